This is an optimization exercise on Yosys and OpenROAD, whose aim is small area and a short achievable clock period, not a production implementation.
RTL that was checked went through simulation tests only; none was proved equivalent to the original.
Order is by start time. A run may have started before the one above it ended, and the first run may already hold edits.
The series may have gaps, and a smaller design here may also do less where the tests do not look.
Only the layout flow was run in runs 1, 3 to 9 and 11; the RTL was not checked for function there.

`flow/constraint.sdc`:
```
create_clock -name core_clock -period 28.0 [get_ports {clk}]
set_input_delay 5.6000 -clock core_clock [delete_from_list [all_inputs] [get_ports {clk}]]
set_output_delay 5.6000 -clock core_clock [all_outputs]
set_load 0.01 [all_outputs]
```
`flow/run.sh`:
```
#!/bin/bash
# synth_recipe.tcl (not shown) runs the flow's synth.tcl, then flattens the netlist and writes it again
# the make line also repeats each setting of config.mk as NAME=value (left out here)
make -C /OpenROAD-flow-scripts/flow DESIGN_CONFIG=/design/flow/config.mk WORK_HOME=/design/flow/orfs CLKGATE_MAP_FILE= SYNTH_SCRIPT=/design/flow/synth_recipe.tcl finish
```
`flow/config.mk`:
```
export PLATFORM = sky130hd
export DESIGN_NAME = color_match
export DESIGN_NICKNAME = color_match
export VERILOG_FILES = /design/flow/design.v
export SDC_FILE = /design/flow/constraint.sdc
export NUM_CORES = 4
export LEC_CHECK = 0
export CAP_MARGIN = 20
export CORE_MARGIN = 2
export CORE_UTILIZATION = 40
export PLACE_DENSITY = 0.6
export SLEW_MARGIN = 20
```
`flow/design.v`:
```
module  rgb_hsv(
	input                         clk,
	input                         rst,	
	input	     [7:0]            rgb_r,
	input	     [7:0]            rgb_g,
	input	     [7:0]            rgb_b,	
	output reg [8:0] 			  hsv_h, 
	output reg [7:0] 			  hsv_s, 
	output reg [7:0] 			  hsv_v  
);
reg [7:0] top; 
reg [13:0] top_60; 
reg [2:0] rgb_se;
reg [2:0] rgb_se_n; 
reg [7:0] max; 
reg [7:0] min; 
reg [7:0] max_min; 
reg [7:0] hsv_s_m;
reg [7:0] max_n;
reg [7:0] division; 
wire r_g, r_b, g_b;
assign r_g = (rgb_r > rgb_g)? 1'b1:1'b0; 
assign r_b = (rgb_r > rgb_b)? 1'b1:1'b0; 
assign g_b = (rgb_g > rgb_b)? 1'b1:1'b0; 
always @ (posedge clk or negedge rst)
begin
	if (!rst)
	begin
		max <= 8'd0;
		min <= 8'd0;
		top <= 8'd0;
		rgb_se <= 3'b010;
	end
	else 
	begin
	case ({r_g,r_b,g_b})
	3'b000:
			begin 
			max <= rgb_b;
			min <= rgb_r;
			top <= rgb_g - rgb_r; 
			rgb_se <= 3'b000;
			end
	3'b001:
			begin 
			max <= rgb_g;
			min <= rgb_r;
			top <= rgb_b - rgb_r; 
			rgb_se <= 3'b001;
			end
	3'b011:
			begin 
			max <= rgb_g;
			min <= rgb_b;
			top <= rgb_r - rgb_b; 
			rgb_se <= 3'b011;
			end
	3'b100:
			begin 
			max <= rgb_b;
			min <= rgb_g;
			top <= rgb_r - rgb_g; 
			rgb_se <= 3'b100;
			end
	3'b110:
			begin 
			max <= rgb_r;
			min <= rgb_g;
			top <= rgb_b - rgb_g; 
			rgb_se <= 3'b110;
			end
	3'b111:
			begin 
			max <= rgb_r;
			min <= rgb_b;
			top <= rgb_g - rgb_b; 
			rgb_se <= 3'b111;
			end
	default
			begin
			max <= 8'd0;
			min <= 8'd0;
			top <= 8'd0;
			rgb_se <= 3'b010;
			end
	endcase
end
end
always @ (posedge clk or negedge rst)
begin
	if (!rst)
		begin
		top_60 <= 14'd0;
		rgb_se_n <= 3'b010;
		max_min <= 8'd0;
		max_n <= 8'd0;
		end
	else
		begin
		top_60 <= {top,6'b000000} - {top,2'b00}; 
		rgb_se_n <= rgb_se;
		max_min <= max - min;
		max_n <= max;
		end
end
always @ (*)
begin
	division = (max_min > 8'd0) ? top_60 / max_min : 8'd240; 
end
always @ (posedge clk or negedge rst)
begin
	if (!rst)
		hsv_h <= 9'd0;
	else 
	begin
	case (rgb_se_n)
	3'b000:
			hsv_h <= 9'd240 - division; 
	3'b001:
			hsv_h <= 9'd120 + division; 
	3'b011:
			hsv_h <= 9'd120 - division; 
	3'b100:
			hsv_h <= 9'd240 + division; 
	3'b110:
			hsv_h <= 9'd360 - division; 
	3'b111:
			hsv_h <= division; 
	default
			hsv_h <= 9'd0;
	endcase
end
end
always @ (*)
begin
	hsv_s_m = (max_n > 8'd0)? ((max_min == max_n) ? 8'd255 : {max_min[7:0],8'b00000000} / max_n) : 8'd0;
end
always@(posedge clk or negedge rst)
begin
	if (!rst)
      hsv_s <= 8'd0;
	else
	hsv_s <= hsv_s_m;
end
always@(posedge clk or negedge rst)
begin
  if (!rst)
  hsv_v <= 8'd0;
  else
  hsv_v <= max_n;
 end
endmodule
module HSVComparator (
    input   clk,
    input wire [8:0] hsv_get_h, hsv_get_s, hsv_get_v,
    input wire [8:0] hsv_set_h, hsv_set_s, hsv_set_v,
    input wire [2:0] threshold_level,
    output reg [1:0] similar_flag  
);
parameter THRESHOLD1_H = 60, THRESHOLD1_S = 32, THRESHOLD1_V = 32;   
parameter THRESHOLD2_H = 15, THRESHOLD2_S = 8,  THRESHOLD2_V = 8;  
parameter THRESHOLD3_H = 10, THRESHOLD3_S = 5,  THRESHOLD3_V = 5;  
parameter THRESHOLD4_H = 5,  THRESHOLD4_S = 3,  THRESHOLD4_V = 3;   
reg [8:0] h_diff, s_diff, v_diff;
function [8:0] abs_diff;
    input [8:0] a, b;
    if (a > b) begin
        abs_diff = a - b;
    end else begin
        abs_diff = b - a;
    end
endfunction
always @(posedge clk) begin
    similar_flag <= 2'b0;  
    h_diff = abs_diff(hsv_get_h, hsv_set_h);
    s_diff = abs_diff(hsv_get_s, hsv_set_s);
    v_diff = abs_diff(hsv_get_v, hsv_set_v);
    if (h_diff > 180) begin
        h_diff = 360 - h_diff;
    end
    if ({hsv_set_h,hsv_set_s,hsv_set_v} == 24'b0)begin
        similar_flag <= 2'b10;
    end
    else begin
    case(threshold_level)
        3'b000: begin  
            if (h_diff <= THRESHOLD1_H && s_diff <= THRESHOLD1_S && v_diff <= THRESHOLD1_V) begin
                similar_flag <= 2'b01;  
            end
        end
        3'b001: begin  
            if (h_diff <= THRESHOLD2_H && s_diff <= THRESHOLD2_S && v_diff <= THRESHOLD2_V) begin
                similar_flag <= 2'b01;  
            end
        end
        3'b010: begin  
            if (h_diff <= THRESHOLD3_H && s_diff <= THRESHOLD3_S && v_diff <= THRESHOLD3_V) begin
                similar_flag <= 2'b01;  
            end
        end
        3'b111: begin  
            if (h_diff <= THRESHOLD4_H && s_diff <= THRESHOLD4_S && v_diff <= THRESHOLD4_V) begin
                similar_flag <= 2'b01;  
            end
        end
        default: ;  
    endcase 
    end
end
endmodule
module color_match (
    input  wire       clk,
    input  wire       rst_n,
    input  wire [7:0] get_r,
    input  wire [7:0] get_g,
    input  wire [7:0] get_b,
    input  wire [7:0] set_r,
    input  wire [7:0] set_g,
    input  wire [7:0] set_b,
    input  wire [2:0] threshold_level,
    output wire [8:0] get_h,
    output wire [7:0] get_s,
    output wire [7:0] get_v,
    output wire [8:0] set_h,
    output wire [7:0] set_s,
    output wire [7:0] set_v,
    output wire [1:0] similar_flag
);
    rgb_hsv rgb_hsv_get_inst (
        .clk   (clk),
        .rst   (rst_n),
        .rgb_r (get_r),
        .rgb_g (get_g),
        .rgb_b (get_b),
        .hsv_h (get_h),
        .hsv_s (get_s),
        .hsv_v (get_v)
    );
    rgb_hsv rgb_hsv_set_inst (
        .clk   (clk),
        .rst   (rst_n),
        .rgb_r (set_r),
        .rgb_g (set_g),
        .rgb_b (set_b),
        .hsv_h (set_h),
        .hsv_s (set_s),
        .hsv_v (set_v)
    );
    HSVComparator HSVComparator_inst (
        .clk             (clk),
        .hsv_get_h       (get_h),
        .hsv_get_s       ({1'b0, get_s}),
        .hsv_get_v       ({1'b0, get_v}),
        .hsv_set_h       (set_h),
        .hsv_set_s       ({1'b0, set_s}),
        .hsv_set_v       ({1'b0, set_v}),
        .threshold_level (threshold_level),
        .similar_flag    (similar_flag)
    );
endmodule
```
==> PnR_summary.wiki, run 1 <==
{| class="wikitable"
! Metric !! Value
|-
| Type of the worst setup path || flop to flop
|-
| Wire length of the first global-routing pass || 159,400 µm
|-
| Area overhead of the layout relative to synthesis || 18.66%
|-
| Fraction of layout instances using a drive strength above 1 || 0.1619
|-
| Flip-flop and latch count after synthesis || 168
|-
| Count of final setup violators || 0
|-
| Count of flip-flops with a built-in enable after synthesis || 0
|-
| Total vias in the final route || 33.12k
|-
| Outcome || no timing/DRC/antenna violations
|-
| Sink Count || 168
|-
| Total Routed Length || 102,000 µm
|-
| Startpoint of the most critical register-to-register path || rgb_hsv_get_inst.max_n[6]
|-
| Transition time at the pin with the least slew margin || 1.010 ns
|-
| DIE AREA || 85,440 µm²
|-
| Setup repair after global routing missed its margin || true
|-
| CTS tree || yes
|-
| Crit-path slowest cell || sky130_fd_sc_hd__or4b_2
|-
| Total CTS buffers || 17
|-
| Clk Latency, worst-skew pair || 0.48 ns
|-
| Worst Min Path Start || rgb_hsv_get_inst.rgb_se[0]
|-
| Vias in the first global route || 30.45k
|-
| Post-Synthesis Mean Instance Area || 7.696 µm²
|-
| Worst rel slew slack || 0.3217
|-
| Number of nets still failing antenna checks after routing || 0
|-
| Type of origin of the critical path || flop
|-
| Depth of the CTS H-tree || 4
|-
| Final #Nets || 5,213
|-
| CTS hold repair buffers || 0
|-
| Starting Density || 0.4043
|-
| Initial antenna violation count || 0
|-
| Placed wire-length estimate after detailed placement || 80,060 µm
|-
| Type of the tightest min-delay check || flop to flop
|-
| Input/output buffers || 104
|-
| WL/cell || 17.88 µm
|-
| CP Capture Type || flop
|-
| All-layer global routing usage || 0.2264
|-
| Share of the yosys chip area belonging to registers || 0.1263
|-
| Minimum clock period after layout || 26.71 ns
|-
| Number of buffers between clock root and the deepest sink || 2
|-
| Smallest setup slack after layout || 1.289 ns
|-
| DRT iter0 DRCs || 2,488
|-
| Initial DRT Pass Iterations || 6
|-
| Global route total overflow || 0
|-
| Maximum fanout along the worst path || 16
|-
| Worst slack after detailed placement || -0.8561 ns
|-
| Critical path launch point || rgb_hsv_get_inst.max_n[6]
|-
| Final period util || 0.9540
|-
| Crit path required time || 28.36 ns
|-
| Proportion of synthesized flip-flops having asynchronous set or reset || 0.9881
|-
| Post-synthesis cell count || 4,320
|-
| Pin count of the biggest net entering global routing || 67
|-
| Area of the mapped netlist || 33,250 µm²
|-
| Num ports || 105
|-
| Core region area || 82,240 µm²
|-
| Number of endpoints with negative hold slack in the final report || 0
|-
| Clock Skew || 0.01842 ns
|-
| Clock slew seen by the registers of the worst setup and hold paths || 0.08 ns
|-
| CP max stage delay || 0.61 ns
|-
| Post-synth net total || 4,913
|-
| Max-cap violations || 0
|-
| Horizontal die dimension || 292.3 µm
|-
| Primary flip-flop cell chosen by synthesis mapping || sky130_fd_sc_hd__dfrtp_1
|-
| Root cell of the clock tree || sky130_fd_sc_hd__clkbuf_16
|-
| DR DRC count || 0
|-
| CP most frequent cell || sky130_fd_sc_hd__o21a_1
|-
| Number of unique standard cell types used by synthesis || 120
|-
| Yosys warning count || 2
|-
| Gp weighted congestion || 0.9092
|-
| Upper clock frequency limit || 0.03744 GHz
|-
| Number of placement rows || 105
|-
| Vertical die dimension || 292.3 µm
|-
| Final slew viol count || 0
|-
| Arr. time, crit path || 27.07 ns
|-
| Drt via density || 5.806
|}
==> cells by family (layout without fill, tap and decap cells) <==
group / Yosys count / count (layout) / share of synthesized area
AO/OA/AOI/OAI: 1394 / 1394 / 0.2874
XOR/XNOR: 245 / 245 / 0.06454
adder cells (fa/ha/maj): 545 / 545 / 0.2097
buffers and inverters: 444 / 756 / 0.05084
flip-flops: 168 / 168 / 0.1263
multiplexers: 175 / 175 / 0.05762
other: 0 / 1 / 0
AND/OR/NAND/NOR: 1349 / 1350 / 0.2036
==> final timing paths <==
check	end	slack, ns	depth (start not counted)
worst max register to register	rgb_hsv_get_inst.hsv_s[0]	1.29	136
worst max-delay path	rgb_hsv_get_inst.hsv_s[0]	1.29	136
worst min register to register	rgb_hsv_get_inst.rgb_se_n[0]	0.34	0
min in group asynchronous	rgb_hsv_set_inst.hsv_s[4]	5.08	1
max in group asynchronous	rgb_hsv_set_inst.top_60[6]	21.09	3
worst min-delay path	rgb_hsv_get_inst.rgb_se_n[0]	0.34	0
==> layer usage <==
layer  up-vias  part of all wire  routed length (µm)  GRT usage
met2       849              0.45               45600     0.3696
li1      16610                 -                   -          -
met1     15530              0.48               49020     0.3176
met5         -                 0                   0          0
met3       124             0.050                5105    0.02276
met4         0             0.022                2280    0.06016
==> repair_timing <==
item                                    4_1_cts  5_1_grt
buffers inserted                              6      113
resized for setup                            17      264
pin swaps                                     7      152
endpoints found under the setup margin       12       22
gates cloned                                  0        2
==> area by class of cell <==
type | count | area [µm²]
inverters | 316 | 1191
clock buffers | 17 | 425.4
clock inverters | 15 | 173.9
diodes | 1 | 2.502
multi-input cells | 3709 | 28720
repair buffers | 408 | 3402
flip-flops and latches | 168 | 4199
well taps | 1070 | 1339
fillers | 8072 | 42790
==> worst max-delay path, delay by kind of cell (launching register included) <==
kind	cells	cell delay, ns
AO/OA/AOI/OAI	68	12.58
adder cells (fa/ha/maj)	16	4.23
buffers and inverters	8	0.99
flip-flops	1	0.41
multiplexers	6	1.68
AND/OR/NAND/NOR	38	6.71
==> layout by cell type (no fill, tap or decap), types with 40 or more instances in the layout <==
| cell | instances |
|---|---|
| sky130_fd_sc_hd__ha_1 | 494 |
| sky130_fd_sc_hd__nor2_1 | 343 |
| sky130_fd_sc_hd__inv_1 | 314 |
| sky130_fd_sc_hd__buf_4 | 292 |
| sky130_fd_sc_hd__nand2_1 | 272 |
| sky130_fd_sc_hd__a21oi_1 | 248 |
| sky130_fd_sc_hd__o21ai_0 | 209 |
| sky130_fd_sc_hd__a21o_1 | 185 |
| sky130_fd_sc_hd__o21a_1 | 181 |
| sky130_fd_sc_hd__nor3_1 | 177 |
| sky130_fd_sc_hd__dfrtp_1 | 162 |
| sky130_fd_sc_hd__xnor2_1 | 155 |
| sky130_fd_sc_hd__clkdlybuf4s50_1 | 103 |
| sky130_fd_sc_hd__mux2_2 | 96 |
| sky130_fd_sc_hd__xor2_1 | 89 |
| sky130_fd_sc_hd__nand2b_1 | 73 |
| sky130_fd_sc_hd__nand3_1 | 65 |
| sky130_fd_sc_hd__nor2b_1 | 64 |
| sky130_fd_sc_hd__mux2i_1 | 62 |
| sky130_fd_sc_hd__nand4_1 | 54 |
| sky130_fd_sc_hd__or3_1 | 40 |
| sky130_fd_sc_hd__o211ai_1 | 40 |
==> cell usage after synthesis, drive strengths merged, types with 46 or more instances <==
master  number  share of area
o21ai      267          0.041
o31ai       47          0.011
clkbuf     107          0.012
nand4       54          0.010
nand2      288          0.033
o21a       183          0.041
xnor2      156          0.041
nand3       68          0.010
nand2b      75          0.014
nor3       188          0.029
or3         46         0.0090
mux2i       69          0.021
dfrtp      162           0.12
mux2       106          0.036
inv        315          0.036
nor2b       66          0.012
nor2       358          0.040
xor2        89          0.023
a21oi      290          0.044
ha         518           0.19
a21o       185          0.042
==> flip-flops by register name (all words and copies together) (netlist names), 9 cells and up <==
| name | count |
|---|---|
| rgb_hsv_get_inst.top_60 | 12 |
| rgb_hsv_set_inst.top_60 | 12 |
| rgb_hsv_get_inst.hsv_h | 9 |
| rgb_hsv_set_inst.hsv_h | 9 |
==> through the flow <==
step                        util  hold slack, ns  setup TNS, ns  instances  cell area (µm²)
after floorplan                -          0.3312       -0.04297       4320            33460
after global placement    0.4462          0.3347         -2.269       5548            36690
after detailed placement  0.4464          0.3355         -4.094       5550            36720
after CTS                 0.4548          0.3462              0       5588            37410
after global routing      0.4797          0.3513        -0.9826       5703            39450
final                     0.4797          0.3415              0       5704            39450
Power of run 1 is not shown: default switching activity piles up to over one toggle a cycle in this logic, so the estimate is an artifact.
==> run 2: changes to the inputs <==
==> flow/design.v (replaced) <==
module rgb_hsv (
    input            clk,
    input            rst,
    input      [7:0] rgb_r,
    input      [7:0] rgb_g,
    input      [7:0] rgb_b,
    output reg [8:0] hsv_h,
    output reg [7:0] hsv_s,
    output reg [7:0] hsv_v
);
parameter KH = 3;    
parameter KS = 4;    
reg [7:0] r1, g1, b1;
always @(posedge clk or negedge rst)
    if (!rst) begin
        r1 <= 8'd0; g1 <= 8'd0; b1 <= 8'd0;
    end else begin
        r1 <= rgb_r; g1 <= rgb_g; b1 <= rgb_b;
    end
wire c_rg = r1 > g1;
wire c_rb = r1 > b1;
wire c_gb = g1 > b1;
reg [7:0] mx, mn, md;
always @(*) begin
    if (c_rg & c_rb)       mx = r1;
    else if (!c_rg & c_gb) mx = g1;
    else                   mx = b1;
    if (!c_rg & !c_rb)     mn = r1;
    else if (c_rb & c_gb)  mn = b1;
    else                   mn = g1;
    if (c_rg ^ c_rb)       md = r1;    
    else if (c_rg ^ c_gb)  md = b1;    
    else                   md = g1;    
end
wire [7:0]  mm  = mx - mn;
wire [7:0]  x   = md - mn;
wire [13:0] n60 = {x, 6'd0} - {x, 2'd0};
reg [8:0] ph;
reg [7:0] ph2;
reg [KH-1:0] qh2;
integer i;
always @(*) begin
    ph = {1'b0, n60[13:6]};
    for (i = 5; i >= 6 - KH; i = i - 1) begin
        ph = {ph[7:0], n60[i]};
        if (ph >= {1'b0, mm}) begin
            ph = ph - {1'b0, mm};
            qh2[i - 6 + KH] = 1'b1;
        end else
            qh2[i - 6 + KH] = 1'b0;
    end
    ph2 = ph[7:0];
end
reg [8:0] ps;
reg [7:0] ps2;
reg [KS-1:0] qs2;
integer j;
always @(*) begin
    ps = {1'b0, mm};
    for (j = 7; j >= 8 - KS; j = j - 1) begin
        ps = {ps[7:0], 1'b0};
        if (ps >= {1'b0, mx}) begin
            ps = ps - {1'b0, mx};
            qs2[j - 8 + KS] = 1'b1;
        end else
            qs2[j - 8 + KS] = 1'b0;
    end
    ps2 = ps[7:0];
end
reg [7:0]    mm_2, mx_2, ph_2, ps_2;
reg [KH-1:0] qh_2;
reg [KS-1:0] qs_2;
reg [5-KH:2] nl_2;
reg [2:0]    sec_2;
reg          mz_2;
always @(posedge clk or negedge rst)
    if (!rst) begin
        mm_2 <= 8'd0; mx_2 <= 8'd0; ph_2 <= 8'd0; ps_2 <= 8'd0;
        qh_2 <= {KH{1'b0}}; qs_2 <= {KS{1'b0}}; nl_2 <= 0;
        sec_2 <= 3'd0; mz_2 <= 1'b1;
    end else begin
        mm_2 <= mm; mx_2 <= mx; ph_2 <= ph2; ps_2 <= ps2;
        qh_2 <= qh2; qs_2 <= qs2; nl_2 <= n60[5-KH:2];
        sec_2 <= {c_rg, c_rb, c_gb}; mz_2 <= (mn == 8'd0);
    end
reg [8:0] th;
reg [5:0] qh;
integer k;
always @(*) begin
    th = {1'b0, ph_2};
    qh = {qh_2, {(6-KH){1'b0}}};
    for (k = 5 - KH; k >= 0; k = k - 1) begin
        th = {th[7:0], (k >= 2) ? nl_2[k] : 1'b0};
        if (th >= {1'b0, mm_2}) begin
            th = th - {1'b0, mm_2};
            qh[k] = 1'b1;
        end
    end
end
reg [8:0] ts;
reg [7:0] qs;
integer l;
always @(*) begin
    ts = {1'b0, ps_2};
    qs = {qs_2, {(8-KS){1'b0}}};
    for (l = 7 - KS; l >= 0; l = l - 1) begin
        ts = {ts[7:0], 1'b0};
        if (ts >= {1'b0, mx_2}) begin
            ts = ts - {1'b0, mx_2};
            qs[l] = 1'b1;
        end
    end
end
wire       neg = ~(^sec_2);
reg  [8:0] base;
always @(*)
    case (sec_2)
        3'b000, 3'b100: base = 9'd240;
        3'b001, 3'b011: base = 9'd120;
        3'b110:         base = 9'd360;
        default:        base = 9'd0;
    endcase
wire [8:0] h3 = (mm_2 == 8'd0) ? 9'd0 : neg ? base - {3'd0, qh} : base + {3'd0, qh};
wire [7:0] s3 = mz_2 ? ((mx_2 == 8'd0) ? 8'd0 : 8'd255) : qs;
always @(posedge clk or negedge rst)
    if (!rst) begin
        hsv_h <= 9'd0; hsv_s <= 8'd0; hsv_v <= 8'd0;
    end else begin
        hsv_h <= h3; hsv_s <= s3; hsv_v <= mx_2;
    end
endmodule
module HSVComparator (
    input            clk,
    input      [8:0] hsv_get_h,
    input      [7:0] hsv_get_s,
    input      [7:0] hsv_get_v,
    input      [8:0] hsv_set_h,
    input      [7:0] hsv_set_s,
    input      [7:0] hsv_set_v,
    input      [2:0] threshold_level,
    output reg [1:0] similar_flag    
);
wire [9:0] dh  = {1'b0, hsv_get_h} - {1'b0, hsv_set_h};
wire [8:0] adh = dh[9] ? -dh[8:0] : dh[8:0];
wire [8:0] ds  = {1'b0, hsv_get_s} - {1'b0, hsv_set_s};
wire [7:0] ads = ds[8] ? -ds[7:0] : ds[7:0];
wire [8:0] dv  = {1'b0, hsv_get_v} - {1'b0, hsv_set_v};
wire [7:0] adv = dv[8] ? -dv[7:0] : dv[7:0];
reg [8:0] th;
reg [7:0] ts;
reg       ok;
always @(*) begin
    ok = 1'b1;
    th = 9'd0; ts = 8'd0;
    case (threshold_level)
        3'b000: begin th = 9'd60; ts = 8'd32; end
        3'b001: begin th = 9'd15; ts = 8'd8;  end
        3'b010: begin th = 9'd10; ts = 8'd5;  end
        3'b111: begin th = 9'd5;  ts = 8'd3;  end
        default: ok = 1'b0;
    endcase
end
wire hit_h = (adh <= th) | (adh >= 9'd360 - th);
wire hit   = ok & hit_h & (ads <= ts) & (adv <= ts);
wire unset = ~|{hsv_set_h, hsv_set_s, hsv_set_v};
always @(posedge clk)
    similar_flag <= unset ? 2'b10 : {1'b0, hit};
endmodule
module color_match (
    input  wire       clk,
    input  wire       rst_n,
    input  wire [7:0] get_r,
    input  wire [7:0] get_g,
    input  wire [7:0] get_b,
    input  wire [7:0] set_r,
    input  wire [7:0] set_g,
    input  wire [7:0] set_b,
    input  wire [2:0] threshold_level,
    output wire [8:0] get_h,
    output wire [7:0] get_s,
    output wire [7:0] get_v,
    output wire [8:0] set_h,
    output wire [7:0] set_s,
    output wire [7:0] set_v,
    output wire [1:0] similar_flag
);
    rgb_hsv rgb_hsv_get_inst (
        .clk   (clk),
        .rst   (rst_n),
        .rgb_r (get_r),
        .rgb_g (get_g),
        .rgb_b (get_b),
        .hsv_h (get_h),
        .hsv_s (get_s),
        .hsv_v (get_v)
    );
    rgb_hsv rgb_hsv_set_inst (
        .clk   (clk),
        .rst   (rst_n),
        .rgb_r (set_r),
        .rgb_g (set_g),
        .rgb_b (set_b),
        .hsv_h (set_h),
        .hsv_s (set_s),
        .hsv_v (set_v)
    );
    HSVComparator HSVComparator_inst (
        .clk             (clk),
        .hsv_get_h       (get_h),
        .hsv_get_s       (get_s),
        .hsv_get_v       (get_v),
        .hsv_set_h       (set_h),
        .hsv_set_s       (set_s),
        .hsv_set_v       (set_v),
        .threshold_level (threshold_level),
        .similar_flag    (similar_flag)
    );
endmodule
==> PnR_summary.wiki, run 2 <==
{| class="wikitable"
! Metric !! Value
|-
| Outcome || no timing/DRC/antenna violations
|-
| Cell types occupying the most area after synthesis || sky130_fd_sc_hd__dfrtp_1 20%, sky130_fd_sc_hd__ha_1 19%, sky130_fd_sc_hd__xnor2_1 6.3%
|-
| WL/cell || 18.19 µm
|-
| Count of flip-flops with a built-in enable after synthesis || 0
|-
| Pin count of the biggest net entering global routing || 73
|-
| Type of the tightest min-delay check || flop to flop
|-
| Maximum fanout along the worst path || 14
|-
| Clock Skew || 0.01443 ns
|-
| Share of the yosys chip area belonging to registers || 0.2064
|-
| Core region area || 56,280 µm²
|-
| Number of buffers inserted by post-CTS setup repair || 0
|-
| Starting Density || 0.4044
|-
| Crit-path slowest cell || sky130_fd_sc_hd__fa_1
|-
| Max-cap violations || 0
|-
| CTS hold repair buffers || 0
|-
| Count of final setup violators || 0
|-
| Worst flop-to-flop path endpoint || rgb_hsv_get_inst.ps_2[2]
|-
| Initial antenna violation count || 0
|-
| CP max stage delay || 0.79 ns
|-
| Upper clock frequency limit || 0.06949 GHz
|-
| Drt via density || 5.628
|-
| Post-synthesis cell count || 2,698
|-
| Number of filler cells placed in the layout || 5,447
|-
| Final core utilization || 0.4491
|-
| Count of buffering cells on the critical path with inverters included || 7
|-
| Area overhead of the layout relative to synthesis || 11.04%
|-
| Number of cells traversed by the worst register-to-register path || 53
|-
| Final period util || 0.5139
|-
| Global route total overflow || 0
|-
| Num ports || 105
|-
| Worst Min Path Start || rgb_hsv_set_inst.mx_2[3]
|-
| Number of endpoints with negative hold slack in the final report || 0
|-
| Post-Synthesis Mean Instance Area || 8.435 µm²
|-
| Horizontal die dimension || 242.5 µm
|-
| Most repeated cell in the gate-level netlist after synthesis || sky130_fd_sc_hd__ha_1
|-
| Number of unique standard cell types used by synthesis || 110
|-
| Flop2flop setup slack || 13.61 ns
|-
| End of the worst hold path || rgb_hsv_set_inst.hsv_v[3]
|-
| Proportion of synthesized flip-flops having asynchronous set or reset || 0.9894
|-
| Most common cell after layout, fill and taps aside || sky130_fd_sc_hd__ha_1
|-
| Most numerous cell types in the synthesized netlist || 354 x sky130_fd_sc_hd__ha_1, 258 x sky130_fd_sc_hd__inv_1, 205 x sky130_fd_sc_hd__nor2_1
|-
| Vertical die dimension || 242.5 µm
|-
| Number of placement rows || 87
|-
| Sink Count || 188
|-
| Yosys warning count || 2
|-
| Depth of the CTS H-tree || 4
|-
| Number of nets still failing antenna checks after routing || 0
|-
| Flip-flop and latch count after synthesis || 188
|-
| Hold depth || 0
|-
| Final #Nets || 3,221
|-
| Worst rel slew slack || 0.2651
|-
| Most frequent cells in the layout || 354 x sky130_fd_sc_hd__ha_1, 258 x sky130_fd_sc_hd__inv_1, 205 x sky130_fd_sc_hd__nor2_1, 186 x sky130_fd_sc_hd__a21oi_1, 184 x sky130_fd_sc_hd__dfrtp_1
|-
| Wire length of the first global-routing pass || 104,700 µm
|-
| DR DRC count || 0
|-
| Gp weighted congestion || 0.9201
|-
| Minimum clock period after layout || 14.39 ns
|-
| Setup TNS Final || 0 ns
|-
| Diode count || 0
|-
| Placed wire-length estimate after detailed placement || 52,820 µm
|-
| Clock slew seen by the registers of the worst setup and hold paths || 0.08 ns
|-
| Cell type with the largest total area after synthesis || sky130_fd_sc_hd__dfrtp_1
|-
| Type of origin of the critical path || flop
|-
| CTS tree || yes
|-
| Arr. time, crit path || 14.76 ns
|-
| Resized cells post-CTS || 0
|-
| Biggest registers after layout || rgb_hsv_get_inst.hsv_h (9), rgb_hsv_set_inst.hsv_h (9)
|-
| Total Routed Length || 64,780 µm
|-
| Critical path launch point || rgb_hsv_get_inst.g1[3]
|-
| DIE AREA || 58,820 µm²
|-
| Input/output buffers || 104
|-
| Root cell of the clock tree || sky130_fd_sc_hd__clkbuf_16
|-
| CP top delay family || compound AO/OA/AOI/OAI gates
|-
| DRT iter0 DRCs || 1,504
|-
| Type of the worst setup path || flop to flop
|-
| Total CTS buffers || 17
|-
| Clk Latency, worst-skew pair || 0.48 ns
|-
| Vias in the first global route || 19.73k
|-
| Initial DRT Pass Iterations || 6
|-
| Transition time at the pin with the least slew margin || 1.100 ns
|-
| Setup repair after global routing missed its margin || false
|-
| Final slew viol count || 0
|-
| Area of the mapped netlist || 22,760 µm²
|-
| Top-area cell type share of the netlist area || 0.2023
|-
| Number of buffers between clock root and the deepest sink || 2
|-
| All-layer global routing usage || 0.2200
|-
| Primary flip-flop cell chosen by synthesis mapping || sky130_fd_sc_hd__dfrtp_1
|-
| Fraction of layout instances using a drive strength above 1 || 0.07270
|-
| Startpoint of the most critical register-to-register path || rgb_hsv_get_inst.g1[3]
|-
| CP Capture Type || flop
|-
| Worst slack after detailed placement || 13.81 ns
|-
| Post-synth net total || 3,126
|-
| Crit path required time || 28.37 ns
|-
| Smallest setup slack after layout || 13.61 ns
|-
| Total vias in the final route || 20.05k
|}
[run 2: changes by cell type after synthesis, moves of 45 or more]
cell	previous run	this run
sky130_fd_sc_hd__o21a_1	183	26
sky130_fd_sc_hd__nor3_1	184	48
sky130_fd_sc_hd__ha_1	518	354
sky130_fd_sc_hd__nor2_1	357	205
sky130_fd_sc_hd__clkbuf_1	107	28
sky130_fd_sc_hd__nand2_1	285	172
sky130_fd_sc_hd__o21ai_0	256	180
sky130_fd_sc_hd__a21o_1	185	102
sky130_fd_sc_hd__inv_1	315	258
sky130_fd_sc_hd__a21oi_1	288	186
sky130_fd_sc_hd__mux2_2	100	55
[run 2: cells by family (layout without fill, tap and decap cells)]
logic type / Yosys count / after routing / synth area share
buffers and inverters: 323 / 431 / 0.05553
xor gates and xnor gates: 245 / 245 / 0.09616
adders and majority gates: 386 / 386 / 0.2181
and+or+nand+nor: 721 / 721 / 0.1560
muxes: 95 / 95 / 0.04887
DFF: 188 / 188 / 0.2064
AOI/OAI and AO/OA: 740 / 740 / 0.2189
[run 2: per-layer routing]
metal / track usage / vias up / routed length, µm
li1: - / 9860 / -
met1: 0.3029 / 9509 / 30710
met2: 0.3602 / 602 / 29400
met3: 0.02858 / 75 / 3375
met4: 0.06191 / 0 / 1295
met5: 0 / - / 0
[run 2: cell type report]
class / count / area [µm²] / area share
Sequential cell: 188 / 4697 / 0.1859
Clock buffer: 20 / 456.7 / 0.01807
Inverter: 277 / 1046 / 0.04139
Tap cell: 756 / 945.9 / 0.03743
Multi-Input combinational cell: 2187 / 16800 / 0.6647
Timing Repair Buffer: 122 / 1180 / 0.04669
Clock inverter: 12 / 148.9 / 0.005892
[run 2: how the worst max path moves through the flow]
stage / slack (ns) / cells after the start / endpoint
after floorplan: 15.84 / 59 / rgb_hsv_get_inst.ps_2[2]
after global placement: 13.91 / 53 / rgb_hsv_get_inst.ps_2[2]
after detailed placement: 13.81 / 53 / rgb_hsv_get_inst.ps_2[2]
after CTS: 13.76 / 54 / rgb_hsv_get_inst.ps_2[4]
after global routing: 12.76 / 53 / rgb_hsv_get_inst.ps_2[4]
final: 13.61 / 53 / rgb_hsv_get_inst.ps_2[2]
[run 2: stage by stage]
step	hold slack, ns	area, µm²	std cells
floorplan	0.3537	22760	2698
global placement	0.3689	24670	3530
detailed placement	0.3698	24670	3530
CTS	0.3872	25270	3562
global route	0.4204	25270	3562
finish	0.3870	25270	3562
Power of run 2 is left out for the same reason.
==> run 3: changes to the inputs <==
--- a/flow/design.v
+++ b/flow/design.v
@@ -9,16 +9,59 @@
     output reg [7:0] hsv_v
 );
-parameter KH = 3;    
+parameter KH = 2;    
 parameter KS = 4;    
+function gt8;
+    input [7:0] a, b;
+    reg         c;
+    integer     i;
+    begin
+        c = 1'b0;
+        for (i = 0; i < 8; i = i + 1)
+            c = (a[i] & ~b[i]) | ((a[i] | ~b[i]) & c);
+        gt8 = c;
+    end
+endfunction
+function [11:0] add12;
+    input [11:0] a, b;
+    input        ci;
+    reg   [12:0] c;
+    reg   [11:0] g, t;
+    integer      k;
+    begin
+        g = a & b;
+        t = a | b;
+        c[0] = ci;
+        for (k = 0; k < 12; k = k + 2) begin
+            c[k+1] = g[k] | (t[k] & c[k]);
+            c[k+2] = g[k+1] | (t[k+1] & g[k]) | (t[k+1] & t[k] & c[k]);
+        end
+        add12 = a ^ b ^ c[11:0];
+    end
+endfunction
+function [8:0] dstep;
+    input [8:0] p;
+    input [7:0] d;
+    reg   [8:0] b;
+    integer     i;
+    begin
+        b[0] = 1'b0;
+        for (i = 0; i < 8; i = i + 1)
+            b[i+1] = (~p[i] & d[i]) | ((~p[i] | d[i]) & b[i]);
+        dstep[8]   = p[8] | ~b[8];
+        dstep[7:0] = p[7:0] ^ ({8{dstep[8]}} & (d ^ b[7:0]));
+    end
+endfunction
 reg [7:0] r1, g1, b1;
+reg       c_rg, c_rb, c_gb;
 always @(posedge clk or negedge rst)
     if (!rst) begin
         r1 <= 8'd0; g1 <= 8'd0; b1 <= 8'd0;
+        c_rg <= 1'b0; c_rb <= 1'b0; c_gb <= 1'b0;
     end else begin
         r1 <= rgb_r; g1 <= rgb_g; b1 <= rgb_b;
-    end
-wire c_rg = r1 > g1;
-wire c_rb = r1 > b1;
-wire c_gb = g1 > b1;
+        c_rg <= gt8(rgb_r, rgb_g);
+        c_rb <= gt8(rgb_r, rgb_b);
+        c_gb <= gt8(rgb_g, rgb_b);
+    end
 reg [7:0] mx, mn, md;
 always @(*) begin
@@ -33,9 +76,11 @@
     else                   md = g1;    
 end
-wire [7:0]  mm  = mx - mn;
-wire [7:0]  x   = md - mn;
-wire [13:0] n60 = {x, 6'd0} - {x, 2'd0};
-reg [8:0] ph;
-reg [7:0] ph2;
+wire [11:0] mm12 = add12({4'd0, mx}, ~{4'd0, mn}, 1'b1);
+wire [11:0] x12  = add12({4'd0, md}, ~{4'd0, mn}, 1'b1);
+wire [7:0]  mm   = mm12[7:0];
+wire [7:0]  x    = x12[7:0];
+wire [11:0] x15  = add12({x, 4'd0}, ~{4'd0, x}, 1'b1);    
+wire [13:0] n60  = {x15, 2'd0};
+reg [8:0]    ph;
 reg [KH-1:0] qh2;
 integer i;
@@ -43,15 +88,9 @@
     ph = {1'b0, n60[13:6]};
     for (i = 5; i >= 6 - KH; i = i - 1) begin
-        ph = {ph[7:0], n60[i]};
-        if (ph >= {1'b0, mm}) begin
-            ph = ph - {1'b0, mm};
-            qh2[i - 6 + KH] = 1'b1;
-        end else
-            qh2[i - 6 + KH] = 1'b0;
-    end
-    ph2 = ph[7:0];
-end
-reg [8:0] ps;
-reg [7:0] ps2;
+        ph = dstep({ph[7:0], n60[i]}, mm);
+        qh2[i - 6 + KH] = ph[8];
+    end
+end
+reg [8:0]    ps;
 reg [KS-1:0] qs2;
 integer j;
@@ -59,12 +98,7 @@
     ps = {1'b0, mm};
     for (j = 7; j >= 8 - KS; j = j - 1) begin
-        ps = {ps[7:0], 1'b0};
-        if (ps >= {1'b0, mx}) begin
-            ps = ps - {1'b0, mx};
-            qs2[j - 8 + KS] = 1'b1;
-        end else
-            qs2[j - 8 + KS] = 1'b0;
-    end
-    ps2 = ps[7:0];
+        ps = dstep({ps[7:0], 1'b0}, mx);
+        qs2[j - 8 + KS] = ps[8];
+    end
 end
 reg [7:0]    mm_2, mx_2, ph_2, ps_2;
@@ -73,14 +107,13 @@
 reg [5-KH:2] nl_2;
 reg [2:0]    sec_2;
-reg          mz_2;
 always @(posedge clk or negedge rst)
     if (!rst) begin
         mm_2 <= 8'd0; mx_2 <= 8'd0; ph_2 <= 8'd0; ps_2 <= 8'd0;
         qh_2 <= {KH{1'b0}}; qs_2 <= {KS{1'b0}}; nl_2 <= 0;
-        sec_2 <= 3'd0; mz_2 <= 1'b1;
+        sec_2 <= 3'd0;
     end else begin
-        mm_2 <= mm; mx_2 <= mx; ph_2 <= ph2; ps_2 <= ps2;
+        mm_2 <= mm; mx_2 <= mx; ph_2 <= ph[7:0]; ps_2 <= ps[7:0];
         qh_2 <= qh2; qs_2 <= qs2; nl_2 <= n60[5-KH:2];
-        sec_2 <= {c_rg, c_rb, c_gb}; mz_2 <= (mn == 8'd0);
+        sec_2 <= {c_rg, c_rb, c_gb};
     end
 reg [8:0] th;
@@ -91,9 +124,6 @@
     qh = {qh_2, {(6-KH){1'b0}}};
     for (k = 5 - KH; k >= 0; k = k - 1) begin
-        th = {th[7:0], (k >= 2) ? nl_2[k] : 1'b0};
-        if (th >= {1'b0, mm_2}) begin
-            th = th - {1'b0, mm_2};
-            qh[k] = 1'b1;
-        end
+        th = dstep({th[7:0], (k >= 2) ? nl_2[k] : 1'b0}, mm_2);
+        qh[k] = th[8];
     end
 end
@@ -105,9 +135,6 @@
     qs = {qs_2, {(8-KS){1'b0}}};
     for (l = 7 - KS; l >= 0; l = l - 1) begin
-        ts = {ts[7:0], 1'b0};
-        if (ts >= {1'b0, mx_2}) begin
-            ts = ts - {1'b0, mx_2};
-            qs[l] = 1'b1;
-        end
+        ts = dstep({ts[7:0], 1'b0}, mx_2);
+        qs[l] = ts[8];
     end
 end
@@ -121,6 +148,9 @@
         default:        base = 9'd0;
     endcase
-wire [8:0] h3 = (mm_2 == 8'd0) ? 9'd0 : neg ? base - {3'd0, qh} : base + {3'd0, qh};
-wire [7:0] s3 = mz_2 ? ((mx_2 == 8'd0) ? 8'd0 : 8'd255) : qs;
+wire       grey = ~|mm_2;
+wire [11:0] hq12 = add12({3'd0, base}, {6'd0, qh} ^ {12{neg}}, neg);
+wire [8:0] hq   = hq12[8:0];
+wire [8:0] h3   = hq & {9{~grey}};
+wire [7:0] s3   = qs & {8{|mx_2}};
 always @(posedge clk or negedge rst)
     if (!rst) begin
@@ -141,27 +171,57 @@
     output reg [1:0] similar_flag    
 );
-wire [9:0] dh  = {1'b0, hsv_get_h} - {1'b0, hsv_set_h};
-wire [8:0] adh = dh[9] ? -dh[8:0] : dh[8:0];
-wire [8:0] ds  = {1'b0, hsv_get_s} - {1'b0, hsv_set_s};
-wire [7:0] ads = ds[8] ? -ds[7:0] : ds[7:0];
-wire [8:0] dv  = {1'b0, hsv_get_v} - {1'b0, hsv_set_v};
-wire [7:0] adv = dv[8] ? -dv[7:0] : dv[7:0];
-reg [8:0] th;
-reg [7:0] ts;
-reg       ok;
-always @(*) begin
-    ok = 1'b1;
-    th = 9'd0; ts = 8'd0;
+function [9:0] sub9;
+    input [8:0] a, b;
+    reg         c;
+    integer     i;
+    begin
+        c = 1'b0;
+        for (i = 0; i < 9; i = i + 1) begin
+            sub9[i] = a[i] ^ b[i] ^ c;
+            c = (~a[i] & b[i]) | ((~a[i] | b[i]) & c);
+        end
+        sub9[9] = c;
+    end
+endfunction
+wire [9:0] dh = sub9(hsv_get_h, hsv_set_h);
+wire [9:0] ds = sub9({1'b0, hsv_get_s}, {1'b0, hsv_set_s});
+wire [9:0] dv = sub9({1'b0, hsv_get_v}, {1'b0, hsv_set_v});
+wire [8:0] ah = dh[8:0] ^ {9{dh[9]}};
+wire [7:0] as = ds[7:0] ^ {8{ds[9]}};
+wire [7:0] av = dv[7:0] ^ {8{dv[9]}};
+wire       nh = dh[9], ns = ds[9], nv = dv[9];
+function gt9;
+    input [8:0] a, b;
+    reg         c;
+    integer     i;
+    begin
+        c = 1'b0;
+        for (i = 0; i < 9; i = i + 1)
+            c = (a[i] & ~b[i]) | ((a[i] | ~b[i]) & c);
+        gt9 = c;
+    end
+endfunction
+wire h0 = nh ? (~gt9(ah, 9'd59) | ~gt9(9'd299, ah)) : (~gt9(ah, 9'd60) | ~gt9(9'd300, ah));
+wire h1 = nh ? (~gt9(ah, 9'd14) | ~gt9(9'd344, ah)) : (~gt9(ah, 9'd15) | ~gt9(9'd345, ah));
+wire h2 = nh ? (~gt9(ah, 9'd9)  | ~gt9(9'd349, ah)) : (~gt9(ah, 9'd10) | ~gt9(9'd350, ah));
+wire h3 = nh ? (~gt9(ah, 9'd4)  | ~gt9(9'd354, ah)) : (~gt9(ah, 9'd5)  | ~gt9(9'd355, ah));
+wire s0 = ~gt9({1'b0, as}, ns ? 9'd31 : 9'd32);
+wire s1 = ~gt9({1'b0, as}, ns ? 9'd7  : 9'd8);
+wire s2 = ~gt9({1'b0, as}, ns ? 9'd4  : 9'd5);
+wire s3 = ~gt9({1'b0, as}, ns ? 9'd2  : 9'd3);
+wire v0 = ~gt9({1'b0, av}, nv ? 9'd31 : 9'd32);
+wire v1 = ~gt9({1'b0, av}, nv ? 9'd7  : 9'd8);
+wire v2 = ~gt9({1'b0, av}, nv ? 9'd4  : 9'd5);
+wire v3 = ~gt9({1'b0, av}, nv ? 9'd2  : 9'd3);
+reg hit;
+always @(*)
     case (threshold_level)
-        3'b000: begin th = 9'd60; ts = 8'd32; end
-        3'b001: begin th = 9'd15; ts = 8'd8;  end
-        3'b010: begin th = 9'd10; ts = 8'd5;  end
-        3'b111: begin th = 9'd5;  ts = 8'd3;  end
-        default: ok = 1'b0;
+        3'b000:  hit = h0 & s0 & v0;
+        3'b001:  hit = h1 & s1 & v1;
+        3'b010:  hit = h2 & s2 & v2;
+        3'b111:  hit = h3 & s3 & v3;
+        default: hit = 1'b0;
     endcase
-end
-wire hit_h = (adh <= th) | (adh >= 9'd360 - th);
-wire hit   = ok & hit_h & (ads <= ts) & (adv <= ts);
-wire unset = ~|{hsv_set_h, hsv_set_s, hsv_set_v};
+wire unset = ~|hsv_set_v;
 always @(posedge clk)
     similar_flag <= unset ? 2'b10 : {1'b0, hit};
--- a/flow/config.mk
+++ b/flow/config.mk
@@ -6,4 +6,5 @@
 export NUM_CORES = 4
 export LEC_CHECK = 0
+export ABC_AREA = 1
 export CAP_MARGIN = 20
 export CORE_MARGIN = 2
==> PnR_summary.wiki, run 3 <==
{| class="wikitable"
! Metric !! Value
|-
| Pin count of the biggest net entering global routing || 80
|-
| Number of nets still failing antenna checks after routing || 0
|-
| Final slew viol count || 0
|-
| Share of the yosys chip area belonging to registers || 0.2452
|-
| Most common cell after layout, fill and taps aside || sky130_fd_sc_hd__nand2_1
|-
| Global route total overflow || 0
|-
| Transition time at the pin with the least slew margin || 0.9428 ns
|-
| Initial DRT Pass Iterations || 6
|-
| Placed wire-length estimate after detailed placement || 40,390 µm
|-
| Worst flop-to-flop path endpoint || rgb_hsv_set_inst.ph_2[7]
|-
| Resized cells post-CTS || 0
|-
| Number of unique standard cell types used by synthesis || 55
|-
| Most numerous cell types in the synthesized netlist || 778 x sky130_fd_sc_hd__nand2_1, 449 x sky130_fd_sc_hd__inv_1, 323 x sky130_fd_sc_hd__nand3_1
|-
| DRT iter0 DRCs || 936
|-
| Number of placement rows || 81
|-
| All-layer global routing usage || 0.1967
|-
| Crit path capture || rgb_hsv_set_inst.ph_2[7]
|-
| Cell types occupying the most area after synthesis || sky130_fd_sc_hd__dfrtp_1 24%, sky130_fd_sc_hd__nand2_1 15%, sky130_fd_sc_hd__inv_1 8.6%
|-
| Setup TNS Final || 0 ns
|-
| Crit path required time || 28.37 ns
|-
| Clock Skew || 0.007994 ns
|-
| Type of the tightest min-delay check || flop to flop
|-
| Top-area cell type share of the netlist area || 0.2432
|-
| Core region area || 48,550 µm²
|-
| Num ports || 105
|-
| Area of the mapped netlist || 19,550 µm²
|-
| Number of cells traversed by the worst register-to-register path || 50
|-
| Post-DP Area || 21,110 µm²
|-
| Starting Density || 0.4027
|-
| Primary flip-flop cell chosen by synthesis mapping || sky130_fd_sc_hd__dfrtp_1
|-
| Yosys warning count || 2
|-
| CTS tree || yes
|-
| Smallest setup slack after layout || 20.36 ns
|-
| Crit-path slowest cell || sky130_fd_sc_hd__fa_1
|-
| Flip-flop and latch count after synthesis || 192
|-
| Startpoint of the most critical register-to-register path || rgb_hsv_set_inst.c_gb
|-
| Total Routed Length || 48,250 µm
|-
| Type of the worst setup path || flop to flop
|-
| Number of endpoints with negative hold slack in the final report || 0
|-
| Fraction of layout instances using a drive strength above 1 || 0.07270
|-
| Input/output buffers || 104
|-
| Final period util || 0.2728
|-
| Setup repair after global routing missed its margin || false
|-
| Total vias in the final route || 17.59k
|-
| Vias in the first global route || 16.73k
|-
| Cell type with the largest total area after synthesis || sky130_fd_sc_hd__dfrtp_1
|-
| Final instance area || 21,690 µm²
|-
| Biggest registers after layout || rgb_hsv_get_inst.hsv_h (9), rgb_hsv_set_inst.hsv_h (9)
|-
| WL/cell || 13.58 µm
|-
| Outcome || no timing/DRC/antenna violations
|-
| Maximum fanout along the worst path || 14
|-
| Gp weighted congestion || 0.9011
|-
| Upper clock frequency limit || 0.1309 GHz
|-
| Post-synthesis cell count || 2,833
|-
| Total CTS buffers || 17
|-
| CTS hold repair buffers || 0
|-
| Minimum clock period after layout || 7.638 ns
|-
| Count of flip-flops with a built-in enable after synthesis || 0
|-
| Worst rel slew slack || 0.3715
|-
| Arr. time, crit path || 8.01 ns
|-
| Fin Hold WS || 0.4015 ns
|-
| Proportion of synthesized flip-flops having asynchronous set or reset || 0.9896
|-
| CP Capture Type || flop
|-
| Area overhead of the layout relative to synthesis || 10.94%
|-
| Final #Nets || 3,129
|-
| Horizontal die dimension || 225.1 µm
|-
| Critical path launch point || rgb_hsv_set_inst.c_gb
|-
| Root cell of the clock tree || sky130_fd_sc_hd__clkbuf_16
|-
| Flop2flop setup slack || 20.36 ns
|-
| Post-synth net total || 3,045
|-
| Post-Synthesis Mean Instance Area || 6.901 µm²
|-
| Diode count || 0
|-
| CP max stage delay || 0.52 ns
|-
| DR DRC count || 0
|-
| DIE AREA || 50,660 µm²
|-
| Number of buffers between clock root and the deepest sink || 2
|-
| Initial antenna violation count || 0
|-
| Type of origin of the critical path || flop
|-
| Depth of the CTS H-tree || 4
|-
| Number of buffers inserted by post-CTS setup repair || 0
|-
| Wire length of the first global-routing pass || 80,560 µm
|-
| CP most frequent cell || sky130_fd_sc_hd__nand2_1
|-
| Sink Count || 192
|-
| Max-cap violations || 0
|-
| Most repeated cell in the gate-level netlist after synthesis || sky130_fd_sc_hd__nand2_1
|-
| Most frequent cells in the layout || 778 x sky130_fd_sc_hd__nand2_1, 449 x sky130_fd_sc_hd__inv_1, 323 x sky130_fd_sc_hd__nand3_1, 190 x sky130_fd_sc_hd__dfrtp_1, 172 x sky130_fd_sc_hd__xor2_1
|-
| Clock slew seen by the registers of the worst setup and hold paths || 0.07 ns
|-
| Clk Latency, worst-skew pair || 0.48 ns
|-
| Vertical die dimension || 225.1 µm
|-
| Count of final setup violators || 0
|-
| Worst slack after detailed placement || 20.35 ns
|-
| Drt via density || 4.952
|}
## run 3: cell count changes after synthesis, moves of 49 or more
| cell | before | now |
|---|---|---|
| sky130_fd_sc_hd__o21ai_0 | 180 | 102 |
| sky130_fd_sc_hd__nor2_1 | 205 | 141 |
| sky130_fd_sc_hd__xnor2_1 | 163 | 35 |
| sky130_fd_sc_hd__xor2_1 | 78 | 172 |
| sky130_fd_sc_hd__nand2_1 | 172 | 778 |
| sky130_fd_sc_hd__inv_1 | 258 | 449 |
| sky130_fd_sc_hd__a21oi_1 | 186 | 64 |
| sky130_fd_sc_hd__nand3_2 | 0 | 51 |
| sky130_fd_sc_hd__mux2_2 | 55 | 0 |
| sky130_fd_sc_hd__a21o_1 | 102 | 4 |
| sky130_fd_sc_hd__ha_1 | 354 | 117 |
| sky130_fd_sc_hd__nand3_1 | 50 | 323 |
| sky130_fd_sc_hd__nand2b_1 | 49 | 0 |
## run 3: area by class of cell
type                            count  area [µm²]
Multi-Input combinational cell   2123       12670
Timing Repair Buffer              113        1121
Inverter                          470        1764
Fill cell                        4873       26860
Sequential cell                   192        4795
Clock buffer                       20       446.7
Tap cell                          622       778.2
Clock inverter                     12       117.6
## run 3: worst min path at each step
stage	depth (start not counted)	slack (ns)	startpoint	to
floorplan	0	0.35	rgb_hsv_get_inst.mx_2[3]	rgb_hsv_get_inst.hsv_v[3]
global placement	0	0.39	rgb_hsv_set_inst.c_rg	rgb_hsv_set_inst.sec_2[2]
detailed placement	0	0.40	rgb_hsv_set_inst.c_rg	rgb_hsv_set_inst.sec_2[2]
CTS	0	0.41	rgb_hsv_set_inst.c_rg	rgb_hsv_set_inst.sec_2[2]
global route	0	0.43	rgb_hsv_set_inst.c_rg	rgb_hsv_set_inst.sec_2[2]
finish	0	0.40	rgb_hsv_set_inst.c_rg	rgb_hsv_set_inst.sec_2[2]
## run 3: through the flow
step	std cells	utilization
CTS	3551	0.4464
detailed placement	3519	0.4348
floorplan	2833	-
global route	3552	0.4468
finish	3552	0.4468
global placement	3518	0.4347
## run 3: kinds of logic after synthesis
family	after synthesis	share of synthesized area
adder cells (fa/ha/maj)	161	0.1189
flip-flops	192	0.2452
AO/OA/AOI/OAI	288	0.08857
buffers and inverters	518	0.1072
AND/OR/NAND/NOR	1461	0.3424
XOR/XNOR	213	0.09772
## run 3: per-layer routing
metal | GRT usage | up-vias | routed length [µm]
met5 | 0 | - | 0
met4 | 0.06751 | 0 | 1116
met3 | 0.02999 | 64 | 1911
met2 | 0.3394 | 292 | 23270
met1 | 0.2502 | 8141 | 21950
li1 | - | 9091 | -
## run 3: worst max-delay path: cells and delay by family (launching register included)
| family | cells | cell delay, ns |
|---|---|---|
| flops | 1 | 0.42 |
| simple gates | 20 | 2.35 |
| fa+ha+maj | 5 | 1.46 |
| buf+inv | 5 | 0.51 |
| compound gates | 18 | 2.41 |
| xor+xnor | 2 | 0.37 |
Power of run 3 is left out for the same reason.
==> run 4: changes to the inputs <==
--- a/flow/design.v
+++ b/flow/design.v
@@ -2,4 +2,5 @@
     input            clk,
     input            rst,
+    input            vld,    
     input      [7:0] rgb_r,
     input      [7:0] rgb_g,
@@ -54,14 +55,10 @@
 reg [7:0] r1, g1, b1;
 reg       c_rg, c_rb, c_gb;
-always @(posedge clk or negedge rst)
-    if (!rst) begin
-        r1 <= 8'd0; g1 <= 8'd0; b1 <= 8'd0;
-        c_rg <= 1'b0; c_rb <= 1'b0; c_gb <= 1'b0;
-    end else begin
-        r1 <= rgb_r; g1 <= rgb_g; b1 <= rgb_b;
-        c_rg <= gt8(rgb_r, rgb_g);
-        c_rb <= gt8(rgb_r, rgb_b);
-        c_gb <= gt8(rgb_g, rgb_b);
-    end
+always @(posedge clk) begin
+    r1 <= rgb_r; g1 <= rgb_g; b1 <= rgb_b;
+    c_rg <= gt8(rgb_r, rgb_g);
+    c_rb <= gt8(rgb_r, rgb_b);
+    c_gb <= gt8(rgb_g, rgb_b);
+end
 reg [7:0] mx, mn, md;
 always @(*) begin
@@ -107,14 +104,9 @@
 reg [5-KH:2] nl_2;
 reg [2:0]    sec_2;
-always @(posedge clk or negedge rst)
-    if (!rst) begin
-        mm_2 <= 8'd0; mx_2 <= 8'd0; ph_2 <= 8'd0; ps_2 <= 8'd0;
-        qh_2 <= {KH{1'b0}}; qs_2 <= {KS{1'b0}}; nl_2 <= 0;
-        sec_2 <= 3'd0;
-    end else begin
-        mm_2 <= mm; mx_2 <= mx; ph_2 <= ph[7:0]; ps_2 <= ps[7:0];
-        qh_2 <= qh2; qs_2 <= qs2; nl_2 <= n60[5-KH:2];
-        sec_2 <= {c_rg, c_rb, c_gb};
-    end
+always @(posedge clk) begin
+    mm_2 <= mm; mx_2 <= mx & {8{vld}}; ph_2 <= ph[7:0]; ps_2 <= ps[7:0];
+    qh_2 <= qh2; qs_2 <= qs2; nl_2 <= n60[5-KH:2];
+    sec_2 <= {c_rg, c_rb, c_gb};
+end
 reg [8:0] th;
 reg [5:0] qh;
@@ -151,6 +143,7 @@
 wire [11:0] hq12 = add12({3'd0, base}, {6'd0, qh} ^ {12{neg}}, neg);
 wire [8:0] hq   = hq12[8:0];
-wire [8:0] h3   = hq & {9{~grey}};
-wire [7:0] s3   = qs & {8{|mx_2}};
+wire       nz   = |mx_2;
+wire [8:0] h3   = hq & {9{~grey & nz}};
+wire [7:0] s3   = qs & {8{nz}};
 always @(posedge clk or negedge rst)
     if (!rst) begin
@@ -245,7 +238,12 @@
     output wire [1:0] similar_flag
 );
+    reg vld;
+    always @(posedge clk or negedge rst_n)
+        if (!rst_n) vld <= 1'b0;
+        else        vld <= 1'b1;
     rgb_hsv rgb_hsv_get_inst (
         .clk   (clk),
         .rst   (rst_n),
+        .vld   (vld),
         .rgb_r (get_r),
         .rgb_g (get_g),
@@ -258,4 +256,5 @@
         .clk   (clk),
         .rst   (rst_n),
+        .vld   (vld),
         .rgb_r (set_r),
         .rgb_g (set_g),
==> flow/flow/run.sh (new file) <==
#!/bin/bash
# The standard layout, with plain buffers (not delay cells) on the ports
set -euo pipefail
export BUFFER_PORTS_ARGS="-buffer_cell sky130_fd_sc_hd__buf_2"
bash standard.sh > standard.log 2>&1
==> flow/standard.sh (new file) <==
#!/bin/bash
# synth_recipe.tcl (not shown) runs the flow's synth.tcl, then flattens the netlist and writes it again
# the make line also repeats each setting of config.mk as NAME=value (left out here)
make -C /OpenROAD-flow-scripts/flow DESIGN_CONFIG=/design/flow/config.mk WORK_HOME=/design/flow/orfs CLKGATE_MAP_FILE= SYNTH_SCRIPT=/design/flow/synth_recipe.tcl "${@:-finish}"
removed: flow/run.sh
==> PnR_summary.wiki, run 4 <==
{| class="wikitable"
! Metric !! Value
|-
| Outcome || no timing/DRC/antenna violations
|-
| Root cell of the clock tree || sky130_fd_sc_hd__clkbuf_16
|-
| Count of flip-flops with a built-in enable after synthesis || 0
|-
| Vias in the first global route || 16.31k
|-
| Worst rel slew slack || 0.4355
|-
| CP Capture Type || flop
|-
| Type of the tightest min-delay check || flop to flop
|-
| Horizontal die dimension || 223.0 µm
|-
| Crit path required time || 28.38 ns
|-
| Cell types occupying the most area after synthesis || sky130_fd_sc_hd__dfxtp_1 15%, sky130_fd_sc_hd__nand2_1 15%, sky130_fd_sc_hd__inv_1 9.0%
|-
| Post-Synth Simple-Gate Area || 0.3578
|-
| Proportion of synthesized flip-flops having asynchronous set or reset || 0.2642
|-
| Setup TNS Final || 0 ns
|-
| Placed wire-length estimate after detailed placement || 40,220 µm
|-
| Main combinational cell family by area after synthesis || simple AND/OR/NAND/NOR gates
|-
| Biggest registers after layout || rgb_hsv_get_inst.hsv_h (9), rgb_hsv_set_inst.hsv_h (9)
|-
| Clock slew seen by the registers of the worst setup and hold paths || 0.07 ns
|-
| Share of the yosys chip area belonging to registers || 0.2148
|-
| Initial DRT Pass Iterations || 8
|-
| Number of endpoints with negative hold slack in the final report || 0
|-
| Number of nets still failing antenna checks after routing || 0
|-
| Sequential Area || 4119 µm²
|-
| Final period util || 0.2712
|-
| Count of final setup violators || 0
|-
| Arr. time, crit path || 7.97 ns
|-
| Total Routed Length || 47,740 µm
|-
| CP top delay family || simple AND/OR/NAND/NOR gates
|-
| Clk Latency, worst-skew pair || 0.49 ns
|-
| Post-Synthesis Mean Instance Area || 6.699 µm²
|-
| Most frequent cells in the layout || 755 x sky130_fd_sc_hd__nand2_1, 459 x sky130_fd_sc_hd__inv_1, 310 x sky130_fd_sc_hd__nand3_1, 176 x sky130_fd_sc_hd__xor2_1, 169 x sky130_fd_sc_hd__nor2_1
|-
| DIE AREA || 49,710 µm²
|-
| Top-area cell type share of the netlist area || 0.1482
|-
| Flop2flop setup slack || 20.41 ns
|-
| Maximum fanout along the worst path || 14
|-
| Max-cap violations || 0
|-
| Total CTS buffers || 17
|-
| Crit-path slowest cell || sky130_fd_sc_hd__ha_1
|-
| Depth of the CTS H-tree || 4
|-
| Area overhead of the layout relative to synthesis || 7.731%
|-
| CP max stage delay || 0.54 ns
|-
| Minimum clock period after layout || 7.595 ns
|-
| Starting Density || 0.4034
|-
| Most repeated cell in the gate-level netlist after synthesis || sky130_fd_sc_hd__nand2_1
|-
| Fraction of synthesized cell area in xor and xnor cells || 0.1011
|-
| Pin count of the biggest net entering global routing || 52
|-
| All-layer global routing usage || 0.1944
|-
| Initial antenna violation count || 1
|-
| Most numerous cell types in the synthesized netlist || 755 x sky130_fd_sc_hd__nand2_1, 459 x sky130_fd_sc_hd__inv_1, 310 x sky130_fd_sc_hd__nand3_1
|-
| Gp weighted congestion || 0.9093
|-
| Setup repair after global routing missed its margin || false
|-
| Input/output buffers || 104
|-
| Number of unique standard cell types used by synthesis || 63
|-
| Primary flip-flop cell chosen by synthesis mapping || sky130_fd_sc_hd__dfxtp_1
|-
| Yosys warning count || 3
|-
| Most common cell after layout, fill and taps aside || sky130_fd_sc_hd__nand2_1
|-
| Vertical die dimension || 223.0 µm
|-
| Fin Hold WS || 0.3752 ns
|-
| Clock Skew || 0.01336 ns
|-
| Type of origin of the critical path || flop
|-
| Type of the worst setup path || flop to flop
|-
| Drt via density || 4.910
|-
| Core region area || 47,550 µm²
|-
| Fraction of layout instances using a drive strength above 1 || 0.1158
|-
| DRT iter0 DRCs || 929
|-
| Number of placement rows || 80
|-
| Post-synthesis cell count || 2,863
|-
| Compound-Gate Fraction of Synth Area || 0.08788
|-
| CTS hold repair buffers || 0
|-
| Global route total overflow || 0
|-
| Upper clock frequency limit || 0.1317 GHz
|-
| Resized cells post-CTS || 0
|-
| Adder-cell share of the synthesized area || 0.1207
|-
| Count of buffering cells on the critical path with inverters included || 5
|-
| DR DRC count || 0
|-
| Num ports || 105
|-
| Area of the mapped netlist || 19,180 µm²
|-
| CTS tree || yes
|-
| Diode count || 0
|-
| Final slew viol count || 0
|-
| Final instance area || 20,660 µm²
|-
| Number of filler cells placed in the layout || 4,836
|-
| Total vias in the final route || 17.52k
|-
| WL/cell || 13.38 µm
|-
| Final #Nets || 3,153
|-
| CP most frequent cell || sky130_fd_sc_hd__nand2_1
|-
| Post-synth net total || 3,075
|-
| Sink Count || 193
|-
| Area of the multi-input gates || 12,810 µm²
|-
| Flip-flop and latch count after synthesis || 193
|-
| Wire length of the first global-routing pass || 79,140 µm
|-
| Number of buffers inserted by post-CTS setup repair || 0
|-
| Number of buffers between clock root and the deepest sink || 2
|-
| Transition time at the pin with the least slew margin || 0.8389 ns
|-
| Cell type with the largest total area after synthesis || sky130_fd_sc_hd__dfxtp_1
|-
| Share of cell area taken by muxes after synthesis || 0
|-
| Post-DP Area || 20,090 µm²
|}
-- run 4: cell count changes after synthesis, moves of 10 or more --
cell	previous run	this run
sky130_fd_sc_hd__dfxtp_1	2	142
sky130_fd_sc_hd__dfrtp_1	190	51
sky130_fd_sc_hd__nor2_1	141	169
sky130_fd_sc_hd__nand2_1	778	755
sky130_fd_sc_hd__nand2_2	42	65
sky130_fd_sc_hd__nand3_1	323	310
sky130_fd_sc_hd__inv_1	449	459
-- run 4: kinds of logic (layout without fill, tap and decap cells) --
kind of cell / after synthesis / in the layout
xor+xnor: 217 / 217
simple gates: 1482 / 1482
other cells: 1 / 1
buf+inv: 529 / 620
flops: 193 / 193
fa+ha+maj: 160 / 160
compound gates: 281 / 281
-- run 4: metrics by stage --
stage,instances,setup slack [ns],util
6_report,3569,20.41,0.4346
5_1_grt,3569,19.43,0.4346
4_1_cts,3569,20.43,0.4346
3_5_place_dp,3537,20.45,0.4226
3_3_place_gp,3537,20.82,0.4226
2_1_floorplan,2863,21.16,-
-- run 4: path summary, 6_finish.rpt --
check,startpoint,endpoint,cells after the start
min in group asynchronous,rst_n,rgb_hsv_get_inst.hsv_h[0],2
max reg2reg,rgb_hsv_get_inst.c_rb,rgb_hsv_get_inst.ph_2[7],50
max in group asynchronous,rst_n,rgb_hsv_set_inst.hsv_s[5],2
min reg2reg,rgb_hsv_set_inst.c_rg,rgb_hsv_set_inst.sec_2[2],0
min,rgb_hsv_set_inst.c_rg,rgb_hsv_set_inst.sec_2[2],0
max,rgb_hsv_get_inst.c_rb,rgb_hsv_get_inst.ph_2[7],50
-- run 4: layer usage --
| layer | global-route usage | wire length [µm] | vias up |
|---|---|---|---|
| met5 | 0 | 0 | - |
| met4 | 0.06105 | 884 | 0 |
| met3 | 0.03029 | 1686 | 48 |
| met2 | 0.3392 | 22950 | 291 |
| met1 | 0.2455 | 22220 | 8048 |
| li1 | - | - | 9137 |
-- run 4: area by class of cell --
cell class                 count  area share
multi-input combinational   2141      0.6200
sequential                   193      0.1994
inverter                     476     0.08781
tap                          615     0.03724
timing repair buffer         112     0.02810
clock buffer                  21     0.02132
clock inverter                11    0.006177
Power of run 4 is left out for the same reason.
==> run 5: changes to the inputs <==
==> flow/run.sh (new file) <==
#!/bin/bash
# synth_recipe.tcl (not shown) runs the flow's synth.tcl, then flattens the netlist and writes it again
# the make line also repeats each setting of config.mk as NAME=value (left out here)
make -C /OpenROAD-flow-scripts/flow DESIGN_CONFIG=/design/flow/config.mk WORK_HOME=/design/flow/orfs CLKGATE_MAP_FILE= SYNTH_SCRIPT=/design/flow/synth_recipe.tcl finish
removed: flow/flow/run.sh
removed: flow/standard.sh
==> PnR_summary.wiki, run 5 <==
{| class="wikitable"
! Metric !! Value
|-
| Outcome || no timing/DRC/antenna violations
|-
| Fraction of layout instances using a drive strength above 1 || 0.08192
|-
| Flip-flop and latch count after synthesis || 193
|-
| DR DRC count || 0
|-
| DRT iter0 DRCs || 906
|-
| Vertical die dimension || 223.0 µm
|-
| Biggest registers after layout || rgb_hsv_get_inst.hsv_h (9), rgb_hsv_set_inst.hsv_h (9)
|-
| Crit-path slowest cell || sky130_fd_sc_hd__ha_1
|-
| Number of endpoints with negative hold slack in the final report || 0
|-
| Final #Nets || 3,153
|-
| Number of nets still failing antenna checks after routing || 0
|-
| Final core utilization || 0.4454
|-
| Number of buffers inserted by post-CTS setup repair || 0
|-
| Post-Synthesis Mean Instance Area || 6.699 µm²
|-
| Number of buffers between clock root and the deepest sink || 2
|-
| Clock Skew || 0.01041 ns
|-
| Depth of the CTS H-tree || 4
|-
| Top-area cell type share of the netlist area || 0.1482
|-
| Max-cap violations || 0
|-
| Total vias in the final route || 17.49k
|-
| Met3 wirelength from detailed routing || 1517 µm
|-
| Upper clock frequency limit || 0.1328 GHz
|-
| WL/cell || 13.16 µm
|-
| Num ports || 105
|-
| Cell type with the largest total area after synthesis || sky130_fd_sc_hd__dfxtp_1
|-
| CTS tree || yes
|-
| DIE AREA || 49,710 µm²
|-
| Gp weighted congestion || 0.8871
|-
| Count of flip-flops with a built-in enable after synthesis || 0
|-
| Primary flip-flop cell chosen by synthesis mapping || sky130_fd_sc_hd__dfxtp_1
|-
| Total Routed Length || 46,960 µm
|-
| Share of the yosys chip area belonging to registers || 0.2148
|-
| Setup repair after global routing missed its margin || false
|-
| CTS hold repair buffers || 0
|-
| Most frequent cells in the layout || 755 x sky130_fd_sc_hd__nand2_1, 459 x sky130_fd_sc_hd__inv_1, 310 x sky130_fd_sc_hd__nand3_1, 176 x sky130_fd_sc_hd__xor2_1, 169 x sky130_fd_sc_hd__nor2_1
|-
| Final slew viol count || 0
|-
| Diode count || 0
|-
| Resized cells post-CTS || 0
|-
| DR top layer || met4
|-
| Proportion of synthesized flip-flops having asynchronous set or reset || 0.2642
|-
| Worst rel slew slack || 0.4059
|-
| Wire length of the first global-routing pass || 78,230 µm
|-
| Area of the mapped netlist || 19,180 µm²
|-
| All-layer global routing usage || 0.1902
|-
| CP top delay family || simple AND/OR/NAND/NOR gates
|-
| Yosys warning count || 3
|-
| Initial antenna violation count || 0
|-
| Count of buffering cells on the critical path with inverters included || 6
|-
| Clock slew seen by the registers of the worst setup and hold paths || 0.07 ns
|-
| Fin Hold WS || 0.3678 ns
|-
| Input/output buffers || 104
|-
| Post-synth net total || 3,075
|-
| Global route total overflow || 0
|-
| Clk Latency, worst-skew pair || 0.47 ns
|-
| Vias in the first global route || 16.25k
|-
| Arr. time, crit path || 7.89 ns
|-
| Starting Density || 0.4034
|-
| Crit path required time || 28.36 ns
|-
| CP max stage delay || 0.52 ns
|-
| Transition time at the pin with the least slew margin || 0.8837 ns
|-
| Number of unique standard cell types used by synthesis || 63
|-
| Post-synthesis cell count || 2,863
|-
| Most common cell after layout, fill and taps aside || sky130_fd_sc_hd__nand2_1
|-
| Total CTS buffers || 17
|-
| Met1 Wirelength || 22,030 µm
|-
| Type of the worst setup path || flop to flop
|-
| Most numerous cell types in the synthesized netlist || 755 x sky130_fd_sc_hd__nand2_1, 459 x sky130_fd_sc_hd__inv_1, 310 x sky130_fd_sc_hd__nand3_1
|-
| Root cell of the clock tree || sky130_fd_sc_hd__clkbuf_16
|-
| Pin count of the biggest net entering global routing || 52
|-
| Most repeated cell in the gate-level netlist after synthesis || sky130_fd_sc_hd__nand2_1
|-
| Placed wire-length estimate after detailed placement || 39,580 µm
|-
| Type of the tightest min-delay check || flop to flop
|-
| Initial DRT Pass Iterations || 5
|-
| CP most frequent cell || sky130_fd_sc_hd__nand2_1
|-
| Final period util || 0.2689
|-
| Sink Count || 193
|-
| Minimum clock period after layout || 7.528 ns
|-
| Cell types occupying the most area after synthesis || sky130_fd_sc_hd__dfxtp_1 15%, sky130_fd_sc_hd__nand2_1 15%, sky130_fd_sc_hd__inv_1 9.0%
|-
| Routed length on met2 || 22,530 µm
|-
| Drt via density || 4.899
|-
| Core region area || 47,550 µm²
|-
| Setup TNS Final || 0 ns
|-
| Type of origin of the critical path || flop
|-
| Number of placement rows || 80
|-
| Number of filler cells placed in the layout || 4,814
|-
| Horizontal die dimension || 223.0 µm
|-
| Area overhead of the layout relative to synthesis || 10.42%
|-
| Maximum fanout along the worst path || 13
|-
| Count of final setup violators || 0
|-
| CP Capture Type || flop
|}
run 5: cell types whose count changed in the layout (fill, tap and decap cells not counted), sizes merged:
cell / previous run / this run
buf: 112 / 9
clkdlybuf4s50: 0 / 103
clkbuf: 21 / 18
bufinv: 3 / 2
clkinv: 5 / 8
clkinvlp: 4 / 1
inv: 475 / 479
run 5: worst paths after layout:
kind | from | end | cells past startpoint | slack [ns]
max in group asynchronous | rst_n | rgb_hsv_set_inst.hsv_s[4] | 2 | 22.33
min in group asynchronous | rst_n | rgb_hsv_get_inst.hsv_h[0] | 2 | 5.23
worst max register to register | rgb_hsv_set_inst.c_rb | rgb_hsv_set_inst.ph_2[7] | 51 | 20.47
worst max-delay path | rgb_hsv_set_inst.c_rb | rgb_hsv_set_inst.ph_2[7] | 51 | 20.47
worst min-delay path | rgb_hsv_get_inst.c_rg | rgb_hsv_get_inst.sec_2[2] | 0 | 0.37
worst min register to register | rgb_hsv_get_inst.c_rg | rgb_hsv_get_inst.sec_2[2] | 0 | 0.37
run 5: layer usage:
| layer | global-route usage | vias to the layer above |
|---|---|---|
| li1 | - | 9142 |
| met1 | 0.2435 | 8005 |
| met2 | 0.3347 | 285 |
| met3 | 0.02147 | 53 |
| met4 | 0.05910 | 0 |
| met5 | 0 | - |
run 5: metrics by stage:
step           area [µm²]  worst slack [ns]  cells
4_1_cts             21180             20.52   3569
6_report            21180             20.47   3569
2_1_floorplan       19180             21.16   2863
3_5_place_dp        20610             20.55   3537
3_3_place_gp        20610             20.61   3537
5_1_grt             21180             19.54   3569
run 5: final cells by class:
cell class | instances | area (µm²) | share of cell area
Clock buffer | 18 | 429.2 | 0.02027
Clock inverter | 14 | 138.9 | 0.006558
Inverter | 476 | 1814 | 0.08567
Multi-Input combinational cell | 2141 | 12810 | 0.6049
Sequential cell | 193 | 4119 | 0.1945
Tap cell | 615 | 769.5 | 0.03634
Timing Repair Buffer | 112 | 1096 | 0.05176
run 5: cell families after synthesis:
| logic type | after synthesis | synth area share |
|---|---|---|
| buffers and inverters | 529 | 0.1176 |
| and+or+nand+nor | 1482 | 0.3578 |
| xor gates and xnor gates | 217 | 0.1011 |
| DFF | 193 | 0.2148 |
| other | 1 | 0.0001955 |
| AOI/OAI and AO/OA | 281 | 0.08788 |
| adders and majority gates | 160 | 0.1207 |
run 5: worst register-to-register path: cells and delay by family (launching register included):
family / cells / cell delay, ns
AOI/OAI and AO/OA: 14 / 1.89
adders and majority gates: 5 / 1.63
DFF: 1 / 0.43
xor gates and xnor gates: 2 / 0.38
and+or+nand+nor: 24 / 2.72
buffers and inverters: 6 / 0.37
Power of run 5 is left out for the same reason.
==> run 6: changes to the inputs <==
--- a/flow/design.v
+++ b/flow/design.v
@@ -11,5 +11,5 @@
 );
 parameter KH = 2;    
-parameter KS = 4;    
+parameter KS = 3;    
 function gt8;
     input [7:0] a, b;
@@ -26,16 +26,17 @@
     input [11:0] a, b;
     input        ci;
-    reg   [12:0] c;
     reg   [11:0] g, t;
-    integer      k;
+    integer      m, n;
     begin
         g = a & b;
         t = a | b;
-        c[0] = ci;
-        for (k = 0; k < 12; k = k + 2) begin
-            c[k+1] = g[k] | (t[k] & c[k]);
-            c[k+2] = g[k+1] | (t[k+1] & g[k]) | (t[k+1] & t[k] & c[k]);
-        end
-        add12 = a ^ b ^ c[11:0];
+        g[0] = g[0] | (t[0] & ci);
+        for (m = 1; m < 12; m = m * 2)
+            for (n = 11; n >= 0; n = n - 1)
+                if ((n / m) % 2 == 1) begin
+                    g[n] = g[n] | (t[n] & g[(n / m) * m - 1]);
+                    t[n] = t[n] & t[(n / m) * m - 1];
+                end
+        add12 = a ^ b ^ {g[10:0], ci};
     end
 endfunction
@@ -53,24 +54,25 @@
     end
 endfunction
+wire c_rg = gt8(rgb_r, rgb_g);
+wire c_rb = gt8(rgb_r, rgb_b);
+wire c_gb = gt8(rgb_g, rgb_b);
 reg [7:0] r1, g1, b1;
-reg       c_rg, c_rb, c_gb;
+reg       xr1, xg1, nr1, nb1;
 always @(posedge clk) begin
-    r1 <= rgb_r; g1 <= rgb_g; b1 <= rgb_b;
-    c_rg <= gt8(rgb_r, rgb_g);
-    c_rb <= gt8(rgb_r, rgb_b);
-    c_gb <= gt8(rgb_g, rgb_b);
-end
-reg [7:0] mx, mn, md;
-always @(*) begin
-    if (c_rg & c_rb)       mx = r1;
-    else if (!c_rg & c_gb) mx = g1;
-    else                   mx = b1;
-    if (!c_rg & !c_rb)     mn = r1;
-    else if (c_rb & c_gb)  mn = b1;
-    else                   mn = g1;
-    if (c_rg ^ c_rb)       md = r1;    
-    else if (c_rg ^ c_gb)  md = b1;    
-    else                   md = g1;    
-end
+    r1  <= rgb_r; g1 <= rgb_g; b1 <= rgb_b;
+    xr1 <= c_rg & c_rb;
+    xg1 <= ~c_rg & c_gb;
+    nr1 <= ~c_rg & ~c_rb;
+    nb1 <= c_rb & c_gb;
+end
+wire xb1 = ~xr1 & ~xg1;
+wire ng1 = ~nr1 & ~nb1;
+wire dr1 = ~xr1 & ~nr1;           
+wire db1 = ~xb1 & ~nb1;           
+wire dg1 = ~dr1 & ~db1;
+wire [7:0] mx = ({8{xr1}} & r1) | ({8{xg1}} & g1) | ({8{xb1}} & b1);
+wire [7:0] mn = ({8{nr1}} & r1) | ({8{ng1}} & g1) | ({8{nb1}} & b1);
+wire [7:0] md = ({8{dr1}} & r1) | ({8{dg1}} & g1) | ({8{db1}} & b1);
+wire neg = (xb1 & nr1) | (xg1 & nb1) | (xr1 & ng1);
 wire [11:0] mm12 = add12({4'd0, mx}, ~{4'd0, mn}, 1'b1);
 wire [11:0] x12  = add12({4'd0, md}, ~{4'd0, mn}, 1'b1);
@@ -103,9 +105,9 @@
 reg [KS-1:0] qs_2;
 reg [5-KH:2] nl_2;
-reg [2:0]    sec_2;
+reg          xr_2, xg_2, neg_2;
 always @(posedge clk) begin
     mm_2 <= mm; mx_2 <= mx & {8{vld}}; ph_2 <= ph[7:0]; ps_2 <= ps[7:0];
     qh_2 <= qh2; qs_2 <= qs2; nl_2 <= n60[5-KH:2];
-    sec_2 <= {c_rg, c_rb, c_gb};
+    xr_2 <= xr1; xg_2 <= xg1; neg_2 <= neg;
 end
 reg [8:0] th;
@@ -131,16 +133,11 @@
     end
 end
-wire       neg = ~(^sec_2);
-reg  [8:0] base;
-always @(*)
-    case (sec_2)
-        3'b000, 3'b100: base = 9'd240;
-        3'b001, 3'b011: base = 9'd120;
-        3'b110:         base = 9'd360;
-        default:        base = 9'd0;
-    endcase
+wire [5:0] bhi = xr_2 ? (neg_2 ? 6'd45 : 6'd0) : xg_2 ? 6'd15 : 6'd30;
+wire [5:0] up  = bhi + {3'd0, qh[5:3]};
+wire [5:0] dn0 = bhi - {3'd0, qh[5:3]};
+wire [5:0] dn1 = bhi + ~{3'd0, qh[5:3]};               
+wire       bw  = |qh[2:0];
+wire [8:0] hq  = neg_2 ? {bw ? dn1 : dn0, 3'd0 - qh[2:0]} : {up, qh[2:0]};
 wire       grey = ~|mm_2;
-wire [11:0] hq12 = add12({3'd0, base}, {6'd0, qh} ^ {12{neg}}, neg);
-wire [8:0] hq   = hq12[8:0];
 wire       nz   = |mx_2;
 wire [8:0] h3   = hq & {9{~grey & nz}};
==> flow/flow/run.sh (new file) <==
#!/bin/bash
# The standard layout, with plain buffers (not delay cells) on the ports
set -euo pipefail
export BUFFER_PORTS_ARGS="-buffer_cell sky130_fd_sc_hd__buf_2"
bash standard.sh > standard.log 2>&1
==> flow/standard.sh (new file) <==
#!/bin/bash
# synth_recipe.tcl (not shown) runs the flow's synth.tcl, then flattens the netlist and writes it again
# the make line also repeats each setting of config.mk as NAME=value (left out here)
make -C /OpenROAD-flow-scripts/flow DESIGN_CONFIG=/design/flow/config.mk WORK_HOME=/design/flow/orfs CLKGATE_MAP_FILE= SYNTH_SCRIPT=/design/flow/synth_recipe.tcl "${@:-finish}"
removed: flow/run.sh
==> PnR_summary.wiki, run 6 <==
{| class="wikitable"
! Metric !! Value
|-
| Maximum fanout along the worst path || 10
|-
| Number of endpoints with negative hold slack in the final report || 0
|-
| Final period util || 0.2863
|-
| Number of unique standard cell types used by synthesis || 62
|-
| Number of cells traversed by the worst register-to-register path || 45
|-
| Global route total overflow || 0
|-
| Area of the mapped netlist || 17,950 µm²
|-
| Type of the tightest min-delay check || flop to flop
|-
| Resized cells post-CTS || 0
|-
| Setup TNS Final || 0 ns
|-
| Most numerous cell types in the synthesized netlist || 699 x sky130_fd_sc_hd__nand2_1, 455 x sky130_fd_sc_hd__inv_1, 289 x sky130_fd_sc_hd__nand3_1
|-
| Initial DRT Pass Iterations || 7
|-
| Number of buffers between clock root and the deepest sink || 2
|-
| Startpoint of the most critical register-to-register path || rgb_hsv_get_inst.xg1
|-
| Root cell of the clock tree || sky130_fd_sc_hd__clkbuf_16
|-
| Vertical die dimension || 215.9 µm
|-
| Number of buffers inserted by post-CTS setup repair || 0
|-
| Type of origin of the critical path || flop
|-
| Worst flop-to-flop path endpoint || rgb_hsv_get_inst.ph_2[6]
|-
| Post-synth net total || 2,910
|-
| Minimum clock period after layout || 8.017 ns
|-
| Diode count || 0
|-
| Setup repair after global routing missed its margin || false
|-
| Clk Latency, worst-skew pair || 0.47 ns
|-
| Core region area || 44,220 µm²
|-
| Clock slew seen by the registers of the worst setup and hold paths || 0.07 ns
|-
| Starting Density || 0.4060
|-
| Flop2flop setup slack || 19.98 ns
|-
| Final slew viol count || 0
|-
| Yosys warning count || 3
|-
| Top-area cell type share of the netlist area || 0.1583
|-
| Max-cap violations || 0
|-
| Gp weighted congestion || 0.9065
|-
| Drt via density || 4.932
|-
| Number of placement rows || 77
|-
| Count of flip-flops with a built-in enable after synthesis || 0
|-
| Crit-path slowest cell || sky130_fd_sc_hd__fa_1
|-
| Most frequent cells in the layout || 699 x sky130_fd_sc_hd__nand2_1, 455 x sky130_fd_sc_hd__inv_1, 289 x sky130_fd_sc_hd__nand3_1, 187 x sky130_fd_sc_hd__nor2_1, 164 x sky130_fd_sc_hd__xor2_1
|-
| CP max stage delay || 0.54 ns
|-
| Initial antenna violation count || 0
|-
| Cell type with the largest total area after synthesis || sky130_fd_sc_hd__dfxtp_1
|-
| Vias in the first global route || 15.77k
|-
| End of the worst hold path || rgb_hsv_set_inst.hsv_s[7]
|-
| CTS hold repair buffers || 0
|-
| Fraction of layout instances using a drive strength above 1 || 0.1051
|-
| Flip-flop and latch count after synthesis || 193
|-
| CP Capture Type || flop
|-
| Biggest registers after layout || rgb_hsv_get_inst.hsv_h (9), rgb_hsv_set_inst.hsv_h (9)
|-
| Transition time at the pin with the least slew margin || 0.9144 ns
|-
| Total vias in the final route || 16.86k
|-
| Input/output buffers || 104
|-
| CTS tree || yes
|-
| Total CTS buffers || 17
|-
| Proportion of synthesized flip-flops having asynchronous set or reset || 0.2642
|-
| Placed wire-length estimate after detailed placement || 38,410 µm
|-
| WL/cell || 13.43 µm
|-
| Outcome || no timing/DRC/antenna violations
|-
| DIE AREA || 46,590 µm²
|-
| Final #Nets || 2,994
|-
| Count of final setup violators || 0
|-
| Most repeated cell in the gate-level netlist after synthesis || sky130_fd_sc_hd__nand2_1
|-
| Horizontal die dimension || 215.9 µm
|-
| Most common cell after layout, fill and taps aside || sky130_fd_sc_hd__nand2_1
|-
| Num ports || 105
|-
| Area overhead of the layout relative to synthesis || 9.339%
|-
| Arr. time, crit path || 8.41 ns
|-
| Post-synthesis cell count || 2,730
|-
| Sink Count || 193
|-
| Hold depth || 2
|-
| Cell types occupying the most area after synthesis || sky130_fd_sc_hd__dfxtp_1 16%, sky130_fd_sc_hd__nand2_1 15%, sky130_fd_sc_hd__inv_1 9.5%
|-
| Upper clock frequency limit || 0.1247 GHz
|-
| Wire length of the first global-routing pass || 77,060 µm
|-
| Share of the yosys chip area belonging to registers || 0.2294
|-
| All-layer global routing usage || 0.2017
|-
| Worst Min Path Start || rgb_hsv_set_inst.qs_2[2]
|-
| Number of nets still failing antenna checks after routing || 0
|-
| Type of the worst setup path || flop to flop
|-
| Clock Skew || 0.01374 ns
|-
| Primary flip-flop cell chosen by synthesis mapping || sky130_fd_sc_hd__dfxtp_1
|-
| Worst rel slew slack || 0.3883
|-
| Number of filler cells placed in the layout || 4,562
|-
| Post-Synthesis Mean Instance Area || 6.576 µm²
|-
| Total Routed Length || 45,930 µm
|-
| DR DRC count || 0
|-
| Crit path required time || 28.40 ns
|-
| DRT iter0 DRCs || 965
|-
| Depth of the CTS H-tree || 4
|-
| Pin count of the biggest net entering global routing || 52
|}
==> run 6: cell count changes after synthesis, moves of 17 or more <==
cell | before | now
sky130_fd_sc_hd__nand2_1 | 755 | 699
sky130_fd_sc_hd__nand3_2 | 50 | 16
sky130_fd_sc_hd__ha_1 | 117 | 89
sky130_fd_sc_hd__o22ai_1 | 15 | 43
sky130_fd_sc_hd__and2_1 | 24 | 0
sky130_fd_sc_hd__nand3_1 | 310 | 289
sky130_fd_sc_hd__o21ai_0 | 97 | 77
sky130_fd_sc_hd__nor2_1 | 169 | 187
sky130_fd_sc_hd__a21oi_1 | 60 | 77
==> run 6: worst max path at each step <==
stage,from,to,cells past startpoint
6_report,rgb_hsv_get_inst.xg1,rgb_hsv_get_inst.ph_2[6],45
4_1_cts,rgb_hsv_get_inst.xg1,rgb_hsv_get_inst.ph_2[6],43
5_1_grt,rgb_hsv_get_inst.xg1,rgb_hsv_get_inst.ph_2[6],43
2_1_floorplan,rgb_hsv_get_inst.xg1,rgb_hsv_get_inst.ph_2[2],44
3_5_place_dp,rgb_hsv_get_inst.xg1,rgb_hsv_get_inst.ph_2[6],43
3_3_place_gp,rgb_hsv_get_inst.xg1,rgb_hsv_get_inst.ph_2[6],43
==> run 6: critical path, delay by kind of cell, from the launching register on <==
kind	cells	cell delay [ns]
AO/OA/AOI/OAI	17	2.27
XOR/XNOR	2	0.32
adder cells (fa/ha/maj)	5	1.85
buffers and inverters	2	0.20
flip-flops	1	0.53
AND/OR/NAND/NOR	19	2.75
==> run 6: through the flow <==
stage / instances / setup slack (ns) / instance area [µm²] / util / hold slack, ns
after global routing: 3419 / 19.26 / 19630 / 0.4439 / 0.4255
after detailed placement: 3387 / 20.05 / 18980 / 0.4292 / 0.3936
final: 3419 / 19.98 / 19630 / 0.4439 / 0.4055
after floorplan: 2730 / 21.22 / 17950 / - / 0.3289
after global placement: 3387 / 20.10 / 18980 / 0.4292 / 0.3962
after CTS: 3419 / 19.99 / 19630 / 0.4439 / 0.4053
==> run 6: layout make-up <==
| class | instances | area (µm²) | area share |
|---|---|---|---|
| clock buffer | 23 | 509.2 | 0.02594 |
| clock inverter | 9 | 141.4 | 0.007203 |
| inverter | 475 | 1783 | 0.09083 |
| multi-input combinational | 2020 | 11790 | 0.6008 |
| sequential | 193 | 4119 | 0.2098 |
| tap | 592 | 740.7 | 0.03773 |
| timing repair buffer | 107 | 543.0 | 0.02766 |
==> run 6: per-layer routing <==
layer,vias up,part of all wire,global-route usage
met3,46,0.040,0.03679
li1,8809,-,-
met4,0,0.016,0.05034
met2,319,0.46,0.3372
met5,-,0,0
met1,7687,0.49,0.2681
==> run 6: cell families after synthesis <==
kind of cell,count (synthesis),synth area share
xor gates and xnor gates,206,0.1013
AOI/OAI and AO/OA,320,0.1104
other,1,0.0002089
DFF,193,0.2294
and+or+nand+nor,1365,0.3393
buffers and inverters,517,0.1144
adders and majority gates,128,0.1050
Power of run 6 is left out for the same reason.
==> run 7: changes to the inputs <==
==> flow/flow/run.sh (replaced) <==
#!/bin/bash
# The standard layout, with plain buffers (not delay cells) on the ports,
# and timing repair asked to leave 21 ns of setup slack at the 28 ns clock
set -euo pipefail
export BUFFER_PORTS_ARGS="-buffer_cell sky130_fd_sc_hd__buf_2"
export SETUP_SLACK_MARGIN=21
bash standard.sh > standard.log 2>&1
==> PnR_summary.wiki, run 7 <==
{| class="wikitable"
! Metric !! Value
|-
| Cell types occupying the most area after synthesis || sky130_fd_sc_hd__dfxtp_1 16%, sky130_fd_sc_hd__nand2_1 15%, sky130_fd_sc_hd__inv_1 9.5%
|-
| Count of final setup violators || 0
|-
| Input/output buffers || 104
|-
| Fraction of synthesized cell area in xor and xnor cells || 0.1013
|-
| Fin Hold WS || 0.4048 ns
|-
| Total vias in the final route || 17.75k
|-
| Upper clock frequency limit || 0.1426 GHz
|-
| Crit path required time || 28.40 ns
|-
| Cell type with the largest total area after synthesis || sky130_fd_sc_hd__dfxtp_1
|-
| Vertical die dimension || 215.9 µm
|-
| CTS tree || yes
|-
| Final slew viol count || 0
|-
| Worst rel slew slack || 0.2339
|-
| Total Routed Length || 50,740 µm
|-
| Setup TNS Final || 0 ns
|-
| CP most frequent cell || sky130_fd_sc_hd__nand2_2
|-
| Total CTS buffers || 17
|-
| Initial DRT Pass Iterations || 6
|-
| Non-Filler Instances || 3,555
|-
| Area of the mapped netlist || 17,950 µm²
|-
| Biggest registers after layout || rgb_hsv_get_inst.hsv_h (9), rgb_hsv_set_inst.hsv_h (9)
|-
| Most repeated cell in the gate-level netlist after synthesis || sky130_fd_sc_hd__nand2_1
|-
| Type of origin of the critical path || flop
|-
| Adder-cell share of the synthesized area || 0.1050
|-
| DRT iter0 DRCs || 991
|-
| Initial antenna violation count || 0
|-
| Final #Nets || 3,130
|-
| Number of unique standard cell types used by synthesis || 62
|-
| CP max stage delay || 0.39 ns
|-
| Type of the worst setup path || flop to flop
|-
| Outcome || no timing/DRC/antenna violations
|-
| Proportion of synthesized flip-flops having asynchronous set or reset || 0.2642
|-
| Compound-Gate Fraction of Synth Area || 0.1104
|-
| Depth of the CTS H-tree || 4
|-
| Number of nets still failing antenna checks after routing || 0
|-
| Most frequent cells in the layout || 606 x sky130_fd_sc_hd__nand2_1, 439 x sky130_fd_sc_hd__inv_1, 248 x sky130_fd_sc_hd__nand3_1, 167 x sky130_fd_sc_hd__nor2_1, 150 x sky130_fd_sc_hd__xor2_1
|-
| All-layer global routing usage || 0.2042
|-
| Minimum clock period after layout || 7.011 ns
|-
| Number of buffers between clock root and the deepest sink || 2
|-
| Post-synth net total || 2,910
|-
| Setup repair after global routing missed its margin || true
|-
| WL/cell || 14.27 µm
|-
| Type of the tightest min-delay check || flop to flop
|-
| Main combinational cell family by area after synthesis || simple AND/OR/NAND/NOR gates
|-
| Primary flip-flop cell chosen by synthesis mapping || sky130_fd_sc_hd__dfxtp_1
|-
| Clock Skew || 0.01114 ns
|-
| Drt via density || 4.994
|-
| Flip-flop and latch count after synthesis || 193
|-
| Placed wire-length estimate after detailed placement || 38,410 µm
|-
| Fraction of layout instances using a drive strength above 1 || 0.2416
|-
| Post-synthesis cell count || 2,730
|-
| Maximum fanout along the worst path || 7
|-
| DIE AREA || 46,590 µm²
|-
| Count of flip-flops with a built-in enable after synthesis || 0
|-
| Top-area cell type share of the netlist area || 0.1583
|-
| DR DRC count || 0
|-
| Most common cell after layout, fill and taps aside || sky130_fd_sc_hd__nand2_1
|-
| Number of endpoints with negative hold slack in the final report || 0
|-
| Num ports || 105
|-
| Total placed cells including tap cells || 3,387
|-
| Share of the yosys chip area belonging to registers || 0.2294
|-
| Arr. time, crit path || 7.41 ns
|-
| Max-cap violations || 0
|-
| Post-Synth Simple-Gate Area || 0.3393
|-
| Clk Latency, worst-skew pair || 0.48 ns
|-
| Diode count || 0
|-
| Vias in the first global route || 16.07k
|-
| Yosys warning count || 3
|-
| Area overhead of the layout relative to synthesis || 22.85%
|-
| Share of cell area taken by muxes after synthesis || 0
|-
| Post-DP Area || 18,980 µm²
|-
| Final instance area || 22,060 µm²
|-
| Horizontal die dimension || 215.9 µm
|-
| Starting Density || 0.4060
|-
| Pin count of the biggest net entering global routing || 52
|-
| Final period util || 0.2504
|-
| Wire length of the first global-routing pass || 78,030 µm
|-
| CP Capture Type || flop
|-
| Most numerous cell types in the synthesized netlist || 699 x sky130_fd_sc_hd__nand2_1, 455 x sky130_fd_sc_hd__inv_1, 289 x sky130_fd_sc_hd__nand3_1
|-
| Global route total overflow || 0
|-
| Sink Count || 193
|-
| Root cell of the clock tree || sky130_fd_sc_hd__clkbuf_16
|-
| Core region area || 44,220 µm²
|-
| CTS hold repair buffers || 0
|-
| Number of filler cells placed in the layout || 4,348
|-
| Number of placement rows || 77
|-
| Post-Synthesis Mean Instance Area || 6.576 µm²
|-
| Transition time at the pin with the least slew margin || 1.145 ns
|-
| Gp weighted congestion || 0.9065
|-
| Clock slew seen by the registers of the worst setup and hold paths || 0.07 ns
|-
| Crit-path slowest cell || sky130_fd_sc_hd__dfxtp_4
|}
[run 7: cells by family after synthesis]
group                    count (synthesis)
XOR/XNOR                               206
AO/OA/AOI/OAI                          320
other                                    1
flip-flops                             193
adder cells (fa/ha/maj)                128
AND/OR/NAND/NOR                       1365
buffers and inverters                  517
[run 7: critical path: cells and delay by family, from the launching register on]
family          cells  cell delay [ns]
compound gates     10             1.30
xor+xnor            3             0.53
fa+ha+maj           3             0.69
buf+inv             2             0.12
flops               1             0.39
simple gates       45             3.89
[run 7: metrics by stage]
stage                     utilization  setup slack [ns]
after floorplan                     -             21.22
after global placement         0.4292             20.10
after detailed placement       0.4292             20.05
after CTS                      0.4525             21.00
after global routing           0.4988             20.52
final                          0.4988             20.99
[run 7: path summary, 6_finish.rpt]
kind / from / to / slack, ns / cells past startpoint
setup / recovery: rgb_hsv_get_inst.mm_2[0] / rgb_hsv_get_inst.hsv_h[8] / 20.99 / 63
hold / removal: rgb_hsv_set_inst.qs_2[2] / rgb_hsv_set_inst.hsv_s[7] / 0.40 / 2
setup reg to reg: rgb_hsv_get_inst.mm_2[0] / rgb_hsv_get_inst.hsv_h[8] / 20.99 / 63
hold reg to reg: rgb_hsv_set_inst.qs_2[2] / rgb_hsv_set_inst.hsv_s[7] / 0.40 / 2
max in group asynchronous: rst_n / rgb_hsv_get_inst.hsv_s[6] / 22.33 / 2
min in group asynchronous: rst_n / rgb_hsv_get_inst.hsv_v[2] / 5.23 / 2
[run 7: layout make-up]
| class | instances | area [µm²] | area share |
|---|---|---|---|
| multi-input cells | 2027 | 13140 | 0.5958 |
| flip-flops and latches | 193 | 4159 | 0.1886 |
| inverters | 475 | 1818 | 0.08243 |
| repair buffers | 236 | 1546 | 0.07012 |
| well taps | 592 | 740.7 | 0.03358 |
| clock buffers | 23 | 509.2 | 0.02309 |
| clock inverters | 9 | 141.4 | 0.006410 |
[run 7: timing repair]
| action | 4_1_cts | 5_1_grt |
|---|---|---|
| resized for setup | 63 | 321 |
| buffers inserted | 23 | 106 |
| pin swaps | 15 | 139 |
| endpoints found under the setup margin | 28 | 46 |
| gates cloned | 1 | 6 |
[run 7: layer usage]
layer  up-vias  part of all wire  wire length, µm  GRT usage
met1      8246              0.46            23470     0.2703
met3        60             0.039             2004    0.03326
li1       9082                 -                -          -
met2       364              0.48            24310     0.3419
met4         0             0.019              962    0.05908
met5         -                 0                0          0
Power of run 7 is left out for the same reason.
==> run 8: changes to the inputs <==
--- a/flow/design.v
+++ b/flow/design.v
@@ -14,11 +14,15 @@
 function gt8;
     input [7:0] a, b;
-    reg         c;
-    integer     i;
-    begin
-        c = 1'b0;
-        for (i = 0; i < 8; i = i + 1)
-            c = (a[i] & ~b[i]) | ((a[i] | ~b[i]) & c);
-        gt8 = c;
+    reg   [7:0] g, t;
+    integer     m, n;
+    begin
+        g = a & ~b;
+        t = a | ~b;
+        for (m = 1; m < 8; m = m * 2)
+            for (n = 0; n < 8; n = n + 2 * m) begin
+                g[n + 2 * m - 1] = g[n + 2 * m - 1] | (t[n + 2 * m - 1] & g[n + m - 1]);
+                t[n + 2 * m - 1] = t[n + 2 * m - 1] & t[n + m - 1];
+            end
+        gt8 = g[7];
     end
 endfunction
@@ -58,17 +62,19 @@
 wire c_gb = gt8(rgb_g, rgb_b);
 reg [7:0] r1, g1, b1;
-reg       xr1, xg1, nr1, nb1;
+reg       xr1, xg1, xb1;    
+reg       nr1, ng1, nb1;    
+reg       dr1, dg1, db1;    
 always @(posedge clk) begin
     r1  <= rgb_r; g1 <= rgb_g; b1 <= rgb_b;
     xr1 <= c_rg & c_rb;
     xg1 <= ~c_rg & c_gb;
+    xb1 <= ~(c_rg & c_rb) & ~(~c_rg & c_gb);
     nr1 <= ~c_rg & ~c_rb;
     nb1 <= c_rb & c_gb;
-end
-wire xb1 = ~xr1 & ~xg1;
-wire ng1 = ~nr1 & ~nb1;
-wire dr1 = ~xr1 & ~nr1;           
-wire db1 = ~xb1 & ~nb1;           
-wire dg1 = ~dr1 & ~db1;
+    ng1 <= ~(~c_rg & ~c_rb) & ~(c_rb & c_gb);
+    dr1 <= c_rg ^ c_rb;
+    db1 <= ~(c_rg ^ c_rb) & (c_rg ^ c_gb);
+    dg1 <= ~(c_rg ^ c_rb) & ~(c_rg ^ c_gb);
+end
 wire [7:0] mx = ({8{xr1}} & r1) | ({8{xg1}} & g1) | ({8{xb1}} & b1);
 wire [7:0] mn = ({8{nr1}} & r1) | ({8{ng1}} & g1) | ({8{nb1}} & b1);
@@ -76,8 +82,14 @@
 wire neg = (xb1 & nr1) | (xg1 & nb1) | (xr1 & ng1);
 wire [11:0] mm12 = add12({4'd0, mx}, ~{4'd0, mn}, 1'b1);
-wire [11:0] x12  = add12({4'd0, md}, ~{4'd0, mn}, 1'b1);
 wire [7:0]  mm   = mm12[7:0];
-wire [7:0]  x    = x12[7:0];
-wire [11:0] x15  = add12({x, 4'd0}, ~{4'd0, x}, 1'b1);    
+wire [11:0] ca = {md, 4'd0};
+wire [11:0] cb = ~{4'd0, md};
+wire [11:0] cc = ~{mn, 4'd0};
+wire [11:0] cd = {4'd0, mn};
+wire [11:0] s1 = ca ^ cb ^ cc;
+wire [11:0] k1 = {(ca[10:0] & cb[10:0]) | (ca[10:0] & cc[10:0]) | (cb[10:0] & cc[10:0]), 1'b1};
+wire [11:0] s2 = s1 ^ k1 ^ cd;
+wire [11:0] k2 = {(s1[10:0] & k1[10:0]) | (s1[10:0] & cd[10:0]) | (k1[10:0] & cd[10:0]), 1'b1};
+wire [11:0] x15  = add12(s2, k2, 1'b0);
 wire [13:0] n60  = {x15, 2'd0};
 reg [8:0]    ph;
@@ -133,10 +145,18 @@
     end
 end
-wire [5:0] bhi = xr_2 ? (neg_2 ? 6'd45 : 6'd0) : xg_2 ? 6'd15 : 6'd30;
-wire [5:0] up  = bhi + {3'd0, qh[5:3]};
-wire [5:0] dn0 = bhi - {3'd0, qh[5:3]};
-wire [5:0] dn1 = bhi + ~{3'd0, qh[5:3]};               
-wire       bw  = |qh[2:0];
-wire [8:0] hq  = neg_2 ? {bw ? dn1 : dn0, 3'd0 - qh[2:0]} : {up, qh[2:0]};
+wire [5:0] q53 = {3'd0, qh[5:3]};
+reg  [5:0] up, dn0, dn1;
+always @(*)
+    case ({xr_2, xg_2, neg_2})
+        3'b100:  begin up = q53;          dn0 = 6'd0;        dn1 = 6'd0;            end
+        3'b101:  begin up = 6'd0;         dn0 = 6'd45 - q53; dn1 = 6'd44 - q53;     end
+        3'b010:  begin up = 6'd15 + q53;  dn0 = 6'd0;        dn1 = 6'd0;            end
+        3'b011:  begin up = 6'd0;         dn0 = 6'd15 - q53; dn1 = 6'd14 - q53;     end
+        3'b000:  begin up = 6'd30 + q53;  dn0 = 6'd0;        dn1 = 6'd0;            end
+        default: begin up = 6'd0;         dn0 = 6'd30 - q53; dn1 = 6'd29 - q53;     end
+    endcase
+wire [2:0] nlo = {qh[2] ^ (qh[1] | qh[0]), qh[1] ^ qh[0], qh[0]};
+wire       bw  = qh[2] | qh[1] | qh[0];
+wire [8:0] hq  = neg_2 ? {bw ? dn1 : dn0, nlo} : {up, qh[2:0]};
 wire       grey = ~|mm_2;
 wire       nz   = |mx_2;
==> flow/flow/run.sh (replaced) <==
#!/bin/bash
# The standard layout, with plain buffers (not delay cells) on the ports.
# Placement runs as standard; from clock tree synthesis on, timing repair is
# asked to leave 21 ns of setup slack at the 28 ns clock.
set -euo pipefail
export BUFFER_PORTS_ARGS="-buffer_cell sky130_fd_sc_hd__buf_2"
bash standard.sh place > standard_place.log 2>&1
export SETUP_SLACK_MARGIN=21
bash standard.sh > standard_finish.log 2>&1
==> PnR_summary.wiki, run 8 <==
{| class="wikitable"
! Metric !! Value
|-
| Area of the mapped netlist || 19,850 µm²
|-
| Max-cap violations || 0
|-
| Total CTS buffers || 25
|-
| Gp weighted congestion || 0.8894
|-
| Vias in the first global route || 16.67k
|-
| Number of endpoints with negative hold slack in the final report || 0
|-
| Worst flop-to-flop path endpoint || rgb_hsv_set_inst.ph_2[7]
|-
| Initial antenna violation count || 0
|-
| Starting Density || 0.4055
|-
| Post-synth net total || 3,144
|-
| DRT iter0 DRCs || 998
|-
| Count of final setup violators || 0
|-
| Flip-flop and latch count after synthesis || 203
|-
| Worst Min Path Start || rgb_hsv_set_inst.mx_2[1]
|-
| Fraction of layout instances using a drive strength above 1 || 0.1739
|-
| Clk Latency, worst-skew pair || 0.56 ns
|-
| Setup repair after global routing missed its margin || true
|-
| Number of cells traversed by the worst register-to-register path || 43
|-
| Number of nets still failing antenna checks after routing || 0
|-
| Proportion of synthesized flip-flops having asynchronous set or reset || 0.2512
|-
| Placed wire-length estimate after detailed placement || 40,650 µm
|-
| Drt via density || 4.917
|-
| Number of filler cells placed in the layout || 4,965
|-
| Most numerous cell types in the synthesized netlist || 823 x sky130_fd_sc_hd__nand2_1, 483 x sky130_fd_sc_hd__inv_1, 266 x sky130_fd_sc_hd__nand3_1
|-
| Total vias in the final route || 18.36k
|-
| Primary flip-flop cell chosen by synthesis mapping || sky130_fd_sc_hd__dfxtp_1
|-
| Num ports || 105
|-
| Most frequent cells in the layout || 801 x sky130_fd_sc_hd__nand2_1, 472 x sky130_fd_sc_hd__inv_1, 239 x sky130_fd_sc_hd__nand3_1, 184 x sky130_fd_sc_hd__xor2_1, 146 x sky130_fd_sc_hd__nor2_1
|-
| Clock slew seen by the registers of the worst setup and hold paths || 0.06 ns
|-
| Setup TNS Final || 0 ns
|-
| Horizontal die dimension || 226.8 µm
|-
| Post-Synthesis Mean Instance Area || 6.780 µm²
|-
| End of the worst hold path || rgb_hsv_set_inst.hsv_v[1]
|-
| Number of buffers between clock root and the deepest sink || 3
|-
| Flop2flop setup slack || 21.24 ns
|-
| Post-synthesis cell count || 2,928
|-
| Input/output buffers || 104
|-
| Area overhead of the layout relative to synthesis || 13.12%
|-
| Final #Nets || 3,267
|-
| DIE AREA || 51,430 µm²
|-
| Total Routed Length || 49,990 µm
|-
| Sink Count || 203
|-
| Type of the tightest min-delay check || flop to flop
|-
| Share of the yosys chip area belonging to registers || 0.2176
|-
| Final slew viol count || 0
|-
| Final period util || 0.2450
|-
| Biggest registers after layout || rgb_hsv_get_inst.hsv_h (9), rgb_hsv_set_inst.hsv_h (9)
|-
| Minimum clock period after layout || 6.859 ns
|-
| DR top layer || met4
|-
| Core region area || 48,950 µm²
|-
| Most repeated cell in the gate-level netlist after synthesis || sky130_fd_sc_hd__nand2_1
|-
| Startpoint of the most critical register-to-register path || rgb_hsv_set_inst.dr1
|-
| Arr. time, crit path || 7.31 ns
|-
| Diode count || 0
|-
| Vertical die dimension || 226.8 µm
|-
| Type of the worst setup path || input pin to flop
|-
| Met3 wirelength from detailed routing || 2270 µm
|-
| Worst rel slew slack || 0.3884
|-
| Upper clock frequency limit || 0.1458 GHz
|-
| Crit path required time || 28.45 ns
|-
| CP Capture Type || flop
|-
| Pin count of the biggest net entering global routing || 52
|-
| Root cell of the clock tree || sky130_fd_sc_hd__clkbuf_16
|-
| DR DRC count || 0
|-
| Type of origin of the critical path || input pin
|-
| Cell type with the largest total area after synthesis || sky130_fd_sc_hd__nand2_1
|-
| Number of placement rows || 81
|-
| Outcome || no timing/DRC/antenna violations
|-
| CTS tree || yes
|-
| Wire length of the first global-routing pass || 81,050 µm
|-
| Global route total overflow || 0
|-
| Met1 Wirelength || 24,850 µm
|-
| Initial DRT Pass Iterations || 6
|-
| Most common cell after layout, fill and taps aside || sky130_fd_sc_hd__nand2_1
|-
| Count of flip-flops with a built-in enable after synthesis || 0
|-
| Routed length on met2 || 21,960 µm
|-
| Number of unique standard cell types used by synthesis || 68
|-
| Yosys warning count || 3
|-
| Depth of the CTS H-tree || 1
|-
| WL/cell || 13.39 µm
|-
| Transition time at the pin with the least slew margin || 0.9109 ns
|-
| Cell types occupying the most area after synthesis || sky130_fd_sc_hd__nand2_1 16%, sky130_fd_sc_hd__dfxtp_1 15%, sky130_fd_sc_hd__inv_1 9.1%
|-
| Hold depth || 0
|-
| Top-area cell type share of the netlist area || 0.1556
|-
| Maximum fanout along the worst path || 3
|-
| Clock Skew || 0.02442 ns
|-
| All-layer global routing usage || 0.1911
|}
-- run 8: cell count changes after synthesis, moves of 20 or more --
cell	before	now
sky130_fd_sc_hd__nand2_1	699	823
sky130_fd_sc_hd__nand3_1	289	266
sky130_fd_sc_hd__fa_1	38	58
sky130_fd_sc_hd__nor2_1	187	146
sky130_fd_sc_hd__nand3_2	16	53
sky130_fd_sc_hd__inv_1	455	483
sky130_fd_sc_hd__xor2_1	164	186
-- run 8: cell type report --
| class | count | area (µm²) | area share |
|---|---|---|---|
| clock buffers | 37 | 730.7 | 0.03254 |
| clock inverters | 9 | 96.34 | 0.004290 |
| inverters | 499 | 1878 | 0.08364 |
| multi-input cells | 2167 | 13630 | 0.6071 |
| flip-flops and latches | 203 | 4372 | 0.1947 |
| well taps | 664 | 830.8 | 0.03700 |
| repair buffers | 155 | 914.6 | 0.04073 |
-- run 8: critical path: stages --
cell and delay, ns:
sky130_fd_sc_hd__buf_2 0.12, sky130_fd_sc_hd__inv_1 0.09, sky130_fd_sc_hd__o22ai_1 0.08, sky130_fd_sc_hd__a31oi_1 0.17
sky130_fd_sc_hd__o22ai_1 0.12, sky130_fd_sc_hd__a21oi_1 0.16, sky130_fd_sc_hd__a21oi_1 0.06, sky130_fd_sc_hd__nor2_1 0.09
sky130_fd_sc_hd__a21oi_1 0.05, sky130_fd_sc_hd__maj3_1 0.38, sky130_fd_sc_hd__ha_1 0.31, sky130_fd_sc_hd__inv_1 0.06
sky130_fd_sc_hd__nor2_1 0.03
-- run 8: how the worst max path moves through the flow --
stage                                     from                        to  slack (ns)  cells past startpoint
after global routing      rgb_hsv_set_inst.dr1  rgb_hsv_set_inst.ph_2[7]       20.88                     43
after global placement                set_g[2]      rgb_hsv_set_inst.dg1       20.59                     13
after detailed placement              set_g[2]      rgb_hsv_set_inst.dg1       20.60                     13
after CTS                 rgb_hsv_get_inst.db1  rgb_hsv_get_inst.ph_2[7]       21.00                     41
final                                 set_g[2]      rgb_hsv_set_inst.dg1       21.14                     13
after floorplan                       set_g[1]      rgb_hsv_set_inst.dg1       20.95                     12
-- run 8: metrics by stage --
stage | hold WS (ns) | cell area [µm²] | util | std cells | setup slack (ns)
final | 0.3722 | 22460 | 0.4587 | 3734 | 21.14
after floorplan | 0.3258 | 19850 | - | 2928 | 20.95
after global routing | 0.3918 | 22460 | 0.4587 | 3734 | 20.88
after detailed placement | 0.3606 | 20790 | 0.4247 | 3640 | 20.60
after CTS | 0.3692 | 21650 | 0.4422 | 3686 | 21.00
after global placement | 0.3587 | 20790 | 0.4247 | 3640 | 20.59
-- run 8: cell families (layout without fill, tap and decap cells) --
group,Yosys count,count (layout),synth area share
adder cells (fa/ha/maj),169,169,0.1280
AND/OR/NAND/NOR,1482,1482,0.3460
XOR/XNOR,233,233,0.1036
other,1,1,0.0001889
AO/OA/AOI/OAI,282,282,0.08805
flip-flops,203,203,0.2176
buffers and inverters,558,700,0.1167
-- run 8: timing repair --
action,in CTS,in global routing
setup buffers,0,48
hold buffers,0,0
gates resized for setup,15,126
setup endpoints to repair,14,34
pin swaps,0,48
-- run 8: layer usage --
metal  up-vias  track usage
met4         0      0.03756
li1       9402            -
met1      8529       0.2761
met2       371       0.3056
met3        57      0.02281
met5         -            0
Power of run 8 is left out for the same reason.
==> run 9: changes to the inputs <==
==> flow/flow/run.sh (replaced) <==
#!/bin/bash
# The standard layout, with plain buffers (not delay cells) on the ports
set -euo pipefail
export BUFFER_PORTS_ARGS="-buffer_cell sky130_fd_sc_hd__buf_2"
bash standard.sh > standard.log 2>&1
==> PnR_summary.wiki, run 9 <==
{| class="wikitable"
! Metric !! Value
|-
| Outcome || no timing/DRC/antenna violations
|-
| CP Capture Type || flop
|-
| Area of the mapped netlist || 19,850 µm²
|-
| Number of endpoints with negative hold slack in the final report || 0
|-
| Core region area || 48,950 µm²
|-
| Setup repair after global routing missed its margin || false
|-
| CP max stage delay || 0.55 ns
|-
| Met1 Wirelength || 24,680 µm
|-
| Global route total overflow || 0
|-
| Most frequent cells in the layout || 823 x sky130_fd_sc_hd__nand2_1, 483 x sky130_fd_sc_hd__inv_1, 266 x sky130_fd_sc_hd__nand3_1, 186 x sky130_fd_sc_hd__xor2_1, 152 x sky130_fd_sc_hd__dfxtp_1
|-
| Type of the worst setup path || flop to flop
|-
| Number of placement rows || 81
|-
| Pin count of the biggest net entering global routing || 52
|-
| Top-area cell type share of the netlist area || 0.1556
|-
| Yosys warning count || 3
|-
| Clock Skew || 0.02059 ns
|-
| Horizontal die dimension || 226.8 µm
|-
| Drt via density || 4.901
|-
| Cell types occupying the most area after synthesis || sky130_fd_sc_hd__nand2_1 16%, sky130_fd_sc_hd__dfxtp_1 15%, sky130_fd_sc_hd__inv_1 9.1%
|-
| Worst rel slew slack || 0.4547
|-
| Area overhead of the layout relative to synthesis || 8.899%
|-
| Depth of the CTS H-tree || 1
|-
| Count of flip-flops with a built-in enable after synthesis || 0
|-
| Most common cell after layout, fill and taps aside || sky130_fd_sc_hd__nand2_1
|-
| Share of the yosys chip area belonging to registers || 0.2176
|-
| Max-cap violations || 0
|-
| Fraction of layout instances using a drive strength above 1 || 0.1244
|-
| Post-synthesis cell count || 2,928
|-
| Non-Filler Instances || 3,686
|-
| DRT iter0 DRCs || 1,087
|-
| Final period util || 0.2545
|-
| Initial DRT Pass Iterations || 6
|-
| Input/output buffers || 104
|-
| Maximum fanout along the worst path || 9
|-
| Starting Density || 0.4055
|-
| Count of buffering cells on the critical path with inverters included || 3
|-
| Type of the tightest min-delay check || flop to flop
|-
| Total Routed Length || 49,110 µm
|-
| Arr. time, crit path || 7.58 ns
|-
| CTS tree || yes
|-
| CP top delay family || simple AND/OR/NAND/NOR gates
|-
| Flip-flop and latch count after synthesis || 203
|-
| DIE AREA || 51,430 µm²
|-
| Transition time at the pin with the least slew margin || 0.8122 ns
|-
| WL/cell || 13.32 µm
|-
| Clk Latency, worst-skew pair || 0.56 ns
|-
| Count of final setup violators || 0
|-
| Root cell of the clock tree || sky130_fd_sc_hd__clkbuf_16
|-
| Sink Count || 203
|-
| Number of unique standard cell types used by synthesis || 68
|-
| Gp weighted congestion || 0.8894
|-
| CTS hold repair buffers || 0
|-
| Number of buffers inserted by post-CTS setup repair || 0
|-
| Fin Hold WS || 0.3725 ns
|-
| Post-Synthesis Mean Instance Area || 6.780 µm²
|-
| Routed length on met2 || 21,270 µm
|-
| Resized cells post-CTS || 0
|-
| Met3 wirelength from detailed routing || 2313 µm
|-
| Smallest setup slack after layout || 20.87 ns
|-
| Total vias in the final route || 18.06k
|-
| Total placed cells including tap cells || 3,640
|-
| Num ports || 105
|-
| Worst slack after detailed placement || 20.60 ns
|-
| Upper clock frequency limit || 0.1403 GHz
|-
| All-layer global routing usage || 0.1909
|-
| Crit-path slowest cell || sky130_fd_sc_hd__dfxtp_1
|-
| Post-synth net total || 3,144
|-
| Wire length of the first global-routing pass || 80,960 µm
|-
| Vertical die dimension || 226.8 µm
|-
| Biggest registers after layout || rgb_hsv_get_inst.hsv_h (9), rgb_hsv_set_inst.hsv_h (9)
|-
| Total CTS buffers || 25
|-
| Number of buffers between clock root and the deepest sink || 3
|-
| Most numerous cell types in the synthesized netlist || 823 x sky130_fd_sc_hd__nand2_1, 483 x sky130_fd_sc_hd__inv_1, 266 x sky130_fd_sc_hd__nand3_1
|-
| Final #Nets || 3,219
|-
| Final slew viol count || 0
|-
| Number of nets still failing antenna checks after routing || 0
|-
| Diode count || 0
|-
| Minimum clock period after layout || 7.125 ns
|-
| Clock slew seen by the registers of the worst setup and hold paths || 0.06 ns
|-
| DR top layer || met4
|-
| Proportion of synthesized flip-flops having asynchronous set or reset || 0.2512
|-
| Most repeated cell in the gate-level netlist after synthesis || sky130_fd_sc_hd__nand2_1
|-
| Vias in the first global route || 16.64k
|-
| DR DRC count || 0
|-
| Placed wire-length estimate after detailed placement || 40,650 µm
|-
| Initial antenna violation count || 0
|-
| Type of origin of the critical path || flop
|-
| Cell type with the largest total area after synthesis || sky130_fd_sc_hd__nand2_1
|-
| Crit path required time || 28.46 ns
|-
| Primary flip-flop cell chosen by synthesis mapping || sky130_fd_sc_hd__dfxtp_1
|-
| Setup TNS Final || 0 ns
|}
==> run 9: cell counts after synthesis <==
No cell type changed its count.
==> run 9: metal layers <==
layer  global-route usage  vias up
met5                    0        -
met4              0.03756        0
met3              0.02281       55
met2               0.3049      373
met1               0.2761     8330
li1                     -     9306
==> run 9: final timing paths <==
path | from | end | slack, ns | cells after the start
setup / recovery | rgb_hsv_get_inst.nr1 | rgb_hsv_get_inst.ph_2[7] | 20.87 | 41
hold / removal | rgb_hsv_set_inst.mx_2[1] | rgb_hsv_set_inst.hsv_v[1] | 0.37 | 0
setup reg to reg | rgb_hsv_get_inst.nr1 | rgb_hsv_get_inst.ph_2[7] | 20.87 | 41
hold reg to reg | rgb_hsv_set_inst.mx_2[1] | rgb_hsv_set_inst.hsv_v[1] | 0.37 | 0
max in group asynchronous | rst_n | rgb_hsv_set_inst.hsv_h[5] | 22.40 | 2
min in group asynchronous | rst_n | rgb_hsv_get_inst.hsv_v[4] | 5.17 | 2
==> run 9: layout make-up <==
| type | instances | area [µm²] |
|---|---|---|
| Clock buffer | 37 | 730.7 |
| Clock inverter | 9 | 96.34 |
| Fill cell | 5021 | 27330 |
| Inverter | 499 | 1876 |
| Multi-Input combinational cell | 2167 | 13220 |
| Sequential cell | 203 | 4319 |
| Tap cell | 664 | 830.8 |
| Timing Repair Buffer | 107 | 543.0 |
==> run 9: cells by family after synthesis <==
family	share of synthesized area
DFF	0.2176
buffers and inverters	0.1167
other	0.0001889
and+or+nand+nor	0.3460
AOI/OAI and AO/OA	0.08805
adders and majority gates	0.1280
xor gates and xnor gates	0.1036
==> run 9: metrics by stage <==
stage	util	area [µm²]
after floorplan	-	19850
final	0.4416	21620
after CTS	0.4416	21620
after global placement	0.4247	20790
after detailed placement	0.4247	20790
after global routing	0.4416	21620
==> run 9: worst register-to-register path: cells and delay by family, from the launching register on <==
family	cells	cell delay, ns
AOI/OAI and AO/OA	15	2.04
xor gates and xnor gates	2	0.31
adders and majority gates	4	1.56
buffers and inverters	3	0.27
DFF	1	0.55
and+or+nand+nor	17	2.31
Power of run 9 is left out for the same reason.
==> run 10: changes to the inputs <==
--- a/flow/design.v
+++ b/flow/design.v
@@ -82,14 +82,8 @@
 wire neg = (xb1 & nr1) | (xg1 & nb1) | (xr1 & ng1);
 wire [11:0] mm12 = add12({4'd0, mx}, ~{4'd0, mn}, 1'b1);
+wire [11:0] x12  = add12({4'd0, md}, ~{4'd0, mn}, 1'b1);
 wire [7:0]  mm   = mm12[7:0];
-wire [11:0] ca = {md, 4'd0};
-wire [11:0] cb = ~{4'd0, md};
-wire [11:0] cc = ~{mn, 4'd0};
-wire [11:0] cd = {4'd0, mn};
-wire [11:0] s1 = ca ^ cb ^ cc;
-wire [11:0] k1 = {(ca[10:0] & cb[10:0]) | (ca[10:0] & cc[10:0]) | (cb[10:0] & cc[10:0]), 1'b1};
-wire [11:0] s2 = s1 ^ k1 ^ cd;
-wire [11:0] k2 = {(s1[10:0] & k1[10:0]) | (s1[10:0] & cd[10:0]) | (k1[10:0] & cd[10:0]), 1'b1};
-wire [11:0] x15  = add12(s2, k2, 1'b0);
+wire [7:0]  x    = x12[7:0];
+wire [11:0] x15  = add12({x, 4'd0}, ~{4'd0, x}, 1'b1);    
 wire [13:0] n60  = {x15, 2'd0};
 reg [8:0]    ph;
==> flow/flow/run.sh (replaced) <==
#!/bin/bash
# The standard layout, with plain buffers (not delay cells) on the ports.
# Placement runs as standard; from clock tree synthesis on, timing repair is
# asked to leave 21 ns of setup slack at the 28 ns clock.
set -euo pipefail
export BUFFER_PORTS_ARGS="-buffer_cell sky130_fd_sc_hd__buf_2"
bash standard.sh place > standard_place.log 2>&1
export SETUP_SLACK_MARGIN=21
bash standard.sh > standard_finish.log 2>&1
==> PnR_summary.wiki, run 10 <==
{| class="wikitable"
! Metric !! Value
|-
| Outcome || no timing/DRC/antenna violations
|-
| Yosys warning count || 3
|-
| Most frequent cells in the layout || 833 x sky130_fd_sc_hd__nand2_1, 406 x sky130_fd_sc_hd__inv_1, 255 x sky130_fd_sc_hd__nand3_1, 179 x sky130_fd_sc_hd__xor2_1, 150 x sky130_fd_sc_hd__nor2_1
|-
| Number of placement rows || 79
|-
| Sink Count || 203
|-
| Flop2flop setup slack || 21.07 ns
|-
| All-layer global routing usage || 0.1883
|-
| Post-DP Area || 19,760 µm²
|-
| CP Capture Type || flop
|-
| Transition time at the pin with the least slew margin || 0.9687 ns
|-
| Cell types occupying the most area after synthesis || sky130_fd_sc_hd__nand2_1 17%, sky130_fd_sc_hd__dfxtp_1 16%, sky130_fd_sc_hd__xor2_1 8.6%
|-
| Total CTS buffers || 24
|-
| Cell type with the largest total area after synthesis || sky130_fd_sc_hd__nand2_1
|-
| WL/cell || 13.49 µm
|-
| Placed wire-length estimate after detailed placement || 38,960 µm
|-
| Clock slew seen by the registers of the worst setup and hold paths || 0.06 ns
|-
| Final #Nets || 3,137
|-
| Post-synth net total || 3,047
|-
| Fraction of layout instances using a drive strength above 1 || 0.1546
|-
| Initial antenna violation count || 2
|-
| Input/output buffers || 104
|-
| Setup TNS Final || 0 ns
|-
| Crit-path slowest cell || sky130_fd_sc_hd__fa_2
|-
| Arr. time, crit path || 7.34 ns
|-
| Startpoint of the most critical register-to-register path || rgb_hsv_set_inst.dr1
|-
| Total vias in the final route || 17.67k
|-
| Number of cells traversed by the worst register-to-register path || 45
|-
| Max-cap violations || 0
|-
| Proportion of synthesized flip-flops having asynchronous set or reset || 0.2512
|-
| Number of buffers between clock root and the deepest sink || 3
|-
| Number of endpoints with negative hold slack in the final report || 0
|-
| Drt via density || 4.940
|-
| Flip-flop and latch count after synthesis || 203
|-
| CP max stage delay || 0.49 ns
|-
| Most common cell after layout, fill and taps aside || sky130_fd_sc_hd__nand2_1
|-
| Minimum clock period after layout || 6.929 ns
|-
| Crit path required time || 28.41 ns
|-
| Final slew viol count || 0
|-
| Share of the yosys chip area belonging to registers || 0.2285
|-
| Worst Min Path Start || rgb_hsv_set_inst.qs_2[2]
|-
| Clk Latency, worst-skew pair || 0.53 ns
|-
| Count of final setup violators || 0
|-
| Vias in the first global route || 16.07k
|-
| Vertical die dimension || 221.4 µm
|-
| Post-Synthesis Mean Instance Area || 6.605 µm²
|-
| Gp weighted congestion || 0.9066
|-
| Diode count || 0
|-
| CTS hold repair buffers || 0
|-
| Final core utilization || 0.4559
|-
| Primary flip-flop cell chosen by synthesis mapping || sky130_fd_sc_hd__dfxtp_1
|-
| Most repeated cell in the gate-level netlist after synthesis || sky130_fd_sc_hd__nand2_1
|-
| Final period util || 0.2475
|-
| Type of the tightest min-delay check || flop to flop
|-
| Post-synthesis cell count || 2,861
|-
| Area overhead of the layout relative to synthesis || 12.30%
|-
| Type of the worst setup path || flop to flop
|-
| Initial DRT Pass Iterations || 7
|-
| DR DRC count || 0
|-
| Number of nets still failing antenna checks after routing || 0
|-
| Number of unique standard cell types used by synthesis || 62
|-
| Biggest registers after layout || rgb_hsv_get_inst.hsv_h (9), rgb_hsv_set_inst.hsv_h (9)
|-
| Upper clock frequency limit || 0.1443 GHz
|-
| Type of origin of the critical path || flop
|-
| Pin count of the biggest net entering global routing || 52
|-
| Worst flop-to-flop path endpoint || rgb_hsv_set_inst.ph_2[6]
|-
| Global route total overflow || 0
|-
| Most numerous cell types in the synthesized netlist || 849 x sky130_fd_sc_hd__nand2_1, 410 x sky130_fd_sc_hd__inv_1, 268 x sky130_fd_sc_hd__nand3_1
|-
| End of the worst hold path || rgb_hsv_set_inst.hsv_s[7]
|-
| Final instance area || 21,220 µm²
|-
| Worst rel slew slack || 0.3488
|-
| CTS tree || yes
|-
| Wire length of the first global-routing pass || 78,340 µm
|-
| DIE AREA || 49,000 µm²
|-
| DRT iter0 DRCs || 1,230
|-
| Clock Skew || 0.01561 ns
|-
| Total Routed Length || 48,230 µm
|-
| Starting Density || 0.4059
|-
| Depth of the CTS H-tree || 1
|-
| Hold depth || 2
|-
| Root cell of the clock tree || sky130_fd_sc_hd__clkbuf_16
|-
| Horizontal die dimension || 221.4 µm
|-
| Setup repair after global routing missed its margin || true
|-
| Maximum fanout along the worst path || 7
|-
| Core region area || 46,560 µm²
|-
| Count of flip-flops with a built-in enable after synthesis || 0
|-
| Num ports || 105
|-
| Area of the mapped netlist || 18,900 µm²
|-
| Top-area cell type share of the netlist area || 0.1686
|}
==> run 10: cells by family (layout without fill, tap and decap cells) <==
kind of cell	Yosys count	in the layout	synth area share
other	1	1	0.0001984
xor gates and xnor gates	228	228	0.1061
AOI/OAI and AO/OA	291	291	0.09355
adders and majority gates	134	134	0.1030
DFF	203	203	0.2285
buffers and inverters	499	607	0.1093
and+or+nand+nor	1505	1505	0.3594
==> run 10: worst max-delay path by stage <==
stage | cells after the start | endpoint | from | slack, ns
after floorplan | 13 | rgb_hsv_get_inst.db1 | get_r[1] | 20.99
after global placement | 14 | rgb_hsv_get_inst.dg1 | get_r[1] | 20.62
after detailed placement | 13 | rgb_hsv_get_inst.dg1 | get_r[1] | 20.59
after CTS | 44 | rgb_hsv_get_inst.ph_2[7] | rgb_hsv_get_inst.dr1 | 20.96
after global routing | 45 | rgb_hsv_set_inst.ph_2[6] | rgb_hsv_set_inst.dr1 | 20.63
final | 45 | rgb_hsv_set_inst.ph_2[6] | rgb_hsv_set_inst.dr1 | 21.07
==> run 10: stage by stage <==
step / hold WS, ns / std cells / setup WS [ns]
floorplan: 0.3258 / 2861 / 20.99
global placement: 0.3988 / 3505 / 20.62
detailed placement: 0.3996 / 3505 / 20.59
CTS: 0.4092 / 3549 / 20.96
global route: 0.4217 / 3576 / 20.63
finish: 0.4085 / 3576 / 21.07
==> run 10: what timing repair did <==
item,CTS,global route
resized for setup,11,122
setup endpoints to repair,21,40
pin swaps,1,50
buffers inserted,0,27
==> run 10: area by class of cell <==
class,instances,area [µm²]
sequential,203,4354
inverter,430,1628
clock inverter,8,70.07
fill,4682,25330
timing repair buffer,133,738.2
multi-input combinational,2159,12930
clock buffer,36,739.5
tap,607,759.5
==> run 10: critical path, delay by kind of cell, from the launching register on <==
family                     cells  cell delay [ns]
DFF                            1             0.36
and+or+nand+nor               21             2.69
adders and majority gates      4             1.54
buffers and inverters          2             0.13
AOI/OAI and AO/OA             16             1.77
xor gates and xnor gates       2             0.31
==> run 10: metal layers <==
metal  wire length [µm]  global-route usage
met5                  0                   0
met2              21950              0.3101
met4                847             0.04460
met3               2015             0.02045
met1              23410              0.2636
Power of run 10 is left out for the same reason.
==> run 11: changes to the inputs <==
--- a/flow/design.v
+++ b/flow/design.v
@@ -11,5 +11,5 @@
 );
 parameter KH = 2;    
-parameter KS = 3;    
+parameter KS = 2;    
 function gt8;
     input [7:0] a, b;
==> PnR_summary.wiki, run 11 <==
{| class="wikitable"
! Metric !! Value
|-
| Setup repair after global routing missed its margin || true
|-
| Vias in the first global route || 16.32k
|-
| Cell types occupying the most area after synthesis || sky130_fd_sc_hd__dfxtp_1 16%, sky130_fd_sc_hd__nand2_1 15%, sky130_fd_sc_hd__xor2_1 9.1%
|-
| Number of endpoints with negative hold slack in the final report || 0
|-
| Horizontal die dimension || 218.6 µm
|-
| Most repeated cell in the gate-level netlist after synthesis || sky130_fd_sc_hd__nand2_1
|-
| Critical path launch point || rgb_hsv_get_inst.r1[0]
|-
| Number of filler cells placed in the layout || 4,519
|-
| Final #Nets || 3,035
|-
| WL/cell || 14.38 µm
|-
| Area overhead of the layout relative to synthesis || 16.24%
|-
| Vertical die dimension || 218.6 µm
|-
| Number of nets still failing antenna checks after routing || 0
|-
| Most frequent cells in the layout || 733 x sky130_fd_sc_hd__nand2_1, 362 x sky130_fd_sc_hd__inv_1, 222 x sky130_fd_sc_hd__nand3_1, 187 x sky130_fd_sc_hd__xor2_1, 133 x sky130_fd_sc_hd__nor2_1
|-
| Startpoint of the most critical register-to-register path || rgb_hsv_get_inst.r1[0]
|-
| Final instance area || 21,420 µm²
|-
| Post-synth net total || 2,876
|-
| Total CTS buffers || 24
|-
| Type of origin of the critical path || flop
|-
| Number of placement rows || 78
|-
| Post-synthesis cell count || 2,690
|-
| Arr. time, crit path || 7.76 ns
|-
| Root cell of the clock tree || sky130_fd_sc_hd__clkbuf_16
|-
| Final slew viol count || 0
|-
| Outcome || no timing/DRC/antenna violations
|-
| Pin count of the biggest net entering global routing || 52
|-
| CP Capture Type || flop
|-
| Clock Skew || 0.02091 ns
|-
| Flop2flop setup slack || 20.65 ns
|-
| Crit-path slowest cell || sky130_fd_sc_hd__fa_1
|-
| Total Routed Length || 49,870 µm
|-
| Number of cells traversed by the worst register-to-register path || 42
|-
| Primary flip-flop cell chosen by synthesis mapping || sky130_fd_sc_hd__dfxtp_1
|-
| CTS tree || yes
|-
| DIE AREA || 47,800 µm²
|-
| Crit path required time || 28.42 ns
|-
| Placed wire-length estimate after detailed placement || 38,860 µm
|-
| Minimum clock period after layout || 7.346 ns
|-
| Initial DRT Pass Iterations || 5
|-
| Area of the multi-input gates || 12,870 µm²
|-
| Transition time at the pin with the least slew margin || 1.308 ns
|-
| Num ports || 105
|-
| Sequential Area || 4325 µm²
|-
| Final period util || 0.2624
|-
| Yosys warning count || 3
|-
| Worst flop-to-flop path endpoint || rgb_hsv_get_inst.ph_2[2]
|-
| Top-area cell type share of the netlist area || 0.1630
|-
| Worst rel slew slack || 0.1216
|-
| Depth of the CTS H-tree || 1
|-
| Wire length of the first global-routing pass || 81,110 µm
|-
| Drt via density || 5.004
|-
| DRT iter0 DRCs || 997
|-
| Type of the worst setup path || flop to flop
|-
| All-layer global routing usage || 0.2050
|-
| Hold depth || 2
|-
| Core region area || 45,380 µm²
|-
| Fin Hold WS || 0.4262 ns
|-
| Flip-flop and latch count after synthesis || 201
|-
| Total vias in the final route || 17.35k
|-
| Number of buffers between clock root and the deepest sink || 3
|-
| Starting Density || 0.4060
|-
| Clock slew seen by the registers of the worst setup and hold paths || 0.06 ns
|-
| Input/output buffers || 104
|-
| Most common cell after layout, fill and taps aside || sky130_fd_sc_hd__nand2_1
|-
| Post-DP Area || 19,460 µm²
|-
| Type of the tightest min-delay check || flop to flop
|-
| Max-cap violations || 0
|-
| Global route total overflow || 0
|-
| Maximum fanout along the worst path || 8
|-
| CP max stage delay || 0.54 ns
|-
| Post-Synthesis Mean Instance Area || 6.850 µm²
|-
| Sink Count || 201
|-
| Proportion of synthesized flip-flops having asynchronous set or reset || 0.2537
|-
| Count of flip-flops with a built-in enable after synthesis || 0
|-
| DR DRC count || 0
|-
| Area of the mapped netlist || 18,430 µm²
|-
| Biggest registers after layout || rgb_hsv_get_inst.hsv_h (9), rgb_hsv_set_inst.hsv_h (9)
|-
| Clk Latency, worst-skew pair || 0.55 ns
|-
| Fraction of layout instances using a drive strength above 1 || 0.1967
|-
| Upper clock frequency limit || 0.1361 GHz
|-
| Count of final setup violators || 0
|-
| Cell type with the largest total area after synthesis || sky130_fd_sc_hd__dfxtp_1
|-
| Number of unique standard cell types used by synthesis || 66
|-
| Diode count || 0
|-
| Crit path capture || rgb_hsv_get_inst.ph_2[2]
|-
| Gp weighted congestion || 0.8809
|-
| Initial antenna violation count || 1
|-
| Most numerous cell types in the synthesized netlist || 759 x sky130_fd_sc_hd__nand2_1, 367 x sky130_fd_sc_hd__inv_1, 238 x sky130_fd_sc_hd__nand3_1
|-
| Setup TNS Final || 0 ns
|-
| Share of the yosys chip area belonging to registers || 0.2322
|}
run 11: how the worst min path moves through the flow:
| stage | start | endpoint | slack (ns) |
|---|---|---|---|
| 6_report | rgb_hsv_set_inst.qs_2[0] | rgb_hsv_set_inst.hsv_s[6] | 0.43 |
| 5_1_grt | rgb_hsv_set_inst.mx_2[1] | rgb_hsv_set_inst.hsv_v[1] | 0.43 |
| 4_1_cts | rgb_hsv_set_inst.mx_2[1] | rgb_hsv_set_inst.hsv_v[1] | 0.43 |
| 3_5_place_dp | rgb_hsv_set_inst.qs_2[0] | rgb_hsv_set_inst.hsv_s[6] | 0.43 |
| 3_3_place_gp | rgb_hsv_set_inst.qs_2[0] | rgb_hsv_set_inst.hsv_s[6] | 0.42 |
| 2_1_floorplan | rgb_hsv_set_inst.xg1 | rgb_hsv_set_inst.xg_2 | 0.33 |
run 11: layer usage:
layer  up-vias  track usage  part of all wire
met5         -            0                 0
met4         0      0.05351             0.021
met3        75      0.01893             0.040
met2       351       0.3313              0.45
met1      8082       0.2915              0.49
li1       8842            -                 -
run 11: cell families after synthesis:
kind of cell               Yosys count  synth area share
adders and majority gates          148            0.1135
and+or+nand+nor                   1372            0.3435
AOI/OAI and AO/OA                  273           0.09404
xor gates and xnor gates           245            0.1201
buffers and inverters              450           0.09635
DFF                                201            0.2322
other                                1         0.0002035
run 11: final cells by class:
cell class / instances / share of cell area
clock buffer: 34 / 0.03365
timing repair buffer: 186 / 0.05339
sequential: 201 / 0.2019
clock inverter: 10 / 0.004673
tap: 600 / 0.03505
multi-input combinational: 2040 / 0.6009
inverter: 396 / 0.07039
run 11: timing repair:
item / CTS / global route
setup endpoints to repair: 18 / 35
setup buffers: 62 / 17
cloned: 1 / 0
hold buffers: 0 / 0
resized for setup: 71 / 79
pin swaps: 27 / 38
run 11: worst max-delay path, delay by kind of cell (launching register included):
kind / cells / cell delay [ns]
compound gates: 8 / 1.28
xor+xnor: 2 / 0.24
fa+ha+maj: 9 / 3.06
buf+inv: 3 / 0.14
flops: 1 / 0.33
simple gates: 20 / 2.17
run 11: through the flow:
stage	setup slack, ns	instances	util
after global placement	20.29	3343	0.4288
after global routing	20.35	3467	0.4720
after detailed placement	20.13	3343	0.4288
after floorplan	20.67	2690	-
after CTS	20.73	3450	0.4628
final	20.65	3467	0.4720
Power of run 11 is left out for the same reason.
==> run 12: changes to the inputs <==
--- a/flow/design.v
+++ b/flow/design.v
@@ -11,5 +11,5 @@
 );
 parameter KH = 2;    
-parameter KS = 2;    
+parameter KS = 3;    
 function gt8;
     input [7:0] a, b;
--- a/flow/config.mk
+++ b/flow/config.mk
@@ -10,4 +10,5 @@
 export CORE_MARGIN = 2
 export CORE_UTILIZATION = 40
+export CTS_BUF_LIST = sky130_fd_sc_hd__clkbuf_4
 export PLACE_DENSITY = 0.6
 export SLEW_MARGIN = 20
==> PnR_summary.wiki, run 12 <==
{| class="wikitable"
! Metric !! Value
|-
| Global route total overflow || 0
|-
| Final period util || 0.2483
|-
| Clk Latency, worst-skew pair || 0.76 ns
|-
| Clock Skew || 0.02791 ns
|-
| Core region area || 46,560 µm²
|-
| Starting Density || 0.4059
|-
| Number of unique standard cell types used by synthesis || 62
|-
| All-layer global routing usage || 0.1921
|-
| Hold depth || 2
|-
| Cell type with the largest total area after synthesis || sky130_fd_sc_hd__nand2_1
|-
| Transition time at the pin with the least slew margin || 0.9307 ns
|-
| Initial DRT Pass Iterations || 9
|-
| Count of final setup violators || 0
|-
| CP max stage delay || 0.43 ns
|-
| Count of buffering cells on the critical path with inverters included || 1
|-
| Count of flip-flops with a built-in enable after synthesis || 0
|-
| DR DRC count || 0
|-
| Arr. time, crit path || 1.35 ns
|-
| Upper clock frequency limit || 0.1438 GHz
|-
| Outcome || no timing/DRC/antenna violations
|-
| Flop2flop setup slack || 21.10 ns
|-
| Vertical die dimension || 221.4 µm
|-
| Final slew viol count || 0
|-
| Met3 Track Usage GR || 0.02603
|-
| Depth of the CTS H-tree || 2
|-
| Total vias in the final route || 18.05k
|-
| Most repeated cell in the gate-level netlist after synthesis || sky130_fd_sc_hd__nand2_1
|-
| Area of the mapped netlist || 18,900 µm²
|-
| CTS tree || yes
|-
| Flip-flop and latch count after synthesis || 203
|-
| Final #Nets || 3,191
|-
| WL/cell || 13.28 µm
|-
| Most numerous cell types in the synthesized netlist || 849 x sky130_fd_sc_hd__nand2_1, 410 x sky130_fd_sc_hd__inv_1, 268 x sky130_fd_sc_hd__nand3_1
|-
| Post-Synthesis Mean Instance Area || 6.605 µm²
|-
| Pin count of the biggest net entering global routing || 52
|-
| Max-cap violations || 0
|-
| Maximum fanout along the worst path || 2
|-
| Input/output buffers || 104
|-
| Initial antenna violation count || 2
|-
| Primary flip-flop cell chosen by synthesis mapping || sky130_fd_sc_hd__dfxtp_1
|-
| Setup repair after global routing missed its margin || true
|-
| Biggest registers after layout || rgb_hsv_get_inst.hsv_h (9), rgb_hsv_set_inst.hsv_h (9)
|-
| Drt via density || 4.937
|-
| Global routing met2 resource utilization || 0.3106
|-
| Num ports || 105
|-
| Gp weighted congestion || 0.9066
|-
| Post-synthesis cell count || 2,861
|-
| Sink Count || 203
|-
| Root cell of the clock tree || sky130_fd_sc_hd__clkbuf_4
|-
| Critical path depth in cells || 1
|-
| Wire length of the first global-routing pass || 79,340 µm
|-
| Crit-path slowest cell || sky130_fd_sc_hd__dfrtp_1
|-
| Fraction of layout instances using a drive strength above 1 || 0.1713
|-
| Horizontal die dimension || 221.4 µm
|-
| Share of the yosys chip area belonging to registers || 0.2285
|-
| Type of the worst setup path || flop to primary output
|-
| Vias in the first global route || 16.48k
|-
| Busiest layer in global routing || met2
|-
| Most frequent cells in the layout || 839 x sky130_fd_sc_hd__nand2_1, 407 x sky130_fd_sc_hd__inv_1, 256 x sky130_fd_sc_hd__nand3_1, 180 x sky130_fd_sc_hd__xor2_1, 150 x sky130_fd_sc_hd__nor2_1
|-
| Yosys warning count || 3
|-
| Total Routed Length || 48,540 µm
|-
| DIE AREA || 49,000 µm²
|-
| Minimum clock period after layout || 6.952 ns
|-
| Startpoint of the most critical register-to-register path || rgb_hsv_set_inst.dr1
|-
| GR Util met1 || 0.2627
|-
| Number of buffers between clock root and the deepest sink || 3
|-
| Type of origin of the critical path || flop
|-
| Post-synth net total || 3,047
|-
| DRT iter0 DRCs || 1,207
|-
| Crit path required time || 22.40 ns
|-
| End of the worst hold path || rgb_hsv_set_inst.hsv_s[7]
|-
| Cell types occupying the most area after synthesis || sky130_fd_sc_hd__nand2_1 17%, sky130_fd_sc_hd__dfxtp_1 16%, sky130_fd_sc_hd__xor2_1 8.6%
|-
| CP top delay family || flip-flops
|-
| Sequential Area || 4358 µm²
|-
| Number of cells traversed by the worst register-to-register path || 45
|-
| Number of endpoints with negative hold slack in the final report || 0
|-
| Worst rel slew slack || 0.3744
|-
| Area of the multi-input gates || 12,880 µm²
|-
| Clock slew seen by the registers of the worst setup and hold paths || 0.07 ns
|-
| Setup TNS Final || 0 ns
|-
| Worst Min Path Start || rgb_hsv_set_inst.qs_2[2]
|-
| Proportion of synthesized flip-flops having asynchronous set or reset || 0.2512
|-
| Most common cell after layout, fill and taps aside || sky130_fd_sc_hd__nand2_1
|-
| Number of placement rows || 79
|-
| Area overhead of the layout relative to synthesis || 12.99%
|-
| Top-area cell type share of the netlist area || 0.1686
|-
| Number of filler cells placed in the layout || 4,728
|-
| CP Capture Type || primary output
|-
| Type of the tightest min-delay check || flop to flop
|-
| Cells along the critical path || buf_2
|-
| Number of nets still failing antenna checks after routing || 0
|-
| Worst flop-to-flop path endpoint || rgb_hsv_set_inst.ph_2[5]
|-
| Total CTS buffers || 54
|-
| Placed wire-length estimate after detailed placement || 38,960 µm
|}
==> run 12: final cells by class <==
| type | instances | share of cell area |
|---|---|---|
| Inverter | 430 | 0.07623 |
| Antenna cell | 2 | 0.0002344 |
| Clock buffer | 73 | 0.02567 |
| Timing Repair Buffer | 157 | 0.04506 |
| Sequential cell | 203 | 0.2041 |
| Clock inverter | 25 | 0.009903 |
| Multi-Input combinational cell | 2159 | 0.6032 |
| Tap cell | 607 | 0.03557 |
==> run 12: logic make-up after synthesis <==
logic type | share of synthesized area
compound gates | 0.09355
xor+xnor | 0.1061
fa+ha+maj | 0.1030
buf+inv | 0.1093
flops | 0.2285
other cells | 0.0001984
simple gates | 0.3594
==> run 12: how the worst max path moves through the flow <==
stage | from | to | slack [ns]
2_1_floorplan | get_r[1] | rgb_hsv_get_inst.db1 | 20.99
3_5_place_dp | get_r[1] | rgb_hsv_get_inst.dg1 | 20.59
6_report | rgb_hsv_get_inst.hsv_v[1] | get_v[1] | 21.05
4_1_cts | rgb_hsv_get_inst.db1 | rgb_hsv_get_inst.ph_2[7] | 20.94
5_1_grt | rgb_hsv_set_inst.dr1 | rgb_hsv_set_inst.ph_2[5] | 20.67
3_3_place_gp | get_r[1] | rgb_hsv_get_inst.dg1 | 20.62
==> run 12: metrics by stage <==
| step | instance area, µm² | hold WS, ns | worst slack, ns | utilization | cells |
|---|---|---|---|---|---|
| detailed placement | 19760 | 0.3996 | 20.59 | 0.4245 | 3505 |
| global placement | 19760 | 0.3988 | 20.62 | 0.4245 | 3505 |
| finish | 21350 | 0.4024 | 21.05 | 0.4587 | 3656 |
| CTS | 20780 | 0.4030 | 20.94 | 0.4464 | 3628 |
| global route | 21350 | 0.4241 | 20.67 | 0.4587 | 3656 |
| floorplan | 18900 | 0.3258 | 20.99 | - | 2861 |
==> run 12: timing repair <==
item,4_1_cts,5_1_grt
endpoints found under the hold margin,0,0
setup buffers,25,26
endpoints found under the setup margin,52,42
hold buffers,0,0
pin swaps,1,45
gates resized for setup,25,102
==> run 12: routing by layer <==
metal  vias up  share of wire
met3        77          0.044
met2       393           0.45
met5         -              0
met1      8219           0.48
met4         0          0.023
li1       9361              -
Power of run 12 is left out for the same reason.
==> run 13: changes to the inputs <==
--- a/flow/config.mk
+++ b/flow/config.mk
@@ -10,5 +10,5 @@
 export CORE_MARGIN = 2
 export CORE_UTILIZATION = 40
-export CTS_BUF_LIST = sky130_fd_sc_hd__clkbuf_4
+export CTS_BUF_LIST = sky130_fd_sc_hd__clkbuf_8
 export PLACE_DENSITY = 0.6
 export SLEW_MARGIN = 20
==> PnR_summary.wiki, run 13 <==
{| class="wikitable"
! Metric !! Value
|-
| CTS tree || yes
|-
| Wire length of the first global-routing pass || 78,600 µm
|-
| Initial DRT Pass Iterations || 6
|-
| Type of the worst setup path || flop to flop
|-
| Count of buffering cells on the critical path with inverters included || 2
|-
| Number of placement rows || 79
|-
| Pin count of the biggest net entering global routing || 52
|-
| CP Capture Type || flop
|-
| Clock Skew || 0.03092 ns
|-
| DRT iter0 DRCs || 1,222
|-
| Post-synthesis cell count || 2,861
|-
| Total vias in the final route || 17.81k
|-
| Most numerous cell types in the synthesized netlist || 849 x sky130_fd_sc_hd__nand2_1, 410 x sky130_fd_sc_hd__inv_1, 268 x sky130_fd_sc_hd__nand3_1
|-
| Upper clock frequency limit || 0.1425 GHz
|-
| Crit-path slowest cell || sky130_fd_sc_hd__fa_2
|-
| Post-synth net total || 3,047
|-
| DR DRC count || 0
|-
| Clk Latency, worst-skew pair || 0.59 ns
|-
| Arr. time, crit path || 7.47 ns
|-
| Vias in the first global route || 16.18k
|-
| Flip-flop and latch count after synthesis || 203
|-
| CP top delay family || simple AND/OR/NAND/NOR gates
|-
| Maximum fanout along the worst path || 7
|-
| Clock slew seen by the registers of the worst setup and hold paths || 0.06 ns
|-
| Drt via density || 4.951
|-
| Outcome || no timing/DRC/antenna violations
|-
| Count of flip-flops with a built-in enable after synthesis || 0
|-
| Horizontal die dimension || 221.4 µm
|-
| Input/output buffers || 104
|-
| Share of the yosys chip area belonging to registers || 0.2285
|-
| Total Routed Length || 48,420 µm
|-
| Post-Synthesis Mean Instance Area || 6.605 µm²
|-
| Yosys warning count || 3
|-
| Initial antenna violation count || 3
|-
| Vertical die dimension || 221.4 µm
|-
| Gp weighted congestion || 0.9066
|-
| Hold depth || 2
|-
| Transition time at the pin with the least slew margin || 0.9375 ns
|-
| Crit path required time || 28.45 ns
|-
| Num ports || 105
|-
| Most frequent cells in the layout || 839 x sky130_fd_sc_hd__nand2_1, 412 x sky130_fd_sc_hd__inv_1, 258 x sky130_fd_sc_hd__nand3_1, 180 x sky130_fd_sc_hd__xor2_1, 150 x sky130_fd_sc_hd__nor2_1
|-
| Count of final setup violators || 0
|-
| Number of buffers between clock root and the deepest sink || 3
|-
| Most common cell after layout, fill and taps aside || sky130_fd_sc_hd__nand2_1
|-
| Sink Count || 203
|-
| Critical path depth in cells || 45
|-
| Top-area cell type share of the netlist area || 0.1686
|-
| All-layer global routing usage || 0.1904
|-
| CP max stage delay || 0.49 ns
|-
| Number of endpoints with negative hold slack in the final report || 0
|-
| CTS hold repair buffers || 0
|-
| Area overhead of the layout relative to synthesis || 12.27%
|-
| Fraction of layout instances using a drive strength above 1 || 0.1555
|-
| Most repeated cell in the gate-level netlist after synthesis || sky130_fd_sc_hd__nand2_1
|-
| Type of origin of the critical path || flop
|-
| Primary flip-flop cell chosen by synthesis mapping || sky130_fd_sc_hd__dfxtp_1
|-
| Final period util || 0.2506
|-
| Startpoint of the most critical register-to-register path || rgb_hsv_set_inst.dr1
|-
| Biggest registers after layout || rgb_hsv_get_inst.hsv_h (9), rgb_hsv_set_inst.hsv_h (9)
|-
| Type of the tightest min-delay check || flop to flop
|-
| Area of the mapped netlist || 18,900 µm²
|-
| Max-cap violations || 0
|-
| Cell type with the largest total area after synthesis || sky130_fd_sc_hd__nand2_1
|-
| Global route total overflow || 0
|-
| Root cell of the clock tree || sky130_fd_sc_hd__clkbuf_8
|-
| Number of unique standard cell types used by synthesis || 62
|-
| Diode count || 0
|-
| Total CTS buffers || 37
|-
| Cell types occupying the most area after synthesis || sky130_fd_sc_hd__nand2_1 17%, sky130_fd_sc_hd__dfxtp_1 16%, sky130_fd_sc_hd__xor2_1 8.6%
|-
| DIE AREA || 49,000 µm²
|-
| WL/cell || 13.46 µm
|-
| Starting Density || 0.4059
|-
| Placed wire-length estimate after detailed placement || 38,960 µm
|-
| Number of cells traversed by the worst register-to-register path || 45
|-
| Minimum clock period after layout || 7.017 ns
|-
| Setup repair after global routing missed its margin || true
|-
| Depth of the CTS H-tree || 2
|-
| Proportion of synthesized flip-flops having asynchronous set or reset || 0.2512
|-
| Final #Nets || 3,149
|-
| Critical path launch point || rgb_hsv_set_inst.dr1
|-
| Setup TNS Final || 0 ns
|-
| Final slew viol count || 0
|-
| Core region area || 46,560 µm²
|-
| Worst Min Path Start || rgb_hsv_set_inst.qs_2[2]
|-
| Number of nets still failing antenna checks after routing || 0
|-
| Worst rel slew slack || 0.3698
|}
==> run 13: cell types whose count changed in the layout (fill, tap and decap cells not counted), sizes merged <==
cell,before,now
diode,2,0
clkinv,25,12
buf,157,132
clkinvlp,2,4
inv,424,429
clkbuf,73,48
==> run 13: metal layers <==
layer | global-route usage | share of wire | vias to the layer above
met5 | 0 | 0 | -
met4 | 0.05889 | 0.021 | 0
met3 | 0.02377 | 0.040 | 68
met2 | 0.3095 | 0.45 | 376
met1 | 0.2627 | 0.49 | 8141
li1 | - | - | 9228
==> run 13: what timing repair did <==
action | CTS | global route
gates resized for setup | 12 | 100
setup buffers | 0 | 26
hold endpoints to repair | 0 | 0
endpoints found under the setup margin | 20 | 40
cloned | 0 | 0
pin swaps | 1 | 45
==> run 13: final timing paths <==
check	endpoint	slack (ns)
hold / removal	rgb_hsv_set_inst.hsv_s[7]	0.41
setup reg to reg	rgb_hsv_set_inst.ph_2[6]	20.98
max in group asynchronous	rgb_hsv_set_inst.hsv_s[4]	22.42
setup / recovery	rgb_hsv_set_inst.ph_2[6]	20.98
min in group asynchronous	rgb_hsv_get_inst.hsv_s[7]	5.13
hold reg to reg	rgb_hsv_set_inst.hsv_s[7]	0.41
==> run 13: layout make-up <==
type | count | area (µm²)
fillers | 4697 | 25340
clock buffers | 48 | 660.6
multi-input cells | 2159 | 12890
well taps | 607 | 759.5
clock inverters | 19 | 205.2
inverters | 430 | 1627
flip-flops and latches | 203 | 4347
repair buffers | 132 | 730.7
==> run 13: logic make-up after synthesis <==
family | after synthesis | share of synthesized area
AND/OR/NAND/NOR | 1505 | 0.3594
flip-flops | 203 | 0.2285
XOR/XNOR | 228 | 0.1061
other | 1 | 0.0001984
AO/OA/AOI/OAI | 291 | 0.09355
buffers and inverters | 499 | 0.1093
adder cells (fa/ha/maj) | 134 | 0.1030
==> run 13: worst register-to-register path: cells and delay by family (launching register included) <==
kind | cells | cell delay (ns)
buffers and inverters | 2 | 0.13
flip-flops | 1 | 0.37
AND/OR/NAND/NOR | 21 | 2.73
AO/OA/AOI/OAI | 16 | 1.81
adder cells (fa/ha/maj) | 4 | 1.54
XOR/XNOR | 2 | 0.31
==> run 13: stage by stage <==
stage,hold slack (ns),setup WS (ns),std cells,area (µm²),utilization
final,0.4086,20.98,3598,21220,0.4558
after global routing,0.4288,20.58,3598,21220,0.4558
after CTS,0.4098,20.96,3572,20660,0.4437
after detailed placement,0.3996,20.59,3505,19760,0.4245
after global placement,0.3988,20.62,3505,19760,0.4245
after floorplan,0.3258,20.99,2861,18900,-
Power of run 13 is left out for the same reason.
==> run 14: changes to the inputs <==
==> flow/flow/run.sh (replaced) <==
#!/bin/bash
# The standard layout, with plain buffers (not delay cells) on the ports.
# Placement runs as standard; from clock tree synthesis on, timing repair is
# asked to leave 21.3 ns of setup slack at the 28 ns clock.
set -euo pipefail
export BUFFER_PORTS_ARGS="-buffer_cell sky130_fd_sc_hd__buf_2"
bash standard.sh place > standard_place.log 2>&1
export SETUP_SLACK_MARGIN=21.3
bash standard.sh > standard_finish.log 2>&1
--- a/flow/config.mk
+++ b/flow/config.mk
@@ -10,5 +10,4 @@
 export CORE_MARGIN = 2
 export CORE_UTILIZATION = 40
-export CTS_BUF_LIST = sky130_fd_sc_hd__clkbuf_8
 export PLACE_DENSITY = 0.6
 export SLEW_MARGIN = 20
==> PnR_summary.wiki, run 14 <==
{| class="wikitable"
! Metric !! Value
|-
| Max-cap violations || 0
|-
| Depth of the CTS H-tree || 1
|-
| Root cell of the clock tree || sky130_fd_sc_hd__clkbuf_16
|-
| WL/cell || 13.53 µm
|-
| Maximum fanout along the worst path || 7
|-
| Area overhead of the layout relative to synthesis || 16.70%
|-
| Pin count of the biggest net entering global routing || 52
|-
| Type of the tightest min-delay check || flop to flop
|-
| CP Capture Type || flop
|-
| Vias in the first global route || 16.27k
|-
| Hold depth || 2
|-
| Worst Min Path Start || rgb_hsv_set_inst.qs_2[2]
|-
| Number of unique standard cell types used by synthesis || 62
|-
| Global route total overflow || 0
|-
| Fraction of layout instances using a drive strength above 1 || 0.1866
|-
| Cell types occupying the most area after synthesis || sky130_fd_sc_hd__nand2_1 17%, sky130_fd_sc_hd__dfxtp_1 16%, sky130_fd_sc_hd__xor2_1 8.6%
|-
| End of the worst hold path || rgb_hsv_set_inst.hsv_s[7]
|-
| Flop2flop setup slack || 21.21 ns
|-
| Core region area || 46,560 µm²
|-
| Gp weighted congestion || 0.9066
|-
| Yosys warning count || 3
|-
| Num ports || 105
|-
| Post-synthesis cell count || 2,861
|-
| Area of the mapped netlist || 18,900 µm²
|-
| CTS hold repair buffers || 0
|-
| Top-area cell type share of the netlist area || 0.1686
|-
| Final slew viol count || 0
|-
| Count of final setup violators || 0
|-
| Number of endpoints with negative hold slack in the final report || 0
|-
| Final period util || 0.2426
|-
| Area of the multi-input gates || 13,160 µm²
|-
| Worst flop-to-flop path endpoint || rgb_hsv_set_inst.ph_2[6]
|-
| Cell type with the largest total area after synthesis || sky130_fd_sc_hd__nand2_1
|-
| Number of cells traversed by the worst register-to-register path || 45
|-
| Worst rel slew slack || 0.3638
|-
| Diode count || 0
|-
| Most repeated cell in the gate-level netlist after synthesis || sky130_fd_sc_hd__nand2_1
|-
| Number of placement rows || 79
|-
| Minimum clock period after layout || 6.794 ns
|-
| Total vias in the final route || 17.99k
|-
| Sink Count || 203
|-
| Most common cell after layout, fill and taps aside || sky130_fd_sc_hd__nand2_1
|-
| Total CTS buffers || 24
|-
| Proportion of synthesized flip-flops having asynchronous set or reset || 0.2512
|-
| Primary flip-flop cell chosen by synthesis mapping || sky130_fd_sc_hd__dfxtp_1
|-
| Number of filler cells placed in the layout || 4,598
|-
| Number of nets still failing antenna checks after routing || 0
|-
| Arr. time, crit path || 7.21 ns
|-
| Upper clock frequency limit || 0.1472 GHz
|-
| Clock Skew || 0.01365 ns
|-
| Total Routed Length || 49,260 µm
|-
| Share of the yosys chip area belonging to registers || 0.2285
|-
| Crit path required time || 28.41 ns
|-
| DRT iter0 DRCs || 1,197
|-
| CP max stage delay || 0.46 ns
|-
| Non-Filler Instances || 3,641
|-
| Outcome || no timing/DRC/antenna violations
|-
| Post-Synthesis Mean Instance Area || 6.605 µm²
|-
| Most numerous cell types in the synthesized netlist || 849 x sky130_fd_sc_hd__nand2_1, 410 x sky130_fd_sc_hd__inv_1, 268 x sky130_fd_sc_hd__nand3_1
|-
| Clk Latency, worst-skew pair || 0.53 ns
|-
| Transition time at the pin with the least slew margin || 0.9464 ns
|-
| All-layer global routing usage || 0.1896
|-
| Type of the worst setup path || flop to flop
|-
| Placed wire-length estimate after detailed placement || 38,960 µm
|-
| Final core utilization || 0.4737
|-
| Setup TNS Final || 0 ns
|-
| Total placed cells including tap cells || 3,505
|-
| Count of flip-flops with a built-in enable after synthesis || 0
|-
| DR DRC count || 0
|-
| Biggest registers after layout || rgb_hsv_get_inst.hsv_h (9), rgb_hsv_set_inst.hsv_h (9)
|-
| Initial DRT Pass Iterations || 6
|-
| Most frequent cells in the layout || 827 x sky130_fd_sc_hd__nand2_1, 401 x sky130_fd_sc_hd__inv_1, 251 x sky130_fd_sc_hd__nand3_1, 180 x sky130_fd_sc_hd__xor2_1, 149 x sky130_fd_sc_hd__nor2_1
|-
| CTS tree || yes
|-
| Flip-flop and latch count after synthesis || 203
|-
| Starting Density || 0.4059
|-
| Setup repair after global routing missed its margin || true
|-
| DIE AREA || 49,000 µm²
|-
| Drt via density || 4.942
|-
| Vertical die dimension || 221.4 µm
|-
| Final #Nets || 3,202
|-
| Input/output buffers || 104
|-
| Crit-path slowest cell || sky130_fd_sc_hd__fa_1
|-
| Clock slew seen by the registers of the worst setup and hold paths || 0.06 ns
|-
| Type of origin of the critical path || flop
|-
| Number of buffers between clock root and the deepest sink || 3
|-
| Sequential Area || 4373 µm²
|-
| Wire length of the first global-routing pass || 78,960 µm
|-
| Startpoint of the most critical register-to-register path || rgb_hsv_set_inst.dr1
|-
| Initial antenna violation count || 2
|-
| Post-synth net total || 3,047
|-
| Horizontal die dimension || 221.4 µm
|}
-- run 14: cell counts after synthesis --
No cell type changed its count.
-- run 14: worst max-delay path: cells and delay by family, from the launching register on --
| kind | cells | cell delay [ns] |
|---|---|---|
| xor+xnor | 2 | 0.31 |
| flops | 1 | 0.36 |
| buf+inv | 2 | 0.13 |
| simple gates | 21 | 2.60 |
| compound gates | 16 | 1.75 |
| fa+ha+maj | 4 | 1.51 |
-- run 14: layer usage --
metal | GRT usage | vias to the layer above | share of wire | routed length (µm)
li1 | - | 9345 | - | -
met1 | 0.2644 | 8208 | 0.48 | 23680
met2 | 0.3131 | 377 | 0.46 | 22560
met3 | 0.02071 | 64 | 0.042 | 2050
met4 | 0.04590 | 0 | 0.020 | 963
met5 | 0 | - | 0 | 0
-- run 14: logic make-up (layout without fill, tap and decap cells) --
kind of cell               count (synthesis)  after routing  share of synthesized area
adders and majority gates                134            134                     0.1030
buffers and inverters                    499            671                     0.1093
xor gates and xnor gates                 228            228                     0.1061
DFF                                      203            203                     0.2285
and+or+nand+nor                         1505           1506                     0.3594
AOI/OAI and AO/OA                        291            291                    0.09355
other                                      1              1                  0.0001984
-- run 14: what timing repair did --
item                                    CTS  global route
setup buffers                            39            52
cloned                                    0             1
pin swaps                                 6            79
resized for setup                        60           158
endpoints found under the setup margin   85            88
-- run 14: cell type report --
cell class	instances	share of cell area
inverters	430	0.07426
flip-flops and latches	203	0.1983
clock inverters	8	0.003177
repair buffers	197	0.05968
clock buffers	36	0.03353
well taps	607	0.03444
multi-input cells	2160	0.5966
-- run 14: stage by stage --
stage          cell area [µm²]  hold WS (ns)  setup slack (ns)
2_1_floorplan            18900        0.3258             20.99
3_3_place_gp             19760        0.3988             20.62
3_5_place_dp             19760        0.3996             20.59
6_report                 22050        0.4084             21.21
4_1_cts                  21060        0.4092             21.25
5_1_grt                  22050        0.4217             20.80
-- run 14: worst max path at each step --
| stage | start | to | slack, ns | cells after the start |
|---|---|---|---|---|
| 6_report | rgb_hsv_set_inst.dr1 | rgb_hsv_set_inst.ph_2[6] | 21.21 | 45 |
| 5_1_grt | rgb_hsv_set_inst.dr1 | rgb_hsv_set_inst.ph_2[6] | 20.80 | 45 |
| 4_1_cts | rgb_hsv_get_inst.hsv_s[6] | get_s[6] | 21.25 | 1 |
| 3_5_place_dp | get_r[1] | rgb_hsv_get_inst.dg1 | 20.59 | 13 |
| 3_3_place_gp | get_r[1] | rgb_hsv_get_inst.dg1 | 20.62 | 14 |
| 2_1_floorplan | get_r[1] | rgb_hsv_get_inst.db1 | 20.99 | 13 |
Power of run 14 is left out for the same reason.
==> run 15: changes to the inputs <==
==> flow/flow/run.sh (replaced) <==
#!/bin/bash
# The standard layout, with plain buffers (not delay cells) on the ports.
# Placement runs as standard; from clock tree synthesis on, timing repair is
# asked to leave 21 ns of setup slack at the 28 ns clock.
set -euo pipefail
export BUFFER_PORTS_ARGS="-buffer_cell sky130_fd_sc_hd__buf_2"
bash standard.sh place > standard_place.log 2>&1
export SETUP_SLACK_MARGIN=21
bash standard.sh > standard_finish.log 2>&1
--- a/flow/config.mk
+++ b/flow/config.mk
@@ -9,5 +9,5 @@
 export CAP_MARGIN = 20
 export CORE_MARGIN = 2
-export CORE_UTILIZATION = 40
-export PLACE_DENSITY = 0.6
+export CORE_UTILIZATION = 60
+export PLACE_DENSITY = 0.75
 export SLEW_MARGIN = 20
==> PnR_summary.wiki, run 15 <==
{| class="wikitable"
! Metric !! Value
|-
| Crit path required time || 28.40 ns
|-
| Total placed cells including tap cells || 3,294
|-
| Total CTS buffers || 22
|-
| Count of final setup violators || 0
|-
| Placed wire-length estimate after detailed placement || 36,590 µm
|-
| Cell type with the largest total area after synthesis || sky130_fd_sc_hd__nand2_1
|-
| Flip-flop and latch count after synthesis || 203
|-
| Fraction of layout instances using a drive strength above 1 || 0.1515
|-
| Input/output buffers || 104
|-
| Type of the tightest min-delay check || flop to flop
|-
| Sink Count || 203
|-
| DR DRC count || 0
|-
| Setup repair after global routing missed its margin || true
|-
| Post-Synthesis Mean Instance Area || 6.605 µm²
|-
| Most frequent cells in the layout || 833 x sky130_fd_sc_hd__nand2_1, 407 x sky130_fd_sc_hd__inv_1, 259 x sky130_fd_sc_hd__nand3_1, 179 x sky130_fd_sc_hd__xor2_1, 150 x sky130_fd_sc_hd__nor2_1
|-
| Number of buffers between clock root and the deepest sink || 3
|-
| Maximum fanout along the worst path || 4
|-
| Global routing met2 resource utilization || 0.4566
|-
| Global route total overflow || 0
|-
| Transition time at the pin with the least slew margin || 0.9720 ns
|-
| Cell types occupying the most area after synthesis || sky130_fd_sc_hd__nand2_1 17%, sky130_fd_sc_hd__dfxtp_1 16%, sky130_fd_sc_hd__xor2_1 8.6%
|-
| CTS hold repair buffers || 0
|-
| Root cell of the clock tree || sky130_fd_sc_hd__clkbuf_16
|-
| Met3 Track Usage GR || 0.03169
|-
| Most repeated cell in the gate-level netlist after synthesis || sky130_fd_sc_hd__nand2_1
|-
| Worst rel slew slack || 0.3466
|-
| Number of filler cells placed in the layout || 2,637
|-
| Final core utilization || 0.6778
|-
| Number of unique standard cell types used by synthesis || 62
|-
| Num ports || 105
|-
| Most numerous cell types in the synthesized netlist || 849 x sky130_fd_sc_hd__nand2_1, 410 x sky130_fd_sc_hd__inv_1, 268 x sky130_fd_sc_hd__nand3_1
|-
| Initial DRT Pass Iterations || 6
|-
| Final #Nets || 3,133
|-
| CP max stage delay || 0.27 ns
|-
| Number of endpoints with negative hold slack in the final report || 0
|-
| Proportion of synthesized flip-flops having asynchronous set or reset || 0.2512
|-
| Number of placement rows || 64
|-
| Total vias in the final route || 18.08k
|-
| GR Util met1 || 0.3701
|-
| DRT iter0 DRCs || 1,190
|-
| Depth of the CTS H-tree || 1
|-
| Non-Filler Instances || 3,359
|-
| Post-synth net total || 3,047
|-
| Fin Hold WS || 0.4004 ns
|-
| Initial antenna violation count || 0
|-
| Total Routed Length || 46,160 µm
|-
| Crit-path slowest cell || sky130_fd_sc_hd__ha_4
|-
| Wire length of the first global-routing pass || 75,910 µm
|-
| Yosys warning count || 3
|-
| Max-cap violations || 0
|-
| Vertical die dimension || 181.5 µm
|-
| Horizontal die dimension || 181.5 µm
|-
| Final slew viol count || 0
|-
| Arr. time, crit path || 7.25 ns
|-
| Setup TNS Final || 0 ns
|-
| Biggest registers after layout || rgb_hsv_get_inst.hsv_h (9), rgb_hsv_set_inst.hsv_h (9)
|-
| Type of origin of the critical path || input pin
|-
| Top-area cell type share of the netlist area || 0.1686
|-
| Upper clock frequency limit || 0.1459 GHz
|-
| Gp weighted congestion || 0.9565
|-
| Outcome || no timing/DRC/antenna violations
|-
| Most common cell after layout, fill and taps aside || sky130_fd_sc_hd__nand2_1
|-
| Minimum clock period after layout || 6.852 ns
|-
| Clock slew seen by the registers of the worst setup and hold paths || 0.07 ns
|-
| Primary flip-flop cell chosen by synthesis mapping || sky130_fd_sc_hd__dfxtp_1
|-
| Final period util || 0.2447
|-
| Starting Density || 0.6130
|-
| Post-synthesis cell count || 2,861
|-
| Area of the mapped netlist || 18,900 µm²
|-
| WL/cell || 13.74 µm
|-
| Type of the worst setup path || input pin to flop
|-
| Drt via density || 5.383
|-
| Clock Skew || 0.02378 ns
|-
| Share of the yosys chip area belonging to registers || 0.2285
|-
| Pin count of the biggest net entering global routing || 52
|-
| Clk Latency, worst-skew pair || 0.52 ns
|-
| Vias in the first global route || 16.45k
|-
| CP Capture Type || flop
|-
| Count of flip-flops with a built-in enable after synthesis || 0
|-
| Cells along the critical path || buf_2, inv_2, a211oi_1, a211oi_1, nor2_1, a21oi_1, a21oi_1, o21ai_1, o21ai_1, nand3_1, o21a_1, inv_1, ha_4, nor2_1
|-
| DIE AREA || 32,930 µm²
|-
| Number of nets still failing antenna checks after routing || 0
|-
| Busiest layer in global routing || met2
|-
| CTS tree || yes
|-
| Core region area || 30,830 µm²
|-
| Diode count || 0
|-
| Area overhead of the layout relative to synthesis || 10.58%
|-
| All-layer global routing usage || 0.2719
|}
## run 15: kinds of logic (layout without fill, tap and decap cells)
kind of cell / Yosys count / in the layout / share of synthesized area
AO/OA/AOI/OAI: 291 / 291 / 0.09355
XOR/XNOR: 228 / 228 / 0.1061
adder cells (fa/ha/maj): 134 / 134 / 0.1030
buffers and inverters: 499 / 601 / 0.1093
flip-flops: 203 / 203 / 0.2285
other: 1 / 1 / 0.0001984
AND/OR/NAND/NOR: 1505 / 1505 / 0.3594
## run 15: area by class of cell
class | instances | area, µm² | share of cell area
Clock inverter | 12 | 121.4 | 0.005808
Inverter | 430 | 1622 | 0.07760
Multi-Input combinational cell | 2159 | 12920 | 0.6183
Timing Repair Buffer | 131 | 735.7 | 0.03521
Clock buffer | 28 | 655.6 | 0.03137
Sequential cell | 203 | 4347 | 0.2080
Tap cell | 396 | 495.5 | 0.02371
## run 15: worst max-delay path: cells and delay by family
kind	cells	cell delay (ns)
compound gates	7	0.91
fa+ha+maj	1	0.27
buf+inv	3	0.27
simple gates	3	0.20
## run 15: final timing paths
path                                               start                        end  slack [ns]  cells past startpoint
worst max-delay path                            get_r[1]       rgb_hsv_get_inst.db1       21.15                     14
min in group asynchronous                          rst_n  rgb_hsv_get_inst.hsv_v[5]        5.19                      2
worst max register to register      rgb_hsv_set_inst.dr1   rgb_hsv_set_inst.ph_2[2]       21.18                     43
worst min-delay path            rgb_hsv_set_inst.qs_2[0]  rgb_hsv_set_inst.hsv_s[5]        0.40                      2
max in group asynchronous                          rst_n  rgb_hsv_set_inst.hsv_v[4]       22.36                      2
worst min register to register  rgb_hsv_set_inst.qs_2[0]  rgb_hsv_set_inst.hsv_s[5]        0.40                      2
## run 15: routing by layer
layer,up-vias,share of wire
met1,8253,0.46
met3,78,0.065
met2,558,0.45
met5,-,0
met4,0,0.025
li1,9193,-
## run 15: timing repair
| item | 4_1_cts | 5_1_grt |
|---|---|---|
| resized for setup | 16 | 108 |
| pin swaps | 1 | 35 |
| buffers inserted | 2 | 23 |
| setup endpoints to repair | 17 | 39 |
| endpoints found under the hold margin | 0 | 0 |
## run 15: through the flow
step / setup slack, ns / instance area [µm²]
after floorplan: 20.99 / 18900
after global placement: 20.65 / 19490
after detailed placement: 20.58 / 19490
after CTS: 21.00 / 20330
after global routing: 20.71 / 20900
final: 21.15 / 20900
Power of run 15 is left out for the same reason.
==> run 16: changes to the inputs <==
--- a/flow/config.mk
+++ b/flow/config.mk
@@ -9,5 +9,5 @@
 export CAP_MARGIN = 20
 export CORE_MARGIN = 2
-export CORE_UTILIZATION = 60
-export PLACE_DENSITY = 0.75
+export CORE_UTILIZATION = 70
+export PLACE_DENSITY = 0.85
 export SLEW_MARGIN = 20
==> PnR_summary.wiki, run 16 <==
{| class="wikitable"
! Metric !! Value
|-
| Pin count of the biggest net entering global routing || 52
|-
| CP max stage delay || 0.47 ns
|-
| WL/cell || 15.19 µm
|-
| Worst Min Path Start || rgb_hsv_set_inst.mx_2[1]
|-
| Crit-path slowest cell || sky130_fd_sc_hd__fa_2
|-
| Maximum fanout along the worst path || 8
|-
| Upper clock frequency limit || 0.1349 GHz
|-
| Global route total overflow || 0
|-
| Cell type with the largest total area after synthesis || sky130_fd_sc_hd__nand2_1
|-
| Flip-flop and latch count after synthesis || 203
|-
| Arr. time, crit path || 7.82 ns
|-
| Root cell of the clock tree || sky130_fd_sc_hd__clkbuf_16
|-
| Area overhead of the layout relative to synthesis || 10.77%
|-
| DRT iter0 DRCs || 1,724
|-
| Main combinational cell family by area after synthesis || simple AND/OR/NAND/NOR gates
|-
| Most common cell after layout, fill and taps aside || sky130_fd_sc_hd__nand2_1
|-
| Count of final setup violators || 0
|-
| Most repeated cell in the gate-level netlist after synthesis || sky130_fd_sc_hd__nand2_1
|-
| Setup TNS Final || 0 ns
|-
| Proportion of synthesized flip-flops having asynchronous set or reset || 0.2512
|-
| Diode count || 0
|-
| DR DRC count || 0
|-
| Clock Skew || 0.009558 ns
|-
| Number of unique standard cell types used by synthesis || 62
|-
| Biggest registers after layout || rgb_hsv_get_inst.hsv_h (9), rgb_hsv_set_inst.hsv_h (9)
|-
| Yosys warning count || 3
|-
| Vias in the first global route || 17.07k
|-
| Vertical die dimension || 168.3 µm
|-
| Share of cell area taken by muxes after synthesis || 0
|-
| Placed wire-length estimate after detailed placement || 37,300 µm
|-
| Initial DRT Pass Iterations || 6
|-
| Most numerous cell types in the synthesized netlist || 849 x sky130_fd_sc_hd__nand2_1, 410 x sky130_fd_sc_hd__inv_1, 268 x sky130_fd_sc_hd__nand3_1
|-
| Type of the tightest min-delay check || flop to flop
|-
| Hold depth || 0
|-
| Crit path required time || 28.41 ns
|-
| Depth of the CTS H-tree || 1
|-
| Share of the yosys chip area belonging to registers || 0.2285
|-
| Worst flop-to-flop path endpoint || rgb_hsv_get_inst.ph_2[4]
|-
| Compound-Gate Fraction of Synth Area || 0.09355
|-
| Worst rel slew slack || 0.4651
|-
| Adder-cell share of the synthesized area || 0.1030
|-
| Minimum clock period after layout || 7.412 ns
|-
| Total CTS buffers || 22
|-
| Final slew viol count || 0
|-
| Outcome || no timing/DRC/antenna violations
|-
| Post-Synth Simple-Gate Area || 0.3594
|-
| Top-area cell type share of the netlist area || 0.1686
|-
| Number of placement rows || 60
|-
| Fraction of layout instances using a drive strength above 1 || 0.1572
|-
| Drt via density || 5.752
|-
| Initial antenna violation count || 0
|-
| Type of origin of the critical path || flop
|-
| Sink Count || 203
|-
| Setup repair after global routing missed its margin || true
|-
| Max-cap violations || 0
|-
| Number of endpoints with negative hold slack in the final report || 0
|-
| Most frequent cells in the layout || 832 x sky130_fd_sc_hd__nand2_1, 405 x sky130_fd_sc_hd__inv_1, 253 x sky130_fd_sc_hd__nand3_1, 180 x sky130_fd_sc_hd__xor2_1, 149 x sky130_fd_sc_hd__nor2_1
|-
| Startpoint of the most critical register-to-register path || rgb_hsv_get_inst.dr1
|-
| Number of cells traversed by the worst register-to-register path || 38
|-
| Total vias in the final route || 19.05k
|-
| Area of the mapped netlist || 18,900 µm²
|-
| CTS tree || yes
|-
| Transition time at the pin with the least slew margin || 0.7967 ns
|-
| Flop2flop setup slack || 20.59 ns
|-
| Post-synth net total || 3,047
|-
| Core region area || 26,730 µm²
|-
| Post-synthesis cell count || 2,861
|-
| Input/output buffers || 104
|-
| End of the worst hold path || rgb_hsv_set_inst.hsv_v[1]
|-
| DIE AREA || 28,330 µm²
|-
| Type of the worst setup path || flop to flop
|-
| Final #Nets || 3,142
|-
| Cell types occupying the most area after synthesis || sky130_fd_sc_hd__nand2_1 17%, sky130_fd_sc_hd__dfxtp_1 16%, sky130_fd_sc_hd__xor2_1 8.6%
|-
| All-layer global routing usage || 0.3276
|-
| Post-Synthesis Mean Instance Area || 6.605 µm²
|-
| Starting Density || 0.7071
|-
| Count of flip-flops with a built-in enable after synthesis || 0
|-
| Primary flip-flop cell chosen by synthesis mapping || sky130_fd_sc_hd__dfxtp_1
|-
| Number of buffers between clock root and the deepest sink || 3
|-
| Total Routed Length || 50,300 µm
|-
| Final period util || 0.2647
|-
| Number of nets still failing antenna checks after routing || 0
|-
| Fraction of synthesized cell area in xor and xnor cells || 0.1061
|-
| Gp weighted congestion || 0.9580
|-
| Clk Latency, worst-skew pair || 0.52 ns
|-
| Clock slew seen by the registers of the worst setup and hold paths || 0.06 ns
|-
| Wire length of the first global-routing pass || 78,270 µm
|-
| CP Capture Type || flop
|-
| Horizontal die dimension || 168.3 µm
|-
| Num ports || 105
|}
[run 16: cell counts after synthesis]
No cell type changed its count.
[run 16: area by class of cell]
cell class / count / area (µm²)
fill: 1944 / 5793
tap: 341 / 426.7
inverter: 430 / 1622
timing repair buffer: 140 / 800.8
clock buffer: 31 / 698.2
multi-input combinational: 2159 / 12980
clock inverter: 8 / 62.56
sequential: 203 / 4345
[run 16: critical path, delay by kind of cell, from the launching register on]
kind            cells  cell delay (ns)
compound gates     16             2.57
fa+ha+maj           5             1.63
simple gates       10             1.45
xor+xnor            3             0.74
buf+inv             4             0.56
flops               1             0.38
[run 16: how the worst max path moves through the flow]
stage | start | depth (start not counted) | slack, ns | endpoint
5_1_grt | rgb_hsv_get_inst.dr1 | 43 | 20.40 | rgb_hsv_get_inst.ph_2[7]
2_1_floorplan | get_r[1] | 13 | 20.99 | rgb_hsv_get_inst.db1
6_report | rgb_hsv_get_inst.dr1 | 38 | 20.59 | rgb_hsv_get_inst.ph_2[4]
3_5_place_dp | get_r[1] | 13 | 20.57 | rgb_hsv_get_inst.dg1
4_1_cts | rgb_hsv_get_inst.dr1 | 43 | 21.01 | rgb_hsv_get_inst.ph_2[7]
3_3_place_gp | get_r[1] | 13 | 20.66 | rgb_hsv_get_inst.dg1
[run 16: cells by family (layout without fill, tap and decap cells)]
| group | after synthesis | count (layout) |
|---|---|---|
| simple gates | 1505 | 1505 |
| other cells | 1 | 1 |
| buf+inv | 499 | 609 |
| flops | 203 | 203 |
| xor+xnor | 228 | 228 |
| compound gates | 291 | 291 |
| fa+ha+maj | 134 | 134 |
[run 16: stage by stage]
step	cell area [µm²]	worst slack [ns]	hold slack, ns	utilization	cells
2_1_floorplan	18900	20.99	0.3258	-	2861
3_3_place_gp	19420	20.66	0.3700	0.7265	3239
3_5_place_dp	19420	20.57	0.3753	0.7265	3239
4_1_cts	20280	21.01	0.3947	0.7587	3281
5_1_grt	20930	20.40	0.4083	0.7832	3312
6_report	20930	20.59	0.3926	0.7832	3312
[run 16: repair_timing]
| item | 4_1_cts | 5_1_grt |
|---|---|---|
| setup buffers | 3 | 31 |
| pin swaps | 2 | 48 |
| resized for setup | 24 | 116 |
| setup endpoints to repair | 18 | 38 |
| hold buffers | 0 | 0 |
[run 16: layer usage]
metal | routed length, µm | GRT usage | up-vias
met4 | 1690 | 0.09895 | 0
li1 | - | - | 9216
met2 | 23410 | 0.5570 | 910
met1 | 21290 | 0.4381 | 8741
met5 | 0 | 0 | -
met3 | 3917 | 0.03902 | 182
Power of run 16 is left out for the same reason.
==> run 17: changes to the inputs <==
==> flow/flow/run.sh (replaced) <==
#!/bin/bash
# The standard layout, with plain buffers (not delay cells) on the ports.
# Placement runs as standard; from clock tree synthesis on, timing repair is
# asked to leave 20.8 ns of setup slack at the 28 ns clock.
set -euo pipefail
export BUFFER_PORTS_ARGS="-buffer_cell sky130_fd_sc_hd__buf_2"
bash standard.sh place > standard_place.log 2>&1
export SETUP_SLACK_MARGIN=20.8
bash standard.sh > standard_finish.log 2>&1
--- a/flow/config.mk
+++ b/flow/config.mk
@@ -9,5 +9,5 @@
 export CAP_MARGIN = 20
 export CORE_MARGIN = 2
-export CORE_UTILIZATION = 70
-export PLACE_DENSITY = 0.85
+export CORE_UTILIZATION = 60
+export PLACE_DENSITY = 0.75
 export SLEW_MARGIN = 20
==> PnR_summary.wiki, run 17 <==
{| class="wikitable"
! Metric !! Value
|-
| Post-Synth Simple-Gate Area || 0.3594
|-
| Minimum clock period after layout || 6.941 ns
|-
| Count of flip-flops with a built-in enable after synthesis || 0
|-
| Main combinational cell family by area after synthesis || simple AND/OR/NAND/NOR gates
|-
| Adder-cell share of the synthesized area || 0.1030
|-
| Cell types occupying the most area after synthesis || sky130_fd_sc_hd__nand2_1 17%, sky130_fd_sc_hd__dfxtp_1 16%, sky130_fd_sc_hd__xor2_1 8.6%
|-
| Num ports || 105
|-
| Core region area || 30,830 µm²
|-
| CTS hold repair buffers || 0
|-
| Diode count || 0
|-
| Maximum fanout along the worst path || 4
|-
| Vertical die dimension || 181.5 µm
|-
| Proportion of synthesized flip-flops having asynchronous set or reset || 0.2512
|-
| Horizontal die dimension || 181.5 µm
|-
| Primary flip-flop cell chosen by synthesis mapping || sky130_fd_sc_hd__dfxtp_1
|-
| Max-cap violations || 0
|-
| Depth of the CTS H-tree || 1
|-
| CTS tree || yes
|-
| Final #Nets || 3,130
|-
| Count of buffering cells on the critical path with inverters included || 3
|-
| Flip-flop and latch count after synthesis || 203
|-
| Post-synth net total || 3,047
|-
| Number of placement rows || 64
|-
| Arr. time, crit path || 7.37 ns
|-
| Wire length of the first global-routing pass || 75,760 µm
|-
| Initial DRT Pass Iterations || 7
|-
| Share of the yosys chip area belonging to registers || 0.2285
|-
| All-layer global routing usage || 0.2714
|-
| Clock Skew || 0.02340 ns
|-
| Fraction of layout instances using a drive strength above 1 || 0.1416
|-
| Crit-path slowest cell || sky130_fd_sc_hd__ha_1
|-
| Most repeated cell in the gate-level netlist after synthesis || sky130_fd_sc_hd__nand2_1
|-
| Total Routed Length || 45,690 µm
|-
| DIE AREA || 32,930 µm²
|-
| Crit path required time || 28.43 ns
|-
| Most numerous cell types in the synthesized netlist || 849 x sky130_fd_sc_hd__nand2_1, 410 x sky130_fd_sc_hd__inv_1, 268 x sky130_fd_sc_hd__nand3_1
|-
| Total CTS buffers || 22
|-
| Sink Count || 203
|-
| Yosys warning count || 3
|-
| Setup TNS Final || 0 ns
|-
| DRT iter0 DRCs || 1,213
|-
| Placed wire-length estimate after detailed placement || 36,590 µm
|-
| Cell type with the largest total area after synthesis || sky130_fd_sc_hd__nand2_1
|-
| Compound-Gate Fraction of Synth Area || 0.09355
|-
| CP top delay family || compound AO/OA/AOI/OAI gates
|-
| Total vias in the final route || 18.02k
|-
| Area of the mapped netlist || 18,900 µm²
|-
| CP Capture Type || flop
|-
| Worst Min Path Start || rgb_hsv_set_inst.qs_2[0]
|-
| Starting Density || 0.6130
|-
| Setup repair after global routing missed its margin || true
|-
| Share of cell area taken by muxes after synthesis || 0
|-
| Final period util || 0.2479
|-
| DR DRC count || 0
|-
| Transition time at the pin with the least slew margin || 0.9647 ns
|-
| Cells along the critical path || buf_2, inv_1, a211oi_1, a211oi_1, nor2_1, a21oi_1, a21oi_1, o21ai_0, o21ai_0, nand3_1, o21a_1, inv_1, ha_1, nor2_1
|-
| Outcome || no timing/DRC/antenna violations
|-
| Number of buffers between clock root and the deepest sink || 3
|-
| CP max stage delay || 0.29 ns
|-
| Area overhead of the layout relative to synthesis || 9.726%
|-
| Pin count of the biggest net entering global routing || 52
|-
| Fraction of synthesized cell area in xor and xnor cells || 0.1061
|-
| Root cell of the clock tree || sky130_fd_sc_hd__clkbuf_16
|-
| Number of nets still failing antenna checks after routing || 0
|-
| Upper clock frequency limit || 0.1441 GHz
|-
| Post-Synthesis Mean Instance Area || 6.605 µm²
|-
| Top-area cell type share of the netlist area || 0.1686
|-
| Type of the worst setup path || input pin to flop
|-
| Count of final setup violators || 0
|-
| Most frequent cells in the layout || 838 x sky130_fd_sc_hd__nand2_1, 408 x sky130_fd_sc_hd__inv_1, 262 x sky130_fd_sc_hd__nand3_1, 181 x sky130_fd_sc_hd__xor2_1, 151 x sky130_fd_sc_hd__nor2_1
|-
| Startpoint of the most critical register-to-register path || rgb_hsv_set_inst.dr1
|-
| Input/output buffers || 104
|-
| Vias in the first global route || 16.39k
|-
| Most common cell after layout, fill and taps aside || sky130_fd_sc_hd__nand2_1
|-
| WL/cell || 13.61 µm
|-
| Worst rel slew slack || 0.3515
|-
| Final slew viol count || 0
|-
| Type of origin of the critical path || input pin
|-
| Post-synthesis cell count || 2,861
|-
| Clk Latency, worst-skew pair || 0.52 ns
|-
| Number of unique standard cell types used by synthesis || 62
|-
| Gp weighted congestion || 0.9565
|-
| Clock slew seen by the registers of the worst setup and hold paths || 0.07 ns
|-
| Type of the tightest min-delay check || flop to flop
|-
| Global route total overflow || 0
|-
| Critical path launch point || get_r[1]
|-
| Biggest registers after layout || rgb_hsv_get_inst.hsv_h (9), rgb_hsv_set_inst.hsv_h (9)
|-
| Drt via density || 5.370
|-
| Number of endpoints with negative hold slack in the final report || 0
|-
| Initial antenna violation count || 1
|}
-- run 17: changes by cell type in the layout (fill, tap and decap cells not counted), moves of 4 or more --
cell                       delta
sky130_fd_sc_hd__nand3_2      -9
sky130_fd_sc_hd__clkinv_2     +6
sky130_fd_sc_hd__buf_4       -13
sky130_fd_sc_hd__nand2_1      +6
sky130_fd_sc_hd__o21ai_1      +4
sky130_fd_sc_hd__o21ai_2      -5
sky130_fd_sc_hd__nand3_1      +9
-- run 17: cell type report --
| type | count | area (µm²) |
|---|---|---|
| multi-input cells | 2159 | 12780 |
| fillers | 2658 | 10090 |
| flip-flops and latches | 203 | 4343 |
| inverters | 430 | 1622 |
| repair buffers | 128 | 716.9 |
| clock buffers | 28 | 655.6 |
| well taps | 396 | 495.5 |
| clock inverters | 12 | 121.4 |
-- run 17: metrics by stage --
stage	area, µm²	instances	setup slack (ns)	utilization	hold slack, ns
floorplan	18900	2861	20.99	-	0.3258
global placement	19490	3294	20.65	0.6322	0.3941
detailed placement	19490	3294	20.58	0.6322	0.3944
CTS	20280	3334	20.81	0.6578	0.4004
global route	20740	3356	20.66	0.6726	0.4092
finish	20740	3356	21.06	0.6726	0.4003
-- run 17: worst register-to-register path: cells and delay by family, from the launching register on --
kind            cells  cell delay (ns)
xor+xnor            2             0.31
fa+ha+maj           4             1.42
buf+inv             2             0.14
flops               1             0.38
compound gates     16             1.84
simple gates       21             2.63
-- run 17: timing repair --
item / in CTS / in global routing
pin swaps: 0 / 29
setup buffers: 0 / 22
endpoints found under the setup margin: 2 / 35
endpoints found under the hold margin: 0 / 0
cloned: 0 / 0
gates resized for setup: 5 / 84
-- run 17: worst paths after layout --
check	slack (ns)	to	cells past startpoint
max	21.06	rgb_hsv_get_inst.db1	14
min	0.40	rgb_hsv_set_inst.hsv_s[5]	2
max reg2reg	21.17	rgb_hsv_set_inst.ph_2[2]	45
min reg2reg	0.40	rgb_hsv_set_inst.hsv_s[5]	2
max in group asynchronous	22.36	rgb_hsv_set_inst.hsv_v[4]	2
min in group asynchronous	5.19	rgb_hsv_get_inst.hsv_v[5]	2
-- run 17: routing by layer --
metal / vias up / GRT usage / part of all wire
met4: 0 / 0.07610 / 0.024
met2: 543 / 0.4544 / 0.45
met3: 68 / 0.03169 / 0.063
met5: - / 0 / 0
met1: 8209 / 0.3703 / 0.46
li1: 9201 / - / -
-- run 17: cell families (layout without fill, tap and decap cells) --
logic type | count (synthesis) | in the layout
adder cells (fa/ha/maj) | 134 | 134
other | 1 | 1
AND/OR/NAND/NOR | 1505 | 1505
flip-flops | 203 | 203
buffers and inverters | 499 | 598
AO/OA/AOI/OAI | 291 | 291
XOR/XNOR | 228 | 228
Power of run 17 is left out for the same reason.
==> run 18: changes to the inputs <==
==> flow/run.sh (new file) <==
#!/bin/bash
# synth_recipe.tcl (not shown) runs the flow's synth.tcl, then flattens the netlist and writes it again
# the make line also repeats each setting of config.mk as NAME=value (left out here)
make -C /OpenROAD-flow-scripts/flow DESIGN_CONFIG=/design/flow/config.mk WORK_HOME=/design/flow/orfs CLKGATE_MAP_FILE= SYNTH_SCRIPT=/design/flow/synth_recipe.tcl finish
removed: flow/flow/run.sh
removed: flow/standard.sh
==> PnR_summary.wiki, run 18 <==
{| class="wikitable"
! Metric !! Value
|-
| Outcome || no timing/DRC/antenna violations
|-
| Final slew viol count || 0
|-
| Final #Nets || 3,110
|-
| Type of the tightest min-delay check || flop to flop
|-
| Clk Latency, worst-skew pair || 0.52 ns
|-
| Yosys warning count || 3
|-
| Flop2flop setup slack || 20.46 ns
|-
| Initial DRT Pass Iterations || 5
|-
| Most numerous cell types in the synthesized netlist || 849 x sky130_fd_sc_hd__nand2_1, 410 x sky130_fd_sc_hd__inv_1, 268 x sky130_fd_sc_hd__nand3_1
|-
| CP max stage delay || 0.54 ns
|-
| Total vias in the final route || 18.01k
|-
| Gp weighted congestion || 0.9222
|-
| CTS tree || yes
|-
| Total placed cells including tap cells || 3,294
|-
| Count of buffering cells on the critical path with inverters included || 3
|-
| Sink Count || 203
|-
| Resized cells post-CTS || 0
|-
| Type of the worst setup path || flop to flop
|-
| Most frequent cells in the layout || 849 x sky130_fd_sc_hd__nand2_1, 410 x sky130_fd_sc_hd__inv_1, 268 x sky130_fd_sc_hd__nand3_1, 186 x sky130_fd_sc_hd__xor2_1, 156 x sky130_fd_sc_hd__nor2_1
|-
| Flip-flop and latch count after synthesis || 203
|-
| Number of placement rows || 64
|-
| Post-DP Area || 20,010 µm²
|-
| Core region area || 30,830 µm²
|-
| Top-area cell type share of the netlist area || 0.1686
|-
| DR DRC count || 0
|-
| Count of final setup violators || 0
|-
| Horizontal die dimension || 181.5 µm
|-
| Total CTS buffers || 24
|-
| Setup TNS Final || 0 ns
|-
| Number of nets still failing antenna checks after routing || 0
|-
| Total Routed Length || 46,070 µm
|-
| Final instance area || 20,840 µm²
|-
| Post-synth net total || 3,047
|-
| DIE AREA || 32,930 µm²
|-
| All-layer global routing usage || 0.2814
|-
| WL/cell || 13.81 µm
|-
| Post-synthesis cell count || 2,861
|-
| Initial antenna violation count || 0
|-
| Clock Skew || 0.01892 ns
|-
| Input/output buffers || 104
|-
| Biggest registers after layout || rgb_hsv_get_inst.hsv_h (9), rgb_hsv_set_inst.hsv_h (9)
|-
| Startpoint of the most critical register-to-register path || rgb_hsv_get_inst.ng1
|-
| Fraction of layout instances using a drive strength above 1 || 0.07415
|-
| Number of endpoints with negative hold slack in the final report || 0
|-
| Hold depth || 0
|-
| Primary flip-flop cell chosen by synthesis mapping || sky130_fd_sc_hd__dfxtp_1
|-
| Placed wire-length estimate after detailed placement || 37,930 µm
|-
| Worst flop-to-flop path endpoint || rgb_hsv_get_inst.ph_2[7]
|-
| Transition time at the pin with the least slew margin || 0.9487 ns
|-
| Type of origin of the critical path || flop
|-
| CP most frequent cell || sky130_fd_sc_hd__nand2_1
|-
| Area overhead of the layout relative to synthesis || 10.28%
|-
| Clock slew seen by the registers of the worst setup and hold paths || 0.06 ns
|-
| Most repeated cell in the gate-level netlist after synthesis || sky130_fd_sc_hd__nand2_1
|-
| Maximum fanout along the worst path || 9
|-
| Non-Filler Instances || 3,336
|-
| Root cell of the clock tree || sky130_fd_sc_hd__clkbuf_16
|-
| Diode count || 0
|-
| Area of the mapped netlist || 18,900 µm²
|-
| Final core utilization || 0.6760
|-
| Post-Synthesis Mean Instance Area || 6.605 µm²
|-
| Share of the yosys chip area belonging to registers || 0.2285
|-
| Worst rel slew slack || 0.3630
|-
| Cell type with the largest total area after synthesis || sky130_fd_sc_hd__nand2_1
|-
| Crit path required time || 28.41 ns
|-
| Crit-path slowest cell || sky130_fd_sc_hd__dfxtp_1
|-
| Starting Density || 0.6130
|-
| Proportion of synthesized flip-flops having asynchronous set or reset || 0.2512
|-
| Wire length of the first global-routing pass || 78,210 µm
|-
| Number of unique standard cell types used by synthesis || 62
|-
| Num ports || 105
|-
| Worst Min Path Start || rgb_hsv_get_inst.mx_2[1]
|-
| Pin count of the biggest net entering global routing || 52
|-
| CP Capture Type || flop
|-
| End of the worst hold path || rgb_hsv_get_inst.hsv_v[1]
|-
| Setup repair after global routing missed its margin || false
|-
| Upper clock frequency limit || 0.1327 GHz
|-
| Count of flip-flops with a built-in enable after synthesis || 0
|-
| Number of buffers between clock root and the deepest sink || 3
|-
| Max-cap violations || 0
|-
| Cell types occupying the most area after synthesis || sky130_fd_sc_hd__nand2_1 17%, sky130_fd_sc_hd__dfxtp_1 16%, sky130_fd_sc_hd__xor2_1 8.6%
|-
| Vias in the first global route || 16.81k
|-
| Number of cells traversed by the worst register-to-register path || 44
|-
| Depth of the CTS H-tree || 1
|-
| Global route total overflow || 0
|-
| Arr. time, crit path || 7.95 ns
|-
| DRT iter0 DRCs || 1,212
|-
| Vertical die dimension || 181.5 µm
|-
| Most common cell after layout, fill and taps aside || sky130_fd_sc_hd__nand2_1
|-
| Drt via density || 5.399
|-
| CP top delay family || simple AND/OR/NAND/NOR gates
|-
| CTS hold repair buffers || 0
|-
| Number of buffers inserted by post-CTS setup repair || 0
|-
| Minimum clock period after layout || 7.536 ns
|-
| Final period util || 0.2691
|}
-- run 18: cell count changes in the layout (fill, tap and decap cells not counted), sizes merged --
cell           previous run  this run
buf                     128         3
clkbuf                   28        33
clkinv                   16        14
clkdlybuf4s50             0       103
inv                     424       423
-- run 18: worst max path at each step --
| stage | start | to | slack (ns) | depth (start not counted) |
|---|---|---|---|---|
| floorplan | get_r[1] | rgb_hsv_get_inst.db1 | 20.99 | 13 |
| global placement | get_g[2] | rgb_hsv_get_inst.dg1 | 20.31 | 12 |
| detailed placement | get_b[2] | rgb_hsv_get_inst.dg1 | 20.26 | 13 |
| CTS | rgb_hsv_get_inst.ng1 | rgb_hsv_get_inst.ph_2[7] | 20.56 | 44 |
| global route | rgb_hsv_get_inst.nr1 | rgb_hsv_get_inst.ph_2[7] | 19.68 | 42 |
| finish | rgb_hsv_get_inst.ng1 | rgb_hsv_get_inst.ph_2[7] | 20.46 | 44 |
-- run 18: through the flow --
| stage | setup slack (ns) | hold slack [ns] |
|---|---|---|
| CTS | 20.56 | 0.4015 |
| detailed placement | 20.26 | 0.3800 |
| floorplan | 20.99 | 0.3258 |
| global route | 19.68 | 0.4190 |
| global placement | 20.31 | 0.3831 |
| finish | 20.46 | 0.3821 |
-- run 18: area by class of cell --
class                           instances  area (µm²)
Tap cell                              396       495.5
Fill cell                            2715        9988
Inverter                              430        1622
Clock inverter                          9       116.4
Clock buffer                           33       718.2
Timing Repair Buffer                  106        1051
Multi-Input combinational cell       2159       12520
Sequential cell                       203        4319
-- run 18: cell families after synthesis --
logic type	after synthesis	share of synthesized area
AOI/OAI and AO/OA	291	0.09355
xor gates and xnor gates	228	0.1061
adders and majority gates	134	0.1030
buffers and inverters	499	0.1093
DFF	203	0.2285
other	1	0.0001984
and+or+nand+nor	1505	0.3594
-- run 18: layer usage --
metal  part of all wire  track usage
met3              0.061      0.03570
met1               0.47       0.3846
met4              0.020      0.06634
met5                  0            0
met2               0.45       0.4740
Power of run 18 is left out for the same reason.

==> port drivers added, routing unchanged <==
The results above use ideal ports. As a check the final layouts listed here were re-extracted and re-timed, cells and wires unchanged.
Step 1, drivers: a clkbuf_16 drives clk and a buf_2 each remaining input, both assumed.
Step 2, shift: input delay + t, output delay - t, t = (earliest + latest rising clock arrival at the registers) / 2. This alone moves slack from input paths to output paths.
Three values: ideal, step 1, step 2; two values: the first two.
| run | shift t [ns] | setup WS [ns] | worst setup path after step 2 | latest minus earliest clock arrival (ns) | cell pins on the clock port's net |
|---|---|---|---|---|---|
| run 1 | 0.528 | 1.289 / 1.289 / 1.289 | register to register | 0.022 / 0.021 | 1 |
| run 2 | 0.536 | 13.610 / 13.610 / 13.610 | register to register | 0.017 / 0.017 | 1 |
| run 3 | 0.533 | 20.362 / 20.362 / 20.320 | input to register | 0.012 / 0.012 | 1 |
| run 4 | 0.542 | 20.405 / 20.405 / 20.405 | register to register | 0.013 / 0.013 | 1 |
| run 5 | 0.522 | 20.472 / 20.472 / 20.472 | register to register | 0.011 / 0.012 | 1 |
| run 6 | 0.522 | 19.983 / 19.983 / 19.983 | register to register | 0.017 / 0.017 | 1 |
| run 7 | 0.525 | 20.989 / 20.989 / 20.804 | input to register | 0.015 / 0.016 | 1 |
| run 8 | 0.596 | 21.141 / 21.159 / 20.567 | input to register | 0.032 / 0.032 | 1 |
| run 9 | 0.596 | 20.875 / 20.875 / 20.579 | input to register | 0.028 / 0.028 | 1 |
| run 10 | 0.582 | 21.071 / 21.071 / 20.684 | input to register | 0.017 / 0.018 | 1 |
| run 11 | 0.589 | 20.654 / 20.654 / 20.637 | input to register | 0.025 / 0.025 | 1 |
| run 12 | 0.796 | 21.048 / 21.001 / 20.525 | input to register | 0.034 / 0.033 | 1 |
| run 13 | 0.625 | 20.983 / 20.983 / 20.659 | input to register | 0.031 / 0.031 | 1 |
| run 14 | 0.585 | 21.206 / 21.206 / 20.703 | input to register | 0.014 / 0.013 | 1 |
| run 15 | 0.564 | 21.148 / 21.125 / 20.622 | input to register | 0.024 / 0.024 | 1 |
| run 16 | 0.566 | 20.588 / 20.588 / 20.588 | register to register | 0.010 / 0.010 | 1 |
| run 17 | 0.564 | 21.059 / 21.096 / 20.532 | input to register | 0.024 / 0.024 | 1 |
| run 18 | 0.572 | 20.464 / 20.464 / 20.262 | input to register | 0.022 / 0.021 | 1 |
After both steps setup and hold are still met in every run listed. For run 8, which loses most, drivers alone change the setup slack by +0.018 ns; drivers and shift together by -0.574 ns.
